This design comes from an exercise in tuning for small area on the open sky130 flow, not from production work. Function was checked by simulation only, so behaviour that the tests miss may differ from the original. Runs are listed by start time; runs that overlapped did not see each other's results, and the first one shown may already differ from the original design. Not every run is shown, and edits may drop behaviour that the tests do not exercise.

### run.sh
#!/bin/bash
# synth_recipe.tcl (not shown) runs the flow's synth.tcl, then flattens the netlist and writes it again
# the make line also repeats each setting of config.mk as NAME=value (left out here)
make -C /OpenROAD-flow-scripts/flow DESIGN_CONFIG=/design/flow/config.mk WORK_HOME=/design/flow/orfs CLKGATE_MAP_FILE= SYNTH_SCRIPT=/design/flow/synth_recipe.tcl finish
### constraint.sdc
create_clock -name core_clock -period 10.0 [get_ports {i_Clock}]
set_input_delay 2.0000 -clock core_clock [delete_from_list [all_inputs] [get_ports {i_Clock}]]
set_output_delay 2.0000 -clock core_clock [all_outputs]
set_load 0.01 [all_outputs]
### design.v
module gcode_parser (
	input         i_Clock,
	input         i_Reset,
	input         i_GValid,
	input  [7:0]  i_GData,
	input         i_TValid,
	input  [7:0]  i_TData,
	output [19:0] o_FBinary,
	output [19:0] o_XBinary,
	output [19:0] o_YBinary,
	output [19:0] o_ZBinary,
	output [19:0] o_EBinary,
	output [7:0]  o_S1Binary,
	output [7:0]  o_S2Binary,
	output [7:0]  o_S3Binary,
	output [7:0]  o_HBinary,
	output [7:0]  o_BBinary,
	output        o_XDirection,
	output        o_YDirection,
	output        o_ZDirection,
	output        o_EDirection,
	output        o_GLineComplete,
	output        o_TLineComplete
	);
	localparam G_IDLE = 4'd0, G_CMD = 4'd1, G_F = 4'd2, G_X = 4'd3, G_Y = 4'd4,
	           G_Z = 4'd5, G_E = 4'd6, G_S1 = 4'd7, G_S2 = 4'd8, G_S3 = 4'd9;
	reg  [3:0]  g_state;
	reg  [6:0]  g_cnt;       
	reg         g_lc;
	reg  [23:0] w_f, w_x, w_y, w_z, w_e;    
	reg  [19:0] r_f, r_x, r_y, r_z, r_e;
	reg  [7:0]  r_s1, r_s2, r_s3;
	reg         r_dx, r_dy, r_dz, r_de;
	wire       g_take = i_GValid & (g_cnt == 7'd0);
	wire       g_cr   = i_GData == 8'd13;
	wire       g_sp   = i_GData == 8'd32;
	wire       g_mi   = i_GData == 8'd45;
	wire [3:0] g_dig  = i_GData[3:0];
	wire g_idle  = g_state == G_IDLE;
	wire g_sline = (g_state == G_S1) | (g_state == G_S2) | (g_state == G_S3);
	wire g_gline = ~g_idle & ~g_sline;
	wire g_fld   = (g_state == G_F) | (g_state == G_X) | (g_state == G_Y) |
	               (g_state == G_Z) | (g_state == G_E);
	wire g_shift = g_take & g_fld & ~g_sp & ~g_cr & ~g_mi;
	wire g_sdig  = g_take & g_sline & ~g_cr;
	wire [3:0] g_q    = g_cnt[6:3];
	wire [2:0] g_ph   = g_cnt[2:0];
	wire       g_step = g_ph[2] | g_ph[1];           
	wire       g_first = g_ph == 3'd7;
	wire       q_f = g_q == 4'd11, q_x = g_q == 4'd10, q_y = g_q == 4'd9,
	           q_z = g_q == 4'd8,  q_e = g_q == 4'd7;
	wire       g_cv = g_gline & g_step;
	wire       g_wide = g_cv & (q_f | q_x | q_y | q_z | q_e);
	wire       s_tgt = (g_state == G_S3) & q_f | (g_state == G_S1) & q_x |
	                   (g_state == G_S2) & q_y;
	wire       s_cv  = g_sline & g_step & s_tgt;
	wire       s_rot = g_sline & g_first & (q_x | q_y | q_z);
	wire [3:0] g_msd = q_f ? w_f[23:20] : q_x ? w_x[23:20] : q_y ? w_y[23:20] :
	                   q_z ? w_z[23:20] : w_e[23:20];
	wire [19:0] e_acc = r_e * 4'd10 + g_msd;
	wire [7:0]  s_acc = r_s3 * 4'd10 + w_x[23:20];
	always @(posedge i_Clock or posedge i_Reset) begin
		if (i_Reset) begin
			g_state <= G_IDLE;
			g_cnt   <= 7'd0;
			g_lc    <= 1'b0;
			w_f <= 24'd0; w_x <= 24'd0; w_y <= 24'd0; w_z <= 24'd0; w_e <= 24'd0;
			r_f <= 20'd0; r_x <= 20'd0; r_y <= 20'd0; r_z <= 20'd0; r_e <= 20'd0;
			r_s1 <= 8'd0; r_s2 <= 8'd0; r_s3 <= 8'd0;
			r_dx <= 1'b0; r_dy <= 1'b0; r_dz <= 1'b0; r_de <= 1'b0;
		end else begin
			g_lc <= g_cnt != 7'd0;
			if (g_cnt != 7'd0)
				g_cnt <= g_cnt - 7'd1;
			else if (g_take & g_cr & ~g_idle)
				g_cnt <= 7'd101;
			if (g_cnt != 7'd0) begin
				if (g_q == 4'd6) g_state <= G_IDLE;
			end else if (g_take) begin
				case (g_state)
					G_IDLE: begin
						if (i_GData == 8'd72) g_state <= G_S1;
						else if (i_GData == 8'd66) g_state <= G_S2;
						else if (i_GData == 8'd83) g_state <= G_S3;
						else if (i_GData == 8'd71) g_state <= G_CMD;
					end
					G_CMD: begin
						if (i_GData == 8'd70) g_state <= G_F;
						else if (i_GData == 8'd88) g_state <= G_X;
						else if (i_GData == 8'd89) g_state <= G_Y;
						else if (i_GData == 8'd90) g_state <= G_Z;
						else if (i_GData == 8'd69) g_state <= G_E;
					end
					G_F, G_X, G_Y, G_Z, G_E: begin
						if (g_sp) g_state <= G_CMD;
					end
					default: ;
				endcase
			end
			if (g_take & g_idle & (i_GData == 8'd71)) begin
				r_dx <= 1'b0; r_dy <= 1'b0; r_dz <= 1'b0; r_de <= 1'b0;
			end
			if (g_take & g_mi & (g_state == G_X)) r_dx <= 1'b1;
			if (g_take & g_mi & (g_state == G_Y)) r_dy <= 1'b1;
			if (g_take & g_mi & (g_state == G_Z)) r_dz <= 1'b1;
			if (g_take & g_mi & (g_state == G_E)) r_de <= 1'b1;
			if (g_shift & (g_state == G_F)) w_f <= {w_f[19:0], g_dig};
			else if (g_cv & q_f) w_f <= {w_f[19:0], w_f[23:20]};
			if (g_shift & (g_state == G_X) | g_sdig) w_x <= {w_x[19:0], g_dig};
			else if (g_cv & q_x | s_cv) w_x <= {w_x[19:0], 4'd0};
			if (g_shift & (g_state == G_Y)) w_y <= {w_y[19:0], g_dig};
			else if (g_cv & q_y) w_y <= {w_y[19:0], 4'd0};
			if (g_shift & (g_state == G_Z)) w_z <= {w_z[19:0], g_dig};
			else if (g_cv & q_z) w_z <= {w_z[19:0], 4'd0};
			if (g_shift & (g_state == G_E)) w_e <= {w_e[19:0], g_dig};
			else if (g_cv & q_e) w_e <= {w_e[19:0], 4'd0};
			if (g_wide) begin
				if (g_first) begin
					r_f <= r_x; r_x <= r_y; r_y <= r_z; r_z <= r_e;
					r_e <= {16'd0, g_msd};
				end else
					r_e <= e_acc;
			end
			if (s_rot) begin
				r_s1 <= r_s2; r_s2 <= r_s3; r_s3 <= r_s1;
			end else if (s_cv & (g_ph == 3'd4))
				r_s3 <= {4'd0, w_x[23:20]};
			else if (s_cv & ~g_ph[2])
				r_s3 <= s_acc;
		end
	end
	assign o_FBinary = r_f;
	assign o_XBinary = r_x;
	assign o_YBinary = r_y;
	assign o_ZBinary = r_z;
	assign o_EBinary = r_e;
	assign o_S1Binary = r_s1;
	assign o_S2Binary = r_s2;
	assign o_S3Binary = r_s3;
	assign o_XDirection = r_dx;
	assign o_YDirection = r_dy;
	assign o_ZDirection = r_dz;
	assign o_EDirection = r_de;
	assign o_GLineComplete = g_lc;
	localparam T_IDLE = 2'd0, T_H = 2'd1, T_B = 2'd2;
	reg  [1:0]  t_state;
	reg  [6:0]  t_cnt;
	reg         t_lc;
	reg  [11:0] w_t;
	reg  [7:0]  r_h, r_b;
	wire       t_take = i_TValid & (t_cnt == 7'd0);
	wire       t_cr   = i_TData == 8'd13;
	wire [3:0] t_q    = t_cnt[6:3];
	wire [2:0] t_ph   = t_cnt[2:0];
	wire       t_step = (t_ph == 3'd6) | (t_ph == 3'd5) | (t_ph == 3'd4);
	wire       t_cv   = t_step & ((t_state == T_B) & (t_q == 4'd11) |
	                              (t_state == T_H) & (t_q == 4'd10));
	wire       t_swap = (t_state == T_H) & (t_ph == 3'd7) & ((t_q == 4'd10) | (t_q == 4'd9));
	wire [7:0] b_acc  = r_b * 4'd10 + w_t[11:8];
	always @(posedge i_Clock or posedge i_Reset) begin
		if (i_Reset) begin
			t_state <= T_IDLE;
			t_cnt   <= 7'd0;
			t_lc    <= 1'b0;
			w_t     <= 12'd0;
			r_h     <= 8'd0;
			r_b     <= 8'd0;
		end else begin
			t_lc <= t_cnt != 7'd0;
			if (t_cnt != 7'd0)
				t_cnt <= t_cnt - 7'd1;
			else if (t_take & t_cr & (t_state != T_IDLE))
				t_cnt <= 7'd101;
			if (t_cnt != 7'd0) begin
				if (t_q == 4'd6) t_state <= T_IDLE;
			end else if (t_take & (t_state == T_IDLE)) begin
				if (i_TData == 8'd72) t_state <= T_H;
				else if (i_TData == 8'd66) t_state <= T_B;
			end
			if (t_take & (t_state != T_IDLE) & ~t_cr) w_t <= {w_t[7:0], i_TData[3:0]};
			else if (t_cv) w_t <= {w_t[7:0], 4'd0};
			if (t_swap) begin
				r_h <= r_b; r_b <= r_h;
			end else if (t_cv & (t_ph == 3'd6))
				r_b <= {4'd0, w_t[11:8]};
			else if (t_cv)
				r_b <= b_acc;
		end
	end
	assign o_HBinary = r_h;
	assign o_BBinary = r_b;
	assign o_TLineComplete = t_lc;
endmodule
### config.mk
export PLATFORM = sky130hd
export DESIGN_NAME = gcode_parser
export DESIGN_NICKNAME = gcode_parser
export VERILOG_FILES = /design/flow/design.v
export SDC_FILE = /design/flow/constraint.sdc
export NUM_CORES = 4
export LEC_CHECK = 0
export CAP_MARGIN = 20
export CORE_MARGIN = 2
export CORE_UTILIZATION = 40
export SLEW_MARGIN = 20
==> impl_metrics.py, run 1 <==
metrics = {
    "routing": {
        "drt_iter0_markers": 430,
        "drt_pass1_iterations": 5,
        "wl_um": 31100,
        "drc": 0,
        "vias_per_cell": 5.17,
        "antenna_left": 0,
        "vias": 10000,
        "wl_per_cell_um": 16.0,
    },
    "floorplanning": {
        "coreArea_mm2": 0.0355,
        "die_area_mm2": 0.0375,
        "fp.dieH_um": 194,
        "rows": 69,
        "fp.dieW_um": 194,
        "io_pins": 166,
        "start_util_pct": 40.6,
    },
    "synthesis": {
        "syn_avg_cell_area_um2": 11.0,
        "synthCells": 1304,
        "ys_warn_count": 1,
        "synth_edf_count": 0,
        "syn-cell-area_mm2": 0.0144,
        "synth_area_leader_cell": "dfrtp_1",
        "seq_area_frac_synth_pct": 51.8,
        "ys_top_cells_by_area": "dfrtp_1 (52%), mux2_2 (12%), nand2_1 (6.4%)",
        "synthArstFlopShare_pct": 100,
        "synth_cell_type_count": 78,
        "synth_seq_cells": 298,
        "syn_nets": 1392,
        "synth_top_area_share_pct": 51.8,
        "synth-main-ff-cell": "dfrtp_1",
    },
    "clock_network": {
        "cts_buffers": 35,
        "worstSkewPairLatency_ns": 0.52,
        "root_buffer": "clkbuf_16",
        "cts_resized": 0,
        "path_clk_slew_ns": 0.06,
        "clock_sinks": 298,
        "cts_buffer_depth": 3,
        "cts_tree": "built",
        "cts_setup_buffers": 0,
        "cts.htree.levels": 2,
        "ctsHoldBuffers": 0,
    },
    "setup_path": {
        "arrival_ns": 5.12,
        "critPathLaunch": "i_GData[0]",
        "start_kind": "primary input",
        "reg2reg_from": "g_cnt[4]",
        "path_class": "in2reg",
        "critPathRequiredTime_ns": 10.39,
        "crit_path_max_fanout": 23,
        "worstSetupEndpointType": "register",
    },
    "timing": {
        "max_freq_ghz": 0.212,
        "layout_min_cycle_time_ns": 4.72,
        "tns_ns": 0,
        "finClkSkew_ns": 0.00919,
        "final-max-slew-violation-count": 0,
        "worstMarginPinSlew_ns": 1.08,
        "hold_violations": 0,
        "setup_slack_ns": 5.28,
        "rsz0062_at_grt": "false",
        "setup_viol": 0,
        "fin_crit_sh_pct": 47.2,
        "slew_headroom_pct": 27.9,
    },
    "placement": {
        "dp.final_hpwl_um": 22000,
        "place_ws_ns": 4.78,
        "io_buffers": 165,
        "place.gp.congestion": 0.861,
    },
    "cells_and_area": {
        "multiInputGateArea_mm2": 0.00657,
        "layout.nets": 1546,
        "n_fill_cell": 3164,
        "drive_gt1_share_pct": 16.7,
        "regArea_mm2": 0.00746,
        "area_growth_pct": 22.6,
        "n_antenna_cell": 0,
    },
    "global_route": {
        "grt_busiest_layer": "met2",
        "use_met3_pct": 3.18,
        "grt_pass1_wl_um": 52100,
        "met1_usage_pct": 24.1,
        "met2_usage_pct": 25.6,
        "grt-ovfl-total": 0,
        "grt_max_degree": 85,
        "antenna_found_initial": 0,
        "grt_pass1_vias": 9803,
        "grt_usage_pct": 16.7,
    },
    "hold_path": {
        "hold_class": "reg2reg",
        "hp-start": "w_y[12]",
    },
    "status": {
        "status": "no timing/DRC/antenna violations",
    },
    "job": {
        "maxCapViolCount": 0,
    },
}
==> metrics by stage <==
| stage | cell area (µm²) | hold slack [ns] | util (%) | instances |
|---|---|---|---|---|
| CTS | 17700 | 0.466 | 49.8 | 1943 |
| floorplan | 14400 | 0.433 | - | 1304 |
| global placement | 16500 | 0.444 | 46.5 | 1882 |
| finish | 17700 | 0.463 | 49.8 | 1943 |
| global route | 17700 | 0.478 | 49.8 | 1943 |
| detailed placement | 16500 | 0.455 | 46.5 | 1882 |
==> Yosys cell counts, drive strengths merged, types with 3 or more instances <==
library cell,n
a221oi,3
and3,7
fa,6
or2,6
a22o,19
nor4,6
nand2b,9
mux2i,17
nand3,18
inv,35
a21oi,46
nor3,9
nand4,9
xnor2,28
o2111ai,3
nor2,50
xor2,22
a32o,4
ha,62
a311oi,3
a22oi,6
o31ai,6
buf,18
dfrtp,298
or3,6
a211o,3
and2,4
nor2b,10
nor4b,5
a31oi,6
nand2,246
o21a,5
clkbuf,42
a211oi,13
mux2,159
o311ai,3
a31o,3
o211ai,8
a2111oi,3
a21o,11
o21ai,61
==> registers in the layout, indices dropped and copies added (netlist names), 2 cells and up <==
name     flops
w_t         12
w_y         24
r_s1         8
r_f         20
w_x         24
w_f         24
t_state      2
r_z         20
r_y         20
r_b          8
r_x         20
r_h          8
r_s2         8
g_cnt        7
r_e         20
w_e         24
g_state      4
t_cnt        7
r_s3         8
w_z         24
==> kinds of logic after synthesis <==
logic type	Yosys count	synth area share [%]
mux	176	13.6
buf+inv	95	2.67
fa+ha+maj	68	6.22
compound gates	222	10.4
xor+xnor	50	3.09
flops	298	51.8
simple gates	395	12.2
==> metal layers <==
metal	up-vias	part of all wire (%)
met1	4883	49
met4	0	1.8
met5	-	0
met2	201	45
met3	47	4.3
li1	4913	-
==> worst max-delay path: stages <==
cell	delay [ns]
clkdlybuf4s50_1	0.92
nor4_1	0.16
a31o_2	0.26
a211oi_2	0.32
and3_1	0.32
or2_1	0.72
mux2_2	0.42
==> area by class of cell <==
cell class              count  share of cell area [%]
inverters                  35                   0.765
multi-input cells         911                    37.2
well taps                 461                    3.26
clock inverters             6                   0.496
clock buffers              55                    6.19
flip-flops and latches    298                    42.2
repair buffers            177                    9.88
==> cell usage in the layout (no fill, tap or decap), types with 5 or more instances in the layout <==
master,instances
xnor2_1,28
o21ai_0,56
mux2i_1,17
inv_1,34
or3_1,6
buf_4,11
o211ai_1,8
a211oi_1,11
nand4_1,9
nand2b_1,9
clkbuf_1,8
a21oi_1,45
nand2_1,246
clkbuf_8,10
fa_1,6
ha_1,62
nor2b_1,10
a21o_1,11
nor3_1,7
a22oi_1,6
mux2_2,159
dfrtp_1,298
and3_1,7
clkbuf_16,37
nor2_1,49
a22o_1,19
nor4_1,5
nor4b_1,5
a31oi_1,6
xor2_1,21
o31ai_1,5
clkdlybuf4s50_1,165
nand3_1,18
==> worst paths after layout <==
kind | end | slack [ns] | cells after the start
worst max-delay path | w_f[16] | 5.28 | 7
worst min-delay path | w_y[12] | 0.46 | 2
worst max register to register | r_e[13] | 5.97 | 12
worst min register to register | w_y[12] | 0.46 | 2
max in group asynchronous | r_x[10] | 6.29 | 4
min in group asynchronous | r_h[3] | 1.77 | 2
Power of run 1 is not shown: the default activity estimate is doubtful for this run.
==> inputs of run 2 (changes only) <==
==> design.v (replaced) <==
module gcode_parser (
	input         i_Clock,
	input         i_Reset,
	input         i_GValid,
	input  [7:0]  i_GData,
	input         i_TValid,
	input  [7:0]  i_TData,
	output [19:0] o_FBinary,
	output [19:0] o_XBinary,
	output [19:0] o_YBinary,
	output [19:0] o_ZBinary,
	output [19:0] o_EBinary,
	output [7:0]  o_S1Binary,
	output [7:0]  o_S2Binary,
	output [7:0]  o_S3Binary,
	output [7:0]  o_HBinary,
	output [7:0]  o_BBinary,
	output        o_XDirection,
	output        o_YDirection,
	output        o_ZDirection,
	output        o_EDirection,
	output        o_GLineComplete,
	output        o_TLineComplete
	);
	function [19:0] ripple20(input [19:0] a, input [19:0] b, input ci);
		integer i;
		reg c;
		begin
			c = ci;
			for (i = 0; i < 20; i = i + 1) begin
				ripple20[i] = a[i] ^ b[i] ^ c;
				c = a[i] & b[i] | a[i] & c | b[i] & c;
			end
		end
	endfunction
	function [7:0] ripple8(input [7:0] a, input [7:0] b, input ci);
		integer i;
		reg c;
		begin
			c = ci;
			for (i = 0; i < 8; i = i + 1) begin
				ripple8[i] = a[i] ^ b[i] ^ c;
				c = a[i] & b[i] | a[i] & c | b[i] & c;
			end
		end
	endfunction
	localparam G_IDLE = 4'b0000, G_CMD = 4'b0110,
	           G_X = 4'b0001, G_Y = 4'b0010, G_Z = 4'b0011, G_E = 4'b0100, G_F = 4'b0101,
	           G_S1 = 4'b1001, G_S2 = 4'b1010, G_S3 = 4'b1011;
	reg  [3:0]  g_state;
	reg  [6:0]  g_cnt;       
	reg         g_lc;
	reg  [23:0] w_f;                  
	reg  [23:0] w_x, w_y, w_z, w_e;   
	reg  [19:0] r_f, r_x, r_y, r_z, r_e;
	reg  [7:0]  r_s1, r_s2, r_s3;
	reg         r_dx, r_dy, r_dz, r_de;
	wire       g_take = i_GValid & (g_cnt == 7'd0);
	wire       g_cr   = i_GData == 8'd13;
	wire       g_sp   = i_GData == 8'd32;
	wire       g_mi   = i_GData == 8'd45;
	wire [3:0] g_dig  = i_GData[3:0];
	wire g_idle  = g_state == G_IDLE;
	wire g_sline = g_state[3];
	wire g_gline = ~g_idle & ~g_sline;
	wire g_start = g_take & g_idle & ((i_GData == 8'd72) | (i_GData == 8'd66) |
	                                  (i_GData == 8'd83) | (i_GData == 8'd71));
	wire g_chr   = g_take & ~g_cr & (g_sline | ~g_sp & ~g_mi);
	wire [2:0] g_fld = g_state[2:0];
	wire d_x = g_chr & (g_fld == 3'd1);
	wire d_y = g_chr & (g_fld == 3'd2);
	wire d_z = g_chr & (g_fld == 3'd3);
	wire d_e = g_chr & (g_fld == 3'd4);
	wire d_f = g_chr & (g_fld == 3'd5);
	wire [3:0] g_q    = g_cnt[6:3];
	wire [2:0] g_ph   = g_cnt[2:0];
	wire       g_step = g_ph[2] | g_ph[1];
	wire       g_first = g_ph == 3'd7;
	wire       g_rnd  = (g_q == 4'd11) | (g_q == 4'd10) | (g_q == 4'd9) |
	                    (g_q == 4'd8) | (g_q == 4'd7);
	wire       g_rot  = g_rnd & g_step;           
	wire       g_wide = g_rot & g_gline;
	wire [3:0] g_msd  = w_f[23:20];
	wire       s_rot  = g_first & ((g_q == 4'd10) | (g_q == 4'd9) | (g_q == 4'd8));
	wire       s_cv   = g_sline & ~g_ph[2] & g_step & (g_q == {2'b10, ~g_state[1:0]}) |
	                    g_sline & (g_ph == 3'd4) & (g_q == {2'b10, ~g_state[1:0]});
	wire       s_new  = g_ph == 3'd4;
	wire [2:0] g_da = g_msd[2:0] | {3{g_msd[3]}};
	wire       g_dc = g_msd[3] & g_msd[0];
	wire [19:0] e_acc = ripple20({r_e[16:0], g_da}, {r_e[18:0], g_msd[3]}, g_dc);
	wire [7:0]  s_acc = ripple8({r_s3[4:0], g_da}, {r_s3[6:0], g_msd[3]}, g_dc);
	always @(posedge i_Clock or posedge i_Reset) begin
		if (i_Reset) begin
			g_state <= G_IDLE;
			g_cnt   <= 7'd0;
			g_lc    <= 1'b0;
			w_f <= 24'd0;
			r_f <= 20'd0; r_x <= 20'd0; r_y <= 20'd0; r_z <= 20'd0; r_e <= 20'd0;
			r_s1 <= 8'd0; r_s2 <= 8'd0; r_s3 <= 8'd0;
			r_dx <= 1'b0; r_dy <= 1'b0; r_dz <= 1'b0; r_de <= 1'b0;
		end else begin
			g_lc <= g_cnt != 7'd0;
			if (g_cnt != 7'd0)
				g_cnt <= g_cnt - 7'd1;
			else if (g_take & g_cr & ~g_idle)
				g_cnt <= 7'd101;
			if (g_cnt != 7'd0) begin
				if (g_q == 4'd6) g_state <= G_IDLE;
			end else if (g_take) begin
				if (g_idle) begin
					if (i_GData == 8'd72) g_state <= G_S1;
					else if (i_GData == 8'd66) g_state <= G_S2;
					else if (i_GData == 8'd83) g_state <= G_S3;
					else if (i_GData == 8'd71) g_state <= G_CMD;
				end else if (g_state == G_CMD) begin
					if (i_GData == 8'd70) g_state <= G_F;
					else if (i_GData == 8'd88) g_state <= G_X;
					else if (i_GData == 8'd89) g_state <= G_Y;
					else if (i_GData == 8'd90) g_state <= G_Z;
					else if (i_GData == 8'd69) g_state <= G_E;
				end else if (~g_sline & g_sp)
					g_state <= G_CMD;
			end
			if (g_take & g_idle & (i_GData == 8'd71)) begin
				r_dx <= 1'b0; r_dy <= 1'b0; r_dz <= 1'b0; r_de <= 1'b0;
			end
			if (g_take & g_mi & (g_state == G_X)) r_dx <= 1'b1;
			if (g_take & g_mi & (g_state == G_Y)) r_dy <= 1'b1;
			if (g_take & g_mi & (g_state == G_Z)) r_dz <= 1'b1;
			if (g_take & g_mi & (g_state == G_E)) r_de <= 1'b1;
			if (d_f) w_f <= {w_f[19:0], g_dig};
			else if (g_rot) w_f <= {w_f[19:0], w_x[23:20]};
			if (g_wide) begin
				if (g_first) begin
					r_f <= r_x; r_x <= r_y; r_y <= r_z; r_z <= r_e;
					r_e <= {16'd0, g_msd};
				end else
					r_e <= e_acc;
			end
			if (s_rot) begin
				r_s1 <= r_s2; r_s2 <= r_s3; r_s3 <= r_s1;
			end else if (s_cv)
				r_s3 <= s_new ? {4'd0, g_msd} : s_acc;
		end
	end
	always @(posedge i_Clock) begin
		if (g_start) begin
			w_x <= 24'd0; w_y <= 24'd0; w_z <= 24'd0; w_e <= 24'd0;
		end else begin
			if (d_x) w_x <= {w_x[19:0], g_dig};
			else if (g_rot) w_x <= {w_x[19:0], w_y[23:20]};
			if (d_y) w_y <= {w_y[19:0], g_dig};
			else if (g_rot) w_y <= {w_y[19:0], w_z[23:20]};
			if (d_z) w_z <= {w_z[19:0], g_dig};
			else if (g_rot) w_z <= {w_z[19:0], w_e[23:20]};
			if (d_e) w_e <= {w_e[19:0], g_dig};
			else if (g_rot) w_e <= {w_e[19:0], w_f[23:20]};
		end
	end
	assign o_FBinary = r_f;
	assign o_XBinary = r_x;
	assign o_YBinary = r_y;
	assign o_ZBinary = r_z;
	assign o_EBinary = r_e;
	assign o_S1Binary = r_s1;
	assign o_S2Binary = r_s2;
	assign o_S3Binary = r_s3;
	assign o_XDirection = r_dx;
	assign o_YDirection = r_dy;
	assign o_ZDirection = r_dz;
	assign o_EDirection = r_de;
	assign o_GLineComplete = g_lc;
	localparam T_IDLE = 2'd0, T_H = 2'd1, T_B = 2'd2;
	reg  [1:0]  t_state;
	reg  [6:0]  t_cnt;
	reg         t_lc;
	reg  [11:0] w_t;         
	reg  [7:0]  r_h, r_b;
	wire       t_take = i_TValid & (t_cnt == 7'd0);
	wire       t_cr   = i_TData == 8'd13;
	wire       t_idle = t_state == T_IDLE;
	wire       t_start = t_take & t_idle & ((i_TData == 8'd72) | (i_TData == 8'd66));
	wire [3:0] t_q    = t_cnt[6:3];
	wire [2:0] t_ph   = t_cnt[2:0];
	wire       t_rnd  = t_q == 4'd11;
	wire       t_rot  = t_rnd & ((t_ph == 3'd6) | (t_ph == 3'd5) | (t_ph == 3'd4));
	wire       t_swap = t_rnd & (t_state == T_H) & ((t_ph == 3'd7) | (t_ph == 3'd3));
	wire [3:0] t_msd  = w_t[11:8];
	wire [2:0] t_da   = t_msd[2:0] | {3{t_msd[3]}};
	wire       t_dc   = t_msd[3] & t_msd[0];
	wire [7:0] b_acc  = ripple8({r_b[4:0], t_da}, {r_b[6:0], t_msd[3]}, t_dc);
	always @(posedge i_Clock or posedge i_Reset) begin
		if (i_Reset) begin
			t_state <= T_IDLE;
			t_cnt   <= 7'd0;
			t_lc    <= 1'b0;
			r_h     <= 8'd0;
			r_b     <= 8'd0;
		end else begin
			t_lc <= t_cnt != 7'd0;
			if (t_cnt != 7'd0)
				t_cnt <= t_cnt - 7'd1;
			else if (t_take & t_cr & ~t_idle)
				t_cnt <= 7'd101;
			if (t_cnt != 7'd0) begin
				if (t_q == 4'd6) t_state <= T_IDLE;
			end else if (t_take & t_idle) begin
				if (i_TData == 8'd72) t_state <= T_H;
				else if (i_TData == 8'd66) t_state <= T_B;
			end
			if (t_swap) begin
				r_h <= r_b; r_b <= r_h;
			end else if (t_rot)
				r_b <= (t_ph == 3'd6) ? {4'd0, t_msd} : b_acc;
		end
	end
	always @(posedge i_Clock) begin
		if (t_start) w_t <= 12'd0;
		else if (t_take & ~t_idle & ~t_cr) w_t <= {w_t[7:0], i_TData[3:0]};
		else if (t_rot) w_t <= {w_t[7:0], w_t[11:8]};
	end
	assign o_HBinary = r_h;
	assign o_BBinary = r_b;
	assign o_TLineComplete = t_lc;
endmodule
==> run 2 against run 1 <==
Net effect: fmax shrank 42%; largest cell class unchanged; worst setup slack lost 3.4 ns; critical path type is now reg2reg; register-to-register slack lost 4.0 ns; area after synthesis shrank 10%; cell area shrank 9.9%; routed wire length shrank 12%; count of clock-buffer cells in the layout shrank 1; die area shrank 9.8%.
==> impl_metrics.py, run 2 <==
metrics = {
    "status": {
        "status": "no timing/DRC/antenna violations",
    },
    "clock_network": {
        "clock_sinks": 298,
        "ctsHoldBuffers": 0,
        "cts_setup_buffers": 0,
        "root_buffer": "clkbuf_16",
        "cts_buffer_depth": 3,
        "cts_resized": 0,
        "worstSkewPairLatency_ns": 0.51,
        "cts_buffers": 34,
        "cts_tree": "built",
        "path_clk_slew_ns": 0.06,
        "cts.htree.levels": 2,
    },
    "timing": {
        "setup_viol": 0,
        "worstMarginPinSlew_ns": 0.979,
        "hold_violations": 0,
        "slew_headroom_pct": 34.7,
        "layout_min_cycle_time_ns": 8.08,
        "fin_crit_sh_pct": 80.8,
        "setup_slack_ns": 1.92,
        "finClkSkew_ns": 0.0157,
        "max_freq_ghz": 0.124,
        "rsz0062_at_grt": "false",
        "final-max-slew-violation-count": 0,
        "tns_ns": 0,
    },
    "synthesis": {
        "synthArstFlopShare_pct": 63.8,
        "synth_seq_cells": 298,
        "syn-cell-area_mm2": 0.0130,
        "ys_warn_count": 1,
        "seq_area_frac_synth_pct": 53.4,
        "synth_top_area_share_pct": 36.7,
        "synth-main-ff-cell": "dfrtp_1",
        "synthCells": 1186,
        "synth_area_leader_cell": "dfrtp_1",
        "syn_nets": 1244,
        "ys_top_cells_by_area": "dfrtp_1 (37%), dfxtp_1 (17%), mux2_2 (9.1%)",
        "synth_cell_type_count": 73,
        "synth.top_cells.by_count": "dfrtp_1 (190), nand2_1 (183), dfxtp_1 (108)",
        "synth_most_common_cell": "dfrtp_1",
        "synth_edf_count": 0,
        "syn_avg_cell_area_um2": 10.9,
    },
    "routing": {
        "drt-met1-wl_um": 12800,
        "drt_pass1_iterations": 4,
        "vias_per_cell": 5.03,
        "drc": 0,
        "wl_met3_um": 1490,
        "wl_um": 27200,
        "vias": 8819,
        "antenna_left": 0,
        "top_layer": "met4",
        "dr_wl_met2_um": 12400,
        "drt_iter0_markers": 439,
        "wl_per_cell_um": 15.5,
    },
    "floorplanning": {
        "start_util_pct": 40.9,
        "io_pins": 166,
        "fp.dieH_um": 184,
        "fp.dieW_um": 184,
        "coreArea_mm2": 0.0317,
        "rows": 65,
        "die_area_mm2": 0.0338,
    },
    "job": {
        "maxCapViolCount": 0,
    },
    "setup_path": {
        "worstSetupEndpointType": "register",
        "path_class": "reg2reg",
        "arrival_ns": 8.50,
        "crit_path_max_fanout": 7,
        "critPathRequiredTime_ns": 10.42,
        "start_kind": "register",
    },
    "cells_and_area": {
        "final_cell_mix": "dfrtp_1 (190), nand2_1 (183), clkdlybuf4s50_1 (165)",
        "area_growth_pct": 22.9,
        "final_common_cell": "dfrtp_1",
        "layout.nets": 1385,
        "n_antenna_cell": 0,
        "drive_gt1_share_pct": 14.1,
    },
    "global_route": {
        "grt_max_degree": 142,
        "grt_pass1_vias": 8433,
        "grt-ovfl-total": 0,
        "antenna_found_initial": 0,
        "grt_pass1_wl_um": 44200,
        "grt_usage_pct": 16.1,
    },
    "placement": {
        "dp.final_hpwl_um": 18600,
        "place.gp.congestion": 0.780,
        "place_ws_ns": 1.96,
        "io_buffers": 165,
    },
    "hold_path": {
        "hold_class": "reg2reg",
    },
}
## run 2: changes by cell type after synthesis, moves of 42 or more
| cell | delta |
|---|---|
| dfrtp_1 | -108 |
| dfxtp_1 | +108 |
| nand2_1 | -63 |
| ha_1 | -54 |
| mux2_2 | -54 |
| mux2i_1 | +46 |
| o21ai_1 | +42 |
## run 2: logic make-up after synthesis
family	after synthesis	synth area share, %
and+or+nand+nor	350	12.1
DFF	298	53.4
AOI/OAI and AO/OA	193	9.47
muxes	168	14.0
buffers and inverters	126	4.73
adders and majority gates	38	5.41
xor gates and xnor gates	13	0.879
## run 2: through the flow
stage	cells	area [µm²]	hold WS, ns	util [%]
after floorplan	1186	13000	0.425	-
after global placement	1693	14800	0.430	46.7
after detailed placement	1693	14800	0.437	46.7
after CTS	1754	15900	0.445	50.2
after global routing	1754	15900	0.466	50.2
final	1754	15900	0.443	50.2
## run 2: layout make-up
cell class	instances	area [µm²]
flip-flops and latches	298	6920
clock buffers	54	1030
inverters	55	214
repair buffers	176	1730
clock inverters	7	65.1
well taps	402	503
multi-input cells	762	5460
fillers	2912	15800
## run 2: path summary, 6_finish.rpt
kind | to | start | slack (ns) | depth (start not counted)
max | r_e[19] | w_f[23] | 1.92 | 26
min | w_y[13] | w_y[9] | 0.44 | 2
max reg2reg | r_e[19] | w_f[23] | 1.92 | 26
min reg2reg | w_y[13] | w_y[9] | 0.44 | 2
max in group asynchronous | r_s2[3] | i_Reset | 6.62 | 3
min in group asynchronous | r_b[1] | i_Reset | 2.09 | 2
## run 2: layer usage
layer,track usage [%],vias to the layer above
li1,-,4334
met1,21.9,4251
met2,26.0,188
met3,3.41,46
met4,4.29,0
met5,0,-
## run 2: critical path, cell delays in order (launching register included)
cell     delay, ns
dfrtp_1       0.46
inv_1         0.13
fa_1          0.43
fa_1          0.40
inv_1         0.08
fa_1          0.17
inv_1         0.05
fa_1          0.38
fa_1          0.41
fa_1          0.40
fa_1          0.40
fa_1          0.41
fa_1          0.40
fa_1          0.40
fa_1          0.41
fa_1          0.39
fa_1          0.39
fa_1          0.39
fa_1          0.36
inv_1         0.07
fa_1          0.16
inv_1         0.05
fa_1          0.38
fa_1          0.39
xor2_1        0.16
xnor2_1       0.13
o31ai_1       0.17
Power of run 2 is not shown: the default activity estimate is doubtful for this run.
==> inputs of run 3 (changes only) <==
--- a/config.mk
+++ b/config.mk
@@ -10,2 +10,5 @@
 export CORE_UTILIZATION = 40
+export CTS_BUF_LIST = sky130_fd_sc_hd__clkbuf_8
+export CTS_CLUSTER_DIAMETER = 60
+export CTS_CLUSTER_SIZE = 20
 export SLEW_MARGIN = 20
==> run 3 against run 2 <==
Net effect: first-iteration DRC count fell by 13%; worst hold slack better by 0.0070 ns; highest routed layer unchanged; non-clock buffer count unchanged; routed wire length shrank 1.4%; sequential cell count stayed put; still clean; register-to-register slack got worse by 0.02 ns; largest cell class unchanged; final cell count is 0.86% lower; fmax is 0.23% lower; critical endpoint unchanged; clock skew is 0.029 ns higher; area after synthesis did not move; global-route usage decreased by 0.32 points.
==> impl_metrics.py, run 3 <==
metrics = {
    "timing": {
        "setup_viol": 0,
        "finClkSkew_ns": 0.0449,
        "fin_crit_sh_pct": 81.0,
        "slew_headroom_pct": 34.5,
        "hold_violations": 0,
        "hold_slack_ns": 0.450,
        "tns_ns": 0,
        "worstMarginPinSlew_ns": 0.983,
        "final-max-slew-violation-count": 0,
        "rsz0062_at_grt": "false",
        "max_freq_ghz": 0.124,
        "layout_min_cycle_time_ns": 8.10,
        "setup_slack_ns": 1.90,
    },
    "global_route": {
        "grt_pass1_vias": 8344,
        "grt_max_degree": 142,
        "antenna_found_initial": 0,
        "grt_pass1_wl_um": 43800,
        "grt-ovfl-total": 0,
        "grt_usage_pct": 15.7,
    },
    "setup_path": {
        "crit_path_max_fanout": 7,
        "crit_end": "r_e[19]",
        "start_kind": "register",
        "arrival_ns": 8.59,
        "path_class": "reg2reg",
        "worstSetupEndpointType": "register",
        "critPathLaunch": "w_f[23]",
        "reg2reg_from": "w_f[23]",
        "critPathRequiredTime_ns": 10.50,
        "worst-r2r-setup-slack_ns": 1.90,
        "reg2reg_to": "r_e[19]",
        "ff2ff_path_depth": 26,
    },
    "clock_network": {
        "cts_resized": 0,
        "cts_tree": "built",
        "cts_buffer_depth": 3,
        "ctsHoldBuffers": 0,
        "path_clk_slew_ns": 0.12,
        "cts_setup_buffers": 0,
        "cts.htree.levels": 1,
        "clock_sinks": 298,
        "root_buffer": "clkbuf_8",
        "cts_buffers": 25,
        "worstSkewPairLatency_ns": 0.59,
    },
    "synthesis": {
        "synth_most_common_cell": "dfrtp_1",
        "syn_nets": 1244,
        "synthArstFlopShare_pct": 63.8,
        "synth_top_area_share_pct": 36.7,
        "synth_seq_cells": 298,
        "syn_avg_cell_area_um2": 10.9,
        "syn-cell-area_mm2": 0.0130,
        "synth_cell_type_count": 73,
        "synth_edf_count": 0,
        "synth-main-ff-cell": "dfrtp_1",
        "ys_warn_count": 1,
        "synth.top_cells.by_count": "dfrtp_1 (190), nand2_1 (183), dfxtp_1 (108)",
        "synthCells": 1186,
        "synth_area_leader_cell": "dfrtp_1",
        "ys_top_cells_by_area": "dfrtp_1 (37%), dfxtp_1 (17%), mux2_2 (9.1%)",
        "seq_area_frac_synth_pct": 53.4,
    },
    "floorplanning": {
        "fp.dieW_um": 184,
        "rows": 65,
        "coreArea_mm2": 0.0317,
        "io_pins": 166,
        "fp.dieH_um": 184,
        "die_area_mm2": 0.0338,
        "start_util_pct": 40.9,
    },
    "cells_and_area": {
        "area_growth_pct": 19.1,
        "final_common_cell": "dfrtp_1",
        "regArea_mm2": 0.00692,
        "final_cell_mix": "dfrtp_1 (190), nand2_1 (183), clkdlybuf4s50_1 (165)",
        "fin_util_pct": 48.6,
        "layout.nets": 1376,
        "multiInputGateArea_mm2": 0.00546,
        "drive_gt1_share_pct": 13.8,
        "n_antenna_cell": 0,
        "n_fill_cell": 2954,
    },
    "routing": {
        "drt_iter0_markers": 380,
        "vias_per_cell": 5.01,
        "antenna_left": 0,
        "drc": 0,
        "wl_per_cell_um": 15.4,
        "wl_um": 26800,
        "drt_pass1_iterations": 4,
        "vias": 8709,
    },
    "placement": {
        "dp.final_hpwl_um": 18600,
        "place.gp.congestion": 0.780,
        "io_buffers": 165,
        "place_ws_ns": 1.96,
    },
    "hold_path": {
        "hold_class": "reg2reg",
    },
    "status": {
        "status": "no timing/DRC/antenna violations",
    },
    "job": {
        "maxCapViolCount": 0,
    },
}
==> run 3: changes by cell type in the layout (fill, tap and decap cells not counted) <==
cell and delta:
clkinvlp_4 +1, inv_6 +6, inv_12 +1, clkinv_2 -2, clkbuf_8 +17, inv_4 +1
clkinv_1 +2, clkbuf_16 -35, clkbuf_1 -11, bufinv_16 +3, inv_8 +2
==> run 3: per-stage QoR <==
stage	cell area (µm²)	std cells
CTS	15400	1739
finish	15400	1739
global route	15400	1739
floorplan	13000	1186
global placement	14800	1693
detailed placement	14800	1693
==> run 3: worst min-delay path by stage <==
stage | startpoint | endpoint | slack [ns] | cells after the start
after detailed placement | w_y[9] | w_y[13] | 0.44 | 2
final | w_y[8] | w_y[12] | 0.45 | 2
after global routing | w_y[6] | w_y[10] | 0.47 | 2
after global placement | w_t[5] | w_t[9] | 0.43 | 2
after CTS | w_y[6] | w_y[10] | 0.44 | 2
after floorplan | w_e[0] | w_e[4] | 0.42 | 2
==> run 3: final cells by class <==
type | instances | area share [%]
repair buffers | 176 | 11.2
clock buffers | 25 | 2.23
well taps | 402 | 3.26
inverters | 55 | 1.39
flip-flops and latches | 298 | 44.8
clock inverters | 21 | 1.67
multi-input cells | 762 | 35.4
==> run 3: logic make-up after synthesis <==
group           Yosys count  synth area share, %
fa+ha+maj                38                 5.41
compound gates          193                 9.47
mux                     168                 14.0
xor+xnor                 13                0.879
flops                   298                 53.4
simple gates            350                 12.1
buf+inv                 126                 4.73
==> run 3: critical path, cell delays in order, from the launching register on <==
cell	delay, ns
dfrtp_1	0.48
inv_1	0.13
fa_1	0.43
fa_1	0.40
inv_1	0.08
fa_1	0.17
inv_1	0.05
fa_1	0.38
fa_1	0.41
fa_1	0.40
fa_1	0.40
fa_1	0.41
fa_1	0.40
fa_1	0.40
fa_1	0.41
fa_1	0.39
fa_1	0.39
fa_1	0.39
fa_1	0.36
inv_1	0.07
fa_1	0.16
inv_1	0.05
fa_1	0.38
fa_1	0.39
xor2_1	0.16
xnor2_1	0.13
o31ai_1	0.17
==> run 3: layer usage <==
metal	part of all wire, %	track usage (%)	vias to the layer above	wire [µm]
met5	0	0	-	0
met1	48	22.0	4210	12800
met2	46	25.7	163	12300
li1	-	-	4309	-
met4	1.6	3.33	0	417
met3	5.0	2.81	27	1350
Power of run 3 is not shown: the default activity estimate is doubtful for this run.
==> inputs of run 4 (changes only) <==
--- a/design.v
+++ b/design.v
@@ -48,3 +48,3 @@
 	           G_X = 4'b0001, G_Y = 4'b0010, G_Z = 4'b0011, G_E = 4'b0100, G_F = 4'b0101,
-	           G_S1 = 4'b1001, G_S2 = 4'b1010, G_S3 = 4'b1011;
+	           G_S1 = 4'b1001, G_S2 = 4'b1101, G_S3 = 4'b1111;
 	reg  [3:0]  g_state;
@@ -69,7 +69,7 @@
 	wire [2:0] g_fld = g_state[2:0];
-	wire d_x = g_chr & (g_fld == 3'd1);
-	wire d_y = g_chr & (g_fld == 3'd2);
-	wire d_z = g_chr & (g_fld == 3'd3);
-	wire d_e = g_chr & (g_fld == 3'd4);
-	wire d_f = g_chr & (g_fld == 3'd5);
+	wire d_x = g_chr & (g_sline | (g_fld == 3'd1));
+	wire d_y = g_chr & ~g_sline & (g_fld == 3'd2);
+	wire d_z = g_chr & ~g_sline & (g_fld == 3'd3);
+	wire d_e = g_chr & ~g_sline & (g_fld == 3'd4);
+	wire d_f = g_chr & ~g_sline & (g_fld == 3'd5);
 	wire [3:0] g_q    = g_cnt[6:3];
@@ -83,6 +83,3 @@
 	wire [3:0] g_msd  = w_f[23:20];
-	wire       s_rot  = g_first & ((g_q == 4'd10) | (g_q == 4'd9) | (g_q == 4'd8));
-	wire       s_cv   = g_sline & ~g_ph[2] & g_step & (g_q == {2'b10, ~g_state[1:0]}) |
-	                    g_sline & (g_ph == 3'd4) & (g_q == {2'b10, ~g_state[1:0]});
-	wire       s_new  = g_ph == 3'd4;
+	wire       s_cv   = g_sline & (g_cnt == 7'd100);
 	wire [2:0] g_da = g_msd[2:0] | {3{g_msd[3]}};
@@ -90,3 +87,2 @@
 	wire [19:0] e_acc = ripple20({r_e[16:0], g_da}, {r_e[18:0], g_msd[3]}, g_dc);
-	wire [7:0]  s_acc = ripple8({r_s3[4:0], g_da}, {r_s3[6:0], g_msd[3]}, g_dc);
 	always @(posedge i_Clock or posedge i_Reset) begin
@@ -139,6 +135,5 @@
 			end
-			if (s_rot) begin
-				r_s1 <= r_s2; r_s2 <= r_s3; r_s3 <= r_s1;
-			end else if (s_cv)
-				r_s3 <= s_new ? {4'd0, g_msd} : s_acc;
+			if (s_cv & (g_state == G_S1)) r_s1 <= cv3;
+			if (s_cv & (g_state == G_S2)) r_s2 <= cv3;
+			if (s_cv & (g_state == G_S3)) r_s3 <= cv3;
 		end
@@ -182,11 +177,18 @@
 	wire       t_start = t_take & t_idle & ((i_TData == 8'd72) | (i_TData == 8'd66));
-	wire [3:0] t_q    = t_cnt[6:3];
-	wire [2:0] t_ph   = t_cnt[2:0];
-	wire       t_rnd  = t_q == 4'd11;
-	wire       t_rot  = t_rnd & ((t_ph == 3'd6) | (t_ph == 3'd5) | (t_ph == 3'd4));
-	wire       t_swap = t_rnd & (t_state == T_H) & ((t_ph == 3'd7) | (t_ph == 3'd3));
-	wire [3:0] t_msd  = w_t[11:8];
-	wire [2:0] t_da   = t_msd[2:0] | {3{t_msd[3]}};
-	wire       t_dc   = t_msd[3] & t_msd[0];
-	wire [7:0] b_acc  = ripple8({r_b[4:0], t_da}, {r_b[6:0], t_msd[3]}, t_dc);
+	wire       t_cv   = ~t_idle & ((t_cnt == 7'd100) & ~s_cv |
+	                               (t_cnt == 7'd99) & g_sline & (g_cnt == 7'd99));
+	wire [11:0] cv_in = s_cv ? w_x[11:0] : w_t;
+	wire [3:0]  cv_a = cv_in[11:8], cv_b = cv_in[7:4], cv_c = cv_in[3:0];
+	reg  [7:0]  cv_p;
+	always @* begin
+		if (cv_a[3])
+			cv_p = cv_a[0] ? 8'd132 : 8'd32;
+		else case (cv_a[2:0])
+			3'd0: cv_p = 8'd0;   3'd1: cv_p = 8'd100; 3'd2: cv_p = 8'd200; 3'd3: cv_p = 8'd44;
+			3'd4: cv_p = 8'd144; 3'd5: cv_p = 8'd244; 3'd6: cv_p = 8'd88;  default: cv_p = 8'd188;
+		endcase
+	end
+	wire [7:0] cv_q = ripple8({1'b0, cv_b, cv_c[2:0] | {3{cv_c[3]}}}, {3'd0, cv_b, cv_c[3]},
+	                          cv_c[3] & cv_c[0]);
+	wire [7:0] cv3  = ripple8(cv_p, cv_q, 1'b0);
 	always @(posedge i_Clock or posedge i_Reset) begin
@@ -205,3 +207,3 @@
 			if (t_cnt != 7'd0) begin
-				if (t_q == 4'd6) t_state <= T_IDLE;
+				if (t_cnt == 7'd1) t_state <= T_IDLE;
 			end else if (t_take & t_idle) begin
@@ -210,6 +212,4 @@
 			end
-			if (t_swap) begin
-				r_h <= r_b; r_b <= r_h;
-			end else if (t_rot)
-				r_b <= (t_ph == 3'd6) ? {4'd0, t_msd} : b_acc;
+			if (t_cv & (t_state == T_H)) r_h <= cv3;
+			if (t_cv & (t_state == T_B)) r_b <= cv3;
 		end
@@ -219,3 +219,2 @@
 		else if (t_take & ~t_idle & ~t_cr) w_t <= {w_t[7:0], i_TData[3:0]};
-		else if (t_rot) w_t <= {w_t[7:0], w_t[11:8]};
 	end
==> flow/run.sh (new file) <==
#!/bin/bash
# The standard layout (standard.sh: the ORFS flow with its own synthesis),
# with two options changed:
#  - port buffers are sky130_fd_sc_hd__buf_1 instead of the buffer_ports
#    default (a clkdlybuf4s50_1 delay cell);
#  - clock tree: clkbuf_8 cluster buffers and no dummy loads.
# make's full output goes to flow.log here; ORFS keeps each step's log under
# orfs/logs/.
set -euo pipefail
bash standard.sh \
  "BUFFER_PORTS_ARGS=-buffer_cell sky130_fd_sc_hd__buf_1" \
  "CTS_ARGS=-sink_clustering_enable -repair_clock_nets -buf_list sky130_fd_sc_hd__clkbuf_8 -sink_clustering_size 20 -sink_clustering_max_diameter 60 -dont_use_dummy_load" \
  finish > flow.log 2>&1
==> standard.sh (new file) <==
#!/bin/bash
# synth_recipe.tcl (not shown) runs the flow's synth.tcl, then flattens the netlist and writes it again
# the make line also repeats each setting of config.mk as NAME=value (left out here)
make -C /OpenROAD-flow-scripts/flow DESIGN_CONFIG=/design/flow/config.mk WORK_HOME=/design/flow/orfs CLKGATE_MAP_FILE= SYNTH_SCRIPT=/design/flow/synth_recipe.tcl "${@:-finish}"
--- a/config.mk
+++ b/config.mk
@@ -10,5 +10,2 @@
 export CORE_UTILIZATION = 40
-export CTS_BUF_LIST = sky130_fd_sc_hd__clkbuf_8
-export CTS_CLUSTER_DIAMETER = 60
-export CTS_CLUSTER_SIZE = 20
 export SLEW_MARGIN = 20
removed: run.sh
==> run 4 against run 3 <==
Net effect: worst hold slack got worse by 0.0053 ns; clock skew is 0.022 ns higher; synthesized cell count grew 4.6%; global-route usage is 1.0 points higher; count of clock-buffer cells in the layout up 2; largest cell class unchanged; die area rose by 0.27%; via count up 6.3%; register-to-register slack improved by 0.14 ns; cell area fell by 7.1%; utilization shrank 3.6 points.
==> impl_metrics.py, run 4 <==
metrics = {
    "status": {
        "status": "no timing/DRC/antenna violations",
    },
    "synthesis": {
        "synthCells": 1240,
        "seq_area_frac_synth_pct": 53.2,
        "synth_area_leader_cell": "dfrtp_1",
        "ys_warn_count": 1,
        "synth_edf_count": 0,
        "synth.top_cells.by_count": "dfrtp_1 (190), nand2_1 (118), o21ai_0 (112)",
        "synth_most_common_cell": "dfrtp_1",
        "synth_top_area_share_pct": 36.6,
        "syn_nets": 1298,
        "synthArstFlopShare_pct": 63.8,
        "syn_avg_cell_area_um2": 10.5,
        "synth_cell_type_count": 75,
        "syn-cell-area_mm2": 0.0130,
        "synth_seq_cells": 298,
        "ys_top_cells_by_area": "dfrtp_1 (37%), dfxtp_1 (17%), mux2_2 (7.7%)",
        "synth-main-ff-cell": "dfrtp_1",
    },
    "floorplanning": {
        "die_area_mm2": 0.0339,
        "start_util_pct": 40.9,
        "rows": 65,
        "fp.dieH_um": 184,
        "fp.dieW_um": 184,
        "io_pins": 166,
        "coreArea_mm2": 0.0318,
    },
    "cells_and_area": {
        "n_fill_cell": 3067,
        "multiInputGateArea_mm2": 0.00550,
        "area_growth_pct": 10.3,
        "regArea_mm2": 0.00692,
        "layout.nets": 1425,
        "final_cell_mix": "dfrtp_1 (190), buf_1 (165), nand2_1 (118)",
        "drive_gt1_share_pct": 11.1,
        "fin_util_pct": 45.1,
        "n_antenna_cell": 0,
        "final_common_cell": "dfrtp_1",
    },
    "clock_network": {
        "cts_resized": 0,
        "cts_tree": "built",
        "cts.htree.levels": 1,
        "path_clk_slew_ns": 0.10,
        "root_buffer": "clkbuf_8",
        "clock_sinks": 298,
        "cts_buffers": 27,
        "worstSkewPairLatency_ns": 0.60,
        "ctsHoldBuffers": 0,
        "cts_setup_buffers": 0,
        "cts_buffer_depth": 3,
    },
    "timing": {
        "fin_crit_sh_pct": 79.6,
        "max_freq_ghz": 0.126,
        "hold_violations": 0,
        "hold_slack_ns": 0.445,
        "rsz0062_at_grt": "false",
        "worstMarginPinSlew_ns": 1.07,
        "tns_ns": 0,
        "setup_viol": 0,
        "final-max-slew-violation-count": 0,
        "finClkSkew_ns": 0.0667,
        "slew_headroom_pct": 28.6,
        "setup_slack_ns": 2.04,
        "layout_min_cycle_time_ns": 7.96,
    },
    "routing": {
        "wl_per_cell_um": 15.7,
        "vias_per_cell": 5.15,
        "wl_um": 28200,
        "drt_iter0_markers": 579,
        "drt_pass1_iterations": 4,
        "vias": 9261,
        "antenna_left": 0,
        "drc": 0,
    },
    "hold_path": {
        "hold_class": "reg2reg",
    },
    "global_route": {
        "grt_pass1_vias": 8817,
        "antenna_found_initial": 0,
        "grt_pass1_wl_um": 46400,
        "grt_usage_pct": 16.7,
        "grt_max_degree": 128,
        "grt-ovfl-total": 0,
    },
    "setup_path": {
        "cp_top_family": "adder cells",
        "cp_slowest_cell": "fa_1",
        "critPathRequiredTime_ns": 10.49,
        "max_stage_delay_ns": 0.45,
        "critPathBufInv": 5,
        "crit_path_max_fanout": 4,
        "path_class": "reg2reg",
        "critPathMostFrequentCell": "fa_1",
        "worstSetupEndpointType": "register",
        "arrival_ns": 8.45,
        "start_kind": "register",
    },
    "placement": {
        "place_ws_ns": 2.03,
        "io_buffers": 165,
        "place.gp.congestion": 0.828,
        "dp.final_hpwl_um": 19200,
    },
    "job": {
        "maxCapViolCount": 0,
    },
}
-- run 4: cell count changes after synthesis, sizes merged, moves of 7 or more --
cell    before  now
a211oi      27   18
a21oi       26   54
buf         43   35
clkbuf      28   45
inv         55   72
mux2       105   89
mux2i       63   46
nand2      184  118
nand3        5   66
nand4        1   16
nor3        22   15
o21ai       91  116
xnor2       11    4
-- run 4: kinds of logic (layout without fill, tap and decap cells) --
logic type / Yosys count / in the layout / synth area share, %
and+or+nand+nor: 360 / 360 / 13.4
DFF: 298 / 298 / 53.2
AOI/OAI and AO/OA: 248 / 248 / 11.5
buffers and inverters: 153 / 278 / 4.87
muxes: 135 / 135 / 11.3
adders and majority gates: 38 / 38 / 5.16
xor gates and xnor gates: 8 / 8 / 0.539
-- run 4: path summary, 6_finish.rpt --
check                      startpoint  endpoint  slack (ns)  depth (start not counted)
hold / removal                 w_z[2]    w_z[6]        0.45                          2
max in group asynchronous     i_Reset    r_b[3]        7.03                          3
setup / recovery               r_e[0]   r_e[19]        2.04                         26
hold reg to reg                w_z[2]    w_z[6]        0.45                          2
min in group asynchronous     i_Reset    r_f[7]        1.58                          2
setup reg to reg               r_e[0]   r_e[19]        2.04                         26
-- run 4: layout make-up --
type,instances,area share [%]
sequential,298,48.3
multi-input combinational,789,38.4
timing repair buffer,178,5.00
tap,435,3.80
clock buffer,27,2.59
inverter,73,1.96
-- run 4: worst reg2reg max path, cell delays in order, from the launching register on --
cell and delay [ns]:
dfrtp_1 0.42, inv_1 0.10, fa_1 0.45, fa_1 0.40, inv_1 0.07, fa_1 0.16
inv_1 0.05, fa_1 0.38, fa_1 0.40, fa_1 0.39, fa_1 0.39, fa_1 0.39
fa_1 0.40, fa_1 0.40, fa_1 0.40, fa_1 0.40, fa_1 0.37, inv_1 0.08
fa_1 0.15, inv_1 0.05, fa_1 0.38, fa_1 0.39, fa_1 0.41, fa_1 0.39
xor2_1 0.16, xnor2_1 0.13, o31ai_1 0.18
-- run 4: metal layers --
| metal | track usage (%) | vias up | share of wire [%] |
|---|---|---|---|
| met4 | 4.19 | 0 | 2.3 |
| met3 | 2.61 | 32 | 4.7 |
| met5 | 0 | - | 0 |
| li1 | - | 4515 | - |
| met2 | 26.7 | 213 | 45 |
| met1 | 23.9 | 4501 | 48 |
-- run 4: metrics by stage --
| stage | instances | area (µm²) |
|---|---|---|
| final | 1800 | 14300 |
| after global routing | 1800 | 14300 |
| after CTS | 1800 | 14300 |
| after detailed placement | 1773 | 13900 |
| after global placement | 1773 | 13900 |
| after floorplan | 1240 | 13000 |
Power of run 4 is not shown: the default activity estimate is doubtful for this run.
==> inputs of run 5 (changes only) <==
==> flow/run.sh (replaced) <==
#!/bin/bash
# The standard layout (standard.sh: the ORFS flow and synthesis script),
# with three options changed:
#  - ABC maps the logic for area (strash; dch -f; amap) instead of ORFS's
#    delay-oriented script; flip-flops are mapped before ABC, as before;
#  - port buffers are sky130_fd_sc_hd__buf_1 instead of the buffer_ports
#    default (a clkdlybuf4s50_1 delay cell);
#  - clock tree: clkbuf_8 cluster buffers and no dummy loads.
# make's full output goes to flow.log here; ORFS keeps each step's log under
# orfs/logs/.
set -euo pipefail
rm -rf scripts_area
cp -r "$FLOW_HOME/scripts" scripts_area
printf 'strash\ndch -f\namap\ntopo\n' > scripts_area/abc_speed.script
bash standard.sh \
  "SCRIPTS_DIR=$PWD/scripts_area" \
  "BUFFER_PORTS_ARGS=-buffer_cell sky130_fd_sc_hd__buf_1" \
  "CTS_ARGS=-sink_clustering_enable -repair_clock_nets -buf_list sky130_fd_sc_hd__clkbuf_8 -sink_clustering_size 16 -sink_clustering_max_diameter 50 -dont_use_dummy_load" \
  finish > flow.log 2>&1
==> run 5 against run 4 <==
Net effect: still clean; critical path depth did not move; worst hold slack improved by 0.028 ns; die area fell by 10%; worst setup slack got worse by 0.018 ns; non-clock buffer count rose by 2; utilization rose by 1.5 points; highest routed layer unchanged.
==> impl_metrics.py, run 5 <==
metrics = {
    "status": {
        "status": "no timing/DRC/antenna violations",
    },
    "clock_network": {
        "cts_setup_buffers": 0,
        "cts.htree.levels": 2,
        "ctsHoldBuffers": 0,
        "clock_sinks": 298,
        "cts_buffer_depth": 3,
        "path_clk_slew_ns": 0.07,
        "cts_buffers": 34,
        "cts_tree": "built",
        "worstSkewPairLatency_ns": 0.54,
        "root_buffer": "clkbuf_8",
        "cts_resized": 0,
    },
    "setup_path": {
        "cp_top_family": "adder cells",
        "worstSetupEndpointType": "register",
        "crit_path_max_fanout": 3,
        "critPathMostFrequentCell": "fa_1",
        "critPathRequiredTime_ns": 10.41,
        "arrival_ns": 8.39,
        "max_stage_delay_ns": 0.47,
        "critPathBufInv": 5,
        "start_kind": "register",
        "cp_slowest_cell": "fa_1",
        "path_class": "reg2reg",
    },
    "synthesis": {
        "synth_most_common_cell": "dfrtp_1",
        "syn-cell-area_mm2": 0.0117,
        "muxShareOfSynthArea_pct": 0,
        "synth_edf_count": 0,
        "synth.top_cells.by_count": "dfrtp_1 (190), nor2_1 (172), dfxtp_1 (108)",
        "syn_avg_cell_area_um2": 11.3,
        "synthXorXnorAreaFrac_pct": 0,
        "ys_warn_count": 1,
        "synth_top_area_share_pct": 40.8,
        "synth-simple-area-share_pct": 9.32,
        "synth_compound_area_share_pct": 22.3,
        "seq_area_frac_synth_pct": 59.4,
        "synth_cell_type_count": 37,
        "synth_area_leader_cell": "dfrtp_1",
        "synth_seq_cells": 298,
        "synth-main-ff-cell": "dfrtp_1",
        "syn_nets": 1089,
        "synth-adder-area-share_pct": 5.76,
        "ys_top_cells_by_area": "dfrtp_1 (41%), dfxtp_1 (19%), o22a_1 (7.9%)",
        "synthArstFlopShare_pct": 63.8,
        "synthCells": 1031,
        "synth_top_family_by_area": "compound AO/OA/AOI/OAI gates",
    },
    "routing": {
        "antenna_left": 0,
        "drt_pass1_iterations": 5,
        "wl_per_cell_um": 16.4,
        "vias": 8891,
        "drt_iter0_markers": 683,
        "drc": 0,
        "vias_per_cell": 5.46,
        "wl_um": 26600,
    },
    "timing": {
        "final-max-slew-violation-count": 0,
        "hold_violations": 0,
        "setup_viol": 0,
        "rsz0062_at_grt": "false",
        "layout_min_cycle_time_ns": 7.98,
        "max_freq_ghz": 0.125,
        "slew_headroom_pct": 30.6,
        "finClkSkew_ns": 0.0668,
        "fin_crit_sh_pct": 79.8,
        "hold_slack_ns": 0.473,
        "tns_ns": 0,
        "worstMarginPinSlew_ns": 1.04,
    },
    "floorplanning": {
        "start_util_pct": 40.6,
        "fp.dieH_um": 175,
        "rows": 62,
        "fp.dieW_um": 175,
        "io_pins": 166,
        "die_area_mm2": 0.0305,
        "coreArea_mm2": 0.0287,
    },
    "global_route": {
        "grt_usage_pct": 17.4,
        "grt_pass1_vias": 8419,
        "grt-ovfl-total": 0,
        "grt_max_degree": 113,
        "grt_pass1_wl_um": 43800,
        "antenna_found_initial": 0,
    },
    "cells_and_area": {
        "final_common_cell": "dfrtp_1",
        "final_cell_mix": "dfrtp_1 (190), nor2_1 (171), buf_1 (165)",
        "n_antenna_cell": 0,
        "layout.nets": 1305,
        "area_growth_pct": 14.8,
        "drive_gt1_share_pct": 4.66,
    },
    "job": {
        "maxCapViolCount": 0,
    },
    "placement": {
        "place.gp.congestion": 0.853,
        "io_buffers": 165,
        "dp.final_hpwl_um": 17800,
    },
    "hold_path": {
        "hold_class": "reg2reg",
    },
}
## run 5: cell types whose count changed in the layout (fill, tap and decap cells not counted), sizes merged, moves of 20 or more
cell,change
mux2i,-46
nand3,-55
mux2,-89
a222oi,+20
o21ai,-99
nor2,+81
clkinv,+98
inv,-70
nand2,-94
a22oi,+77
o22a,+104
## run 5: cells by family (layout without fill, tap and decap cells)
family	count (synthesis)	after routing
adder cells (fa/ha/maj)	38	38
AND/OR/NAND/NOR	254	254
AO/OA/AOI/OAI	340	340
flip-flops	298	298
buffers and inverters	101	315
## run 5: final timing paths
kind,start,slack (ns),cells past startpoint,to
worst min register to register,w_y[6],0.47,2,w_y[10]
worst max register to register,r_e[0],2.02,26,r_e[19]
worst max-delay path,r_e[0],2.02,26,r_e[19]
min in group asynchronous,i_Reset,1.64,2,r_f[16]
max in group asynchronous,i_Reset,6.84,3,r_e[2]
worst min-delay path,w_y[6],0.47,2,w_y[10]
## run 5: cell type report
class	instances	area, µm²
fillers	2740	15300
inverters	101	388
flip-flops and latches	298	6920
repair buffers	180	732
well taps	384	480
multi-input cells	632	4390
clock buffers	34	468
## run 5: layer usage
metal / vias to the layer above / routed length [µm] / track usage, %
met2: 243 / 11700 / 25.9
met1: 4348 / 12900 / 25.9
met5: - / 0 / 0
met4: 0 / 464 / 4.69
li1: 4261 / - / -
met3: 39 / 1500 / 3.35
## run 5: worst reg2reg max path: cells and delay by family (launching register included)
| kind | cells | cell delay (ns) |
|---|---|---|
| simple gates | 1 | 0.06 |
| compound gates | 2 | 0.33 |
| buf+inv | 5 | 0.42 |
| fa+ha+maj | 18 | 6.67 |
| flops | 1 | 0.39 |
## run 5: through the flow
step	worst slack (ns)	instances	utilization, %	instance area, µm²
after global placement	2.05	1595	44.9	12900
after detailed placement	2.02	1595	44.9	12900
final	2.02	1629	46.6	13400
after global routing	1.62	1629	46.6	13400
after CTS	2.01	1629	46.6	13400
after floorplan	0.673	1031	-	11700
Power of run 5 is not shown: the default activity estimate is doubtful for this run.
==> inputs of run 6 (changes only) <==
--- a/flow/run.sh
+++ b/flow/run.sh
@@ -17,3 +17,3 @@
   "BUFFER_PORTS_ARGS=-buffer_cell sky130_fd_sc_hd__buf_1" \
-  "CTS_ARGS=-sink_clustering_enable -repair_clock_nets -buf_list sky130_fd_sc_hd__clkbuf_8 -sink_clustering_size 16 -sink_clustering_max_diameter 50 -dont_use_dummy_load" \
+  "CTS_ARGS=-sink_clustering_enable -repair_clock_nets -buf_list sky130_fd_sc_hd__clkbuf_16 -sink_clustering_size 30 -sink_clustering_max_diameter 100 -dont_use_dummy_load" \
   finish > flow.log 2>&1
==> run 6 against run 5 <==
Net effect: clock skew down 0.029 ns; final cell count down 1.2%; still clean on timing, DRC and antenna; critical path type unchanged; fmax about the same; die area unchanged; non-clock buffer count unchanged; first-iteration DRC count down 0.15%; sequential cell count unchanged; critical path depth unchanged; global-route usage down 0.49 points; sequential share of layout area up 0.46 points.
==> impl_metrics.py, run 6 <==
metrics = {
    "floorplanning": {
        "fp.dieW_um": 175,
        "die_area_mm2": 0.0305,
        "fp.dieH_um": 175,
        "rows": 62,
        "coreArea_mm2": 0.0287,
        "io_pins": 166,
        "start_util_pct": 40.6,
    },
    "cells_and_area": {
        "final_cells": 1609,
        "n_antenna_cell": 0,
        "layout.nets": 1285,
        "regArea_mm2": 0.00692,
        "area_growth_pct": 13.8,
        "final_common_cell": "dfrtp_1",
        "drive_gt1_share_pct": 3.10,
        "multiInputGateArea_mm2": 0.00439,
        "final_cell_mix": "dfrtp_1 (190), nor2_1 (171), buf_1 (165)",
        "n_fill_cell": 2741,
    },
    "placement": {
        "place_ws_ns": 2.02,
        "post-place-cells": 1595,
        "place.gp.congestion": 0.853,
        "io_buffers": 165,
        "dp.final_hpwl_um": 17800,
    },
    "timing": {
        "fin_crit_sh_pct": 79.8,
        "finClkSkew_ns": 0.0377,
        "worstMarginPinSlew_ns": 1.03,
        "final-max-slew-violation-count": 0,
        "slew_headroom_pct": 31.2,
        "rsz0062_at_grt": "false",
        "max_freq_ghz": 0.125,
        "tns_ns": 0,
        "hold_slack_ns": 0.480,
        "setup_slack_ns": 2.02,
        "setup_viol": 0,
        "hold_violations": 0,
        "layout_min_cycle_time_ns": 7.98,
    },
    "setup_path": {
        "cp_top_family": "adder cells",
        "critPathLaunch": "r_e[0]",
        "max_stage_delay_ns": 0.46,
        "worstSetupEndpointType": "register",
        "worst-r2r-setup-slack_ns": 2.02,
        "start_kind": "register",
        "reg2reg_from": "r_e[0]",
        "crit_end": "r_e[19]",
        "path_class": "reg2reg",
        "critPathMostFrequentCell": "fa_1",
        "critPathRequiredTime_ns": 10.39,
        "crit_path_max_fanout": 3,
        "cp.depth": 26,
        "critPathBufInv": 5,
        "ff2ff_path_depth": 26,
        "arrival_ns": 8.37,
        "cp_slowest_cell": "fa_1",
        "reg2reg_to": "r_e[19]",
    },
    "synthesis": {
        "ys_top_cells_by_area": "dfrtp_1 (41%), dfxtp_1 (19%), o22a_1 (7.9%)",
        "syn_avg_cell_area_um2": 11.3,
        "synthCells": 1031,
        "synth_edf_count": 0,
        "synth_seq_cells": 298,
        "synth.top_cells.by_count": "dfrtp_1 (190), nor2_1 (172), dfxtp_1 (108)",
        "synth_top_area_share_pct": 40.8,
        "seq_area_frac_synth_pct": 59.4,
        "synth_cell_type_count": 37,
        "syn-cell-area_mm2": 0.0117,
        "synthArstFlopShare_pct": 63.8,
        "syn_nets": 1089,
        "ys_warn_count": 1,
        "synth-main-ff-cell": "dfrtp_1",
        "synth_area_leader_cell": "dfrtp_1",
        "synth_most_common_cell": "dfrtp_1",
    },
    "routing": {
        "drc": 0,
        "vias_per_cell": 5.46,
        "antenna_left": 0,
        "wl_um": 26200,
        "drt_pass1_iterations": 6,
        "vias": 8787,
        "drt_iter0_markers": 682,
        "wl_per_cell_um": 16.3,
    },
    "global_route": {
        "grt_max_degree": 113,
        "grt_pass1_wl_um": 43100,
        "antenna_found_initial": 0,
        "grt-ovfl-total": 0,
        "grt_pass1_vias": 8272,
        "grt_usage_pct": 16.9,
    },
    "clock_network": {
        "worstSkewPairLatency_ns": 0.50,
        "cts_resized": 0,
        "cts_setup_buffers": 0,
        "root_buffer": "clkbuf_16",
        "cts_buffer_depth": 3,
        "ctsHoldBuffers": 0,
        "cts.htree.levels": 1,
        "cts_tree": "built",
        "clock_sinks": 298,
        "path_clk_slew_ns": 0.11,
        "cts_buffers": 14,
    },
    "job": {
        "maxCapViolCount": 0,
    },
    "hold_path": {
        "hold_class": "reg2reg",
    },
    "status": {
        "status": "no timing/DRC/antenna violations",
    },
}
## run 6: cell counts after synthesis
No cell type changed its count.
## run 6: worst reg2reg max path: cells and delay by family (launching register included)
family	cells	cell delay (ns)
adders and majority gates	18	6.65
buffers and inverters	5	0.42
DFF	1	0.41
AOI/OAI and AO/OA	2	0.33
and+or+nand+nor	1	0.06
## run 6: stage by stage
stage	utilization, %	area, µm²
after floorplan	-	11700
after global placement	44.9	12900
after detailed placement	44.9	12900
after CTS	46.2	13200
after global routing	46.2	13300
final	46.2	13300
## run 6: area by class of cell
class                           instances  share of cell area, %
Timing Repair Buffer                  180                   5.52
Multi-Input combinational cell        632                   33.1
Sequential cell                       298                   52.2
Tap cell                              384                   3.62
Clock buffer                           14                   2.64
Inverter                              101                   2.93
## run 6: kinds of logic after synthesis
| family | Yosys count | synth area share, % |
|---|---|---|
| buffers and inverters | 101 | 3.25 |
| and+or+nand+nor | 254 | 9.32 |
| adders and majority gates | 38 | 5.76 |
| DFF | 298 | 59.4 |
| AOI/OAI and AO/OA | 340 | 22.3 |
## run 6: worst min-delay path by stage
stage,start,to,slack [ns],cells past startpoint
2_1_floorplan,w_x[0],w_x[4],0.43,2
3_3_place_gp,w_t[0],w_t[0],0.46,2
3_5_place_dp,w_t[0],w_t[0],0.46,2
4_1_cts,w_t[0],w_t[0],0.48,2
5_1_grt,w_t[0],w_t[0],0.50,2
6_report,w_e[13],w_e[17],0.48,2
## run 6: metal layers
layer  vias to the layer above  share of wire (%)  track usage (%)
met1                      4304                 49             25.8
met2                       228                 45             25.9
met5                         -                  0                0
li1                       4229                  -                -
met4                         0                1.3             3.61
met3                        26                5.1             2.11
Power of run 6 is not shown: the default activity estimate is doubtful for this run.
==> inputs of run 7 (changes only) <==
--- a/config.mk
+++ b/config.mk
@@ -9,3 +9,3 @@
 export CORE_MARGIN = 2
-export CORE_UTILIZATION = 40
+export CORE_UTILIZATION = 55
 export SLEW_MARGIN = 20
==> run 7 against run 6 <==
Net effect: area after synthesis did not move; non-clock buffer count rose by 1; routed wire length fell by 4.1%; count of clock-buffer cells in the layout fell by 1; largest cell class unchanged; worst hold slack got worse by 0.0027 ns; utilization rose by 17 points; critical endpoint unchanged; final cell count fell by 6.8%; fmax fell by 1.3%; global-route usage rose by 5.2 points; critical path type unchanged.
==> impl_metrics.py, run 7 <==
metrics = {
    "routing": {
        "drt_iter0_markers": 558,
        "drc": 0,
        "drt_pass1_iterations": 7,
        "wl_per_cell_um": 16.7,
        "vias": 8747,
        "antenna_left": 0,
        "wl_um": 25100,
        "vias_per_cell": 5.83,
    },
    "timing": {
        "final-max-slew-violation-count": 0,
        "rsz0062_at_grt": "false",
        "worstMarginPinSlew_ns": 1.09,
        "fin_crit_sh_pct": 80.8,
        "max_freq_ghz": 0.124,
        "hold_violations": 0,
        "slew_headroom_pct": 27.2,
        "layout_min_cycle_time_ns": 8.08,
        "setup_viol": 0,
        "finClkSkew_ns": 0.0167,
        "hold_slack_ns": 0.477,
        "tns_ns": 0,
    },
    "synthesis": {
        "synth_cell_type_count": 37,
        "synth_most_common_cell": "dfrtp_1",
        "synth_area_leader_cell": "dfrtp_1",
        "seq_area_frac_synth_pct": 59.4,
        "syn_avg_cell_area_um2": 11.3,
        "syn-cell-area_mm2": 0.0117,
        "synth.top_cells.by_count": "dfrtp_1 (190), nor2_1 (172), dfxtp_1 (108)",
        "synthCells": 1031,
        "synth_top_area_share_pct": 40.8,
        "syn_nets": 1089,
        "ys_warn_count": 1,
        "synthArstFlopShare_pct": 63.8,
        "synth-main-ff-cell": "dfrtp_1",
        "ys_top_cells_by_area": "dfrtp_1 (41%), dfxtp_1 (19%), o22a_1 (7.9%)",
        "synth_edf_count": 0,
        "synth_seq_cells": 298,
    },
    "status": {
        "status": "no timing/DRC/antenna violations",
    },
    "cells_and_area": {
        "final_cell_mix": "dfrtp_1 (190), nor2_1 (171), buf_1 (165)",
        "final_common_cell": "dfrtp_1",
        "final_cells": 1500,
        "drive_gt1_share_pct": 2.94,
        "layout.nets": 1285,
        "n_antenna_cell": 0,
        "area_growth_pct": 12.4,
    },
    "global_route": {
        "grt-ovfl-total": 0,
        "grt_pass1_wl_um": 40800,
        "antenna_found_initial": 0,
        "grt_usage_pct": 22.1,
        "grt_pass1_vias": 8031,
        "grt_max_degree": 112,
    },
    "floorplanning": {
        "fp.dieH_um": 150,
        "start_util_pct": 55.8,
        "fp.dieW_um": 150,
        "die_area_mm2": 0.0224,
        "io_pins": 166,
        "coreArea_mm2": 0.0209,
        "rows": 53,
    },
    "clock_network": {
        "clock_sinks": 298,
        "cts_tree": "built",
        "cts_setup_buffers": 0,
        "root_buffer": "clkbuf_16",
        "cts_buffer_depth": 3,
        "cts.htree.levels": 1,
        "worstSkewPairLatency_ns": 0.49,
        "ctsHoldBuffers": 0,
        "cts_resized": 0,
        "path_clk_slew_ns": 0.11,
        "cts_buffers": 13,
    },
    "job": {
        "maxCapViolCount": 0,
    },
    "setup_path": {
        "worstSetupEndpointType": "register",
        "critPathRequiredTime_ns": 10.37,
        "critPathMostFrequentCell": "fa_1",
        "crit_path_max_fanout": 5,
        "cp_slowest_cell": "dfrtp_1",
        "start_kind": "register",
        "reg2reg_from": "w_f[23]",
        "critPathBufInv": 5,
        "arrival_ns": 8.45,
        "cp.depth": 26,
        "worst-r2r-setup-slack_ns": 1.92,
        "cp_top_family": "adder cells",
        "max_stage_delay_ns": 0.45,
        "reg2reg_to": "r_e[19]",
        "ff2ff_path_depth": 26,
        "path_class": "reg2reg",
    },
    "hold_path": {
        "whs_endpoint": "w_t[0]",
        "hold_depth": 2,
        "hold_class": "reg2reg",
        "hp-start": "w_t[0]",
    },
    "placement": {
        "io_buffers": 165,
        "dp.final_hpwl_um": 16900,
        "post-place-cells": 1487,
        "place.gp.congestion": 0.921,
    },
}
run 7: cell types whose count changed in the layout (fill, tap and decap cells not counted):
| cell | previous run | this run |
|---|---|---|
| nand3_2 | 1 | 0 |
| clkinv_1 | 98 | 99 |
| buf_4 | 15 | 16 |
| clkinv_2 | 1 | 0 |
| nand3_1 | 10 | 11 |
| clkbuf_16 | 14 | 13 |
run 7: cells by family after synthesis:
group           share of synthesized area [%]
compound gates                           22.3
fa+ha+maj                                5.76
buf+inv                                  3.25
flops                                    59.4
simple gates                             9.32
run 7: worst min-delay path, stage by stage (launching register included):
cell and delay, ns:
dfxtp_1 0.34, clkinv_1 0.05, a21oi_1 0.05
run 7: layout make-up:
cell class	count	area [µm²]
tap	275	344
timing repair buffer	181	739
clock buffer	13	325
inverter	101	387
multi-input combinational	632	4390
fill	1831	7790
sequential	298	6920
run 7: worst max-delay path by stage:
| stage | startpoint | endpoint |
|---|---|---|
| 6_report | w_f[23] | r_e[19] |
| 5_1_grt | r_e[0] | r_e[19] |
| 4_1_cts | r_e[0] | r_e[19] |
| 3_5_place_dp | r_e[0] | r_e[19] |
| 3_3_place_gp | r_e[0] | r_e[19] |
| 2_1_floorplan | g_cnt[6] | r_f[0] |
run 7: routing by layer:
layer	wire length [µm]	up-vias	track usage (%)
met5	0	-	0
met1	11800	4325	34.2
li1	-	4218	-
met4	370	0	4.57
met3	1250	26	2.13
met2	11700	178	34.3
run 7: per-stage QoR:
stage / util, % / instance area [µm²] / setup WS, ns
after floorplan: - / 11700 / 0.673
after global placement: 61.1 / 12800 / 2.06
after CTS: 62.7 / 13100 / 1.98
after global routing: 62.7 / 13100 / 1.52
after detailed placement: 61.1 / 12800 / 2.00
final: 62.7 / 13100 / 1.92
Power of run 7 is not shown: the default activity estimate is doubtful for this run.
==> inputs of run 8 (changes only) <==
--- a/design.v
+++ b/design.v
@@ -83,3 +83,3 @@
 	wire [3:0] g_msd  = w_f[23:20];
-	wire       s_cv   = g_sline & (g_cnt == 7'd100);
+	wire       s_cv   = g_sline & ((g_cnt == 7'd100) & ~t_cv | (g_cnt == 7'd99) & t_cv1);
 	wire [2:0] g_da = g_msd[2:0] | {3{g_msd[3]}};
@@ -169,3 +169,3 @@
 	reg  [1:0]  t_state;
-	reg  [6:0]  t_cnt;
+	reg         t_win;
 	reg         t_lc;
@@ -173,8 +173,11 @@
 	reg  [7:0]  r_h, r_b;
-	wire       t_take = i_TValid & (t_cnt == 7'd0);
+	wire       t_last = t_lc & (w_t[6:0] == 7'd100);
+	wire       t_take = i_TValid & (~t_win | t_last);
 	wire       t_cr   = i_TData == 8'd13;
-	wire       t_idle = t_state == T_IDLE;
-	wire       t_start = t_take & t_idle & ((i_TData == 8'd72) | (i_TData == 8'd66));
-	wire       t_cv   = ~t_idle & ((t_cnt == 7'd100) & ~s_cv |
-	                               (t_cnt == 7'd99) & g_sline & (g_cnt == 7'd99));
+	wire       t_idle = t_last | (t_state == T_IDLE);
+	wire       t_h    = i_TData == 8'd72;
+	wire       t_b    = i_TData == 8'd66;
+	wire       t_start = t_take & t_idle & (t_h | t_b);
+	wire       t_cv   = t_win & ~t_lc;
+	wire       t_cv1  = t_lc & (w_t[6:0] == 7'd0);    
 	wire [11:0] cv_in = s_cv ? w_x[11:0] : w_t;
@@ -196,3 +199,3 @@
 			t_state <= T_IDLE;
-			t_cnt   <= 7'd0;
+			t_win   <= 1'b0;
 			t_lc    <= 1'b0;
@@ -201,13 +204,11 @@
 		end else begin
-			t_lc <= t_cnt != 7'd0;
-			if (t_cnt != 7'd0)
-				t_cnt <= t_cnt - 7'd1;
+			if (t_last) begin
+				t_win <= 1'b0;
+				t_lc  <= 1'b0;
+			end else if (t_win)
+				t_lc <= 1'b1;
 			else if (t_take & t_cr & ~t_idle)
-				t_cnt <= 7'd101;
-			if (t_cnt != 7'd0) begin
-				if (t_cnt == 7'd1) t_state <= T_IDLE;
-			end else if (t_take & t_idle) begin
-				if (i_TData == 8'd72) t_state <= T_H;
-				else if (i_TData == 8'd66) t_state <= T_B;
-			end
+				t_win <= 1'b1;
+			if (t_last | t_take & t_idle)
+				t_state <= t_start & t_h ? T_H : t_start ? T_B : T_IDLE;
 			if (t_cv & (t_state == T_H)) r_h <= cv3;
@@ -219,2 +220,4 @@
 		else if (t_take & ~t_idle & ~t_cr) w_t <= {w_t[7:0], i_TData[3:0]};
+		else if (t_cv) w_t[6:0] <= 7'd0;
+		else if (t_win) w_t[6:0] <= w_t[6:0] + 7'd1;
 	end
==> run 8 against run 7 <==
Net effect: final cell count increased by 0.73%; largest cell class unchanged; cell area fell by 1.1%; synthesized cell count up 1.8%; still clean on timing, DRC and antenna; critical endpoint unchanged.
==> impl_metrics.py, run 8 <==
metrics = {
    "status": {
        "status": "no timing/DRC/antenna violations",
    },
    "timing": {
        "setup_viol": 0,
        "slew_headroom_pct": 35.1,
        "max_freq_ghz": 0.124,
        "fin_crit_sh_pct": 80.4,
        "setup_slack_ns": 1.96,
        "final-max-slew-violation-count": 0,
        "worstMarginPinSlew_ns": 0.974,
        "hold_violations": 0,
        "tns_ns": 0,
        "rsz0062_at_grt": "false",
        "finClkSkew_ns": 0.0232,
        "layout_min_cycle_time_ns": 8.04,
    },
    "setup_path": {
        "crit_path_max_fanout": 3,
        "ff2ff_path_depth": 26,
        "critPathLaunch": "r_e[0]",
        "start_kind": "register",
        "worst-r2r-setup-slack_ns": 1.96,
        "critPathRequiredTime_ns": 10.37,
        "arrival_ns": 8.41,
        "reg2reg_from": "r_e[0]",
        "path_class": "reg2reg",
        "reg2reg_to": "r_e[19]",
        "worstSetupEndpointType": "register",
        "crit_end": "r_e[19]",
    },
    "synthesis": {
        "synthArstFlopShare_pct": 63.0,
        "ys_warn_count": 1,
        "synthCells": 1050,
        "seq_area_frac_synth_pct": 58.7,
        "synth_cell_type_count": 38,
        "synth_top_area_share_pct": 39.9,
        "synth-main-ff-cell": "dfrtp_1",
        "synth.top_cells.by_count": "nor2_1 (196), dfrtp_1 (184), dfxtp_1 (108)",
        "syn_nets": 1107,
        "ys_top_cells_by_area": "dfrtp_1 (40%), dfxtp_1 (19%), o22a_1 (7.5%)",
        "synth_edf_count": 0,
        "synth_area_leader_cell": "dfrtp_1",
        "syn-cell-area_mm2": 0.0115,
        "synth_seq_cells": 292,
        "syn_avg_cell_area_um2": 11.0,
        "synth_most_common_cell": "nor2_1",
    },
    "cells_and_area": {
        "area_growth_pct": 12.4,
        "n_antenna_cell": 0,
        "final_cell_mix": "nor2_1 (194), dfrtp_1 (184), buf_1 (165)",
        "drive_gt1_share_pct": 2.58,
        "final_common_cell": "nor2_1",
        "regArea_mm2": 0.00677,
        "n_fill_cell": 1786,
        "layout.nets": 1300,
        "multiInputGateArea_mm2": 0.00441,
    },
    "clock_network": {
        "path_clk_slew_ns": 0.11,
        "cts_resized": 0,
        "clock_sinks": 292,
        "cts.htree.levels": 1,
        "cts_buffer_depth": 3,
        "cts_setup_buffers": 0,
        "ctsHoldBuffers": 0,
        "root_buffer": "clkbuf_16",
        "cts_buffers": 13,
        "cts_tree": "built",
        "worstSkewPairLatency_ns": 0.48,
    },
    "hold_path": {
        "hold_class": "reg2reg",
    },
    "routing": {
        "drt_pass1_iterations": 7,
        "vias_per_cell": 5.73,
        "wl_per_cell_um": 16.3,
        "wl_um": 24600,
        "drt_iter0_markers": 513,
        "vias": 8662,
        "antenna_left": 0,
        "drc": 0,
    },
    "job": {
        "maxCapViolCount": 0,
    },
    "placement": {
        "place.gp.congestion": 0.854,
        "place_ws_ns": 1.99,
        "io_buffers": 165,
        "dp.final_hpwl_um": 16800,
    },
    "floorplanning": {
        "coreArea_mm2": 0.0204,
        "start_util_pct": 56.4,
        "fp.dieW_um": 149,
        "die_area_mm2": 0.0221,
        "fp.dieH_um": 149,
        "rows": 52,
        "io_pins": 166,
    },
    "global_route": {
        "grt_max_degree": 112,
        "grt_usage_pct": 22.1,
        "grt_pass1_wl_um": 40500,
        "antenna_found_initial": 0,
        "grt-ovfl-total": 0,
        "grt_pass1_vias": 7999,
    },
}
## run 8: cell count changes after synthesis, sizes merged, moves of 5 or more
cell	before	now
nor2	172	196
nor3	10	20
o221a	9	0
dfrtp	190	184
o22a	105	99
nand3	11	6
## run 8: metal layers
layer,GRT usage (%),up-vias,wire length (µm)
li1,-,4259,-
met2,35.1,207,11500
met1,33.4,4168,11400
met5,0,-,0
met4,4.29,0,357
met3,2.60,28,1260
## run 8: cells by family after synthesis
family | Yosys count | share of synthesized area (%)
DFF | 292 | 58.7
buffers and inverters | 105 | 3.42
AOI/OAI and AO/OA | 334 | 21.9
and+or+nand+nor | 282 | 10.3
adders and majority gates | 37 | 5.71
## run 8: cell type report
type / instances / share of cell area, %
repair buffers: 178 / 5.53
flip-flops and latches: 292 / 52.2
inverters: 105 / 3.10
clock buffers: 13 / 2.51
well taps: 270 / 2.61
multi-input cells: 653 / 34.0
## run 8: stage by stage
stage,util (%),cell area [µm²],hold slack (ns),std cells
after floorplan,-,11500,0.451,1050
after global placement,61.8,12600,0.472,1498
after detailed placement,61.8,12600,0.478,1498
after CTS,63.4,12900,0.494,1511
after global routing,63.4,13000,0.518,1511
final,63.4,13000,0.491,1511
## run 8: critical path, cell delays in order, from the launching register on
cell and delay, ns:
dfrtp_1 0.41, clkinv_1 0.14, fa_1 0.46, fa_1 0.40
clkinv_1 0.07, fa_1 0.16, clkinv_1 0.07, fa_1 0.40
fa_1 0.40, fa_1 0.39, fa_1 0.39, fa_1 0.39
fa_1 0.41, fa_1 0.38, clkinv_1 0.07, fa_1 0.16
clkinv_1 0.08, fa_1 0.38, fa_1 0.39, fa_1 0.39
fa_1 0.40, fa_1 0.40, fa_1 0.39, fa_1 0.39
nand2_1 0.06, o21ai_0 0.07, o32ai_1 0.27
## run 8: worst min path at each step
stage               cells after the start  startpoint      end
floorplan                               2      w_x[2]   w_x[6]
detailed placement                      2      w_x[6]   w_x[6]
global route                            2     w_z[15]  w_z[15]
global placement                        2      w_y[6]  w_y[10]
CTS                                     2      w_x[6]   w_x[6]
finish                                  2      w_x[6]   w_x[6]
Power of run 8 is not shown: the default activity estimate is doubtful for this run.
==> inputs of run 9 (changes only) <==
--- a/config.mk
+++ b/config.mk
@@ -10,2 +10,3 @@
 export CORE_UTILIZATION = 55
+export GPL_TIMING_DRIVEN = 0
 export SLEW_MARGIN = 20
==> run 9 against run 8 <==
Net effect: area after synthesis did not move; die area unchanged; sequential cell count did not move; largest cell class unchanged; sequential share of layout area down 0.78 points; non-clock buffer count grew 3; clock skew shrank 0.0011 ns; first-iteration DRC count rose by 9.0%; fmax shrank 0.43%.
==> impl_metrics.py, run 9 <==
metrics = {
    "status": {
        "status": "no timing/DRC/antenna violations",
    },
    "setup_path": {
        "cp_top_family": "adder cells",
        "max_stage_delay_ns": 0.47,
        "cp_slowest_cell": "fa_1",
        "crit_end": "r_e[19]",
        "arrival_ns": 8.45,
        "cp.depth": 26,
        "critPathRequiredTime_ns": 10.38,
        "reg2reg_from": "r_e[0]",
        "critPathBufInv": 5,
        "reg2reg_to": "r_e[19]",
        "critPathLaunch": "r_e[0]",
        "crit_path_max_fanout": 3,
        "critPathMostFrequentCell": "fa_1",
        "ff2ff_path_depth": 26,
        "start_kind": "register",
        "path_class": "reg2reg",
        "worst-r2r-setup-slack_ns": 1.93,
        "worstSetupEndpointType": "register",
    },
    "synthesis": {
        "ys_top_cells_by_area": "dfrtp_1 (40%), dfxtp_1 (19%), o22a_1 (7.5%)",
        "synthArstFlopShare_pct": 63.0,
        "synth_top_family_by_area": "compound AO/OA/AOI/OAI gates",
        "syn_nets": 1107,
        "synth_seq_cells": 292,
        "synth_edf_count": 0,
        "muxShareOfSynthArea_pct": 0,
        "synth-adder-area-share_pct": 5.71,
        "synth_area_leader_cell": "dfrtp_1",
        "synthCells": 1050,
        "synth-main-ff-cell": "dfrtp_1",
        "syn_avg_cell_area_um2": 11.0,
        "synth-simple-area-share_pct": 10.3,
        "ys_warn_count": 1,
        "seq_area_frac_synth_pct": 58.7,
        "synth_cell_type_count": 38,
        "synth_compound_area_share_pct": 21.9,
        "synthXorXnorAreaFrac_pct": 0,
        "synth_most_common_cell": "nor2_1",
        "syn-cell-area_mm2": 0.0115,
        "synth.top_cells.by_count": "nor2_1 (196), dfrtp_1 (184), dfxtp_1 (108)",
        "synth_top_area_share_pct": 39.9,
    },
    "timing": {
        "slew_headroom_pct": 39.5,
        "finClkSkew_ns": 0.0221,
        "max_freq_ghz": 0.124,
        "layout_min_cycle_time_ns": 8.07,
        "hold_violations": 0,
        "worstMarginPinSlew_ns": 0.899,
        "setup_viol": 0,
        "rsz0062_at_grt": "false",
        "fin_crit_sh_pct": 80.7,
        "final-max-slew-violation-count": 0,
    },
    "job": {
        "maxCapViolCount": 0,
    },
    "clock_network": {
        "worstSkewPairLatency_ns": 0.49,
        "cts_setup_buffers": 0,
        "cts_tree": "built",
        "cts.htree.levels": 1,
        "cts_resized": 0,
        "cts_buffer_depth": 3,
        "root_buffer": "clkbuf_16",
        "ctsHoldBuffers": 0,
        "clock_sinks": 292,
        "cts_buffers": 13,
        "path_clk_slew_ns": 0.11,
    },
    "routing": {
        "drt_pass1_iterations": 5,
        "wl_per_cell_um": 16.3,
        "antenna_left": 0,
        "drt_iter0_markers": 559,
        "drc": 0,
        "vias": 8730,
        "vias_per_cell": 5.76,
        "wl_um": 24600,
    },
    "global_route": {
        "grt-ovfl-total": 0,
        "grt_max_degree": 84,
        "grt_pass1_wl_um": 40200,
        "grt_usage_pct": 22.0,
        "grt_pass1_vias": 7920,
        "antenna_found_initial": 0,
    },
    "placement": {
        "dp.final_hpwl_um": 17300,
        "place.gp.congestion": 0.862,
        "io_buffers": 165,
        "post-place-cells": 1501,
    },
    "floorplanning": {
        "io_pins": 166,
        "fp.dieH_um": 149,
        "fp.dieW_um": 149,
        "die_area_mm2": 0.0221,
        "rows": 52,
        "start_util_pct": 56.4,
        "coreArea_mm2": 0.0204,
    },
    "cells_and_area": {
        "n_fill_cell": 1719,
        "final_cells": 1515,
        "layout.nets": 1303,
        "drive_gt1_share_pct": 3.54,
        "multiInputGateArea_mm2": 0.00443,
        "final_common_cell": "nor2_1",
        "final_cell_mix": "nor2_1 (189), dfrtp_1 (184), buf_1 (165)",
        "area_growth_pct": 14.1,
        "regArea_mm2": 0.00677,
    },
    "hold_path": {
        "hold_depth": 2,
        "hold_class": "reg2reg",
    },
}
## run 9: cells by family (layout without fill, tap and decap cells)
kind of cell             count (synthesis)  count (layout)
AND/OR/NAND/NOR                        282             282
buffers and inverters                  105             299
AO/OA/AOI/OAI                          334             334
flip-flops                             292             292
adder cells (fa/ha/maj)                 37              37
other                                    0               1
## run 9: layout make-up
cell class / count / area share (%)
clock buffer: 13 / 2.47
tap: 270 / 2.57
multi-input combinational: 653 / 33.7
sequential: 292 / 51.4
antenna: 1 / 0.0190
timing repair buffer: 181 / 6.81
inverter: 105 / 3.04
## run 9: worst min path at each step
stage / start / to / slack, ns
global route: w_x[6] / w_x[6] / 0.52
global placement: w_y[18] / w_y[22] / 0.47
finish: w_z[19] / w_z[23] / 0.49
detailed placement: w_f[0] / w_f[0] / 0.47
floorplan: w_x[2] / w_x[6] / 0.45
CTS: w_z[19] / w_z[23] / 0.50
## run 9: layer usage
layer / GRT usage [%] / routed length, µm / vias to the layer above
li1: - / - / 4270
met1: 33.0 / 11700 / 4253
met5: 0 / 0 / -
met4: 3.86 / 271 / 0
met3: 2.91 / 1220 / 17
met2: 35.1 / 11400 / 190
## run 9: through the flow
stage	setup TNS, ns	setup WS, ns	hold WS [ns]	area [µm²]	util (%)
global placement	-203.10	-3.39	0.473	12500	61.1
CTS	0	1.90	0.496	13100	64.3
global route	0	1.52	0.520	13200	64.4
detailed placement	0	1.95	0.473	12800	62.7
finish	0	1.93	0.488	13200	64.4
floorplan	0	0.880	0.451	11500	-
## run 9: tightest hold or removal path: stages, from the launching register on
cell and delay, ns:
dfxtp_1 0.34, a22oi_1 0.06, nor2_1 0.07
Power of run 9 is not shown: the default activity estimate is doubtful for this run.
==> inputs of run 10 (changes only) <==
--- a/config.mk
+++ b/config.mk
@@ -7,6 +7,5 @@
 export LEC_CHECK = 0
-export CAP_MARGIN = 20
+export CAP_MARGIN = 0
 export CORE_MARGIN = 2
 export CORE_UTILIZATION = 55
-export GPL_TIMING_DRIVEN = 0
-export SLEW_MARGIN = 20
+export SLEW_MARGIN = 0
==> run 10 against run 9 <==
Net effect: via count is 1.2% lower; worst hold slack improved by 0.0033 ns; fmax increased by 0.43%; count of clock-buffer cells in the layout did not move; critical path type unchanged; critical endpoint unchanged.
==> impl_metrics.py, run 10 <==
metrics = {
    "status": {
        "status": "no timing/DRC/antenna violations",
    },
    "synthesis": {
        "synth-simple-area-share_pct": 10.3,
        "synthCells": 1050,
        "synth_top_area_share_pct": 39.9,
        "synth_top_family_by_area": "compound AO/OA/AOI/OAI gates",
        "synth_seq_cells": 292,
        "synth_cell_type_count": 38,
        "synthXorXnorAreaFrac_pct": 0,
        "synth.top_cells.by_count": "nor2_1 (196), dfrtp_1 (184), dfxtp_1 (108)",
        "synth-main-ff-cell": "dfrtp_1",
        "syn_nets": 1107,
        "synth_area_leader_cell": "dfrtp_1",
        "ys_top_cells_by_area": "dfrtp_1 (40%), dfxtp_1 (19%), o22a_1 (7.5%)",
        "syn_avg_cell_area_um2": 11.0,
        "synth_most_common_cell": "nor2_1",
        "synthArstFlopShare_pct": 63.0,
        "synth_compound_area_share_pct": 21.9,
        "seq_area_frac_synth_pct": 58.7,
        "muxShareOfSynthArea_pct": 0,
        "synth-adder-area-share_pct": 5.71,
        "ys_warn_count": 1,
        "synth_edf_count": 0,
        "syn-cell-area_mm2": 0.0115,
    },
    "floorplanning": {
        "fp.dieW_um": 149,
        "coreArea_mm2": 0.0204,
        "fp.dieH_um": 149,
        "start_util_pct": 56.4,
        "rows": 52,
        "die_area_mm2": 0.0221,
        "io_pins": 166,
    },
    "global_route": {
        "antenna_found_initial": 0,
        "grt_pass1_wl_um": 40500,
        "grt_max_degree": 112,
        "grt-ovfl-total": 0,
        "grt_pass1_vias": 7999,
        "grt_usage_pct": 22.1,
    },
    "routing": {
        "wl_per_cell_um": 16.2,
        "drt_iter0_markers": 558,
        "drc": 0,
        "drt_pass1_iterations": 7,
        "vias": 8621,
        "antenna_left": 0,
        "wl_um": 24500,
        "vias_per_cell": 5.71,
    },
    "timing": {
        "hold_violations": 0,
        "final-max-slew-violation-count": 0,
        "worstMarginPinSlew_ns": 1.17,
        "layout_min_cycle_time_ns": 8.04,
        "tns_ns": 0,
        "finClkSkew_ns": 0.0235,
        "max_freq_ghz": 0.124,
        "slew_headroom_pct": 21.7,
        "rsz0062_at_grt": "false",
        "setup_viol": 0,
        "fin_crit_sh_pct": 80.4,
    },
    "placement": {
        "place.gp.congestion": 0.854,
        "post-place-cells": 1498,
        "io_buffers": 165,
        "dp.final_hpwl_um": 16800,
    },
    "setup_path": {
        "critPathBufInv": 5,
        "worstSetupEndpointType": "register",
        "critPathRequiredTime_ns": 10.37,
        "path_class": "reg2reg",
        "cp_top_family": "adder cells",
        "max_stage_delay_ns": 0.46,
        "arrival_ns": 8.41,
        "critPathMostFrequentCell": "fa_1",
        "crit_path_max_fanout": 3,
        "cp_slowest_cell": "fa_1",
        "start_kind": "register",
    },
    "clock_network": {
        "cts_resized": 0,
        "root_buffer": "clkbuf_16",
        "path_clk_slew_ns": 0.11,
        "cts_tree": "built",
        "clock_sinks": 292,
        "ctsHoldBuffers": 0,
        "worstSkewPairLatency_ns": 0.48,
        "cts_buffer_depth": 3,
        "cts.htree.levels": 1,
        "cts_buffers": 13,
        "cts_setup_buffers": 0,
    },
    "cells_and_area": {
        "final_cell_mix": "nor2_1 (194), dfrtp_1 (184), buf_1 (165)",
        "area_growth_pct": 12.3,
        "final_common_cell": "nor2_1",
        "n_antenna_cell": 0,
        "fin_util_pct": 63.4,
        "final_cells": 1511,
        "drive_gt1_share_pct": 2.50,
        "n_fill_cell": 1789,
        "layout.nets": 1300,
    },
    "job": {
        "maxCapViolCount": 0,
    },
    "hold_path": {
        "hold_class": "reg2reg",
    },
}
-- run 10: changes by cell type in the layout (fill, tap and decap cells not counted), sizes merged --
cell    delta
buf        -3
diode      -1
clkinv     -1
inv        +1
-- run 10: path summary, 6_finish.rpt --
path / startpoint / to / slack (ns) / cells past startpoint
max: r_e[0] / r_e[19] / 1.96 / 26
min: w_x[6] / w_x[6] / 0.49 / 2
min reg2reg: w_x[6] / w_x[6] / 0.49 / 2
max reg2reg: r_e[0] / r_e[19] / 1.96 / 26
max in group asynchronous: i_Reset / t_lc / 6.93 / 3
min in group asynchronous: i_Reset / r_f[18] / 1.64 / 2
-- run 10: routing by layer --
metal / wire length [µm] / track usage, %
met2: 11400 / 35.1
met4: 357 / 4.29
met3: 1270 / 2.60
met1: 11400 / 33.4
met5: 0 / 0
-- run 10: final cells by class --
class                           count  area (µm²)  share of cell area, %
Inverter                          105         402                   3.10
Clock buffer                       13         325                   2.51
Multi-Input combinational cell    653        4400                   34.0
Sequential cell                   292        6770                   52.3
Tap cell                          270         338                   2.61
Timing Repair Buffer              178         717                   5.54
-- run 10: through the flow --
stage	instance area, µm²	setup WS (ns)	hold WS, ns
6_report	12900	1.96	0.491
5_1_grt	12900	1.58	0.518
4_1_cts	12900	1.98	0.494
3_5_place_dp	12600	1.99	0.478
3_3_place_gp	12600	2.07	0.472
2_1_floorplan	11500	0.880	0.451
-- run 10: worst register-to-register path, stage by stage (launching register included) --
cell and delay [ns]:
dfrtp_1 0.41, clkinv_1 0.14, fa_1 0.46, fa_1 0.40, clkinv_1 0.07, fa_1 0.16, clkinv_1 0.07, fa_1 0.40
fa_1 0.40, fa_1 0.39, fa_1 0.39, fa_1 0.39, fa_1 0.41, fa_1 0.38, clkinv_1 0.07, fa_1 0.17
clkinv_1 0.08, fa_1 0.39, fa_1 0.40, fa_1 0.39, fa_1 0.40, fa_1 0.40, fa_1 0.39, fa_1 0.39
nand2_1 0.06, o21ai_0 0.07, o32ai_1 0.27
-- run 10: logic make-up after synthesis --
group / Yosys count
AND/OR/NAND/NOR: 282
adder cells (fa/ha/maj): 37
flip-flops: 292
AO/OA/AOI/OAI: 334
buffers and inverters: 105
Power of run 10 is not shown: the default activity estimate is doubtful for this run.
==> inputs of run 11 (changes only) <==
--- a/flow/run.sh
+++ b/flow/run.sh
@@ -13,3 +13,3 @@
 cp -r "$FLOW_HOME/scripts" scripts_area
-printf 'strash\ndch -f\namap\ntopo\n' > scripts_area/abc_speed.script
+printf 'strash\ndch -f\namap -F 50 -A 50\ntopo\n' > scripts_area/abc_speed.script
 bash standard.sh \
@@ -17,3 +17,3 @@
   "BUFFER_PORTS_ARGS=-buffer_cell sky130_fd_sc_hd__buf_1" \
-  "CTS_ARGS=-sink_clustering_enable -repair_clock_nets -buf_list sky130_fd_sc_hd__clkbuf_16 -sink_clustering_size 30 -sink_clustering_max_diameter 100 -dont_use_dummy_load" \
+  "CTS_ARGS=-sink_clustering_enable -repair_clock_nets -buf_list sky130_fd_sc_hd__clkbuf_8 -sink_clustering_size 20 -sink_clustering_max_diameter 80 -dont_use_dummy_load" \
   finish > flow.log 2>&1
--- a/config.mk
+++ b/config.mk
@@ -7,5 +7,5 @@
 export LEC_CHECK = 0
-export CAP_MARGIN = 0
+export CAP_MARGIN = 20
 export CORE_MARGIN = 2
 export CORE_UTILIZATION = 55
-export SLEW_MARGIN = 0
+export SLEW_MARGIN = 20
==> run 11 against run 10 <==
Net effect: synthesized cell count fell by 1.8%; critical path depth fell by 1; final cell count fell by 0.73%; worst hold slack got worse by 0.0058 ns; non-clock buffer count rose by 3; utilization fell by 0.38 points; fmax fell by 0.95%; routed wire length rose by 2.7%; still clean on timing, DRC and antenna; via count rose by 2.1%.
==> impl_metrics.py, run 11 <==
metrics = {
    "clock_network": {
        "ctsHoldBuffers": 0,
        "cts_setup_buffers": 0,
        "cts_resized": 0,
        "clock_sinks": 292,
        "cts_buffers": 18,
        "cts_buffer_depth": 3,
        "path_clk_slew_ns": 0.12,
        "cts.htree.levels": 1,
        "cts_tree": "built",
        "root_buffer": "clkbuf_8",
        "worstSkewPairLatency_ns": 0.55,
    },
    "timing": {
        "finClkSkew_ns": 0.0492,
        "worstMarginPinSlew_ns": 1.02,
        "fin_crit_sh_pct": 81.2,
        "max_freq_ghz": 0.123,
        "tns_ns": 0,
        "final-max-slew-violation-count": 0,
        "rsz0062_at_grt": "false",
        "setup_viol": 0,
        "slew_headroom_pct": 31.5,
        "hold_violations": 0,
        "layout_min_cycle_time_ns": 8.12,
    },
    "setup_path": {
        "cp_slowest_cell": "fa_1",
        "start_kind": "register",
        "arrival_ns": 8.53,
        "max_stage_delay_ns": 0.49,
        "cp_top_family": "adder cells",
        "worstSetupEndpointType": "register",
        "critPathBufInv": 5,
        "critPathRequiredTime_ns": 10.42,
        "crit_path_max_fanout": 3,
        "critPathMostFrequentCell": "fa_1",
        "path_class": "reg2reg",
    },
    "synthesis": {
        "syn_avg_cell_area_um2": 11.1,
        "synth_cell_type_count": 38,
        "synth-main-ff-cell": "dfrtp_1",
        "synth.top_cells.by_count": "nor2_1 (189), dfrtp_1 (184), dfxtp_1 (108)",
        "synth_most_common_cell": "nor2_1",
        "syn_nets": 1088,
        "seq_area_frac_synth_pct": 59.0,
        "synthCells": 1031,
        "syn-cell-area_mm2": 0.0115,
        "synth_edf_count": 0,
        "ys_top_cells_by_area": "dfrtp_1 (40%), dfxtp_1 (19%), o22a_1 (7.6%)",
        "synth_seq_cells": 292,
        "ys_warn_count": 1,
        "synthArstFlopShare_pct": 63.0,
        "synth_top_area_share_pct": 40.1,
        "synth_area_leader_cell": "dfrtp_1",
    },
    "floorplanning": {
        "fp.dieH_um": 148,
        "die_area_mm2": 0.0220,
        "start_util_pct": 56.3,
        "rows": 52,
        "coreArea_mm2": 0.0204,
        "io_pins": 166,
        "fp.dieW_um": 148,
    },
    "cells_and_area": {
        "final_cell_mix": "nor2_1 (188), dfrtp_1 (184), buf_1 (165)",
        "layout.nets": 1289,
        "drive_gt1_share_pct": 3.17,
        "final_common_cell": "nor2_1",
        "area_growth_pct": 11.8,
        "n_antenna_cell": 0,
    },
    "global_route": {
        "grt-ovfl-total": 0,
        "grt_max_degree": 108,
        "grt_pass1_wl_um": 41200,
        "antenna_found_initial": 0,
        "grt_usage_pct": 22.6,
        "grt_pass1_vias": 8013,
    },
    "status": {
        "status": "no timing/DRC/antenna violations",
    },
    "routing": {
        "vias": 8799,
        "drc": 0,
        "wl_per_cell_um": 16.8,
        "wl_um": 25200,
        "drt_pass1_iterations": 8,
        "vias_per_cell": 5.87,
        "antenna_left": 0,
        "drt_iter0_markers": 597,
    },
    "job": {
        "maxCapViolCount": 0,
    },
    "hold_path": {
        "hold_class": "reg2reg",
    },
    "placement": {
        "dp.final_hpwl_um": 17100,
        "place.gp.congestion": 0.841,
        "io_buffers": 165,
    },
}
run 11: changes by cell type after synthesis, moves of 3 or more:
cell / previous run / this run
clkinv_1: 105 / 92
o221ai_1: 4 / 0
nand2_1: 26 / 29
nor3_1: 20 / 13
o21ai_0: 15 / 20
o22ai_1: 19 / 14
a22oi_1: 82 / 89
nor2_1: 196 / 189
a211oi_1: 6 / 0
run 11: path summary, 6_finish.rpt:
check                           startpoint       to  slack, ns  depth (start not counted)
worst max-delay path                r_e[0]  r_e[19]       1.88                         25
worst min-delay path               w_x[13]  w_x[17]       0.48                          2
worst min register to register     w_x[13]  w_x[17]       0.48                          2
worst max register to register      r_e[0]  r_e[19]       1.88                         25
max in group asynchronous          i_Reset  r_e[13]       6.95                          3
min in group asynchronous          i_Reset  r_y[11]       1.62                          2
run 11: kinds of logic (layout without fill, tap and decap cells):
family,after synthesis,after routing,share of synthesized area [%]
XOR/XNOR,1,1,0.0763
AO/OA/AOI/OAI,339,339,22.3
buffers and inverters,92,291,3.01
flip-flops,292,292,59.0
adder cells (fa/ha/maj),37,37,5.74
AND/OR/NAND/NOR,270,270,9.87
run 11: cell type report:
class	instances	area [µm²]
inverter	92	353
sequential	292	6770
timing repair buffer	181	739
multi-input combinational	647	4380
fill	1794	7540
tap	270	338
clock buffer	18	248
run 11: through the flow:
stage	instances	setup slack (ns)	util (%)	cell area [µm²]	hold WS, ns
floorplan	1031	0.256	-	11500	0.455
CTS	1500	1.91	63.0	12800	0.489
finish	1500	1.88	63.0	12800	0.485
detailed placement	1482	1.99	61.8	12600	0.469
global placement	1482	2.06	61.8	12600	0.464
global route	1500	1.53	63.0	12800	0.501
run 11: worst min-delay path, stage by stage, from the launching register on:
cell and delay (ns):
dfxtp_1 0.35, a22oi_1 0.06, nor2_1 0.08
run 11: per-layer routing:
metal	global-route usage [%]	routed length, µm	vias up
met1	34.9	12100	4333
met4	4.29	378	0
met3	3.01	1270	27
met2	34.9	11400	216
met5	0	0	-
li1	-	-	4223
Power of run 11 is not shown: the default activity estimate is doubtful for this run.
==> inputs of run 12 (changes only) <==
--- a/flow/run.sh
+++ b/flow/run.sh
@@ -17,3 +17,3 @@
   "BUFFER_PORTS_ARGS=-buffer_cell sky130_fd_sc_hd__buf_1" \
-  "CTS_ARGS=-sink_clustering_enable -repair_clock_nets -buf_list sky130_fd_sc_hd__clkbuf_8 -sink_clustering_size 20 -sink_clustering_max_diameter 80 -dont_use_dummy_load" \
+  "CTS_ARGS=-sink_clustering_enable -repair_clock_nets -buf_list sky130_fd_sc_hd__clkbuf_16 -sink_clustering_size 30 -sink_clustering_max_diameter 100 -dont_use_dummy_load" \
   finish > flow.log 2>&1
==> run 12 against run 11 <==
Net effect: largest cell class unchanged; non-clock buffer count unchanged; routed wire length down 0.16%; clock skew down 0.031 ns; register-to-register slack about the same; critical path depth unchanged; worst setup slack better by 0.014 ns; via count down 0.28%; final cell count down 0.33%; area after synthesis unchanged.
==> impl_metrics.py, run 12 <==
metrics = {
    "clock_network": {
        "cts_buffers": 13,
        "cts.htree.levels": 1,
        "cts_buffer_depth": 3,
        "cts_resized": 0,
        "worstSkewPairLatency_ns": 0.48,
        "ctsHoldBuffers": 0,
        "clock_sinks": 292,
        "path_clk_slew_ns": 0.11,
        "root_buffer": "clkbuf_16",
        "cts_setup_buffers": 0,
        "cts_tree": "built",
    },
    "setup_path": {
        "reg2reg_to": "r_e[19]",
        "arrival_ns": 8.48,
        "cp_top_family": "adder cells",
        "cp.depth": 25,
        "worst-r2r-setup-slack_ns": 1.90,
        "max_stage_delay_ns": 0.49,
        "crit_end": "r_e[19]",
        "worstSetupEndpointType": "register",
        "crit_path_max_fanout": 3,
        "critPathBufInv": 5,
        "reg2reg_from": "r_e[0]",
        "ff2ff_path_depth": 25,
        "critPathRequiredTime_ns": 10.38,
        "critPathLaunch": "r_e[0]",
        "critPathMostFrequentCell": "fa_1",
        "start_kind": "register",
        "cp_slowest_cell": "fa_1",
        "path_class": "reg2reg",
    },
    "job": {
        "maxCapViolCount": 0,
    },
    "timing": {
        "fin_crit_sh_pct": 81.0,
        "max_freq_ghz": 0.123,
        "final-max-slew-violation-count": 0,
        "setup_viol": 0,
        "worstMarginPinSlew_ns": 1.04,
        "rsz0062_at_grt": "false",
        "layout_min_cycle_time_ns": 8.10,
        "slew_headroom_pct": 30.5,
        "finClkSkew_ns": 0.0185,
        "hold_slack_ns": 0.489,
        "hold_violations": 0,
        "tns_ns": 0,
    },
    "synthesis": {
        "syn_avg_cell_area_um2": 11.1,
        "syn-cell-area_mm2": 0.0115,
        "synth_top_area_share_pct": 40.1,
        "ys_warn_count": 1,
        "synth_area_leader_cell": "dfrtp_1",
        "synthCells": 1031,
        "seq_area_frac_synth_pct": 59.0,
        "synth-main-ff-cell": "dfrtp_1",
        "synth.top_cells.by_count": "nor2_1 (189), dfrtp_1 (184), dfxtp_1 (108)",
        "syn_nets": 1088,
        "synthArstFlopShare_pct": 63.0,
        "ys_top_cells_by_area": "dfrtp_1 (40%), dfxtp_1 (19%), o22a_1 (7.6%)",
        "synth_most_common_cell": "nor2_1",
        "synth_edf_count": 0,
        "synth_cell_type_count": 38,
        "synth_seq_cells": 292,
    },
    "cells_and_area": {
        "final_cell_mix": "nor2_1 (188), dfrtp_1 (184), buf_1 (165)",
        "n_antenna_cell": 0,
        "fin_util_pct": 63.4,
        "final_common_cell": "nor2_1",
        "stdcell_area_mm2": 0.0129,
        "layout.nets": 1284,
        "area_growth_pct": 12.5,
        "drive_gt1_share_pct": 2.78,
    },
    "placement": {
        "dp.final_hpwl_um": 17100,
        "io_buffers": 165,
        "placed_area_mm2": 0.0126,
        "place.gp.congestion": 0.841,
    },
    "global_route": {
        "grt_pass1_vias": 8013,
        "grt_max_degree": 108,
        "grt_usage_pct": 22.6,
        "antenna_found_initial": 0,
        "grt-ovfl-total": 0,
        "grt_pass1_wl_um": 41200,
    },
    "routing": {
        "vias_per_cell": 5.87,
        "antenna_left": 0,
        "wl_um": 25100,
        "drt_pass1_iterations": 6,
        "drt_iter0_markers": 678,
        "wl_per_cell_um": 16.8,
        "drc": 0,
        "vias": 8774,
    },
    "floorplanning": {
        "io_pins": 166,
        "rows": 52,
        "start_util_pct": 56.3,
        "fp.dieW_um": 148,
        "coreArea_mm2": 0.0204,
        "die_area_mm2": 0.0220,
        "fp.dieH_um": 148,
    },
    "status": {
        "status": "no timing/DRC/antenna violations",
    },
    "hold_path": {
        "hold_class": "reg2reg",
    },
}
run 12: cell counts after synthesis:
Identical to the previous run, type by type.
run 12: logic make-up (layout without fill, tap and decap cells):
group           after synthesis  after routing  synth area share (%)
compound gates              339            339                  22.3
flops                       292            292                  59.0
simple gates                270            270                  9.87
buf+inv                      92            286                  3.01
fa+ha+maj                    37             37                  5.74
xor+xnor                      1              1                0.0763
run 12: how the worst min path moves through the flow:
stage	from	to	slack, ns	cells past startpoint
after CTS	r_h[7]	r_h[7]	0.49	2
after global placement	r_dx	r_dx	0.46	2
after floorplan	w_f[0]	w_f[0]	0.45	2
after detailed placement	r_dz	r_dz	0.47	2
final	r_dz	r_dz	0.49	2
after global routing	w_y[3]	w_y[7]	0.53	2
run 12: per-layer routing:
metal,global-route usage (%),wire [µm]
met3,2.91,1410
met1,35.1,12000
met2,34.7,11400
met5,0,0
met4,4.38,369
run 12: metrics by stage:
step           worst slack (ns)  instances
3_3_place_gp               2.06       1482
2_1_floorplan             0.256       1031
4_1_cts                    1.90       1495
5_1_grt                    1.54       1495
3_5_place_dp               1.99       1482
6_report                   1.90       1495
run 12: cell type report:
class	instances	area [µm²]
fill	1770	7460
multi-input combinational	647	4380
sequential	292	6770
timing repair buffer	181	739
clock buffer	13	325
inverter	92	353
tap	270	338
run 12: worst register-to-register path, cell delays in order, from the launching register on:
cell      delay (ns)
dfrtp_1         0.42
clkinv_1        0.16
fa_1            0.49
fa_1            0.41
clkinv_1        0.07
fa_1            0.16
clkinv_1        0.08
fa_1            0.40
fa_1            0.40
fa_1            0.39
fa_1            0.40
fa_1            0.40
fa_1            0.39
fa_1            0.37
clkinv_1        0.07
fa_1            0.16
clkinv_1        0.07
fa_1            0.38
fa_1            0.39
fa_1            0.39
fa_1            0.39
fa_1            0.40
fa_1            0.39
fa_1            0.38
xor2_1          0.17
o32ai_1         0.25
Power of run 12 is not shown: the default activity estimate is doubtful for this run.
==> inputs of run 13 (changes only) <==
--- a/flow/run.sh
+++ b/flow/run.sh
@@ -17,3 +17,3 @@
   "BUFFER_PORTS_ARGS=-buffer_cell sky130_fd_sc_hd__buf_1" \
-  "CTS_ARGS=-sink_clustering_enable -repair_clock_nets -buf_list sky130_fd_sc_hd__clkbuf_16 -sink_clustering_size 30 -sink_clustering_max_diameter 100 -dont_use_dummy_load" \
+  "CTS_ARGS=-sink_clustering_enable -repair_clock_nets -buf_list sky130_fd_sc_hd__clkbuf_8 -sink_clustering_size 16 -sink_clustering_max_diameter 80 -dont_use_dummy_load" \
   finish > flow.log 2>&1
==> run 13 against run 12 <==
Net effect: still clean on timing, DRC and antenna; clock skew grew 0.025 ns; synthesized cell count is the same; cell area shrank 0.15%; via count grew 0.16%; largest cell class unchanged; highest routed layer unchanged.
==> impl_metrics.py, run 13 <==
metrics = {
    "floorplanning": {
        "rows": 52,
        "start_util_pct": 56.3,
        "fp.dieW_um": 148,
        "io_pins": 166,
        "coreArea_mm2": 0.0204,
        "die_area_mm2": 0.0220,
        "fp.dieH_um": 148,
    },
    "cells_and_area": {
        "final_cell_mix": "nor2_1 (188), dfrtp_1 (184), buf_1 (165)",
        "final_common_cell": "nor2_1",
        "area_growth_pct": 12.3,
        "drive_gt1_share_pct": 3.48,
        "layout.nets": 1293,
        "final_cells": 1505,
        "n_fill_cell": 1769,
    },
    "placement": {
        "dp.final_hpwl_um": 17100,
        "io_buffers": 165,
        "post-place-cells": 1482,
        "place.gp.congestion": 0.841,
    },
    "job": {
        "maxCapViolCount": 0,
    },
    "synthesis": {
        "synth_area_leader_cell": "dfrtp_1",
        "ys_warn_count": 1,
        "synth_seq_cells": 292,
        "ys_top_cells_by_area": "dfrtp_1 (40%), dfxtp_1 (19%), o22a_1 (7.6%)",
        "synth.top_cells.by_count": "nor2_1 (189), dfrtp_1 (184), dfxtp_1 (108)",
        "syn_avg_cell_area_um2": 11.1,
        "synthArstFlopShare_pct": 63.0,
        "syn-cell-area_mm2": 0.0115,
        "synthCells": 1031,
        "synth-main-ff-cell": "dfrtp_1",
        "synth_edf_count": 0,
        "synth_most_common_cell": "nor2_1",
        "synth_top_area_share_pct": 40.1,
        "synth_cell_type_count": 38,
        "seq_area_frac_synth_pct": 59.0,
        "syn_nets": 1088,
    },
    "global_route": {
        "grt_max_degree": 108,
        "grt-ovfl-total": 0,
        "grt_usage_pct": 22.7,
        "grt_pass1_vias": 8064,
        "antenna_found_initial": 0,
        "grt_pass1_wl_um": 41300,
    },
    "setup_path": {
        "crit_path_max_fanout": 3,
        "reg2reg_to": "r_e[19]",
        "reg2reg_from": "r_e[0]",
        "worstSetupEndpointType": "register",
        "path_class": "reg2reg",
        "critPathRequiredTime_ns": 10.41,
        "worst-r2r-setup-slack_ns": 1.87,
        "arrival_ns": 8.54,
        "crit_end": "r_e[19]",
        "critPathLaunch": "r_e[0]",
        "start_kind": "register",
        "ff2ff_path_depth": 25,
    },
    "timing": {
        "final-max-slew-violation-count": 0,
        "slew_headroom_pct": 29.2,
        "layout_min_cycle_time_ns": 8.13,
        "max_freq_ghz": 0.123,
        "finClkSkew_ns": 0.0438,
        "worstMarginPinSlew_ns": 1.06,
        "hold_violations": 0,
        "setup_viol": 0,
        "fin_crit_sh_pct": 81.3,
        "tns_ns": 0,
        "rsz0062_at_grt": "false",
    },
    "routing": {
        "vias": 8788,
        "wl_per_cell_um": 16.8,
        "wl_um": 25200,
        "drc": 0,
        "drt_iter0_markers": 553,
        "vias_per_cell": 5.84,
        "drt_pass1_iterations": 8,
        "antenna_left": 0,
    },
    "clock_network": {
        "path_clk_slew_ns": 0.10,
        "worstSkewPairLatency_ns": 0.55,
        "cts_setup_buffers": 0,
        "cts_resized": 0,
        "clock_sinks": 292,
        "cts_buffers": 22,
        "cts_buffer_depth": 3,
        "cts.htree.levels": 1,
        "root_buffer": "clkbuf_8",
        "cts_tree": "built",
        "ctsHoldBuffers": 0,
    },
    "status": {
        "status": "no timing/DRC/antenna violations",
    },
    "hold_path": {
        "hold_depth": 2,
        "hold_class": "reg2reg",
    },
}
run 13: cell counts after synthesis:
No cell type changed its count.
run 13: per-layer routing:
layer | wire [µm] | vias up | track usage [%]
met5 | 0 | - | 0
met4 | 381 | 0 | 4.76
met3 | 1300 | 34 | 3.19
met2 | 11400 | 215 | 34.7
met1 | 12200 | 4299 | 34.9
li1 | - | 4240 | -
run 13: critical path, cell delays in order (launching register included):
cell and delay, ns:
dfrtp_1 0.41, clkinv_1 0.16, fa_1 0.49, fa_1 0.41, clkinv_1 0.06, fa_1 0.15, clkinv_1 0.08, fa_1 0.40
fa_1 0.40, fa_1 0.39, fa_1 0.39, fa_1 0.41, fa_1 0.39, fa_1 0.37, clkinv_1 0.07, fa_1 0.17
clkinv_1 0.07, fa_1 0.38, fa_1 0.39, fa_1 0.40, fa_1 0.39, fa_1 0.40, fa_1 0.39, fa_1 0.38
xor2_1 0.17, o32ai_1 0.25
run 13: cells by family after synthesis:
family | count (synthesis) | share of synthesized area [%]
compound gates | 339 | 22.3
xor+xnor | 1 | 0.0763
fa+ha+maj | 37 | 5.74
buf+inv | 92 | 3.01
flops | 292 | 59.0
simple gates | 270 | 9.87
run 13: how the worst min path moves through the flow:
| stage | start | to | slack [ns] |
|---|---|---|---|
| after CTS | w_z[12] | w_z[16] | 0.45 |
| after floorplan | w_f[0] | w_f[0] | 0.45 |
| after global routing | w_z[11] | w_z[15] | 0.46 |
| after global placement | r_dx | r_dx | 0.46 |
| after detailed placement | r_dz | r_dz | 0.47 |
| final | w_z[11] | w_z[15] | 0.45 |
run 13: area by class of cell:
cell class | count | area [µm²] | area share, %
Antenna cell | 1 | 2.50 | 0.0194
Sequential cell | 292 | 6770 | 52.5
Timing Repair Buffer | 181 | 739 | 5.74
Inverter | 92 | 353 | 2.74
Clock buffer | 22 | 303 | 2.35
Multi-Input combinational cell | 647 | 4380 | 34.0
Tap cell | 270 | 338 | 2.62
run 13: stage by stage:
| step | utilization (%) | worst slack, ns | hold slack [ns] | area (µm²) |
|---|---|---|---|---|
| floorplan | - | 0.256 | 0.455 | 11500 |
| global placement | 61.8 | 2.06 | 0.464 | 12600 |
| detailed placement | 61.8 | 1.99 | 0.469 | 12600 |
| CTS | 63.3 | 1.91 | 0.447 | 12900 |
| global route | 63.3 | 1.54 | 0.464 | 12900 |
| finish | 63.3 | 1.87 | 0.446 | 12900 |
Power of run 13 is not shown: the default activity estimate is doubtful for this run.
==> inputs of run 14 (changes only) <==
--- a/flow/run.sh
+++ b/flow/run.sh
@@ -2,8 +2,10 @@
 # The standard layout (standard.sh: the ORFS flow and synthesis script),
-# with three options changed:
+# with these options changed:
 #  - ABC maps the logic for area (strash; dch -f; amap) instead of ORFS's
 #    delay-oriented script; flip-flops are mapped before ABC, as before;
+#  - no ADDER_MAP_FILE: adders are left to ABC instead of fa/ha cells;
 #  - port buffers are sky130_fd_sc_hd__buf_1 instead of the buffer_ports
 #    default (a clkdlybuf4s50_1 delay cell);
-#  - clock tree: clkbuf_8 cluster buffers and no dummy loads.
+#  - clock tree: clkbuf_8 cluster buffers (at most 16 sinks, 80 um) and no
+#    dummy loads.
 # make's full output goes to flow.log here; ORFS keeps each step's log under
@@ -16,2 +18,3 @@
   "SCRIPTS_DIR=$PWD/scripts_area" \
+  "ADDER_MAP_FILE=" \
   "BUFFER_PORTS_ARGS=-buffer_cell sky130_fd_sc_hd__buf_1" \
==> run 14 against run 13 <==
Net effect: still clean; worst setup slack gained 0.49 ns; synthesized cell count grew 10%; cell area shrank 0.69%; area after synthesis shrank 0.63%; count of clock-buffer cells in the layout is the same; sequential cell count is the same; routed wire length grew 1.2%; critical endpoint unchanged; largest cell class unchanged.
==> impl_metrics.py, run 14 <==
metrics = {
    "clock_network": {
        "path_clk_slew_ns": 0.09,
        "root_buffer": "clkbuf_8",
        "clock_sinks": 292,
        "worstSkewPairLatency_ns": 0.54,
        "cts_buffers": 22,
        "cts_setup_buffers": 0,
        "cts.htree.levels": 1,
        "ctsHoldBuffers": 0,
        "cts_tree": "built",
        "cts_resized": 0,
        "cts_buffer_depth": 3,
    },
    "setup_path": {
        "start_kind": "register",
        "cp_slowest_cell": "a222oi_1",
        "max_stage_delay_ns": 0.48,
        "arrival_ns": 8.08,
        "path_class": "reg2reg",
        "worst-r2r-setup-slack_ns": 2.36,
        "crit_path_max_fanout": 6,
        "ff2ff_path_depth": 37,
        "critPathRequiredTime_ns": 10.44,
        "critPathMostFrequentCell": "o21ai_0",
        "worstSetupEndpointType": "register",
    },
    "cells_and_area": {
        "stdcell_area_mm2": 0.0128,
        "layout.nets": 1362,
        "final_common_cell": "nor2_1",
        "final_cell_mix": "nor2_1 (242), dfrtp_1 (184), buf_1 (165)",
        "drive_gt1_share_pct": 3.21,
        "area_growth_pct": 12.2,
    },
    "placement": {
        "place_ws_ns": 2.48,
        "placed_area_mm2": 0.0125,
        "place.gp.congestion": 0.889,
        "io_buffers": 165,
        "dp.final_hpwl_um": 17300,
    },
    "timing": {
        "final-max-slew-violation-count": 0,
        "rsz0062_at_grt": "false",
        "worstMarginPinSlew_ns": 0.960,
        "hold_slack_ns": 0.469,
        "setup_viol": 0,
        "tns_ns": 0,
        "hold_violations": 0,
        "max_freq_ghz": 0.131,
        "slew_headroom_pct": 35.6,
        "layout_min_cycle_time_ns": 7.64,
        "fin_crit_sh_pct": 76.4,
        "finClkSkew_ns": 0.0484,
        "setup_slack_ns": 2.36,
    },
    "synthesis": {
        "synth_most_common_cell": "nor2_1",
        "synth_area_leader_cell": "dfrtp_1",
        "synth_edf_count": 0,
        "synth-main-ff-cell": "dfrtp_1",
        "seq_area_frac_synth_pct": 59.4,
        "syn-cell-area_mm2": 0.0114,
        "synth_seq_cells": 292,
        "ys_warn_count": 1,
        "synth_cell_type_count": 41,
        "synth.top_cells.by_count": "nor2_1 (242), dfrtp_1 (184), dfxtp_1 (108)",
        "synthCells": 1139,
        "syn_avg_cell_area_um2": 10.0,
        "syn_nets": 1159,
        "synth_top_area_share_pct": 40.4,
        "synthArstFlopShare_pct": 63.0,
        "ys_top_cells_by_area": "dfrtp_1 (40%), dfxtp_1 (19%), nor2_1 (8.0%)",
    },
    "routing": {
        "vias_per_cell": 5.77,
        "drc": 0,
        "vias": 9290,
        "antenna_left": 0,
        "wl_per_cell_um": 15.8,
        "wl_um": 25500,
        "drt_iter0_markers": 625,
        "drt_pass1_iterations": 5,
    },
    "status": {
        "status": "no timing/DRC/antenna violations",
    },
    "floorplanning": {
        "start_util_pct": 56.2,
        "fp.dieW_um": 148,
        "rows": 52,
        "fp.dieH_um": 148,
        "io_pins": 166,
        "coreArea_mm2": 0.0203,
        "die_area_mm2": 0.0219,
    },
    "hold_path": {
        "hold_depth": 1,
        "hold_class": "reg2reg",
    },
    "global_route": {
        "grt_max_degree": 135,
        "grt_pass1_vias": 8406,
        "grt_pass1_wl_um": 41700,
        "grt-ovfl-total": 0,
        "grt_usage_pct": 22.7,
        "antenna_found_initial": 1,
    },
    "job": {
        "maxCapViolCount": 0,
    },
}
## run 14: cell types whose count changed after synthesis, moves of 4 or more
cell,delta
o22ai_1,+18
a31oi_1,+4
o21ai_0,+50
clkinv_1,-10
a21oi_1,+23
o32ai_1,-15
nor2b_1,+4
o22a_1,-21
a22oi_1,+8
nand2_1,+25
fa_1,-26
nor2_1,+53
ha_1,-11
## run 14: critical path: cells and delay by family (launching register included)
| family | cells | cell delay (ns) |
|---|---|---|
| AOI/OAI and AO/OA | 21 | 5.93 |
| and+or+nand+nor | 15 | 1.07 |
| DFF | 1 | 0.41 |
| buffers and inverters | 1 | 0.11 |
## run 14: area by class of cell
type                       instances  area (µm²)
fill                            1775        7500
sequential                       292        6770
timing repair buffer             179         724
multi-input combinational        765        4350
inverter                          82         317
tap                              270         338
antenna                            1        2.50
clock buffer                      22         303
## run 14: routing by layer
layer | GRT usage, % | routed length, µm | vias up
met5 | 0 | 0 | -
met1 | 33.7 | 12000 | 4377
met4 | 4.95 | 497 | 0
li1 | - | - | 4631
met2 | 35.8 | 11600 | 248
met3 | 3.27 | 1410 | 34
## run 14: path summary, 6_finish.rpt
check,endpoint,from
setup / recovery,r_e[19],r_e[0]
hold / removal,g_cnt[0],g_cnt[0]
setup reg to reg,r_e[19],r_e[0]
hold reg to reg,g_cnt[0],g_cnt[0]
max in group asynchronous,g_cnt[3],i_Reset
min in group asynchronous,r_h[1],i_Reset
## run 14: kinds of logic (layout without fill, tap and decap cells)
| family | count (synthesis) | in the layout | share of synthesized area (%) |
|---|---|---|---|
| AO/OA/AOI/OAI | 412 | 412 | 25.1 |
| XOR/XNOR | 1 | 1 | 0.0768 |
| buffers and inverters | 82 | 283 | 2.70 |
| flip-flops | 292 | 292 | 59.4 |
| other | 0 | 1 | 0 |
| AND/OR/NAND/NOR | 352 | 352 | 12.8 |
## run 14: per-stage QoR
stage	cells	utilization, %
after detailed placement	1588	61.5
after CTS	1610	63.0
after global placement	1588	61.5
after floorplan	1139	-
after global routing	1611	63.0
final	1611	63.0
Power of run 14 is not shown: the default activity estimate is doubtful for this run.
==> inputs of run 15 (changes only) <==
--- a/config.mk
+++ b/config.mk
@@ -9,3 +9,3 @@
 export CORE_MARGIN = 2
-export CORE_UTILIZATION = 55
+export CORE_UTILIZATION = 62
 export SLEW_MARGIN = 20
==> run 15 against run 14 <==
Net effect: still clean; critical path depth stayed put; global-route usage is 2.1 points higher; utilization is 7.8 points higher; fmax is 0.58% lower; critical path type unchanged.
==> impl_metrics.py, run 15 <==
metrics = {
    "cells_and_area": {
        "final_cells": 1571,
        "final_common_cell": "nor2_1",
        "drive_gt1_share_pct": 3.28,
        "n_fill_cell": 1451,
        "stdcell_area_mm2": 0.0128,
        "area_growth_pct": 11.9,
        "layout.nets": 1363,
        "final_cell_mix": "nor2_1 (242), dfrtp_1 (184), buf_1 (165)",
    },
    "clock_network": {
        "worstSkewPairLatency_ns": 0.55,
        "cts_resized": 0,
        "root_buffer": "clkbuf_8",
        "clock_sinks": 292,
        "path_clk_slew_ns": 0.10,
        "cts_buffers": 22,
        "cts_setup_buffers": 0,
        "cts_buffer_depth": 3,
        "ctsHoldBuffers": 0,
        "cts.htree.levels": 1,
        "cts_tree": "built",
    },
    "setup_path": {
        "cp_slowest_cell": "a222oi_1",
        "arrival_ns": 8.12,
        "critPathMostFrequentCell": "o21ai_0",
        "crit_path_max_fanout": 6,
        "start_kind": "register",
        "worstSetupEndpointType": "register",
        "max_stage_delay_ns": 0.50,
        "critPathRequiredTime_ns": 10.43,
        "path_class": "reg2reg",
    },
    "synthesis": {
        "ys_top_cells_by_area": "dfrtp_1 (40%), dfxtp_1 (19%), nor2_1 (8.0%)",
        "synth_most_common_cell": "nor2_1",
        "synth_area_leader_cell": "dfrtp_1",
        "synth_cell_type_count": 41,
        "synth.top_cells.by_count": "nor2_1 (242), dfrtp_1 (184), dfxtp_1 (108)",
        "synthCells": 1139,
        "syn_avg_cell_area_um2": 10.0,
        "syn-cell-area_mm2": 0.0114,
        "seq_area_frac_synth_pct": 59.4,
        "syn_nets": 1159,
        "synth_seq_cells": 292,
        "synth_edf_count": 0,
        "ys_warn_count": 1,
        "synth-main-ff-cell": "dfrtp_1",
        "synthArstFlopShare_pct": 63.0,
        "synth_top_area_share_pct": 40.4,
    },
    "routing": {
        "drt_iter0_markers": 788,
        "wl_um": 24900,
        "antenna_left": 0,
        "wl_per_cell_um": 15.9,
        "vias": 9402,
        "drc": 0,
        "vias_per_cell": 5.98,
        "drt_pass1_iterations": 9,
    },
    "global_route": {
        "grt_pass1_wl_um": 40800,
        "grt_max_degree": 107,
        "antenna_found_initial": 1,
        "grt_usage_pct": 24.8,
        "grt_pass1_vias": 8340,
        "grt-ovfl-total": 0,
    },
    "timing": {
        "setup_slack_ns": 2.31,
        "finClkSkew_ns": 0.0487,
        "final-max-slew-violation-count": 0,
        "tns_ns": 0,
        "fin_crit_sh_pct": 76.9,
        "hold_violations": 0,
        "worstMarginPinSlew_ns": 0.991,
        "max_freq_ghz": 0.130,
        "layout_min_cycle_time_ns": 7.69,
        "rsz0062_at_grt": "false",
        "slew_headroom_pct": 33.9,
        "setup_viol": 0,
    },
    "floorplanning": {
        "start_util_pct": 63.3,
        "rows": 49,
        "io_pins": 166,
        "fp.dieH_um": 140,
        "coreArea_mm2": 0.0180,
        "die_area_mm2": 0.0195,
        "fp.dieW_um": 140,
    },
    "placement": {
        "placed_area_mm2": 0.0124,
        "place_ws_ns": 2.60,
        "post-place-cells": 1548,
        "io_buffers": 165,
        "dp.final_hpwl_um": 16700,
        "place.gp.congestion": 0.919,
    },
    "status": {
        "status": "no timing/DRC/antenna violations",
    },
    "hold_path": {
        "hold_class": "reg2reg",
    },
    "job": {
        "maxCapViolCount": 0,
    },
}
-- run 15: cell counts after synthesis --
No cell type changed its count.
-- run 15: through the flow --
| stage | utilization [%] | hold WS, ns |
|---|---|---|
| final | 70.8 | 0.437 |
| after CTS | 70.7 | 0.447 |
| after global routing | 70.8 | 0.476 |
| after floorplan | - | 0.432 |
| after global placement | 69.0 | 0.452 |
| after detailed placement | 69.0 | 0.458 |
-- run 15: kinds of logic (layout without fill, tap and decap cells) --
group	Yosys count	in the layout	synth area share [%]
flops	292	292	59.4
xor+xnor	1	1	0.0768
compound gates	412	412	25.1
simple gates	352	352	12.8
other cells	0	1	0
buf+inv	82	284	2.70
-- run 15: worst paths after layout --
kind	slack, ns	cells past startpoint	end	from
max in group asynchronous	6.83	3	r_f[0]	i_Reset
worst min register to register	0.44	2	w_y[2]	w_z[22]
worst max-delay path	2.31	37	r_e[19]	r_e[0]
worst min-delay path	0.44	2	w_y[2]	w_z[22]
worst max register to register	2.31	37	r_e[19]	r_e[0]
min in group asynchronous	1.69	2	r_x[10]	i_Reset
-- run 15: cell type report --
cell class / count / area (µm²) / share of cell area (%)
antenna: 1 / 2.50 / 0.0196
clock buffer: 22 / 303 / 2.37
tap: 229 / 287 / 2.25
sequential: 292 / 6770 / 53.0
multi-input combinational: 765 / 4360 / 34.1
inverter: 82 / 314 / 2.46
timing repair buffer: 180 / 732 / 5.74
-- run 15: critical path, delay by kind of cell (launching register included) --
kind                   cells  cell delay, ns
AOI/OAI and AO/OA         21            5.92
buffers and inverters      1            0.12
DFF                        1            0.42
and+or+nand+nor           15            1.15
-- run 15: routing by layer --
| layer | track usage (%) | vias up | part of all wire, % |
|---|---|---|---|
| li1 | - | 4630 | - |
| met3 | 3.03 | 39 | 6.3 |
| met5 | 0 | - | 0 |
| met2 | 39.8 | 287 | 46 |
| met4 | 5.74 | 0 | 2.0 |
| met1 | 36.9 | 4446 | 46 |
Power of run 15 is not shown: the default activity estimate is doubtful for this run.
==> inputs of run 16 (changes only) <==
--- a/flow/run.sh
+++ b/flow/run.sh
@@ -20,3 +20,3 @@
   "BUFFER_PORTS_ARGS=-buffer_cell sky130_fd_sc_hd__buf_1" \
-  "CTS_ARGS=-sink_clustering_enable -repair_clock_nets -buf_list sky130_fd_sc_hd__clkbuf_8 -sink_clustering_size 16 -sink_clustering_max_diameter 80 -dont_use_dummy_load" \
+  "CTS_ARGS=-sink_clustering_enable -repair_clock_nets -buf_list sky130_fd_sc_hd__clkbuf_16 -sink_clustering_size 24 -sink_clustering_max_diameter 120 -dont_use_dummy_load" \
   finish > flow.log 2>&1
--- a/config.mk
+++ b/config.mk
@@ -9,3 +9,3 @@
 export CORE_MARGIN = 2
-export CORE_UTILIZATION = 62
+export CORE_UTILIZATION = 55
 export SLEW_MARGIN = 20
==> run 16 against run 15 <==
Net effect: still clean on timing, DRC and antenna; worst setup slack gained 0.066 ns; worst hold slack gained 0.0095 ns; final cell count grew 2.2%; critical path depth is the same; utilization shrank 7.3 points; clock skew shrank 0.00068 ns; fmax grew 0.86%; count of clock-buffer cells in the layout shrank 6; via count shrank 2.1%; critical path type unchanged.
==> impl_metrics.py, run 16 <==
metrics = {
    "setup_path": {
        "crit_end": "r_e[19]",
        "max_stage_delay_ns": 0.48,
        "critPathMostFrequentCell": "o21ai_0",
        "worstSetupEndpointType": "register",
        "ff2ff_path_depth": 37,
        "reg2reg_to": "r_e[19]",
        "start_kind": "register",
        "worst-r2r-setup-slack_ns": 2.38,
        "critPathLaunch": "r_e[0]",
        "crit_path_max_fanout": 6,
        "reg2reg_from": "r_e[0]",
        "critPathRequiredTime_ns": 10.40,
        "arrival_ns": 8.02,
        "path_class": "reg2reg",
        "cp_slowest_cell": "a222oi_1",
    },
    "floorplanning": {
        "rows": 52,
        "start_util_pct": 56.2,
        "fp.dieH_um": 148,
        "io_pins": 166,
        "coreArea_mm2": 0.0203,
        "fp.dieW_um": 148,
        "die_area_mm2": 0.0219,
    },
    "global_route": {
        "grt-ovfl-total": 0,
        "grt_usage_pct": 22.8,
        "grt_max_degree": 135,
        "antenna_found_initial": 1,
        "grt_pass1_vias": 8383,
        "grt_pass1_wl_um": 41600,
    },
    "cells_and_area": {
        "final_cells": 1605,
        "drive_gt1_share_pct": 2.77,
        "fin_util_pct": 63.5,
        "final_common_cell": "nor2_1",
        "final_cell_mix": "nor2_1 (242), dfrtp_1 (184), buf_1 (165)",
        "layout.nets": 1356,
        "area_growth_pct": 13.1,
    },
    "synthesis": {
        "synth_top_area_share_pct": 40.4,
        "ys_top_cells_by_area": "dfrtp_1 (40%), dfxtp_1 (19%), nor2_1 (8.0%)",
        "synth_cell_type_count": 41,
        "ys_warn_count": 1,
        "synthArstFlopShare_pct": 63.0,
        "synth_seq_cells": 292,
        "seq_area_frac_synth_pct": 59.4,
        "synth_edf_count": 0,
        "synth_area_leader_cell": "dfrtp_1",
        "synth-main-ff-cell": "dfrtp_1",
        "syn_nets": 1159,
        "synth_most_common_cell": "nor2_1",
        "synthCells": 1139,
        "syn_avg_cell_area_um2": 10.0,
        "syn-cell-area_mm2": 0.0114,
        "synth.top_cells.by_count": "nor2_1 (242), dfrtp_1 (184), dfxtp_1 (108)",
    },
    "routing": {
        "drt_pass1_iterations": 6,
        "wl_per_cell_um": 15.9,
        "antenna_left": 0,
        "vias_per_cell": 5.73,
        "drt_iter0_markers": 680,
        "drc": 0,
        "wl_um": 25600,
        "vias": 9204,
    },
    "clock_network": {
        "root_buffer": "clkbuf_16",
        "path_clk_slew_ns": 0.09,
        "clock_sinks": 292,
        "ctsHoldBuffers": 0,
        "cts_buffers": 16,
        "cts_setup_buffers": 0,
        "cts.htree.levels": 1,
        "cts_resized": 0,
        "cts_buffer_depth": 3,
        "cts_tree": "built",
        "worstSkewPairLatency_ns": 0.49,
    },
    "timing": {
        "fin_crit_sh_pct": 76.2,
        "hold_slack_ns": 0.446,
        "hold_violations": 0,
        "final-max-slew-violation-count": 0,
        "setup_viol": 0,
        "layout_min_cycle_time_ns": 7.62,
        "slew_headroom_pct": 36.2,
        "max_freq_ghz": 0.131,
        "worstMarginPinSlew_ns": 0.952,
        "rsz0062_at_grt": "false",
        "finClkSkew_ns": 0.0480,
        "tns_ns": 0,
    },
    "placement": {
        "io_buffers": 165,
        "post-place-cells": 1588,
        "dp.final_hpwl_um": 17300,
        "place.gp.congestion": 0.889,
    },
    "hold_path": {
        "hp-start": "w_z[9]",
        "hold_class": "reg2reg",
    },
    "job": {
        "maxCapViolCount": 0,
    },
    "status": {
        "status": "no timing/DRC/antenna violations",
    },
}
## run 16: cell types whose count changed in the layout (fill, tap and decap cells not counted), sizes merged
cell    change
clkbuf      -6
buf         -1
## run 16: worst min-delay path by stage
stage,slack (ns),endpoint,cells after the start
detailed placement,0.46,g_cnt[0],1
finish,0.45,w_z[13],2
floorplan,0.43,w_x[6],2
CTS,0.45,w_z[13],2
global route,0.48,w_z[13],2
global placement,0.46,g_cnt[0],1
## run 16: cell type report
cell class / instances / area, µm²
multi-input combinational: 765 / 4350
timing repair buffer: 179 / 724
antenna: 1 / 2.50
clock buffer: 16 / 400
tap: 270 / 338
sequential: 292 / 6770
inverter: 82 / 317
fill: 1757 / 7410
## run 16: cell families (layout without fill, tap and decap cells)
group	after synthesis	count (layout)	synth area share (%)
XOR/XNOR	1	1	0.0768
AO/OA/AOI/OAI	412	412	25.1
buffers and inverters	82	277	2.70
other	0	1	0
AND/OR/NAND/NOR	352	352	12.8
flip-flops	292	292	59.4
## run 16: worst max-delay path: cells and delay by family, from the launching register on
family,cells,cell delay [ns]
buffers and inverters,1,0.11
AND/OR/NAND/NOR,15,1.08
flip-flops,1,0.41
AO/OA/AOI/OAI,21,5.91
## run 16: layer usage
| metal | GRT usage, % | vias up | wire, µm |
|---|---|---|---|
| li1 | - | 4618 | - |
| met1 | 33.8 | 4355 | 12200 |
| met2 | 36.5 | 214 | 11800 |
| met3 | 3.27 | 17 | 1260 |
| met4 | 3.71 | 0 | 277 |
| met5 | 0 | - | 0 |
## run 16: per-stage QoR
step,setup WS (ns),cell area [µm²]
2_1_floorplan,3.56,11400
3_5_place_dp,2.48,12500
5_1_grt,1.41,12900
4_1_cts,2.45,12900
3_3_place_gp,2.99,12500
6_report,2.38,12900
Power of run 16 is not shown: the default activity estimate is doubtful for this run.
==> inputs of run 17 (changes only) <==
--- a/flow/run.sh
+++ b/flow/run.sh
@@ -20,3 +20,3 @@
   "BUFFER_PORTS_ARGS=-buffer_cell sky130_fd_sc_hd__buf_1" \
-  "CTS_ARGS=-sink_clustering_enable -repair_clock_nets -buf_list sky130_fd_sc_hd__clkbuf_16 -sink_clustering_size 24 -sink_clustering_max_diameter 120 -dont_use_dummy_load" \
+  "CTS_ARGS=-sink_clustering_enable -repair_clock_nets -buf_list sky130_fd_sc_hd__clkbuf_8 -sink_clustering_size 18 -sink_clustering_max_diameter 100 -dont_use_dummy_load" \
   finish > flow.log 2>&1
==> run 17 against run 16 <==
Net effect: synthesized cell count unchanged; critical path type unchanged; critical path depth unchanged; register-to-register slack about the same; count of clock-buffer cells in the layout up 4; routed wire length down 0.45%; non-clock buffer count unchanged; clock skew up 0.013 ns; fmax about the same; worst hold slack worse by 0.030 ns; global-route usage down 0.12 points; sequential share of layout area up 0.51 points.
==> impl_metrics.py, run 17 <==
metrics = {
    "timing": {
        "slew_headroom_pct": 34.6,
        "max_freq_ghz": 0.131,
        "final-max-slew-violation-count": 0,
        "setup_viol": 0,
        "hold_violations": 0,
        "rsz0062_at_grt": "false",
        "layout_min_cycle_time_ns": 7.62,
        "worstMarginPinSlew_ns": 0.975,
        "fin_crit_sh_pct": 76.2,
        "finClkSkew_ns": 0.0608,
        "tns_ns": 0,
    },
    "clock_network": {
        "root_buffer": "clkbuf_8",
        "ctsHoldBuffers": 0,
        "cts.htree.levels": 1,
        "cts_buffers": 20,
        "cts_resized": 0,
        "worstSkewPairLatency_ns": 0.56,
        "cts_tree": "built",
        "clock_sinks": 292,
        "path_clk_slew_ns": 0.11,
        "cts_buffer_depth": 3,
        "cts_setup_buffers": 0,
    },
    "routing": {
        "vias_per_cell": 5.74,
        "antenna_left": 0,
        "drc": 0,
        "drt_pass1_iterations": 6,
        "wl_per_cell_um": 15.8,
        "vias": 9243,
        "drt_iter0_markers": 636,
        "wl_um": 25400,
    },
    "global_route": {
        "grt_usage_pct": 22.6,
        "grt_busiest_layer": "met2",
        "antenna_found_initial": 1,
        "grt-ovfl-total": 0,
        "met1_usage_pct": 33.3,
        "use_met3_pct": 3.21,
        "grt_pass1_vias": 8424,
        "met2_usage_pct": 36.3,
        "grt_max_degree": 135,
        "grt_pass1_wl_um": 41500,
    },
    "synthesis": {
        "syn_avg_cell_area_um2": 10.0,
        "synth_area_leader_cell": "dfrtp_1",
        "synth_cell_type_count": 41,
        "synthCells": 1139,
        "seq_area_frac_synth_pct": 59.4,
        "synthArstFlopShare_pct": 63.0,
        "synth_most_common_cell": "nor2_1",
        "synth.top_cells.by_count": "nor2_1 (242), dfrtp_1 (184), dfxtp_1 (108)",
        "syn_nets": 1159,
        "synth-main-ff-cell": "dfrtp_1",
        "synth_top_area_share_pct": 40.4,
        "syn-cell-area_mm2": 0.0114,
        "synth_seq_cells": 292,
        "synth_edf_count": 0,
        "ys_warn_count": 1,
        "ys_top_cells_by_area": "dfrtp_1 (40%), dfxtp_1 (19%), nor2_1 (8.0%)",
    },
    "floorplanning": {
        "rows": 52,
        "die_area_mm2": 0.0219,
        "fp.dieW_um": 148,
        "start_util_pct": 56.2,
        "fp.dieH_um": 148,
        "io_pins": 166,
        "coreArea_mm2": 0.0203,
    },
    "setup_path": {
        "cp_top_family": "compound AO/OA/AOI/OAI gates",
        "ff2ff_path_depth": 37,
        "start_kind": "register",
        "path_class": "reg2reg",
        "critPathBufInv": 1,
        "critPathMostFrequentCell": "o21ai_0",
        "critPathRequiredTime_ns": 10.46,
        "worstSetupEndpointType": "register",
        "arrival_ns": 8.08,
        "worst-r2r-setup-slack_ns": 2.38,
        "cp_slowest_cell": "a222oi_1",
        "cp.depth": 37,
        "crit_path_max_fanout": 6,
        "max_stage_delay_ns": 0.48,
    },
    "status": {
        "status": "no timing/DRC/antenna violations",
    },
    "cells_and_area": {
        "final_cell_mix": "nor2_1 (242), dfrtp_1 (184), buf_1 (165)",
        "regArea_mm2": 0.00677,
        "n_fill_cell": 1781,
        "layout.nets": 1360,
        "area_growth_pct": 12.0,
        "multiInputGateArea_mm2": 0.00435,
        "drive_gt1_share_pct": 3.06,
        "final_common_cell": "nor2_1",
    },
    "job": {
        "maxCapViolCount": 0,
    },
    "placement": {
        "io_buffers": 165,
        "place.gp.congestion": 0.889,
        "dp.final_hpwl_um": 17300,
    },
    "hold_path": {
        "hold_depth": 2,
        "hold_class": "reg2reg",
    },
}
-- run 17: changes by cell type in the layout (fill, tap and decap cells not counted), sizes merged --
| cell | delta |
|---|---|
| clkbuf | +4 |
-- run 17: worst paths after layout --
check                        start        to
setup / recovery            r_e[0]   r_e[19]
hold / removal              w_z[8]   w_z[12]
setup reg to reg            r_e[0]   r_e[19]
hold reg to reg             w_z[8]   w_z[12]
max in group asynchronous  i_Reset  g_cnt[1]
min in group asynchronous  i_Reset   r_x[17]
-- run 17: cells by family (layout without fill, tap and decap cells) --
| group | count (synthesis) | count (layout) | share of synthesized area (%) |
|---|---|---|---|
| AND/OR/NAND/NOR | 352 | 352 | 12.8 |
| buffers and inverters | 82 | 281 | 2.70 |
| XOR/XNOR | 1 | 1 | 0.0768 |
| other | 0 | 1 | 0 |
| flip-flops | 292 | 292 | 59.4 |
| AO/OA/AOI/OAI | 412 | 412 | 25.1 |
-- run 17: worst register-to-register path: cells and delay by family (launching register included) --
| family | cells | cell delay (ns) |
|---|---|---|
| AO/OA/AOI/OAI | 21 | 5.94 |
| flip-flops | 1 | 0.41 |
| AND/OR/NAND/NOR | 15 | 1.09 |
| buffers and inverters | 1 | 0.11 |
-- run 17: area by class of cell --
cell class	instances	share of cell area, %
well taps	270	2.65
repair buffers	179	5.67
multi-input cells	765	34.0
diodes	1	0.0196
flip-flops and latches	292	53.0
inverters	82	2.48
clock buffers	20	2.16
-- run 17: per-stage QoR --
stage / hold WS [ns] / setup slack, ns / area, µm² / cells / utilization, %
2_1_floorplan: 0.432 / 3.56 / 11400 / 1139 / -
3_3_place_gp: 0.457 / 2.99 / 12500 / 1588 / 61.5
3_5_place_dp: 0.459 / 2.48 / 12500 / 1588 / 61.5
4_1_cts: 0.427 / 2.45 / 12800 / 1608 / 62.9
5_1_grt: 0.440 / 1.41 / 12800 / 1609 / 62.9
6_report: 0.417 / 2.38 / 12800 / 1609 / 62.9
-- run 17: metal layers --
metal | vias up | wire length, µm
met5 | - | 0
li1 | 4630 | -
met3 | 27 | 1300
met4 | 0 | 338
met2 | 218 | 11600
met1 | 4368 | 12200
Power of run 17 is not shown: the default activity estimate is doubtful for this run.
==> inputs of run 18 (changes only) <==
--- a/flow/run.sh
+++ b/flow/run.sh
@@ -8,3 +8,3 @@
 #    default (a clkdlybuf4s50_1 delay cell);
-#  - clock tree: clkbuf_8 cluster buffers (at most 16 sinks, 80 um) and no
+#  - clock tree: clkbuf_8 cluster buffers (at most 18 sinks, 100 um) and no
 #    dummy loads.
==> run 18 against run 17 <==
Net effect: area after synthesis unchanged; routed wire length is the same; largest cell class unchanged; sequential share of layout area stayed put; highest routed layer unchanged.
==> impl_metrics.py, run 18 <==
metrics = {
    "status": {
        "status": "no timing/DRC/antenna violations",
    },
    "global_route": {
        "antenna_found_initial": 1,
        "grt-ovfl-total": 0,
        "grt_usage_pct": 22.6,
        "grt_pass1_vias": 8424,
        "grt_max_degree": 135,
        "grt_pass1_wl_um": 41500,
    },
    "routing": {
        "drt_iter0_markers": 636,
        "vias_per_cell": 5.74,
        "wl_per_cell_um": 15.8,
        "vias": 9243,
        "wl_um": 25400,
        "drt_pass1_iterations": 6,
        "antenna_left": 0,
        "drc": 0,
    },
    "floorplanning": {
        "rows": 52,
        "start_util_pct": 56.2,
        "die_area_mm2": 0.0219,
        "fp.dieW_um": 148,
        "io_pins": 166,
        "coreArea_mm2": 0.0203,
        "fp.dieH_um": 148,
    },
    "synthesis": {
        "ys_warn_count": 1,
        "synth_cell_type_count": 41,
        "synth_top_area_share_pct": 40.4,
        "synth_edf_count": 0,
        "synth_seq_cells": 292,
        "syn_avg_cell_area_um2": 10.0,
        "seq_area_frac_synth_pct": 59.4,
        "synth-main-ff-cell": "dfrtp_1",
        "syn-cell-area_mm2": 0.0114,
        "ys_top_cells_by_area": "dfrtp_1 (40%), dfxtp_1 (19%), nor2_1 (8.0%)",
        "synthArstFlopShare_pct": 63.0,
        "synth_most_common_cell": "nor2_1",
        "synth_area_leader_cell": "dfrtp_1",
        "synthCells": 1139,
        "synth.top_cells.by_count": "nor2_1 (242), dfrtp_1 (184), dfxtp_1 (108)",
        "syn_nets": 1159,
    },
    "placement": {
        "place.gp.congestion": 0.889,
        "placed_area_mm2": 0.0125,
        "io_buffers": 165,
        "place_ws_ns": 2.48,
        "dp.final_hpwl_um": 17300,
    },
    "timing": {
        "setup_slack_ns": 2.38,
        "hold_violations": 0,
        "tns_ns": 0,
        "worstMarginPinSlew_ns": 0.975,
        "fin_crit_sh_pct": 76.2,
        "finClkSkew_ns": 0.0608,
        "max_freq_ghz": 0.131,
        "rsz0062_at_grt": "false",
        "final-max-slew-violation-count": 0,
        "slew_headroom_pct": 34.6,
        "layout_min_cycle_time_ns": 7.62,
        "setup_viol": 0,
    },
    "clock_network": {
        "cts_tree": "built",
        "clock_sinks": 292,
        "ctsHoldBuffers": 0,
        "cts_buffer_depth": 3,
        "root_buffer": "clkbuf_8",
        "worstSkewPairLatency_ns": 0.56,
        "path_clk_slew_ns": 0.11,
        "cts_setup_buffers": 0,
        "cts.htree.levels": 1,
        "cts_buffers": 20,
        "cts_resized": 0,
    },
    "setup_path": {
        "path_class": "reg2reg",
        "worstSetupEndpointType": "register",
        "critPathMostFrequentCell": "o21ai_0",
        "cp_slowest_cell": "a222oi_1",
        "arrival_ns": 8.08,
        "crit_path_max_fanout": 6,
        "critPathRequiredTime_ns": 10.46,
        "start_kind": "register",
        "max_stage_delay_ns": 0.48,
    },
    "cells_and_area": {
        "stdcell_area_mm2": 0.0128,
        "final_common_cell": "nor2_1",
        "drive_gt1_share_pct": 3.06,
        "final_cell_mix": "nor2_1 (242), dfrtp_1 (184), buf_1 (165)",
        "layout.nets": 1360,
        "area_growth_pct": 12.0,
    },
    "job": {
        "maxCapViolCount": 0,
    },
    "hold_path": {
        "hold_class": "reg2reg",
    },
}
run 18: stage by stage:
| stage | hold slack [ns] | cells | util, % |
|---|---|---|---|
| final | 0.417 | 1609 | 62.9 |
| after global routing | 0.440 | 1609 | 62.9 |
| after CTS | 0.427 | 1608 | 62.9 |
| after detailed placement | 0.459 | 1588 | 61.5 |
| after global placement | 0.457 | 1588 | 61.5 |
| after floorplan | 0.432 | 1139 | - |
run 18: layout make-up:
type,count,area [µm²]
antenna,1,2.50
clock buffer,20,275
fill,1781,7530
inverter,82,317
multi-input combinational,765,4350
sequential,292,6770
tap,270,338
timing repair buffer,179,724
run 18: path summary, 6_finish.rpt:
check	slack (ns)	endpoint	cells after the start	from
worst min register to register	0.42	w_z[12]	2	w_z[8]
max in group asynchronous	7.14	g_cnt[1]	3	i_Reset
worst max-delay path	2.38	r_e[19]	37	r_e[0]
worst max register to register	2.38	r_e[19]	37	r_e[0]
worst min-delay path	0.42	w_z[12]	2	w_z[8]
min in group asynchronous	1.69	r_x[17]	2	i_Reset
run 18: kinds of logic (layout without fill, tap and decap cells):
group	Yosys count	after routing	synth area share [%]
xor gates and xnor gates	1	1	0.0768
buffers and inverters	82	281	2.70
and+or+nand+nor	352	352	12.8
other	0	1	0
AOI/OAI and AO/OA	412	412	25.1
DFF	292	292	59.4
run 18: per-layer routing:
layer	GRT usage (%)	vias to the layer above	routed length, µm
met5	0	-	0
met4	4.48	0	338
met3	3.21	27	1300
met2	36.3	218	11600
met1	33.3	4368	12200
li1	-	4630	-
run 18: worst max-delay path, delay by kind of cell (launching register included):
kind,cells,cell delay [ns]
simple gates,15,1.07
compound gates,21,5.94
flops,1,0.41
buf+inv,1,0.11
Power of run 18 is not shown: the default activity estimate is doubtful for this run.

static timing again, ports no longer ideal:
The results above use ideal ports. As a check the final layouts listed here were re-extracted and re-timed, cells and wires unchanged. Step 1: set_driving_cell puts a clkbuf_16 on i_Clock and a buf_2 on each other input, an assumption about the parent block. Step 2 adds t to the input delays and takes it off the output delays; t is the mean of the earliest and latest rising clock arrival at the registers after step 1. Input paths then give back, and output paths get back, about the clock's delay inside the block. Slacks: ideal / step 1 / step 2; pairs: ideal / step 1.
| run | t, ns | slack for setup (ns) | slew at the worst register clock pin (ns) | worst slew at a driven data input, ns |
|---|---|---|---|---|
| run 1 | 0.560 | 5.278 / 5.302 / 4.742 | 0.06 / 0.06 | 0.03 |
| run 2 | 0.552 | 1.923 / 1.923 / 1.923 | 0.06 / 0.06 | 0.09 |
| run 3 | 0.617 | 1.904 / 1.904 / 1.904 | 0.12 / 0.12 | 0.08 |
| run 4 | 0.607 | 2.040 / 2.040 / 2.040 | 0.12 / 0.12 | 0.03 |
| run 5 | 0.554 | 2.021 / 2.021 / 2.021 | 0.09 / 0.09 | 0.06 |
| run 6 | 0.530 | 2.022 / 2.022 / 2.022 | 0.11 / 0.11 | 0.06 |
| run 7 | 0.528 | 1.918 / 1.918 / 1.918 | 0.11 / 0.11 | 0.06 |
| run 8 | 0.518 | 1.961 / 1.961 / 1.961 | 0.11 / 0.11 | 0.07 |
| run 9 | 0.524 | 1.926 / 1.926 / 1.926 | 0.11 / 0.11 | 0.07 |
| run 10 | 0.518 | 1.961 / 1.961 / 1.961 | 0.12 / 0.12 | 0.07 |
| run 11 | 0.564 | 1.884 / 1.884 / 1.884 | 0.12 / 0.12 | 0.07 |
| run 12 | 0.527 | 1.898 / 1.898 / 1.898 | 0.11 / 0.11 | 0.07 |
| run 13 | 0.578 | 1.872 / 1.872 / 1.872 | 0.10 / 0.10 | 0.08 |
| run 14 | 0.566 | 2.357 / 2.357 / 2.357 | 0.11 / 0.11 | 0.07 |
| run 15 | 0.568 | 2.312 / 2.312 / 2.312 | 0.10 / 0.10 | 0.08 |
| run 16 | 0.518 | 2.378 / 2.378 / 2.378 | 0.09 / 0.09 | 0.08 |
| run 17 | 0.570 | 2.380 / 2.380 / 2.380 | 0.11 / 0.11 | 0.08 |
| run 18 | 0.570 | 2.380 / 2.380 / 2.380 | 0.11 / 0.11 | 0.08 |
After both steps every run listed still meets setup and hold. For run 1, which loses most, drivers alone change the setup slack by +0.024 ns; drivers and shift together by -0.536 ns.
